Source: an optimization exercise on an open RTL-to-GDS flow (aim: small area and a short achievable clock period). Production flows keep margins and buffers that such runs may drop.
Where RTL was checked, it was by simulation tests only, not by an equivalence proof against the original.
Runs are listed by start time; runs that overlapped did not see each other's results, and the first one shown may already differ from the original design.
Some runs may be left out. An edit can pass the tests and still lose a function that they never use.
The RTL of runs 6 to 9, 13, 17, 19 and 30 was laid out without a check of its function.
Power is estimated from default activity; no workload was simulated.

===== design.v =====
module RegistroCargaIn
#(parameter N = 4)
(
	clk, rst, Z_in, Y_in, mode_in, btn_change_in, Z_m, Y_m, mode_m, btn_change_m
);
	input logic clk;
	input logic rst;
	input logic [N-1:0] Z_in;
	input logic [N-1:0] Y_in;
	input logic [1:0] mode_in;
	input logic [1:0] btn_change_in;
	output logic [N-1:0] Z_m;
	output logic [N-1:0] Y_m;
	output logic [1:0] mode_m;
	output logic [1:0] btn_change_m;
	always @ (posedge clk or posedge rst)
		if (rst) begin
			Z_m <= 0;
			Y_m <= 0;
			mode_m <= 0;
			btn_change_m <= 0;
		end
		else begin
			Z_m <= Z_in;
			Y_m <= Y_in;
			mode_m <= mode_in;
			btn_change_m <= btn_change_in;
		end
endmodule
module RegistroCargaOut
#(parameter N = 4)
(
clk, rst, segA_out, segA_m, segB_out, segB_m, segD_out, segD_m, aritm_out_out, aritm_out_m
);
	input logic clk;
	input logic rst;
	output logic [6:0] segA_out;
	output logic [6:0] segB_out;
	output logic [6:0] segD_out;
	output logic [N-1:0] aritm_out_out;
	input [6:0] segA_m;
	input [6:0] segB_m;
	input [6:0] segD_m;
	input [N-1:0] aritm_out_m;
	always @ (posedge clk or posedge rst)
		if (rst) begin
			segA_out <= 0;
			segB_out <= 0;
			segD_out <= 0;
			aritm_out_out <= 0;
		end
		else begin
			segA_out <= segA_m;
			segB_out <= segB_m;
			segD_out <= segD_m;
			aritm_out_out <= aritm_out_m;
		end
endmodule
 module bin2bcd(
    bin,
     bcd
    );
    input [7:0] bin;
    output [11:0] bcd;
    reg [11 : 0] bcd; 
     reg [3:0] i;   
     always @(bin)
        begin
            bcd = 0;  
            for (i = 0; i < 8; i = i+1)  
            begin
                bcd = {bcd[10:0],bin[7-i]};  
                if(i < 7 && bcd[3:0] > 4) 
                    bcd[3:0] = bcd[3:0] + 3;
                if(i < 7 && bcd[7:4] > 4)
                    bcd[7:4] = bcd[7:4] + 3;
                if(i < 7 && bcd[11:8] > 4)
                    bcd[11:8] = bcd[11:8] + 3;  
            end
        end     
endmodule
module paramCalculator 
	# (parameter N = 4)	 
	(
	input		logic		[N-1 : 0]    Z, Y		,	 
	input		logic		[1 : 0]    mode		,	 
	input		logic		[1 : 0]    btn_change,	 
	output   logic    [6 : 0]    segA, segB,   
										  segD,
	output   logic    [N-1 : 0]  aritm_out  
	);
	logic    [N : 0]      temp_out;		 
	logic    [2*N-1 : 0]  prod_out;		 
	logic    [7 : 0]  	 bcd;				 
	logic 		  	  		 flag_N, flag_Z, 
								 flag_C, flag_V;
	logic    [N-1 : 0]    a1, b1;
	logic    [N   : 0]    p1;
	integer i;
	bin2bcd uut (
        .bin(aritm_out), 
        .bcd(bcd)
    );
	always_comb begin
		aritm_out = 0;
		temp_out	= 0;
		prod_out	= 0;
		flag_N = 0;
		flag_Z = 0;
		flag_C = 0;
		flag_V = 0;
		a1 = Z;
      b1 = Y;
      p1= 0;
		i = 0;
		case ({btn_change, mode})
			{2'b11, 2'b00}	:	begin		 
										temp_out = Z + Y;
										if (temp_out[N])
											begin
												aritm_out = 0;
												flag_C = 1;
											end
										else if (temp_out == 0)
											flag_Z = 1;
										else
											aritm_out = temp_out;
									 end
			{2'b11, 2'b01}	:	begin		 
										if (Z < Y)
											begin
												aritm_out = Y - Z;
												flag_N = 1; 			 
											end
										else if (Y == Z)
											flag_Z = 1;
										else if (Z > Y)
											aritm_out = Z - Y;
										end
			{2'b11, 2'b10}	:	begin		 
										prod_out = Z * Y;
										if (prod_out[2*N-1:N] != 0)
											begin
												aritm_out = 0;
												flag_C = 1;
											end
										else if (Z == 0  || Y == 0)
											begin
												flag_Z = 1;
												aritm_out = 0;
											end
										else
											aritm_out = prod_out[N-1:0];
										end
			{2'b11, 2'b11}	:	begin		 
										if (Y == 0)
											begin
												flag_V = 1;
												aritm_out = 0;
											end
										else if (Z == 0)
											begin
												flag_Z = 1;
												aritm_out = 0;
											end
										else  
											begin
											for(i=0;i < N;i=i+1)    
												begin  
													p1 = {p1[N-1:0],a1[N-1]};
													a1[N-1:1] = a1[N-2:0];
													p1 = p1-{1'b0,b1};
													if(p1[N] == 1)    
														begin
														 a1[0] = 0;
														 p1 = p1 + b1;   
														end
													else
														a1[0] = 1;
												end
											aritm_out = a1;
											end
										end	
			{2'b10, 2'b00}	:	begin		 
										if (Y == 0)
											begin
												flag_V = 1;
												aritm_out = 0;
											end
										else if (Z == 0)
											begin
												flag_Z = 1;
												aritm_out = 0;
											end
										else
											aritm_out = Z % Y;
										end	
			{2'b10, 2'b01}	:	begin		 
										aritm_out = Z & Y;
										if (aritm_out == 0)
											flag_Z = 1;
										end	
			{2'b10, 2'b10}	:	begin		 
										aritm_out = Z | Y;
										if (aritm_out == 0)
											flag_Z = 1;
										end
			{2'b10, 2'b11}	:	begin		 
										aritm_out = Z ^ Y;
										if (aritm_out == 0)
											flag_Z = 1;
										end
			{2'b00, 2'b10}	:	begin		 
										aritm_out = Z << Y;
										if (aritm_out == 0)
											flag_Z = 1;
										end
			{2'b00, 2'b01}	:	begin		 
										aritm_out = Z >> Y;
										if (aritm_out == 0)
											flag_Z = 1;
										end
			default:	
				aritm_out = 0;
		endcase
		case (bcd[3:0])
			4'b0000: segA = 7'b0000001;  
			4'b0001: segA = 7'b1001111;  
			4'b0010: segA = 7'b0010010;  
			4'b0011: segA = 7'b0000110;  
			4'b0100: segA = 7'b1001100;  
			4'b0101: segA = 7'b0100100;  
			4'b0110: segA = 7'b0100000;  
			4'b0111: segA = 7'b0001111;  
			4'b1000: segA = 7'b0000000;  
			4'b1001: segA = 7'b0000100;  
			default: segA = 7'b1111111;  
		 endcase
		case (bcd[7:4])
			4'b0000: segB = 7'b0000001;  
			4'b0001: segB = 7'b1001111;  
			4'b0010: segB = 7'b0010010;  
			4'b0011: segB = 7'b0000110;  
			4'b0100: segB = 7'b1001100;  
			4'b0101: segB = 7'b0100100;  
			4'b0110: segB = 7'b0100000;  
			4'b0111: segB = 7'b0001111;  
			4'b1000: segB = 7'b0000000;  
			4'b1001: segB = 7'b0000100;  
			default: segB = 7'b1111111;  
		endcase
		case ({flag_N, flag_Z, flag_C, flag_V})
			4'b1000:	begin
							segD = 7'b1111110;	 
						end
			4'b0100:	begin
							segD = 7'b0010010;    
						end
			4'b0010:	begin
							segD = 7'b1010101;    
						end
			4'b0001:	begin
							segD = 7'b1000001;    
						end
			default: 
						begin
							segD = 7'b1111111;  
						end
		endcase
	end
endmodule
module RegistroALU #(parameter N=16)
(
	clk, rst, Z_in, Y_in, mode_in, btn_change_in,
   segA_out, segB_out, segD_out, aritm_out_out
);
	input logic clk;
	input logic rst;
	input logic [N-1:0] Z_in;
	input logic [N-1:0] Y_in;
	input logic [1:0] mode_in;
	input logic [1:0] btn_change_in;
	logic [N-1:0] Z_m;
	logic [N-1:0] Y_m;
	logic [1:0] mode_m;	
	logic [1:0] btn_change_m;	
	output logic [6:0] segA_out;
	output logic [6:0] segB_out;
	output logic [6:0] segD_out;
	output logic [N-1:0] aritm_out_out;
	logic [6:0] segA_m;
	logic [6:0] segB_m;
	logic [6:0] segD_m;
	logic [N-1:0] aritm_out_m;
	RegistroCargaIn #(.N(N)) registroIn(clk, rst, Z_in, Y_in, mode_in, btn_change_in, Z_m, Y_m, mode_m, btn_change_m);
	paramCalculator #(.N(N)) alu_m(.Z(Z_m),
							.Y(Y_m),
							.mode(mode_m),
							.btn_change(btn_change_m),
							.segA(segA_m),
							.segB(segB_m),
							.segD(segD_m),
							.aritm_out(aritm_out_m)
							);
	RegistroCargaOut #(.N(N)) registroOut(clk, rst, segA_out, segA_m, segB_out, segB_m, segD_out, segD_m, aritm_out_out, aritm_out_m);
endmodule

===== run.sh =====
#!/bin/bash
# synth_recipe.tcl (not shown) runs the flow's synth.tcl, then flattens the netlist and writes it again
# the make line also repeats each setting of config.mk as NAME=value (left out here)
make -C /OpenROAD-flow-scripts/flow DESIGN_CONFIG=/design/flow/config.mk WORK_HOME=/design/flow/orfs CLKGATE_MAP_FILE= SYNTH_SCRIPT=/design/flow/synth_recipe.tcl finish

===== config.mk =====
export PLATFORM = sky130hd
export DESIGN_NAME = RegistroALU
export DESIGN_NICKNAME = RegistroALU
export VERILOG_FILES = /design/flow/design.v
export SDC_FILE = /design/flow/constraint.sdc
export NUM_CORES = 4
export LEC_CHECK = 0
export CAP_MARGIN = 20
export CORE_MARGIN = 2
export CORE_UTILIZATION = 40
export SLEW_MARGIN = 20

===== constraint.sdc =====
create_clock -name core_clock -period 55.0 [get_ports {clk}]
set_input_delay 11.0000 -clock core_clock [delete_from_list [all_inputs] [get_ports {clk}]]
set_output_delay 11.0000 -clock core_clock [all_outputs]
set_load 0.01 [all_outputs]

==> flow_summary.json, run 1 <==
{
  "rows": 121,
  "hold_class": "flop to flop",
  "yosysSeqAreaShare": 0.04074,
  "grt_pass1_vias": 41980,
  "drt_iter0_markers": 3443,
  "path_max_fanout": 16,
  "cts.sinks": 72,
  "die_h_um": 336.5,
  "netlist_top_cells_count": "ha_1, nor2_1, inv_1, nand2_1, a21oi_1",
  "ctsLongestPathBuffers": 2,
  "synth-seq-cells": 72,
  "fin_crit_ps": 51310,
  "yosys_most_used_dff": "dfrtp_1",
  "vias": 44000,
  "detail_route.first_pass.iterations": 8,
  "antenna_left": 0,
  "ys_types": 93,
  "maxCapViolCount": 0,
  "h-tree-depth": 3,
  "cts_root_buffer": "clkbuf_16",
  "syn_avg_cell_area_um2": 7.519,
  "grt_first_pass_wirelength_um": 244000,
  "reg2regPathDepth": 280,
  "worst_slew_pin_slew_ps": 1124,
  "synth_area_leaders": "ha_1, fa_1, xnor2_1",
  "numPortBuffers": 74,
  "slew_violations": 0,
  "synth_top_area_frac": 0.2337,
  "place_hpwl_um": 124800,
  "grt_usage": 0.2770,
  "clock_skew_ps": 19.29,
  "synth_top_area_cell": "ha_1",
  "crit_top_cell": "a21oi_1",
  "grt_max_degree": 54,
  "whs_path_depth": 2,
  "mappedNetlistArea_um2": 44220,
  "register_area_um2": 1823,
  "antenna_found_initial": 12,
  "status": "no timing/DRC/antenna violations",
  "initial_core_util": 0.4045,
  "cp.required_ps": 55280,
  "dieArea_um2": 113200,
  "critPathLaunchType": "flop",
  "synth_edf_count": 0,
  "yosysWarnings": 6,
  "drt_wl_total_um": 160500,
  "gr-total-overflow": 0,
  "die_x_um": 336.5,
  "cts_hold_buffers": 0,
  "pin_count": 75,
  "area_growth_pct": 10.62,
  "fmax_mhz": 19.49,
  "worstSetupPathType": "flop to flop",
  "gp_congestion": 1.034,
  "numCtsBuffers": 9,
  "yosys.cell_count.top_type": "ha_1",
  "end_kind": "flop",
  "final_nets": 7130,
  "fin_util": 0.4475,
  "cp_slowest_cell": "or4_1",
  "fin_crit_sh": 0.9329,
  "path_clk_slew_ps": 80,
  "regToRegSetupSlack_ps": 3690,
  "wl_per_cell_um": 21.34,
  "final-hold-violation-count": 0,
  "multi_input_area_um2": 40350,
  "tns_ps": 0,
  "clock_latency_ps": 390,
  "coreArea_um2": 109300,
  "critPathArrivalTime_ps": 51590,
  "critPathMaxStageDelay_ps": 570,
  "setup_viol": 0,
  "cts_tree": "built",
  "drc_errors": 0,
  "synthArstFlopShare": 1.000,
  "syn_inst": 5881,
  "vias_per_cell": 5.850,
  "drive_above_1_share": 0.09381,
  "relSlewSlack": 0.2429,
  "num-fill-cells": 11130
}
==> final timing paths <==
path,from,to
worst max-delay path,registroIn.Y_m[0],registroOut.segA_out[0]
worst min-delay path,registroIn.btn_change_m[1],registroOut.segD_out[4]
worst max register to register,registroIn.Y_m[0],registroOut.segA_out[0]
worst min register to register,registroIn.btn_change_m[1],registroOut.segD_out[4]
max in group asynchronous,rst,registroIn.Y_m[1]
min in group asynchronous,rst,registroOut.segA_out[6]
==> final cells by class <==
class | instances | area share
antenna | 2 | 0.0001023
clock buffer | 10 | 0.004681
clock inverter | 6 | 0.001381
inverter | 503 | 0.03870
multi-input combinational | 5123 | 0.8249
sequential | 72 | 0.03727
tap | 1476 | 0.03775
timing repair buffer | 330 | 0.05522
==> logic make-up after synthesis <==
| family | Yosys count | share of synthesized area |
|---|---|---|
| DFF | 72 | 0.04074 |
| buffers and inverters | 688 | 0.05916 |
| xor gates and xnor gates | 484 | 0.09586 |
| adders and majority gates | 1053 | 0.3365 |
| and+or+nand+nor | 1724 | 0.1783 |
| AOI/OAI and AO/OA | 1684 | 0.2457 |
| muxes | 176 | 0.04369 |
==> layout by cell type (no fill, tap or decap), types with 34 or more instances in the layout <==
cell             count
a21o_1             249
mux2_2             135
inv_1              481
buf_4              251
dfrtp_1             59
nand3_1             72
mux2i_1             40
o21ai_0            368
nor2b_1             66
a211oi_1            38
o21a_1             120
xor2_1             175
o21bai_1            73
nand2_1            483
a31oi_1             34
nor2_1             609
fa_1               224
nor3_1             171
nand2b_1            65
a21oi_1            404
ha_1               824
clkdlybuf4s50_1     74
o31ai_1             55
a21boi_0            37
xnor2_1            286
==> layer usage <==
| layer | GRT usage | routed length (um) | vias to the layer above |
|---|---|---|---|
| li1 | - | - | 21150 |
| met1 | 0.3647 | 69700 | 20990 |
| met2 | 0.4497 | 70860 | 1507 |
| met3 | 0.05504 | 13190 | 353 |
| met4 | 0.09669 | 6738 | 8 |
| met5 | 0 | 60 | - |
==> critical path, delay by kind of cell (launching register included) <==
kind / cells / cell delay (ps)
buf+inv: 13 / 2050
simple gates: 56 / 8170
compound gates: 149 / 26420
xor+xnor: 40 / 6930
fa+ha+maj: 21 / 6710
mux: 1 / 280
flops: 1 / 500
==> through the flow <==
| stage | instance area, um2 | instances | hold slack [ps] | setup slack (ps) |
|---|---|---|---|---|
| after CTS | 48190 | 7478 | 1011 | 17.52 |
| after global routing | 48910 | 7520 | 1036 | -298.7 |
| after global placement | 47870 | 7461 | 1019 | 144.3 |
| after detailed placement | 47870 | 7462 | 1009 | -778.5 |
| final | 48920 | 7522 | 1062 | 3691 |
| after floorplan | 44350 | 5881 | 732.6 | 80.52 |
==> timing repair <==
action,CTS,global route
pin swaps,1,52
cloned,0,3
resized for setup,4,92
setup endpoints to repair,8,16
buffers inserted,0,39
==> state kept, by name (all words and copies together), names as in the netlist <==
signal,count
registroIn.Y_m,16
registroIn.Z_m,16
registroOut.aritm_out_out,16
registroOut.segA_out,7
registroOut.segB_out,7
registroOut.segD_out,6
registroIn.btn_change_m,2
registroIn.mode_m,2
Power of run 1 is not shown: default switching activity piles up to over one toggle a cycle in this logic, so the estimate is an artifact.
==> run 2, diff against run 1 <==
==> design.v (replaced) <==
module RegistroCargaIn #(parameter KA = 10)
(
	input  logic          clk,
	input  logic          rst,
	input  logic [15:0]   R_d,
	input  logic [15:0]   Y_d,
	input  logic [KA-1:0] rem_d,
	input  logic [3:0]    op_d,
	input  logic          zz_d,
	output logic [15:0]   R_q,
	output logic [15:0]   Y_q,
	output logic [KA-1:0] rem_q,
	output logic [3:0]    op_q,
	output logic          zz_q
);
	always @ (posedge clk or posedge rst)
		if (rst) begin
			R_q <= 0;
			Y_q <= 0;
			rem_q <= 0;
			op_q <= 0;
			zz_q <= 0;
		end
		else begin
			R_q <= R_d;
			Y_q <= Y_d;
			rem_q <= rem_d;
			op_q <= op_d;
			zz_q <= zz_d;
		end
endmodule
module RegistroCargaOut
(
	input  logic        clk,
	input  logic        rst,
	input  logic [15:0] res_d,
	input  logic [6:0]  segD_d,
	output logic [15:0] res_q,
	output logic [6:0]  segD_q
);
	always @ (posedge clk or posedge rst)
		if (rst) begin
			res_q <= 0;
			segD_q <= 0;
		end
		else begin
			res_q <= res_d;
			segD_q <= segD_d;
		end
endmodule
module bin2bcd
(
	input  logic [7:0] bin,
	input  logic       on,
	output logic [6:0] segA,
	output logic [6:0] segB
);
	logic [11:0] bcd;
	integer i;
	function automatic logic [6:0] seg7(input logic [3:0] d);
		case (d)
			4'd0: seg7 = 7'b0000001;
			4'd1: seg7 = 7'b1001111;
			4'd2: seg7 = 7'b0010010;
			4'd3: seg7 = 7'b0000110;
			4'd4: seg7 = 7'b1001100;
			4'd5: seg7 = 7'b0100100;
			4'd6: seg7 = 7'b0100000;
			4'd7: seg7 = 7'b0001111;
			4'd8: seg7 = 7'b0000000;
			default: seg7 = 7'b0000100;
		endcase
	endfunction
	always_comb begin
		bcd = 0;
		for (i = 0; i < 8; i = i + 1) begin
			bcd = {bcd[10:0], bin[7-i]};
			if (i < 7 && bcd[3:0] > 4) bcd[3:0] = bcd[3:0] + 3;
			if (i < 7 && bcd[7:4] > 4) bcd[7:4] = bcd[7:4] + 3;
		end
		segA = on ? seg7(bcd[3:0]) : 7'b0000000;
		segB = on ? seg7(bcd[7:4]) : 7'b0000000;
	end
endmodule
module divRow #(parameter J = 1)
(
	input  logic [15:0] r,
	input  logic        b,
	input  logic [15:0] Y,
	output logic        q,
	output logic [15:0] ro
);
	logic [J-1:0] t, rn;
	logic [J:0]   d;
	logic         hz;
	generate
		if (J == 1) begin : g1
			assign t = b;
		end else begin : gn
			assign t = {r[J-2:0], b};
		end
		if (J == 16) begin : g16
			assign hz = 1'b1;
			assign ro = rn;
		end else begin : gl
			assign hz = ~|Y[15:J];
			assign ro = {{(16-J){1'b0}}, rn};
		end
	endgenerate
	assign d  = {1'b0, t} - {1'b0, Y[J-1:0]};
	assign q  = hz & ~d[J];
	assign rn = q ? d[J-1:0] : t;
endmodule
module divFront #(parameter KA = 10)
(
	input  logic [15:0]   Z, Y,
	input  logic [3:0]    op,
	output logic [15:0]   R,
	output logic [KA-1:0] rem,
	output logic          zz
);
	logic [15:0]   rr [0:KA];
	logic [KA-1:0] qhi;
	genvar g;
	assign rr[0] = 16'd0;
	generate
		for (g = 1; g <= KA; g++) begin : rows
			divRow #(.J(g)) row (.r(rr[g-1]), .b(Z[16-g]), .Y(Y), .q(qhi[KA-g]), .ro(rr[g]));
		end
	endgenerate
	assign rem = rr[KA][KA-1:0];
	assign zz  = (Z == 16'd0);
	assign R   = (op == 4'b1111 || op == 4'b1000) ? {qhi, Z[15-KA:0]} : Z;
endmodule
module paramCalculator #(parameter KA = 10)
(
	input  logic [15:0]   R,
	input  logic [15:0]   Y,
	input  logic [KA-1:0] rem,
	input  logic [3:0]    op,
	input  logic          zz,
	output logic [15:0]   res,
	output logic [6:0]    segD
);
	logic [15:0]    rr [KA:16];
	logic [15-KA:0] qlo;
	genvar g;
	assign rr[KA] = {{(16-KA){1'b0}}, rem};
	generate
		for (g = KA + 1; g <= 16; g++) begin : rows
			divRow #(.J(g)) row (.r(rr[g-1]), .b(R[16-g]), .Y(Y), .q(qlo[16-g]), .ro(rr[g]));
		end
	endgenerate
	logic [15:0] Z;
	logic [16:0] s, p;
	logic [16:0] d1;
	logic [15:0] d2, lg, zs;
	logic        ovf, zy, yz, big, fN, fZ, fC, fV;
	assign Z  = R;
	assign s  = {1'b0, Z} + {1'b0, Y};
	assign d1 = {1'b0, Z} - {1'b0, Y};
	assign d2 = Y - Z;
	assign p  = {1'b0, Z} * {1'b0, Y};
	assign zy = (Z == 16'd0);
	assign yz = (Y == 16'd0);
	assign big = |Y[15:4];
	always_comb begin
		for (int i = 0; i < 16; i++) zs[i] = |(Z >> i);
		ovf = p[16];
		for (int j = 1; j < 16; j++) ovf = ovf | (Y[j] & zs[16-j]);
	end
	always_comb begin
		res = 16'd0;
		fN = 1'b0; fZ = 1'b0; fC = 1'b0; fV = 1'b0;
		lg = 16'd0;
		case (op)
			4'b1100: begin  
				if (s[16]) fC = 1'b1;
				else begin
					res = s[15:0];
					fZ = zy & yz;
				end
			end
			4'b1101: begin  
				if (d1[16]) begin
					res = d2;
					fN = 1'b1;
				end else if (d1[15:0] == 16'd0) fZ = 1'b1;
				else res = d1[15:0];
			end
			4'b1110: begin  
				if (ovf) fC = 1'b1;
				else if (zy | yz) fZ = 1'b1;
				else res = p[15:0];
			end
			4'b1111: begin  
				if (yz) fV = 1'b1;
				else if (zz) fZ = 1'b1;
				else res = {R[15:16-KA], qlo};
			end
			4'b1000: begin  
				if (yz) fV = 1'b1;
				else if (zz) fZ = 1'b1;
				else res = rr[16];
			end
			4'b1001, 4'b1010, 4'b1011, 4'b0010, 4'b0001: begin
				case (op)
					4'b1001: lg = Z & Y;
					4'b1010: lg = Z | Y;
					4'b1011: lg = Z ^ Y;
					4'b0010: lg = big ? 16'd0 : Z << Y[3:0];
					default: lg = big ? 16'd0 : Z >> Y[3:0];
				endcase
				res = lg;
				fZ = (lg == 16'd0);
			end
			default: ;
		endcase
		case ({fN, fZ, fC, fV})
			4'b1000: segD = 7'b1111110;
			4'b0100: segD = 7'b0010010;
			4'b0010: segD = 7'b1010101;
			4'b0001: segD = 7'b1000001;
			default: segD = 7'b1111111;
		endcase
	end
endmodule
module RegistroALU #(parameter N=16)
(
	clk, rst, Z_in, Y_in, mode_in, btn_change_in,
	segA_out, segB_out, segD_out, aritm_out_out
);
	localparam KA = 10;               
	input  logic clk;
	input  logic rst;
	input  logic [N-1:0] Z_in;
	input  logic [N-1:0] Y_in;
	input  logic [1:0] mode_in;
	input  logic [1:0] btn_change_in;
	output logic [6:0] segA_out;
	output logic [6:0] segB_out;
	output logic [6:0] segD_out;
	output logic [N-1:0] aritm_out_out;
	logic [15:0]   R_a,  R_m;
	logic [KA-1:0] rem_a, rem_m;
	logic          zz_a, zz_m;
	logic [15:0]   Y_m;
	logic [3:0]    op_m;
	logic [15:0]   res_b;
	logic [6:0]    segD_b;
	divFront #(.KA(KA)) front (
		.Z(Z_in), .Y(Y_in), .op({btn_change_in, mode_in}),
		.R(R_a), .rem(rem_a), .zz(zz_a));
	RegistroCargaIn #(.KA(KA)) registroIn (
		.clk(clk), .rst(rst),
		.R_d(R_a), .Y_d(Y_in), .rem_d(rem_a), .op_d({btn_change_in, mode_in}), .zz_d(zz_a),
		.R_q(R_m), .Y_q(Y_m), .rem_q(rem_m), .op_q(op_m), .zz_q(zz_m));
	paramCalculator #(.KA(KA)) alu (
		.R(R_m), .Y(Y_m), .rem(rem_m), .op(op_m), .zz(zz_m),
		.res(res_b), .segD(segD_b));
	RegistroCargaOut registroOut (
		.clk(clk), .rst(rst), .res_d(res_b), .segD_d(segD_b),
		.res_q(aritm_out_out), .segD_q(segD_out));
	bin2bcd display (
		.bin(aritm_out_out[7:0]), .on(segD_out[6] | segD_out[4]),
		.segA(segA_out), .segB(segB_out));
endmodule
==> flow_summary.json, run 2 <==
{
  "status": "no timing/DRC/antenna violations",
  "grt_first_pass_wirelength_um": 112600,
  "synth_edf_count": 0,
  "slew_violations": 0,
  "synth_top_area_cell": "ha_1",
  "antenna_left": 0,
  "fin_crit_sh": 0.5187,
  "numPortBuffers": 74,
  "antenna_found_initial": 1,
  "yosys.cell_count.top_type": "ha_1",
  "grt_pass1_vias": 18710,
  "critPathArrivalTime_ps": 28780,
  "fin_util": 0.4421,
  "drc_errors": 0,
  "vias_per_cell": 6.018,
  "dieArea_um2": 50910,
  "synth_top_area_frac": 0.1777,
  "setup_viol": 0,
  "internal_power_mw": 0.3341,
  "tns_ps": 0,
  "ctsLongestPathBuffers": 2,
  "swShare": 0.5419,
  "worst_slew_pin_slew_ps": 991.5,
  "critPathLaunchType": "input port",
  "place_hpwl_um": 58000,
  "rows": 81,
  "yosysSeqAreaShare": 0.08787,
  "gp_congestion": 1.005,
  "numCtsBuffers": 9,
  "finalHoldWorstSlack_ps": 1004,
  "fin_crit_ps": 28530,
  "ir_worst_vdd_v": 0.00007929,
  "cts.sinks": 69,
  "path_clk_slew_ps": 70,
  "final_cell_mix": "ha_1, inv_1, nor2_1, nand2_1, a21oi_1",
  "syn_avg_cell_area_um2": 8.047,
  "grt_max_degree": 70,
  "coreArea_um2": 48750,
  "die_x_um": 225.6,
  "hold_class": "flop to flop",
  "yosysWarnings": 9,
  "area_growth_pct": 9.672,
  "cp.required_ps": 55250,
  "detail_route.first_pass.iterations": 8,
  "postCtsResizedCells": 0,
  "rsz0062_at_grt": "no",
  "gr-total-overflow": 0,
  "h-tree-depth": 3,
  "final-hold-violation-count": 0,
  "vias": 18980,
  "post-cts-setup-buffer-count": 0,
  "final_nets": 2913,
  "path_max_fanout": 13,
  "maxCapViolCount": 0,
  "yosys_most_used_dff": "dfrtp_1",
  "fmax_mhz": 35.05,
  "leakage_nw": 9.652,
  "die_h_um": 225.6,
  "pin_count": 75,
  "initial_core_util": 0.4031,
  "synth_area_leaders": "ha_1, fa_1, dfrtp_1",
  "mappedNetlistArea_um2": 19650,
  "largestRegisters": "registroIn.R_q (16), registroIn.Y_q (16), registroOut.res_q (16)",
  "final_common_cell": "ha_1",
  "critPathMaxStageDelay_ps": 780,
  "power_frac_clock": 0.081,
  "synth-seq-cells": 69,
  "wl_per_cell_um": 23.60,
  "cts_hold_buffers": 0,
  "cts_tree": "built",
  "powerDensity_nw_per_um2": 33.84,
  "drive_above_1_share": 0.08678,
  "end_kind": "flop",
  "cts_root_buffer": "clkbuf_16",
  "worstSetupPathType": "input port to flop",
  "netlist_top_cells_count": "ha_1, inv_1, nor2_1, nand2_1, a21oi_1",
  "synthArstFlopShare": 1.000,
  "drt_wl_total_um": 74420,
  "cp_slowest_cell": "a211oi_1",
  "relSlewSlack": 0.3320,
  "n_antenna_cell": 0,
  "crit_top_cell": "o21ai_0",
  "p_switching_mw": 0.3953,
  "clock_skew_ps": 15.29,
  "drt_iter0_markers": 1770,
  "ys_types": 89,
  "syn_inst": 2442,
  "p_seq_frac": 0.081,
  "power_frac_comb": 0.838,
  "grt_usage": 0.2930,
  "clock_latency_ps": 370
}
run 2: cell types whose count changed after synthesis, moves of 71 or more:
cell | before | now
xnor2_1 | 302 | 123
xor2_1 | 182 | 32
o21a_1 | 120 | 44
nor2_1 | 613 | 217
clkbuf_1 | 146 | 75
nor3_1 | 175 | 40
ha_1 | 826 | 279
fa_1 | 227 | 112
a21oi_1 | 425 | 147
a21o_1 | 249 | 28
nand2_1 | 483 | 207
inv_1 | 492 | 261
o21ai_0 | 390 | 128
run 2: logic make-up (layout without fill, tap and decap cells):
| logic type | after synthesis | after routing | synth area share |
|---|---|---|---|
| xor+xnor | 157 | 157 | 0.07106 |
| simple gates | 691 | 691 | 0.1645 |
| compound gates | 607 | 607 | 0.2099 |
| buf+inv | 358 | 405 | 0.06972 |
| mux | 169 | 169 | 0.1052 |
| flops | 69 | 69 | 0.08787 |
| fa+ha+maj | 391 | 391 | 0.2918 |
run 2: worst max-delay path, delay by kind of cell:
family | cells | cell delay, ps
adder cells (fa/ha/maj) | 9 | 3120
AND/OR/NAND/NOR | 19 | 3410
buffers and inverters | 7 | 1580
multiplexers | 4 | 1620
AO/OA/AOI/OAI | 36 | 8040
run 2: worst paths after layout:
| check | from | endpoint | slack (ps) | cells after the start |
|---|---|---|---|---|
| setup / recovery | Y_in[12] | registroIn.rem_q[7] | 26470 | 75 |
| hold / removal | registroIn.op_q[3] | registroOut.segD_q[4] | 1000 | 3 |
| setup reg to reg | registroIn.Y_q[8] | registroOut.res_q[8] | 38320 | 51 |
| hold reg to reg | registroIn.op_q[3] | registroOut.segD_q[4] | 1000 | 3 |
| max in group asynchronous | rst | registroIn.Y_q[1] | 43120 | 3 |
| min in group asynchronous | rst | registroOut.res_q[14] | 11230 | 3 |
run 2: final cells by class:
| class | instances | area, um2 |
|---|---|---|
| fill | 4935 | 27200 |
| multi-input combinational | 2015 | 16590 |
| sequential | 69 | 1729 |
| timing repair buffer | 124 | 1116 |
| inverter | 265 | 994.7 |
| tap | 664 | 830.8 |
| clock buffer | 9 | 225.2 |
| clock inverter | 7 | 63.81 |
run 2: power groups by stage:
| stage | Sequential [mW] | Clock, mW | Combinational [mW] |
|---|---|---|---|
| after floorplan | 0.0595 | 0 | 0.401 |
| after global placement | 0.0598 | 0 | 0.596 |
| after detailed placement | 0.0600 | 0 | 0.606 |
| after CTS | 0.0590 | 0.0601 | 0.611 |
| after global routing | 0.0595 | 0.0624 | 0.668 |
| final | 0.0591 | 0.0590 | 0.611 |
run 2: routing by layer:
metal	GRT usage	part of all wire	wire, um
met5	0	0	0
met4	0.1248	0.047	3513
met3	0.04007	0.066	4939
met2	0.4773	0.45	33660
met1	0.3887	0.43	32310
run 2: stage by stage:
step           area [um2]  power (mW)  std cells  setup slack (ps)
2_1_floorplan       19650      0.4601       2442             28250
3_3_place_gp        21250      0.6561       3136             26400
3_5_place_dp        21250      0.6656       3136             26010
4_1_cts             21540      0.7299       3152             26290
5_1_grt             21550      0.7900       3153             24680
6_report            21550      0.7293       3153             26470
==> run 3, diff against run 2 <==
--- a/design.v
+++ b/design.v
@@ -82,7 +82,7 @@
 		segB = on ? seg7(bcd[7:4]) : 7'b0000000;
 	end
 endmodule
-module divRow #(parameter J = 1)
+module divRow #(parameter J = 1, parameter RIP = 5)
 (
 	input  logic [15:0] r,
 	input  logic        b,
@@ -107,7 +107,19 @@
 			assign ro = {{(16-J){1'b0}}, rn};
 		end
 	endgenerate
-	assign d  = {1'b0, t} - {1'b0, Y[J-1:0]};
+	generate
+		if (J <= RIP) begin : rip
+			logic [J:0] bw;
+			assign bw[0] = 1'b0;
+			for (genvar i = 0; i < J; i++) begin : bit_
+				assign d[i]    = t[i] ^ Y[i] ^ bw[i];
+				assign bw[i+1] = (~t[i] & Y[i]) | (~t[i] & bw[i]) | (Y[i] & bw[i]);
+			end
+			assign d[J] = bw[J];
+		end else begin : cla
+			assign d = {1'b0, t} - {1'b0, Y[J-1:0]};
+		end
+	endgenerate
 	assign q  = hz & ~d[J];
 	assign rn = q ? d[J-1:0] : t;
 endmodule
@@ -157,10 +169,39 @@
 	logic [15:0] d2, lg, zs;
 	logic        ovf, zy, yz, big, fN, fZ, fC, fV;
 	assign Z  = R;
-	assign s  = {1'b0, Z} + {1'b0, Y};
-	assign d1 = {1'b0, Z} - {1'b0, Y};
-	assign d2 = Y - Z;
-	assign p  = {1'b0, Z} * {1'b0, Y};
+	function automatic logic [16:0] radd(input logic [15:0] a, input logic [15:0] b, input logic ci);
+		logic c;
+		c = ci;
+		for (int i = 0; i < 16; i++) begin
+			radd[i] = a[i] ^ b[i] ^ c;
+			c = (a[i] & b[i]) | (a[i] & c) | (b[i] & c);
+		end
+		radd[16] = c;
+	endfunction
+	logic [16:0] nd1, nd2;
+	assign s   = radd(Z, Y, 1'b0);
+	assign nd1 = radd(Z, ~Y, 1'b1);    
+	assign nd2 = radd(~Z, Y, 1'b1);    
+	assign d1  = {~nd1[16], nd1[15:0]};
+	assign d2  = nd2[15:0];
+	always_comb begin
+		logic [16:0] ps, pc, pp, ns, nc, cc;
+		ps = 0; pc = 0;
+		for (int i = 0; i < 16; i++) begin
+			pp = ({1'b0, Z} << i) & {17{Y[i]}};
+			for (int k = 0; k < 17; k++) begin
+				ns[k] = ps[k] ^ pc[k] ^ pp[k];
+				nc[k] = (ps[k] & pc[k]) | (ps[k] & pp[k]) | (pc[k] & pp[k]);
+			end
+			ps = ns;
+			pc = {nc[15:0], 1'b0};
+		end
+		cc = 0;
+		for (int k = 0; k < 17; k++) begin
+			p[k] = ps[k] ^ pc[k] ^ cc[k];
+			if (k < 16) cc[k+1] = (ps[k] & pc[k]) | (ps[k] & cc[k]) | (pc[k] & cc[k]);
+		end
+	end
 	assign zy = (Z == 16'd0);
 	assign yz = (Y == 16'd0);
 	assign big = |Y[15:4];
@@ -230,7 +271,7 @@
 	clk, rst, Z_in, Y_in, mode_in, btn_change_in,
 	segA_out, segB_out, segD_out, aritm_out_out
 );
-	localparam KA = 10;               
+	localparam KA = 6;               
 	input  logic clk;
 	input  logic rst;
 	input  logic [N-1:0] Z_in;
--- a/config.mk
+++ b/config.mk
@@ -5,6 +5,7 @@
 export SDC_FILE = /design/flow/constraint.sdc
 export NUM_CORES = 4
 export LEC_CHECK = 0
+export ABC_AREA = 1
 export CAP_MARGIN = 20
 export CORE_MARGIN = 2
 export CORE_UTILIZATION = 40
==> flow_summary.json, run 3 <==
{
  "path_clk_slew_ps": 60,
  "maxCapViolCount": 0,
  "grt_first_pass_wirelength_um": 102100,
  "critPathMaxStageDelay_ps": 940,
  "powerDensity_nw_per_um2": 45.20,
  "ir_worst_vdd_v": 0.00009479,
  "final-hold-violation-count": 0,
  "internal_power_mw": 0.4265,
  "hold_class": "flop to flop",
  "largestRegisters": "registroIn.R_q (16), registroIn.Y_q (16), registroOut.res_q (16)",
  "drt_iter0_markers": 1384,
  "n_antenna_cell": 0,
  "detail_route.first_pass.iterations": 5,
  "numCtsBuffers": 9,
  "synth_top_area_frac": 0.1843,
  "final_common_cell": "nand2_1",
  "area_growth_pct": 9.494,
  "clock_skew_ps": 13.01,
  "slew_violations": 0,
  "cts.sinks": 65,
  "relSlewSlack": 0.3626,
  "antenna_found_initial": 0,
  "ctsLongestPathBuffers": 2,
  "synthArstFlopShare": 1.000,
  "syn_avg_cell_area_um2": 6.859,
  "path_max_fanout": 21,
  "die_x_um": 218.9,
  "cp.required_ps": 55230,
  "drt_wl_total_um": 65710,
  "netlist_top_cells_count": "nand2_1, inv_1, ha_1, o21ai_0",
  "power_frac_comb": 0.862,
  "fin_crit_sh": 0.3972,
  "ys_types": 65,
  "tns_ps": 0,
  "gr-total-overflow": 0,
  "leakage_nw": 9.986,
  "yosysSeqAreaShare": 0.08809,
  "crit_top_cell": "nand2_1",
  "place_hpwl_um": 52360,
  "p_seq_frac": 0.063,
  "regToRegSetupSlack_ps": 33150,
  "dpl_cell_area_um2": 19870,
  "h-tree-depth": 3,
  "rows": 78,
  "vias_per_cell": 5.446,
  "worstSetupPathType": "flop to flop",
  "synth-seq-cells": 65,
  "final_nets": 3150,
  "wl_per_cell_um": 19.69,
  "pin_count": 75,
  "grt_usage": 0.2775,
  "gp_congestion": 0.9743,
  "fmax_mhz": 45.77,
  "die_h_um": 218.9,
  "postCtsResizedCells": 0,
  "finalInstanceArea_um2": 20220,
  "setup_viol": 0,
  "mappedNetlistArea_um2": 18460,
  "clock_latency_ps": 370,
  "cts_hold_buffers": 0,
  "cts_root_buffer": "clkbuf_16",
  "drc_errors": 0,
  "worst_slew_pin_slew_ps": 956.1,
  "dieArea_um2": 47900,
  "final_cell_mix": "nand2_1, inv_1, ha_1, o21ai_0",
  "vias": 18170,
  "drive_above_1_share": 0.05371,
  "swShare": 0.5333,
  "synth_area_leaders": "fa_1, ha_1, nand2_1",
  "post-cts-setup-buffer-count": 0,
  "synth_edf_count": 0,
  "end_kind": "flop",
  "synth_top_area_cell": "fa_1",
  "fin_crit_ps": 21850,
  "rsz0062_at_grt": "no",
  "cp_slowest_cell": "dfrtp_1",
  "syn_inst": 2692,
  "num-fill-cells": 4807,
  "antenna_left": 0,
  "yosysWarnings": 9,
  "coreArea_um2": 45480,
  "p_switching_mw": 0.4873,
  "critPathArrivalTime_ps": 22080,
  "yosys.cell_count.top_type": "nand2_1",
  "power_frac_clock": 0.076,
  "yosys_most_used_dff": "dfrtp_1",
  "initial_core_util": 0.4060,
  "grt_pass1_vias": 18320,
  "grt_max_degree": 66,
  "status": "no timing/DRC/antenna violations",
  "cts_tree": "built",
  "critPathLaunchType": "flop",
  "numPortBuffers": 74
}
[run 3: cell count changes in the layout (fill, tap and decap cells not counted), sizes merged, moves of 33 or more]
cell / change
nand2b: -33
mux2i: -50
xor2: +35
o21a: -40
nor2b: -40
nor2: -58
fa: +58
mux2: -88
nand3: +150
nand2: +495
inv: +139
xnor2: -94
ha: -69
o21ai: +65
[run 3: worst max-delay path, delay by kind of cell (launching register included)]
family	cells	cell delay (ps)
buffers and inverters	14	3330
AOI/OAI and AO/OA	26	4400
DFF	1	940
and+or+nand+nor	49	8970
adders and majority gates	10	4020
[run 3: final timing paths]
check / startpoint / to / cells past startpoint
min reg2reg: registroIn.R_q[0] / registroOut.res_q[0] / 3
max: registroIn.Y_q[6] / registroOut.res_q[3] / 99
min in group asynchronous: rst / registroIn.Y_q[0] / 3
min: registroIn.R_q[0] / registroOut.res_q[0] / 3
max reg2reg: registroIn.Y_q[6] / registroOut.res_q[3] / 99
max in group asynchronous: rst / registroIn.Y_q[1] / 3
[run 3: cell type report]
type	count	area, um2	area share
clock buffers	10	229.0	0.01133
clock inverters	6	115.1	0.005694
inverters	410	1541	0.07625
multi-input cells	2139	14960	0.7401
flip-flops and latches	65	1629	0.08058
well taps	600	750.7	0.03713
repair buffers	107	988.4	0.04889
[run 3: kinds of logic (layout without fill, tap and decap cells)]
family	Yosys count	count (layout)	share of synthesized area
AO/OA/AOI/OAI	484	484	0.1538
XOR/XNOR	97	97	0.04784
adder cells (fa/ha/maj)	380	380	0.3266
buffers and inverters	488	533	0.1015
flip-flops	65	65	0.08809
multiplexers	10	10	0.005557
AND/OR/NAND/NOR	1168	1168	0.2766
[run 3: power by group through the flow]
stage	Clock, mW	Sequential (mW)	Combinational, mW
2_1_floorplan	0	0.0560	0.564
3_3_place_gp	0	0.0580	0.788
3_5_place_dp	0	0.0580	0.805
4_1_cts	0.0706	0.0571	0.808
5_1_grt	0.0722	0.0576	0.891
6_report	0.0692	0.0571	0.787
[run 3: through the flow]
step	hold slack (ps)	power [mW]	std cells	worst slack (ps)	utilization
after floorplan	614.1	0.6201	2692	36580	-
after global placement	775.9	0.8457	3321	34140	0.4370
after detailed placement	795.5	0.8633	3321	33370	0.4370
after CTS	803.0	0.9353	3337	33290	0.4445
after global routing	857.5	1.020	3337	30740	0.4445
final	806.4	0.9138	3337	33150	0.4445
[run 3: per-layer routing]
layer	global-route usage	wire, um	up-vias
met1	0.3691	29340	8651
met3	0.03160	3396	127
li1	-	-	8826
met5	0	0	-
met4	0.1007	2489	0
met2	0.4643	30490	569
==> run 4, diff against run 3 <==
==> flow/run.sh (new file) <==
#!/bin/bash
# Standard layout, with repair_timing aiming for 37 ns of setup slack at the design's period.
set -euo pipefail
bash standard.sh SETUP_SLACK_MARGIN=37 finish > layout.log 2>&1
==> standard.sh (new file) <==
#!/bin/bash
# synth_recipe.tcl (not shown) runs the flow's synth.tcl, then flattens the netlist and writes it again
# the make line also repeats each setting of config.mk as NAME=value (left out here)
make -C /OpenROAD-flow-scripts/flow DESIGN_CONFIG=/design/flow/config.mk WORK_HOME=/design/flow/orfs CLKGATE_MAP_FILE= SYNTH_SCRIPT=/design/flow/synth_recipe.tcl "${@:-finish}"
removed: run.sh
==> flow_summary.json, run 4 <==
{
  "n_antenna_cell": 0,
  "detail_route.first_pass.iterations": 8,
  "startpoint": "Y_in[10]",
  "setup_viol": 0,
  "place_hpwl_um": 51550,
  "numPortBuffers": 74,
  "area_growth_pct": 15.81,
  "antenna_left": 0,
  "numCtsBuffers": 9,
  "crit_top_cell": "fa_2",
  "fmax_mhz": 56.09,
  "cp.required_ps": 55270,
  "reg2regPathDepth": 99,
  "die_h_um": 218.9,
  "syn_avg_cell_area_um2": 6.859,
  "antenna_found_initial": 2,
  "synth_edf_count": 0,
  "die_x_um": 218.9,
  "rsz0062_at_grt": "yes",
  "clock_latency_ps": 380,
  "netlist_top_cells_count": "nand2_1, inv_1, ha_1, o21ai_0",
  "r2r_end": "registroOut.res_q[2]",
  "vias": 18790,
  "synth_top_area_frac": 0.1843,
  "relSlewSlack": 0.3297,
  "multi_input_area_um2": 15480,
  "drive_above_1_share": 0.1170,
  "grt_first_pass_wirelength_um": 101500,
  "leakage_nw": 10.51,
  "grt_max_degree": 66,
  "wl_per_cell_um": 19.66,
  "yosys_most_used_dff": "dfrtp_1",
  "regToRegSetupSlack_ps": 38260,
  "cts_tree": "built",
  "dieArea_um2": 47900,
  "h-tree-depth": 3,
  "whs_path_depth": 3,
  "hold_path_end": "registroOut.res_q[0]",
  "clock_skew_ps": 14.84,
  "rr_startpoint": "registroIn.R_q[9]",
  "coreArea_um2": 45480,
  "end_kind": "flop",
  "critPathLaunchType": "input port",
  "mappedNetlistArea_um2": 18460,
  "final_common_cell": "nand2_1",
  "synth-seq-cells": 65,
  "dpl.cell_count": 3321,
  "slew_violations": 0,
  "yosys.cell_count.top_type": "nand2_1",
  "pin_count": 75,
  "drt_wl_total_um": 67100,
  "powerDensity_nw_per_um2": 44.25,
  "rows": 78,
  "critPathMaxStageDelay_ps": 390,
  "fin_crit_ps": 17830,
  "hold_class": "flop to flop",
  "fin_cells": 3413,
  "gp_congestion": 1.003,
  "cts_root_buffer": "clkbuf_16",
  "register_area_um2": 1642,
  "syn_inst": 2692,
  "final-hold-violation-count": 0,
  "yosysWarnings": 9,
  "num-fill-cells": 4676,
  "worstSetupPathType": "input port to flop",
  "grt_pass1_vias": 18260,
  "maxCapViolCount": 0,
  "synth_top_area_cell": "fa_1",
  "status": "no timing/DRC/antenna violations",
  "worstHoldStart": "registroIn.R_q[0]",
  "worst_slew_pin_slew_ps": 1006,
  "synthArstFlopShare": 1.000,
  "vias_per_cell": 5.507,
  "final_cell_mix": "nand2_1, inv_1, ha_1, nand3_1, fa_1",
  "drc_errors": 0,
  "fin_crit_sh": 0.3242,
  "path_clk_slew_ps": 70,
  "critPathArrivalTime_ps": 18100,
  "cts.sinks": 65,
  "ir_worst_vdd_v": 0.00009033,
  "final_nets": 3226,
  "drt_iter0_markers": 1451,
  "synth_area_leaders": "fa_1, ha_1, nand2_1",
  "ctsLongestPathBuffers": 2,
  "path_max_fanout": 5,
  "ys_types": 65,
  "yosysSeqAreaShare": 0.08809,
  "gr-total-overflow": 0,
  "grt_usage": 0.2754,
  "tns_ps": 0,
  "largestRegisters": "registroIn.R_q (16), registroIn.Y_q (16), registroOut.res_q (16)",
  "initial_core_util": 0.4060,
  "cp_slowest_cell": "fa_2",
  "p_total_mw": 0.9462
}
[run 4: cell counts after synthesis]
Identical to the previous run, type by type.
[run 4: worst max path at each step]
stage,to,slack [ps],cells past startpoint
finish,registroIn.rem_q[1],37170,42
global route,registroOut.res_q[2],36850,100
CTS,registroIn.rem_q[1],36960,43
detailed placement,registroOut.res_q[2],33520,95
global placement,registroOut.res_q[2],34520,99
floorplan,registroIn.rem_q[1],37010,42
[run 4: final cells by class]
cell class	count	area share
repair buffers	173	0.07478
flip-flops and latches	65	0.07677
clock buffers	9	0.01053
inverters	410	0.07384
clock inverters	7	0.003569
well taps	600	0.03511
repair inverters	4	0.001404
multi-input cells	2145	0.7240
[run 4: where the power goes]
group / internal [mW] / switching [mW] / total (mW)
clock: 0.0354 / 0.0261 / 0.0615
sequential: 0.0511 / 0.00532 / 0.0565
combinational: 0.343 / 0.485 / 0.828
total: 0.430 / 0.516 / 0.946
[run 4: cells by family after synthesis]
logic type / synth area share
AO/OA/AOI/OAI: 0.1538
XOR/XNOR: 0.04784
adder cells (fa/ha/maj): 0.3266
buffers and inverters: 0.1015
flip-flops: 0.08809
multiplexers: 0.005557
AND/OR/NAND/NOR: 0.2766
[run 4: timing repair]
action                     4_1_cts  5_1_grt
resized for setup               56      127
setup endpoints to repair       23       23
hold buffers                     0        0
cloned                           1       12
pin swaps                       18       43
setup buffers                   18       45
[run 4: per-stage QoR]
stage | area, um2 | hold WS, ps | util | worst slack [ps]
final | 21380 | 823.2 | 0.4702 | 37170
after global routing | 21380 | 878.8 | 0.4702 | 36850
after CTS | 20540 | 816.3 | 0.4516 | 36960
after detailed placement | 19910 | 810.7 | 0.4378 | 33520
after global placement | 19910 | 795.4 | 0.4378 | 34520
after floorplan | 18500 | 614.1 | - | 37010
[run 4: per-layer routing]
layer  vias up  routed length (um)  GRT usage
met2       651               30260     0.4474
met4         4                2556    0.09887
met3       126                4061    0.03604
met1      9021               30200     0.3751
li1       8992                   -          -
met5         -                  27          0
[run 4: worst max-delay path, delay by kind of cell]
kind	cells	cell delay [ps]
compound gates	5	740
fa+ha+maj	11	3230
buf+inv	8	660
mux	2	590
simple gates	16	1860
==> run 5, diff against run 4 <==
==> flow/run.sh (replaced) <==
#!/bin/bash
# Standard layout, with repair_timing aiming for 33 ns of setup slack at the design's period.
set -euo pipefail
bash standard.sh SETUP_SLACK_MARGIN=33 finish > layout.log 2>&1
==> flow_summary.json, run 5 <==
{
  "path_clk_slew_ps": 70,
  "synth-simple-area-share": 0.2766,
  "grt_pass1_vias": 18320,
  "whs_path_depth": 3,
  "slew_violations": 0,
  "power_frac_clock": 0.075,
  "vias_per_cell": 5.470,
  "critPathMaxStageDelay_ps": 550,
  "cts_hold_buffers": 0,
  "finalHoldWorstSlack_ps": 806.5,
  "p_seq_frac": 0.062,
  "worstSetupPathType": "input port to flop",
  "yosys_most_used_dff": "dfrtp_1",
  "netlist_top_cells_count": "nand2_1, inv_1, ha_1, o21ai_0",
  "synth-adder-area-share": 0.3266,
  "coreArea_um2": 45480,
  "internal_power_mw": 0.4275,
  "powerDensity_nw_per_um2": 45.15,
  "vias": 18280,
  "numCtsBuffers": 9,
  "reg2regPathDepth": 100,
  "gr-total-overflow": 0,
  "yosys.cell_count.top_type": "nand2_1",
  "setup_viol": 0,
  "cp.required_ps": 55260,
  "critPathArrivalTime_ps": 20110,
  "grt_first_pass_wirelength_um": 102100,
  "syn_avg_cell_area_um2": 6.859,
  "path_max_fanout": 12,
  "final_nets": 3154,
  "cts_tree": "built",
  "antenna_left": 0,
  "n_antenna_cell": 0,
  "yosysSeqAreaShare": 0.08809,
  "h-tree-depth": 3,
  "hold_class": "flop to flop",
  "synth-seq-cells": 65,
  "fin_crit_ps": 19850,
  "largestRegisters": "registroIn.R_q (16), registroIn.Y_q (16), registroOut.res_q (16)",
  "end_kind": "flop",
  "gp_congestion": 0.9743,
  "power_frac_comb": 0.862,
  "final_common_cell": "nand2_1",
  "ctsLongestPathBuffers": 2,
  "drt_wl_total_um": 65690,
  "relSlewSlack": 0.3343,
  "leakage_nw": 9.994,
  "final_cell_mix": "nand2_1, inv_1, ha_1, o21ai_0, fa_1",
  "syn_inst": 2692,
  "pin_count": 75,
  "dieArea_um2": 47900,
  "detail_route.first_pass.iterations": 5,
  "status": "no timing/DRC/antenna violations",
  "ys_types": 65,
  "maxCapViolCount": 0,
  "initial_core_util": 0.4060,
  "synth_edf_count": 0,
  "synthMuxAreaShare": 0.005557,
  "area_growth_pct": 9.853,
  "drc_errors": 0,
  "fin_crit_sh": 0.3609,
  "die_x_um": 218.9,
  "clock_latency_ps": 370,
  "worstHoldStart": "registroIn.R_q[0]",
  "rows": 78,
  "multi_input_area_um2": 14980,
  "synth_area_leaders": "fa_1, ha_1, nand2_1",
  "startpoint": "Y_in[9]",
  "ir_worst_vdd_v": 0.00009531,
  "mappedNetlistArea_um2": 18460,
  "tns_ps": 0,
  "synth_top_family_by_area": "adder cells",
  "antenna_found_initial": 0,
  "die_h_um": 218.9,
  "drive_above_1_share": 0.05910,
  "cts.sinks": 65,
  "synth_top_area_cell": "fa_1",
  "synth_compound_area_frac": 0.1538,
  "yosysWarnings": 9,
  "p_switching_mw": 0.4883,
  "final-hold-violation-count": 0,
  "swShare": 0.5332,
  "synthArstFlopShare": 1.000,
  "register_area_um2": 1630,
  "cts_root_buffer": "clkbuf_16",
  "worst_slew_pin_slew_ps": 998.6,
  "numPortBuffers": 74,
  "place_hpwl_um": 52360,
  "wl_per_cell_um": 19.66,
  "fmax_mhz": 50.37,
  "rr_startpoint": "registroIn.Y_q[6]",
  "clock_skew_ps": 12.69,
  "synth-xor-area-share": 0.04784,
  "grt_usage": 0.2775,
  "rsz0062_at_grt": "no",
  "synth_top_area_frac": 0.1843,
  "grt_max_degree": 66,
  "cp_slowest_cell": "o21ai_1",
  "drt_iter0_markers": 1474,
  "num-fill-cells": 4806,
  "critPathLaunchType": "input port"
}
==> run 5: changes by cell type in the layout (fill, tap and decap cells not counted), sizes merged <==
| cell | before | now |
|---|---|---|
| clkdlybuf4s50 | 59 | 74 |
| clkinv | 5 | 7 |
| nand3 | 175 | 174 |
| dlymetal6s2s | 11 | 0 |
| buf | 98 | 37 |
| clkbuf | 14 | 10 |
| nand2 | 707 | 702 |
| bufinv | 1 | 3 |
| clkinvlp | 13 | 4 |
==> run 5: layout make-up <==
type                       count  share of cell area
multi-input combinational   2139              0.7387
sequential                    65             0.08038
inverter                     410             0.07655
timing repair buffer         111             0.05040
tap                          600             0.03701
clock buffer                  10             0.01129
clock inverter                 6            0.005675
==> run 5: cells by family after synthesis <==
| kind of cell | count (synthesis) |
|---|---|
| flops | 65 |
| simple gates | 1168 |
| buf+inv | 488 |
| mux | 10 |
| fa+ha+maj | 380 |
| compound gates | 484 |
| xor+xnor | 97 |
==> run 5: power by group through the flow <==
| stage | registers (mW) | clock network, mW | logic, mW |
|---|---|---|---|
| after floorplan | 0.0560 | 0 | 0.564 |
| after global placement | 0.0580 | 0 | 0.788 |
| after detailed placement | 0.0580 | 0 | 0.805 |
| after CTS | 0.0571 | 0.0706 | 0.808 |
| after global routing | 0.0576 | 0.0722 | 0.891 |
| final | 0.0572 | 0.0691 | 0.789 |
==> run 5: critical path: cells and delay by family <==
kind                     cells  cell delay (ps)
AO/OA/AOI/OAI                5             1180
adder cells (fa/ha/maj)     11             3640
buffers and inverters        7              940
multiplexers                 2              670
AND/OR/NAND/NOR             18             2670
==> run 5: metrics by stage <==
step	util	std cells	power (mW)	area, um2	setup WS (ps)
floorplan	-	2692	0.6201	18460	36580
global placement	0.4370	3321	0.8457	19870	34140
detailed placement	0.4370	3321	0.8633	19870	33370
CTS	0.4445	3337	0.9353	20220	33290
global route	0.4460	3341	1.021	20280	33070
finish	0.4460	3341	0.9158	20280	35150
==> run 5: worst paths after layout <==
path                       slack (ps)                    to
max                             35150   registroIn.rem_q[1]
min                               810  registroOut.res_q[0]
max reg2reg                     35160  registroOut.res_q[3]
min reg2reg                       810  registroOut.res_q[0]
max in group asynchronous       43190     registroIn.Y_q[1]
min in group asynchronous       11200    registroIn.R_q[15]
==> run 5: per-layer routing <==
| layer | global-route usage | vias to the layer above | part of all wire |
|---|---|---|---|
| met5 | 0 | - | 0 |
| met1 | 0.3691 | 8737 | 0.45 |
| met4 | 0.1007 | 0 | 0.038 |
| li1 | - | 8838 | - |
| met2 | 0.4643 | 569 | 0.46 |
| met3 | 0.03160 | 131 | 0.048 |
==> run 5: repair_timing <==
action	in CTS	in global routing
endpoints found under the setup margin	0	16
setup buffers	0	4
gates resized for setup	0	14
==> run 6, diff against run 5 <==
==> design.v (replaced) <==
module RegistroCargaIn #(parameter KA = 6)
(
	input  logic          clk,
	input  logic          rst,
	input  logic [15:0]   R_d,
	input  logic [15:0]   Y_d,
	input  logic [KA-1:0] rem_d,
	input  logic [3:0]    op_d,
	input  logic          zz_d,
	input  logic          bb_d,
	output logic [15:0]   R_q,
	output logic [15:0]   Y_q,
	output logic [KA-1:0] rem_q,
	output logic [3:0]    op_q,
	output logic          zz_q,
	output logic          bb_q
);
	always @ (posedge clk or posedge rst)
		if (rst) begin
			R_q <= 0;
			Y_q <= 0;
			rem_q <= 0;
			op_q <= 0;
			zz_q <= 0;
			bb_q <= 0;
		end
		else begin
			R_q <= R_d;
			Y_q <= Y_d;
			rem_q <= rem_d;
			op_q <= op_d;
			zz_q <= zz_d;
			bb_q <= bb_d;
		end
endmodule
module RegistroCargaOut
(
	input  logic        clk,
	input  logic        rst,
	input  logic [15:0] res_d,
	input  logic [6:0]  segD_d,
	output logic [15:0] res_q,
	output logic [6:0]  segD_q
);
	always @ (posedge clk or posedge rst)
		if (rst) begin
			res_q <= 0;
			segD_q <= 0;
		end
		else begin
			res_q <= res_d;
			segD_q <= segD_d;
		end
endmodule
module bin2bcd
(
	input  logic [7:0] bin,
	input  logic       on,
	output logic [6:0] segA,
	output logic [6:0] segB
);
	function automatic logic [3:0] add3(input logic [3:0] d);
		add3[3] = d[3] | d[2] & (d[1] | d[0]);
		add3[2] = d[2] & ~d[1] & ~d[0] | d[3] & d[0];
		add3[1] = ~d[2] & d[1] | d[1] & d[0] | d[3] & ~d[0];
		add3[0] = ~d[3] & ~d[2] & d[0] | d[2] & d[1] & ~d[0] | d[3] & ~d[0];
	endfunction
	function automatic logic [6:0] seg7(input logic [3:0] d);
		seg7[6] = ~d[3] & ~d[2] & ~d[1] & d[0] | d[2] & ~d[1] & ~d[0];
		seg7[5] = d[2] & (d[1] ^ d[0]);
		seg7[4] = ~d[2] & d[1] & ~d[0];
		seg7[3] = ~d[3] & ~d[2] & ~d[1] & d[0] | d[2] & ~d[1] & ~d[0] | d[2] & d[1] & d[0];
		seg7[2] = d[0] | d[2] & ~d[1];
		seg7[1] = ~d[3] & ~d[2] & (d[1] | d[0]) | d[2] & d[1] & d[0];
		seg7[0] = ~d[3] & ~d[2] & ~d[1] | d[2] & d[1] & d[0];
	endfunction
	logic [3:0] u1, u2, u3, u4, u5, t6, t7;
	always_comb begin
		u1 = add3({1'b0, bin[7:5]});
		u2 = add3({u1[2:0], bin[4]});
		u3 = add3({u2[2:0], bin[3]});
		u4 = add3({u3[2:0], bin[2]});
		u5 = add3({u4[2:0], bin[1]});
		t6 = add3({1'b0, u1[3], u2[3], u3[3]});
		t7 = add3({t6[2:0], u4[3]});
		segA = on ? seg7({u5[2:0], bin[0]}) : 7'b0000000;
		segB = on ? seg7({t7[2:0], u5[3]}) : 7'b0000000;
	end
endmodule
module divRow #(parameter J = 1)
(
	input  logic [15:0] r,
	input  logic        b,
	input  logic [15:0] Y,
	output logic        q,
	output logic [15:0] ro
);
	logic [J-1:0] t, rn;
	logic [J:0]   d;
	logic         hz;
	generate
		if (J == 1) begin : g1
			assign t = b;
		end else begin : gn
			assign t = {r[J-2:0], b};
		end
		if (J == 16) begin : g16
			assign hz = 1'b1;
			assign ro = rn;
		end else begin : gl
			assign hz = ~|Y[15:J];
			assign ro = {{(16-J){1'b0}}, rn};
		end
		if (J <= 5) begin : rip
			logic [J:0] bw;
			assign bw[0] = 1'b0;
			for (genvar i = 0; i < J; i++) begin : bit_
				assign d[i]    = t[i] ^ Y[i] ^ bw[i];
				assign bw[i+1] = (~t[i] & Y[i]) | (~t[i] & bw[i]) | (Y[i] & bw[i]);
			end
			assign d[J] = bw[J];
		end else begin : cla
			assign d = {1'b0, t} - {1'b0, Y[J-1:0]};
		end
	endgenerate
	assign q  = hz & ~d[J];
	assign rn = q ? d[J-1:0] : t;
endmodule
module macRow #(parameter J = 9)
(
	input  logic [15:0] r,
	input  logic        b,
	input  logic [15:0] Y,
	input  logic        m,
	output logic        q,
	output logic [15:0] ro,
	output logic        ov
);
	logic [J-1:0] t, w, rn;
	logic [J:0]   s;
	logic [J+1:0] s1;
	logic         hz;
	assign t = {r[J-2:0], b & ~m};
	assign w = m ? (Y[J-1:0] & {J{b}}) : ~Y[J-1:0];
	assign s1 = {1'b0, t, 1'b1} + {1'b0, w, ~m};
	assign s  = s1[J+1:1];
	generate
		if (J == 16) begin : g16
			assign hz = 1'b1;
			assign ro = rn;
		end else begin : gl
			assign hz = ~|Y[15:J];
			assign ro = {{(16-J){1'b0}}, rn};
		end
	endgenerate
	assign q  = hz & s[J];
	assign rn = (m | q) ? s[J-1:0] : t;
	assign ov = m & (s[J] | b & ~hz);
endmodule
module aluFront #(parameter KA = 6)
(
	input  logic [15:0]   Z, Y,
	input  logic [3:0]    op,
	output logic [15:0]   R,
	output logic [15:0]   Yr,
	output logic [KA-1:0] rem,
	output logic          zz,
	output logic          bb
);
	logic [15:0]   rr [0:KA];
	logic [KA-1:0] qhi;
	logic          dm, mul, shl, shr, sw, big;
	logic [15:0]   zs, oh, msk, A;
	logic [7:0]    B;
	genvar g;
	assign rr[0] = 16'd0;
	generate
		for (g = 1; g <= KA; g++) begin : rows
			divRow #(.J(g)) row (.r(rr[g-1]), .b(Z[16-g]), .Y(Y), .q(qhi[KA-g]), .ro(rr[g]));
		end
	endgenerate
	always_comb begin
		dm  = (op == 4'b1111) | (op == 4'b1000);
		mul = (op == 4'b1110);
		shl = (op == 4'b0010);
		shr = (op == 4'b0001);
		rem = dm ? rr[KA][KA-1:0] : '0;
		for (int i = 0; i < 16; i++) zs[i] = shr ? Z[15-i] : Z[i];
		sw  = |Y[15:8];
		big = |Y[15:4];
		oh  = 16'd1 << Y[3:0];
		msk = 16'hFFFF >> Y[3:0];
		if (mul) begin
			A = sw ? Y : Z;
			B = sw ? Z[7:0] : Y[7:0];
		end else begin
			A = Y[3] ? oh : zs;
			B = big ? 8'd0 : (Y[3] ? zs[7:0] : oh[7:0]);
		end
		if (dm)                    R = {qhi, Z[15-KA:0]};
		else if (mul | shl | shr)  R = {8'd0, B};
		else                       R = Z;
		Yr = (mul | shl | shr) ? A : Y;
		if (shl | shr) zz = big | ((zs & msk) == 16'd0);
		else           zz = (Z == 16'd0) | (Y == 16'd0);
		bb = (|Z[15:8]) & sw;
	end
endmodule
module paramCalculator #(parameter KA = 6)
(
	input  logic [15:0]   R,
	input  logic [15:0]   Y,
	input  logic [KA-1:0] rem,
	input  logic [3:0]    op,
	input  logic          zz,
	input  logic          bb,
	output logic [15:0]   res,
	output logic [6:0]    segD
);
	logic [15:0]    rr [KA:16];
	logic [15-KA:0] qlo;
	logic [16:9]    ov;
	logic           mm;
	genvar g;
	assign mm = (op == 4'b1110) | (op == 4'b0010) | (op == 4'b0001);
	assign rr[KA] = {{(16-KA){1'b0}}, rem};
	generate
		for (g = KA + 1; g <= 8; g++) begin : rows
			divRow #(.J(g)) row (.r(rr[g-1]), .b(R[16-g]), .Y(Y), .q(qlo[16-g]), .ro(rr[g]));
		end
		for (g = 9; g <= 16; g++) begin : macs
			macRow #(.J(g)) row (.r(rr[g-1]), .b(R[16-g]), .Y(Y), .m(mm), .q(qlo[16-g]), .ro(rr[g]), .ov(ov[g]));
		end
	endgenerate
	function automatic logic [16:0] radd(input logic [15:0] a, input logic [15:0] b, input logic ci);
		logic c;
		c = ci;
		for (int i = 0; i < 16; i++) begin
			radd[i] = a[i] ^ b[i] ^ c;
			c = (a[i] & b[i]) | (a[i] & c) | (b[i] & c);
		end
		radd[16] = c;
	endfunction
	function automatic logic gtr(input logic [15:0] a, input logic [15:0] b);
		logic c;
		c = 1'b0;
		for (int i = 0; i < 16; i++) c = (a[i] & ~b[i]) | (a[i] & c) | (~b[i] & c);
		gtr = c;
	endfunction
	logic        sub, gt, yz, ovf, fN, fZ, fC, fV;
	logic [16:0] s;
	logic [15:0] lg, acc;
	always_comb begin
		sub = op[0];
		gt  = gtr(R, Y);
		s   = radd(R, sub ? ~Y : Y, sub & gt);
		yz  = (Y == 16'd0);
		acc = rr[16];
		ovf = bb | (|ov);
		res = 16'd0;
		fN = 1'b0; fZ = 1'b0; fC = 1'b0; fV = 1'b0;
		lg = 16'd0;
		case (op)
			4'b1100: begin  
				if (s[16]) fC = 1'b1;
				else begin
					res = s[15:0];
					fZ = (s[15:0] == 16'd0);
				end
			end
			4'b1101: begin  
				if (gt) res = s[15:0];
				else begin
					res = ~s[15:0];
					fZ = (s[15:0] == 16'hFFFF);
					fN = ~fZ;
				end
			end
			4'b1110: begin  
				if (ovf) fC = 1'b1;
				else begin
					res = acc;
					fZ = zz;
				end
			end
			4'b1111: begin  
				if (yz) fV = 1'b1;
				else begin
					res = {R[15:16-KA], qlo};
					fZ = zz;
				end
			end
			4'b1000: begin  
				if (yz) fV = 1'b1;
				else begin
					res = acc;
					fZ = zz;
				end
			end
			4'b0010: begin  
				res = acc;
				fZ = zz;
			end
			4'b0001: begin  
				for (int i = 0; i < 16; i++) res[i] = acc[15-i];
				fZ = zz;
			end
			4'b1001, 4'b1010, 4'b1011: begin
				case (op[1:0])
					2'b01:   lg = R & Y;
					2'b10:   lg = R | Y;
					default: lg = R ^ Y;
				endcase
				res = lg;
				fZ = (lg == 16'd0);
			end
			default: ;
		endcase
		case ({fN, fZ, fC, fV})
			4'b1000: segD = 7'b1111110;
			4'b0100: segD = 7'b0010010;
			4'b0010: segD = 7'b1010101;
			4'b0001: segD = 7'b1000001;
			default: segD = 7'b1111111;
		endcase
	end
endmodule
module RegistroALU #(parameter N=16)
(
	clk, rst, Z_in, Y_in, mode_in, btn_change_in,
	segA_out, segB_out, segD_out, aritm_out_out
);
	localparam KA = 7;                
	input  logic clk;
	input  logic rst;
	input  logic [N-1:0] Z_in;
	input  logic [N-1:0] Y_in;
	input  logic [1:0] mode_in;
	input  logic [1:0] btn_change_in;
	output logic [6:0] segA_out;
	output logic [6:0] segB_out;
	output logic [6:0] segD_out;
	output logic [N-1:0] aritm_out_out;
	logic [15:0]   R_a, R_m, Y_a, Y_m;
	logic [KA-1:0] rem_a, rem_m;
	logic          zz_a, zz_m, bb_a, bb_m;
	logic [3:0]    op_m;
	logic [15:0]   res_b;
	logic [6:0]    segD_b;
	aluFront #(.KA(KA)) front (
		.Z(Z_in), .Y(Y_in), .op({btn_change_in, mode_in}),
		.R(R_a), .Yr(Y_a), .rem(rem_a), .zz(zz_a), .bb(bb_a));
	RegistroCargaIn #(.KA(KA)) registroIn (
		.clk(clk), .rst(rst),
		.R_d(R_a), .Y_d(Y_a), .rem_d(rem_a), .op_d({btn_change_in, mode_in}), .zz_d(zz_a), .bb_d(bb_a),
		.R_q(R_m), .Y_q(Y_m), .rem_q(rem_m), .op_q(op_m), .zz_q(zz_m), .bb_q(bb_m));
	paramCalculator #(.KA(KA)) alu (
		.R(R_m), .Y(Y_m), .rem(rem_m), .op(op_m), .zz(zz_m), .bb(bb_m),
		.res(res_b), .segD(segD_b));
	RegistroCargaOut registroOut (
		.clk(clk), .rst(rst), .res_d(res_b), .segD_d(segD_b),
		.res_q(aritm_out_out), .segD_q(segD_out));
	bin2bcd display (
		.bin(aritm_out_out[7:0]), .on(segD_out[6] | segD_out[4]),
		.segA(segA_out), .segB(segB_out));
endmodule
==> flow/run.sh (replaced) <==
#!/bin/bash
# Standard layout, with repair_timing aiming for 37 ns of setup slack at the design's period.
set -euo pipefail
bash standard.sh SETUP_SLACK_MARGIN=37 finish > layout.log 2>&1
==> flow_summary.json, run 6 <==
{
  "status": "no timing/DRC/antenna violations",
  "ys_types": 68,
  "mappedNetlistArea_um2": 16140,
  "vias": 18680,
  "finalInstanceArea_um2": 20800,
  "h-tree-depth": 3,
  "n_antenna_cell": 0,
  "final_common_cell": "nand2_1",
  "die_x_um": 204.9,
  "final-hold-violation-count": 0,
  "num-fill-cells": 3915,
  "dieArea_um2": 41960,
  "final_cell_mix": "nand2_1, inv_1, o21ai_0, buf_4, nand3_1",
  "cp.required_ps": 55260,
  "path_max_fanout": 6,
  "initial_core_util": 0.4061,
  "maxCapViolCount": 0,
  "relSlewSlack": 0.2908,
  "clock_skew_ps": 8.007,
  "hold_class": "flop to flop",
  "antenna_found_initial": 1,
  "detail_route.first_pass.iterations": 5,
  "drt_wl_total_um": 62440,
  "grt_usage": 0.2794,
  "path_clk_slew_ps": 60,
  "dpl_cell_area_um2": 17270,
  "tns_ps": 0,
  "end_kind": "flop",
  "fmax_mhz": 51.09,
  "synth_edf_count": 0,
  "area_growth_pct": 28.91,
  "grt_max_degree": 95,
  "clock_latency_ps": 350,
  "cts_root_buffer": "clkbuf_16",
  "cts.sinks": 67,
  "critPathArrivalTime_ps": 19840,
  "largestRegisters": "registroIn.R_q (16), registroIn.Y_q (16), registroOut.res_q (16)",
  "rows": 73,
  "powerDensity_nw_per_um2": 41.20,
  "synth_area_leaders": "nand2_1, ha_1, inv_1",
  "yosys.cell_count.top_type": "nand2_1",
  "antenna_left": 0,
  "critPathLaunchType": "input port",
  "gp_congestion": 0.9795,
  "numCtsBuffers": 9,
  "synthArstFlopShare": 1.000,
  "synth_top_area_frac": 0.1321,
  "crit_top_cell": "fa_2",
  "place_hpwl_um": 46000,
  "slew_violations": 0,
  "numPortBuffers": 74,
  "grt_pass1_vias": 17180,
  "wl_per_cell_um": 18.52,
  "synth-seq-cells": 67,
  "netlist_top_cells_count": "nand2_1, inv_1, o21ai_0, nand3_1, ha_1",
  "setup_viol": 0,
  "coreArea_um2": 39730,
  "critPathMaxStageDelay_ps": 370,
  "yosysWarnings": 9,
  "cp_slowest_cell": "fa_2",
  "leakage_nw": 10.49,
  "cts_tree": "built",
  "drt_iter0_markers": 1666,
  "rsz0062_at_grt": "yes",
  "fin_crit_sh": 0.3559,
  "fin_crit_ps": 19570,
  "pin_count": 75,
  "drc_errors": 0,
  "die_h_um": 204.9,
  "syn_inst": 2633,
  "ir_worst_vdd_v": 0.00003037,
  "worst_slew_pin_slew_ps": 1060,
  "final_nets": 3086,
  "synth_top_area_cell": "nand2_1",
  "worstSetupPathType": "input port to flop",
  "yosysSeqAreaShare": 0.1039,
  "yosys_most_used_dff": "dfrtp_1",
  "drive_above_1_share": 0.2287,
  "vias_per_cell": 5.541,
  "gr-total-overflow": 0,
  "syn_avg_cell_area_um2": 6.129,
  "grt_first_pass_wirelength_um": 92110,
  "ctsLongestPathBuffers": 2
}
==> run 6: power breakdown <==
part | total (mW) | switching (mW) | internal, mW
Sequential | 0.0657 | 0.00887 | 0.0568
Clock | 0.0620 | 0.0212 | 0.0408
Combinational | 0.729 | 0.430 | 0.300
==> run 6: path summary, 6_finish.rpt <==
check,startpoint,end,slack (ps),cells after the start
max,Y_in[10],registroIn.rem_q[6],35430,58
min,registroIn.zz_q,registroOut.segD_q[0],830,6
max reg2reg,registroIn.Y_q[8],registroOut.segD_q[5],37820,128
min reg2reg,registroIn.zz_q,registroOut.segD_q[0],830,6
max in group asynchronous,rst,registroIn.Y_q[2],43160,3
min in group asynchronous,rst,registroIn.bb_q,11240,3
==> run 6: through the flow <==
| step | setup WS (ps) | instances | hold slack, ps | util | power [mW] |
|---|---|---|---|---|---|
| final | 35430 | 3372 | 832.2 | 0.5235 | 0.8569 |
| after global routing | 34980 | 3372 | 916.4 | 0.5235 | 0.9325 |
| after CTS | 35650 | 3247 | 834.0 | 0.4695 | 0.7604 |
| after detailed placement | 33190 | 3168 | 819.5 | 0.4345 | 0.6631 |
| after global placement | 33770 | 3168 | 807.5 | 0.4345 | 0.6598 |
| after floorplan | 35480 | 2633 | 645.2 | - | 0.4885 |
==> run 6: logic make-up after synthesis <==
group                    Yosys count  share of synthesized area
AND/OR/NAND/NOR                 1143                     0.3306
buffers and inverters            564                     0.1420
AO/OA/AOI/OAI                    554                     0.1923
adder cells (fa/ha/maj)          206                     0.1769
XOR/XNOR                          93                    0.05048
flip-flops                        67                     0.1039
multiplexers                       6                   0.003799
==> run 6: layout make-up <==
type                    instances  area (um2)  area share
multi-input cells            2006       13830      0.6649
flip-flops and latches         67        1688     0.08114
clock inverters                 6       88.84    0.004271
repair buffers                263        2305      0.1108
inverters                     491        1961     0.09426
repair inverters                4       32.53    0.001564
clock buffers                  10       239.0     0.01149
well taps                     525       656.9     0.03158
==> run 6: critical path, delay by kind of cell <==
family / cells / cell delay, ps
adders and majority gates: 12 / 3260
muxes: 1 / 260
buffers and inverters: 12 / 1010
and+or+nand+nor: 19 / 2610
AOI/OAI and AO/OA: 14 / 1650
==> run 6: per-layer routing <==
metal / track usage / vias up / share of wire / routed length (um)
met3: 0.04916 / 202 / 0.074 / 4648
met2: 0.4681 / 744 / 0.47 / 29200
li1: - / 9024 / - / -
met5: 0 / - / 0.00019 / 12
met4: 0.1326 / 2 / 0.052 / 3270
met1: 0.3467 / 8712 / 0.41 / 25310
==> run 6: what timing repair did <==
| item | 4_1_cts | 5_1_grt |
|---|---|---|
| endpoints found under the setup margin | 31 | 31 |
| pin swaps | 65 | 156 |
| resized for setup | 196 | 268 |
| endpoints found under the hold margin | 0 | 0 |
| hold buffers | 0 | 0 |
| gates cloned | 5 | 6 |
| buffers inserted | 58 | 119 |
==> run 7, diff against run 6 <==
==> flow/run.sh (replaced) <==
#!/bin/bash
# Standard layout, with repair_timing aiming for 40 ns of setup slack at the design's period.
set -euo pipefail
bash standard.sh SETUP_SLACK_MARGIN=40 finish > layout.log 2>&1
==> flow_summary.json, run 7 <==
{
  "drt_iter0_markers": 1555,
  "largestRegisters": "registroIn.R_q (16), registroIn.Y_q (16), registroOut.res_q (16)",
  "synth-seq-cells": 67,
  "final_common_cell": "nand2_1",
  "final.setup.worst_slack_ps": 35180,
  "critPathMaxStageDelay_ps": 410,
  "ctsLongestPathBuffers": 2,
  "final_cell_mix": "nand2_1, inv_1, buf_4, o21ai_0, nor2_1",
  "cts_tree": "built",
  "rr_startpoint": "registroIn.Y_q[15]",
  "register_area_um2": 1688,
  "maxCapViolCount": 0,
  "die_h_um": 204.9,
  "numCtsBuffers": 9,
  "cts_root_buffer": "clkbuf_16",
  "worst_slew_pin_slew_ps": 1157,
  "ir_worst_vdd_v": 0.00002982,
  "hold_class": "flop to flop",
  "relSlewSlack": 0.2285,
  "dp_slack_ps": 33160,
  "worstSetupPathType": "input port to flop",
  "cp.required_ps": 55270,
  "vias": 19650,
  "fin_crit_ps": 19820,
  "drc_errors": 0,
  "whs_path_depth": 6,
  "leakage_nw": 11.43,
  "ys_types": 68,
  "antenna_left": 0,
  "grt_max_degree": 68,
  "internal_power_mw": 0.4539,
  "synth_top_area_frac": 0.1321,
  "initial_core_util": 0.4061,
  "clock_skew_ps": 9.631,
  "p_switching_mw": 0.5083,
  "setup_viol": 0,
  "status": "no timing/DRC/antenna violations",
  "clock_latency_ps": 350,
  "place_hpwl_um": 45320,
  "pin_count": 75,
  "antenna_found_initial": 1,
  "dpl_cell_area_um2": 17630,
  "path_max_fanout": 6,
  "fmax_mhz": 50.45,
  "critPathLaunchType": "input port",
  "end_kind": "flop",
  "yosysSeqAreaShare": 0.1039,
  "cp.depth": 59,
  "area_growth_pct": 41.88,
  "yosys.cell_count.top_type": "nand2_1",
  "syn_avg_cell_area_um2": 6.129,
  "synth_area_leaders": "nand2_1, ha_1, inv_1",
  "rows": 73,
  "slew_violations": 0,
  "fin_util": 0.5762,
  "num-fill-cells": 3671,
  "tns_ps": 0,
  "wl_per_cell_um": 18.99,
  "worstHoldStart": "registroIn.bb_q",
  "synth_top_area_cell": "nand2_1",
  "path_clk_slew_ps": 60,
  "multi_input_area_um2": 14710,
  "detail_route.first_pass.iterations": 10,
  "p_seq_frac": 0.068,
  "synth_edf_count": 0,
  "synthArstFlopShare": 1.000,
  "final_nets": 3223,
  "critPathArrivalTime_ps": 20100,
  "h-tree-depth": 3,
  "rsz0062_at_grt": "yes",
  "dpl.cell_count": 3167,
  "yosys_most_used_dff": "dfrtp_1",
  "mappedNetlistArea_um2": 16140,
  "grt_pass1_vias": 18780,
  "numPortBuffers": 74,
  "power_frac_clock": 0.060,
  "dieArea_um2": 41960,
  "grt_usage": 0.3041,
  "crit_top_cell": "fa_2",
  "cts.sinks": 67,
  "syn_inst": 2633,
  "power_frac_comb": 0.871,
  "drt_wl_total_um": 66610,
  "crit_buf_inv": 13,
  "grt_first_pass_wirelength_um": 100600,
  "gp_congestion": 0.9586,
  "fin_crit_sh": 0.3604,
  "drive_above_1_share": 0.3057,
  "cp_slowest_cell": "fa_2",
  "cts_hold_buffers": 0,
  "reg2regPathDepth": 137,
  "n_antenna_cell": 0,
  "fin_cells": 3508,
  "swShare": 0.5283,
  "finalHoldWorstSlack_ps": 832.9,
  "yosysWarnings": 9,
  "startpoint": "Y_in[15]",
  "p_total_mw": 0.9622,
  "coreArea_um2": 39730,
  "final-hold-violation-count": 0,
  "finalInstanceArea_um2": 22890,
  "die_x_um": 204.9,
  "path_delay_family": "adder cells",
  "vias_per_cell": 5.601,
  "netlist_top_cells_count": "nand2_1, inv_1, o21ai_0, nand3_1, ha_1",
  "powerDensity_nw_per_um2": 42.03,
  "gr-total-overflow": 0
}
[run 7: cell counts after synthesis]
No cell type changed its count.
[run 7: timing repair]
item / in CTS / in global routing
setup endpoints to repair: 34 / 41
resized for setup: 428 / 171
cloned: 9 / 0
buffers inserted: 248 / 69
endpoints found under the hold margin: 0 / 0
pin swaps: 168 / 154
[run 7: cell families after synthesis]
family                   after synthesis  synth area share
AO/OA/AOI/OAI                        554            0.1923
buffers and inverters                564            0.1420
adder cells (fa/ha/maj)              206            0.1769
multiplexers                           6          0.003799
AND/OR/NAND/NOR                     1143            0.3306
XOR/XNOR                              93           0.05048
flip-flops                            67            0.1039
[run 7: path summary, 6_finish.rpt]
check,slack (ps),to
min in group asynchronous,11240,registroIn.Y_q[12]
max,35180,registroIn.rem_q[1]
min reg2reg,830,registroOut.segD_q[6]
min,830,registroOut.segD_q[6]
max in group asynchronous,43160,registroIn.Y_q[6]
max reg2reg,37840,registroOut.res_q[0]
[run 7: final cells by class]
cell class / count / area share
inverters: 491 / 0.08837
repair buffers: 400 / 0.1524
clock buffers: 11 / 0.01104
clock inverters: 4 / 0.002186
well taps: 525 / 0.02869
multi-input cells: 2007 / 0.6424
flip-flops and latches: 67 / 0.07372
repair inverters: 3 / 0.001148
[run 7: worst reg2reg max path: cells and delay by family, from the launching register on]
family | cells | cell delay (ps)
buf+inv | 18 | 1420
simple gates | 74 | 7810
flops | 1 | 530
xor+xnor | 2 | 380
fa+ha+maj | 7 | 1900
compound gates | 36 | 5010
[run 7: layer usage]
layer	global-route usage	part of all wire	vias to the layer above
met1	0.3745	0.40	9305
met4	0.1447	0.052	2
li1	-	-	9295
met5	0	0.00018	-
met3	0.04057	0.067	241
met2	0.5228	0.48	806
[run 7: power by group through the flow]
stage	clock [mW]	combinational (mW)	sequential, mW
2_1_floorplan	0	0.447	0.0662
3_3_place_gp	0	0.615	0.0663
3_5_place_dp	0	0.621	0.0665
4_1_cts	0.0591	0.759	0.0656
5_1_grt	0.0613	0.916	0.0669
6_report	0.0581	0.838	0.0658
==> run 8, diff against run 7 <==
--- a/design.v
+++ b/design.v
@@ -136,14 +136,12 @@
 	output logic [15:0] ro,
 	output logic        ov
 );
-	logic [J-1:0] t, w, rn;
-	logic [J:0]   s;
-	logic [J+1:0] s1;
+	logic [J-1:0] t, x, rn;
+	logic [J:0]   d;
 	logic         hz;
-	assign t = {r[J-2:0], b & ~m};
-	assign w = m ? (Y[J-1:0] & {J{b}}) : ~Y[J-1:0];
-	assign s1 = {1'b0, t, 1'b1} + {1'b0, w, ~m};
-	assign s  = s1[J+1:1];
+	assign t = {r[J-2:0], b | m};
+	assign x = Y[J-1:0] & {J{b | ~m}};
+	assign d = {1'b0, t} - {1'b0, x};
 	generate
 		if (J == 16) begin : g16
 			assign hz = 1'b1;
@@ -153,9 +151,9 @@
 			assign ro = {{(16-J){1'b0}}, rn};
 		end
 	endgenerate
-	assign q  = hz & s[J];
-	assign rn = (m | q) ? s[J-1:0] : t;
-	assign ov = m & (s[J] | b & ~hz);
+	assign q  = hz & ~d[J];
+	assign rn = (m | q) ? d[J-1:0] : t;
+	assign ov = m & (d[J] | b & ~hz);
 endmodule
 module aluFront #(parameter KA = 6)
 (
@@ -229,7 +227,8 @@
 			divRow #(.J(g)) row (.r(rr[g-1]), .b(R[16-g]), .Y(Y), .q(qlo[16-g]), .ro(rr[g]));
 		end
 		for (g = 9; g <= 16; g++) begin : macs
-			macRow #(.J(g)) row (.r(rr[g-1]), .b(R[16-g]), .Y(Y), .m(mm), .q(qlo[16-g]), .ro(rr[g]), .ov(ov[g]));
+			macRow #(.J(g)) row (.r(g == 9 ? rr[8] | {16{mm}} : rr[g-1]), .b(R[16-g]), .Y(Y), .m(mm),
+				.q(qlo[16-g]), .ro(rr[g]), .ov(ov[g]));
 		end
 	endgenerate
 	function automatic logic [16:0] radd(input logic [15:0] a, input logic [15:0] b, input logic ci);
@@ -255,7 +254,7 @@
 		gt  = gtr(R, Y);
 		s   = radd(R, sub ? ~Y : Y, sub & gt);
 		yz  = (Y == 16'd0);
-		acc = rr[16];
+		acc = ~rr[16];
 		ovf = bb | (|ov);
 		res = 16'd0;
 		fN = 1'b0; fZ = 1'b0; fC = 1'b0; fV = 1'b0;
@@ -293,7 +292,7 @@
 			4'b1000: begin  
 				if (yz) fV = 1'b1;
 				else begin
-					res = acc;
+					res = rr[16];
 					fZ = zz;
 				end
 			end
@@ -330,7 +329,7 @@
 	clk, rst, Z_in, Y_in, mode_in, btn_change_in,
 	segA_out, segB_out, segD_out, aritm_out_out
 );
-	localparam KA = 7;                
+	localparam KA = 6;                
 	input  logic clk;
 	input  logic rst;
 	input  logic [N-1:0] Z_in;
==> flow/run.sh (replaced) <==
#!/bin/bash
# Standard layout, with repair_timing asked for more setup slack than the period needs.
set -euo pipefail
bash standard.sh SETUP_SLACK_MARGIN=38 TNS_END_PERCENT=20 finish > layout.log 2>&1
==> flow_summary.json, run 8 <==
{
  "mappedNetlistArea_um2": 15240,
  "p_total_mw": 1.015,
  "critPathArrivalTime_ps": 18530,
  "whs_path_depth": 3,
  "vias_per_cell": 5.512,
  "synth-adder-area-share": 0.1847,
  "worst_slew_pin_slew_ps": 1150,
  "hold_class": "flop to flop",
  "grt_usage": 0.2910,
  "initial_core_util": 0.4056,
  "critPathMaxStageDelay_ps": 360,
  "status": "no timing/DRC/antenna violations",
  "yosys.cell_count.top_type": "nand2_1",
  "vias": 17760,
  "drc_errors": 0,
  "wl_per_cell_um": 18.43,
  "ys_types": 64,
  "antenna_found_initial": 0,
  "critPathLaunchType": "input port",
  "fin_crit_sh": 0.3324,
  "final_common_cell": "nand2_1",
  "r2r_end": "registroOut.segD_q[5]",
  "clock_skew_ps": 9.927,
  "final_nets": 2947,
  "die_h_um": 199.2,
  "drive_above_1_share": 0.2779,
  "synthMuxAreaShare": 0.005501,
  "detail_route.first_pass.iterations": 8,
  "cts.sinks": 66,
  "numPortBuffers": 74,
  "synth-seq-cells": 66,
  "synth_top_area_frac": 0.1388,
  "path_max_fanout": 5,
  "synth_edf_count": 0,
  "setup_viol": 0,
  "fin_crit_ps": 18280,
  "synth_top_area_cell": "ha_1",
  "synth_area_leaders": "ha_1, nand2_1, dfrtp_1",
  "drt_wl_total_um": 59370,
  "num-fill-cells": 3569,
  "ctsLongestPathBuffers": 2,
  "gr-total-overflow": 0,
  "register_area_um2": 1662,
  "synth_top_family_by_area": "simple AND/OR/NAND/NOR gates",
  "path_clk_slew_ps": 50,
  "yosysSeqAreaShare": 0.1084,
  "syn_inst": 2449,
  "crit_top_cell": "buf_4",
  "worstSetupPathType": "input port to flop",
  "drt_iter0_markers": 1510,
  "synth_compound_area_frac": 0.1666,
  "coreArea_um2": 37580,
  "regToRegSetupSlack_ps": 37700,
  "final_cell_mix": "nand2_1, inv_1, buf_4, nor2_1, nand3_1",
  "synth-xor-area-share": 0.05287,
  "end_kind": "flop",
  "clock_latency_ps": 350,
  "hold_path_end": "registroOut.res_q[0]",
  "rr_startpoint": "registroIn.Y_q[6]",
  "slew_violations": 0,
  "syn_avg_cell_area_um2": 6.223,
  "pin_count": 75,
  "die_x_um": 199.2,
  "numCtsBuffers": 9,
  "largestRegisters": "registroIn.R_q (16), registroIn.Y_q (16), registroOut.res_q (16)",
  "leakage_nw": 10.02,
  "multi_input_area_um2": 13840,
  "rows": 71,
  "cts_tree": "built",
  "yosysWarnings": 9,
  "dieArea_um2": 39680,
  "yosys_most_used_dff": "dfrtp_1",
  "gp_congestion": 0.9794,
  "area_growth_pct": 35.96,
  "fmax_mhz": 54.70,
  "cts_root_buffer": "clkbuf_16",
  "place_hpwl_um": 42590,
  "antenna_left": 0,
  "netlist_top_cells_count": "nand2_1, inv_1, nor2_1, nand3_1, ha_1",
  "rsz0062_at_grt": "yes",
  "cp.required_ps": 55240,
  "synth-simple-area-share": 0.3550,
  "powerDensity_nw_per_um2": 48.99,
  "h-tree-depth": 3,
  "worstHoldStart": "registroIn.bb_q",
  "maxCapViolCount": 0,
  "reg2regPathDepth": 130,
  "finalHoldWorstSlack_ps": 770.0,
  "grt_max_degree": 67,
  "relSlewSlack": 0.2337,
  "fin_util": 0.5514,
  "cp_slowest_cell": "fa_2",
  "final-hold-violation-count": 0,
  "synthArstFlopShare": 1.000,
  "ir_worst_vdd_v": 0.00003600,
  "grt_pass1_vias": 17180,
  "grt_first_pass_wirelength_um": 90890,
  "tns_ps": 0
}
==> run 8: cell count changes in the layout (fill, tap and decap cells not counted), sizes merged, moves of 11 or more <==
| cell | before | now |
|---|---|---|
| buf | 330 | 232 |
| inv | 474 | 390 |
| nand2 | 650 | 612 |
| nor2 | 169 | 212 |
| o21ai | 299 | 174 |
| nand3 | 208 | 197 |
==> run 8: worst max path at each step <==
stage / start / cells past startpoint / slack (ps) / endpoint
after floorplan: registroIn.Y_q[1] / 140 / 37130 / registroOut.res_q[15]
after global placement: registroIn.Y_q[1] / 134 / 32520 / registroOut.res_q[15]
after detailed placement: registroIn.Y_q[1] / 134 / 31800 / registroOut.res_q[0]
after CTS: Y_in[8] / 44 / 37040 / registroIn.rem_q[1]
after global routing: Y_in[9] / 44 / 36410 / registroIn.rem_q[1]
final: Y_in[9] / 53 / 36720 / registroIn.R_q[13]
==> run 8: repair_timing <==
| action | CTS | global route |
|---|---|---|
| setup endpoints to repair | 30 | 31 |
| hold buffers | 0 | 0 |
| cloned | 10 | 0 |
| buffers inserted | 140 | 72 |
| pin swaps | 86 | 176 |
| resized for setup | 318 | 215 |
==> run 8: layout make-up <==
class,count,area share
clock buffer,10,0.01105
multi-input combinational,1915,0.6681
clock inverter,6,0.003261
timing repair buffer,307,0.1278
inverter,404,0.07748
tap,511,0.03086
timing repair inverter,2,0.001147
antenna,1,0.0001208
sequential,66,0.08019
==> run 8: worst max-delay path: cells and delay by family <==
kind                       cells  cell delay, ps
buffers and inverters         41            5160
adders and majority gates      2             640
AOI/OAI and AO/OA              2             510
and+or+nand+nor                8            1190
==> run 8: kinds of logic (layout without fill, tap and decap cells) <==
logic type	after synthesis	in the layout
other cells	0	1
mux	8	8
xor+xnor	92	92
flops	66	66
buf+inv	475	729
fa+ha+maj	204	204
simple gates	1164	1171
compound gates	440	440
==> run 8: power breakdown <==
group / switching [mW] / internal [mW] / total [mW]
sequential: 0.00875 / 0.0565 / 0.0653
combinational: 0.511 / 0.382 / 0.893
clock: 0.0221 / 0.0351 / 0.0572
total: 0.542 / 0.474 / 1.02
==> run 8: stage by stage <==
stage | std cells | setup WS [ps] | area [um2]
2_1_floorplan | 2449 | 37130 | 15350
3_3_place_gp | 2983 | 32520 | 16470
3_5_place_dp | 2983 | 31800 | 16470
4_1_cts | 3149 | 37040 | 19160
5_1_grt | 3221 | 36410 | 20720
6_report | 3222 | 36720 | 20720
==> run 8: per-layer routing <==
metal  share of wire  vias up  global-route usage
met5               0        -                   0
li1                -     8555                   -
met4           0.048        0              0.1288
met2            0.48      713              0.5016
met1            0.40     8304              0.3556
met3           0.073      189             0.04810
==> run 9, diff against run 8 <==
==> flow/run.sh (replaced) <==
#!/bin/bash
# Standard layout, with repair_timing asked for more setup slack than the period needs.
set -euo pipefail
bash standard.sh SETUP_SLACK_MARGIN=37 finish > layout.log 2>&1
==> flow_summary.json, run 9 <==
{
  "status": "no timing/DRC/antenna violations",
  "vias_per_cell": 5.559,
  "numPortBuffers": 74,
  "cts_tree": "built",
  "synthArstFlopShare": 1.000,
  "synth-seq-cells": 66,
  "power_frac_clock": 0.063,
  "cp.required_ps": 55260,
  "syn_inst": 2449,
  "leakage_nw": 9.957,
  "cts_hold_buffers": 0,
  "fin_util": 0.5410,
  "yosys_most_used_dff": "dfrtp_1",
  "swShare": 0.5379,
  "internal_power_mw": 0.4506,
  "coreArea_um2": 37580,
  "gr-total-overflow": 0,
  "dieArea_um2": 39680,
  "initial_core_util": 0.4056,
  "ys_types": 64,
  "fin_crit_sh": 0.3287,
  "critPathMaxStageDelay_ps": 380,
  "pin_count": 75,
  "detail_route.first_pass.iterations": 6,
  "syn_avg_cell_area_um2": 6.223,
  "cts_root_buffer": "clkbuf_16",
  "hold_class": "flop to flop",
  "n_antenna_cell": 0,
  "fin_cells": 3199,
  "drt_wl_total_um": 58480,
  "drt_iter0_markers": 1534,
  "synth_top_area_cell": "ha_1",
  "die_x_um": 199.2,
  "drc_errors": 0,
  "regToRegSetupSlack_ps": 37580,
  "rows": 71,
  "grt_pass1_vias": 16520,
  "final-hold-violation-count": 0,
  "rr_startpoint": "registroIn.Y_q[3]",
  "grt_usage": 0.2797,
  "final_nets": 2925,
  "worst_slew_pin_slew_ps": 1121,
  "num-fill-cells": 3597,
  "cts.sinks": 66,
  "clock_skew_ps": 9.008,
  "setup_viol": 0,
  "powerDensity_nw_per_um2": 47.97,
  "antenna_left": 0,
  "dpl.cell_count": 2981,
  "critPathArrivalTime_ps": 18340,
  "yosysWarnings": 9,
  "reg2regPathDepth": 127,
  "grt_first_pass_wirelength_um": 87710,
  "r2r_end": "registroOut.res_q[1]",
  "critPathLaunchType": "input port",
  "vias": 17780,
  "h-tree-depth": 3,
  "antenna_found_initial": 0,
  "dpl_cell_area_um2": 16410,
  "startpoint": "Y_in[12]",
  "synth_edf_count": 0,
  "yosys.cell_count.top_type": "nand2_1",
  "relSlewSlack": 0.2463,
  "numCtsBuffers": 9,
  "mappedNetlistArea_um2": 15240,
  "netlist_top_cells_count": "nand2_1, inv_1, nor2_1, nand3_1, ha_1",
  "die_h_um": 199.2,
  "drive_above_1_share": 0.2626,
  "ctsLongestPathBuffers": 2,
  "maxCapViolCount": 0,
  "crit_path_end": "registroIn.rem_q[1]",
  "cp_slowest_cell": "fa_2",
  "fmax_mhz": 55.32,
  "p_switching_mw": 0.5246,
  "slew_violations": 0,
  "largestRegisters": "registroIn.R_q (16), registroIn.Y_q (16), registroOut.res_q (16)",
  "wl_per_cell_um": 18.28,
  "worstSetupPathType": "input port to flop",
  "finalInstanceArea_um2": 20330,
  "crit_top_cell": "fa_2",
  "yosysSeqAreaShare": 0.1084,
  "path_max_fanout": 5,
  "final_cell_mix": "nand2_1, inv_1, nor2_1, buf_4, nand3_1",
  "place_hpwl_um": 41900,
  "synth_area_leaders": "ha_1, nand2_1, dfrtp_1",
  "grt_max_degree": 67,
  "clock_latency_ps": 350,
  "ir_worst_vdd_v": 0.00003461,
  "tns_ps": 0,
  "whs_path_depth": 3,
  "area_growth_pct": 33.41,
  "rsz0062_at_grt": "yes",
  "synth_top_area_frac": 0.1388,
  "path_clk_slew_ps": 50,
  "power_frac_comb": 0.870,
  "p_seq_frac": 0.067,
  "end_kind": "flop",
  "fin_crit_ps": 18080,
  "gp_congestion": 0.9989,
  "final_common_cell": "nand2_1"
}
-- run 9: cell counts after synthesis --
No cell type changed its count.
-- run 9: what timing repair did --
item	4_1_cts	5_1_grt
setup endpoints to repair	29	30
pin swaps	55	174
gates resized for setup	206	356
buffers inserted	108	86
cloned	8	0
-- run 9: cells by family after synthesis --
kind of cell,share of synthesized area
DFF,0.1084
AOI/OAI and AO/OA,0.1666
buffers and inverters,0.1269
muxes,0.005501
xor gates and xnor gates,0.05287
and+or+nand+nor,0.3550
adders and majority gates,0.1847
-- run 9: stage by stage --
stage / setup WS (ps) / total power [mW] / hold slack, ps
finish: 36920 / 0.9752 / 784.5
global route: 36450 / 1.064 / 853.5
CTS: 36640 / 0.8778 / 719.7
detailed placement: 31860 / 0.7429 / 669.0
global placement: 32420 / 0.7383 / 672.2
floorplan: 37000 / 0.5534 / 549.3
-- run 9: power by group through the flow --
stage / combinational (mW) / sequential, mW / clock (mW)
2_1_floorplan: 0.487 / 0.0662 / 0
3_3_place_gp: 0.671 / 0.0669 / 0
3_5_place_dp: 0.676 / 0.0671 / 0
4_1_cts: 0.750 / 0.0654 / 0.0627
5_1_grt: 0.932 / 0.0667 / 0.0648
6_report: 0.848 / 0.0656 / 0.0614
-- run 9: worst min path at each step --
| stage | from | endpoint | slack, ps |
|---|---|---|---|
| after detailed placement | registroIn.bb_q | registroOut.res_q[0] | 670 |
| after global placement | registroIn.bb_q | registroOut.res_q[0] | 670 |
| final | registroIn.bb_q | registroOut.res_q[0] | 780 |
| after CTS | registroIn.bb_q | registroOut.res_q[0] | 720 |
| after floorplan | registroIn.bb_q | registroOut.res_q[0] | 550 |
| after global routing | registroIn.bb_q | registroOut.res_q[0] | 850 |
-- run 9: final cells by class --
cell class | count | area (um2) | share of cell area
clock buffer | 11 | 232.7 | 0.01145
clock inverter | 5 | 78.83 | 0.003877
inverter | 404 | 1607 | 0.07902
multi-input combinational | 1914 | 13570 | 0.6674
sequential | 66 | 1662 | 0.08173
tap | 511 | 639.4 | 0.03145
timing repair buffer | 287 | 2535 | 0.1247
timing repair inverter | 1 | 7.507 | 0.0003693
-- run 9: routing by layer --
| layer | up-vias | share of wire | wire length, um | GRT usage |
|---|---|---|---|---|
| met1 | 8358 | 0.41 | 23840 | 0.3553 |
| met3 | 188 | 0.064 | 3765 | 0.03409 |
| met4 | 0 | 0.044 | 2562 | 0.1028 |
| met5 | - | 0 | 0 | 0 |
| met2 | 717 | 0.48 | 28310 | 0.4842 |
| li1 | 8519 | - | - | - |
-- run 9: critical path: cells and delay by family --
family	cells	cell delay (ps)
fa+ha+maj	11	3420
simple gates	15	2090
buf+inv	11	980
compound gates	7	830
==> run 10, diff against run 9 <==
--- a/design.v
+++ b/design.v
@@ -111,7 +111,7 @@
 			assign hz = ~|Y[15:J];
 			assign ro = {{(16-J){1'b0}}, rn};
 		end
-		if (J <= 5) begin : rip
+		if (J <= 1) begin : rip
 			logic [J:0] bw;
 			assign bw[0] = 1'b0;
 			for (genvar i = 0; i < J; i++) begin : bit_
==> flow/run.sh (replaced) <==
#!/bin/bash
# Standard layout, with repair_timing asked for more setup slack than the period needs.
set -euo pipefail
bash standard.sh SETUP_SLACK_MARGIN=33 finish > layout.log 2>&1
==> flow_summary.json, run 10 <==
{
  "clock_skew_ps": 8.086,
  "rr_startpoint": "registroIn.Y_q[6]",
  "critPathLaunchType": "input port",
  "ir_worst_vdd_v": 0.00003085,
  "final.setup.worst_slack_ps": 34870,
  "final_common_cell": "nand2_1",
  "mappedNetlistArea_um2": 15130,
  "worstHoldStart": "registroIn.op_q[2]",
  "netlist_top_cells_count": "nand2_1, inv_1, nor2_1, o21ai_0, ha_1",
  "reg2regPathDepth": 140,
  "synth-seq-cells": 66,
  "critPathMaxStageDelay_ps": 610,
  "relSlewSlack": 0.3743,
  "coreArea_um2": 37490,
  "grt_usage": 0.2656,
  "ys_types": 61,
  "leakage_nw": 8.663,
  "cp_slowest_cell": "o21ai_1",
  "yosysWarnings": 9,
  "setup_viol": 0,
  "detail_route.first_pass.iterations": 5,
  "gp_congestion": 0.9813,
  "fmax_mhz": 49.69,
  "crit_top_cell": "nand2_1",
  "die_h_um": 198.5,
  "n_antenna_cell": 0,
  "antenna_left": 0,
  "cp.required_ps": 55250,
  "maxCapViolCount": 0,
  "pin_count": 75,
  "syn_inst": 2473,
  "final_cell_mix": "nand2_1, inv_1, nor2_1, o21ai_0, ha_1",
  "yosys_most_used_dff": "dfrtp_1",
  "area_growth_pct": 11.50,
  "cts.sinks": 66,
  "fin_crit_ps": 20130,
  "vias_per_cell": 5.404,
  "vias": 16410,
  "dieArea_um2": 39390,
  "wl_per_cell_um": 17.11,
  "fin_crit_sh": 0.3659,
  "syn_avg_cell_area_um2": 6.117,
  "grt_first_pass_wirelength_um": 82480,
  "end_kind": "flop",
  "tns_ps": 0,
  "place_hpwl_um": 42070,
  "yosys.cell_count.top_type": "nand2_1",
  "h-tree-depth": 3,
  "slew_violations": 0,
  "numCtsBuffers": 9,
  "die_x_um": 198.5,
  "clock_latency_ps": 350,
  "largestRegisters": "registroIn.R_q (16), registroIn.Y_q (16), registroOut.res_q (16)",
  "whs_path_depth": 3,
  "num-fill-cells": 4008,
  "synth_top_area_frac": 0.1472,
  "initial_core_util": 0.4035,
  "ctsLongestPathBuffers": 2,
  "r2r_end": "registroOut.res_q[7]",
  "drive_above_1_share": 0.08036,
  "drt_wl_total_um": 51970,
  "rsz0062_at_grt": "no",
  "cts_tree": "built",
  "rows": 71,
  "worstSetupPathType": "input port to flop",
  "hold_class": "flop to flop",
  "grt_max_degree": 67,
  "numPortBuffers": 74,
  "path_clk_slew_ps": 50,
  "drt_iter0_markers": 1292,
  "synth_edf_count": 0,
  "powerDensity_nw_per_um2": 49.18,
  "yosysSeqAreaShare": 0.1092,
  "regToRegSetupSlack_ps": 34980,
  "worst_slew_pin_slew_ps": 936.3,
  "status": "no timing/DRC/antenna violations",
  "synthArstFlopShare": 1.000,
  "final_nets": 2766,
  "drc_errors": 0,
  "synth_top_area_cell": "ha_1",
  "dp_slack_ps": 32660,
  "grt_pass1_vias": 15700,
  "path_max_fanout": 10,
  "hold_path_end": "registroOut.res_q[0]",
  "antenna_found_initial": 0,
  "gr-total-overflow": 0,
  "critPathArrivalTime_ps": 20380,
  "final-hold-violation-count": 0,
  "cts_root_buffer": "clkbuf_16",
  "synth_area_leaders": "ha_1, nand2_1, dfrtp_1"
}
-- run 10: changes by cell type after synthesis, sizes merged, moves of 7 or more --
cell	before	now
xnor2	28	35
o21ai	174	196
nor3	34	23
ha	169	178
nand3	197	189
nand2	605	646
-- run 10: kinds of logic after synthesis --
family	count (synthesis)	synth area share
compound gates	456	0.1732
xor+xnor	95	0.05500
fa+ha+maj	207	0.1856
buf+inv	467	0.1199
flops	66	0.1092
mux	6	0.004301
simple gates	1176	0.3529
-- run 10: layer usage --
layer / GRT usage / share of wire
met1: 0.3336 / 0.44
met2: 0.4511 / 0.46
met3: 0.04222 / 0.057
met4: 0.1128 / 0.044
met5: 0 / 0
-- run 10: repair_timing --
item | in CTS | in global routing
setup endpoints to repair | 16 | 22
hold buffers | 0 | 0
resized for setup | 5 | 40
setup buffers | 0 | 11
pin swaps | 0 | 2
cloned | 1 | 0
-- run 10: power by group --
part           switching (mW)  total (mW)  internal, mW  leakage (nW)
combinational           0.434       0.708         0.274          7.73
clock                  0.0227      0.0557        0.0331         0.138
sequential            0.00909      0.0659        0.0568         0.793
-- run 10: worst max path at each step --
stage	startpoint	end	slack [ps]
2_1_floorplan	registroIn.Y_q[2]	registroOut.res_q[0]	36990
3_3_place_gp	registroIn.Y_q[6]	registroOut.res_q[6]	33270
3_5_place_dp	registroIn.Y_q[6]	registroOut.res_q[6]	32660
4_1_cts	registroIn.Y_q[2]	registroOut.res_q[14]	33150
5_1_grt	registroIn.Y_q[6]	registroOut.res_q[0]	33100
6_report	Y_in[8]	registroIn.rem_q[2]	34870
-- run 10: per-stage QoR --
stage	std cells	instance area [um2]	power [mW]	util	hold slack, ps
5_1_grt	3037	16870	0.9237	0.4499	697.5
2_1_floorplan	2473	15130	0.5625	-	592.4
6_report	3037	16870	0.8295	0.4499	663.9
3_3_place_gp	3009	16330	0.7506	0.4356	649.0
3_5_place_dp	3009	16330	0.7559	0.4356	660.9
4_1_cts	3026	16640	0.8188	0.4438	669.7
-- run 10: final cells by class --
| type | count | area (um2) | area share |
|---|---|---|---|
| inverter | 400 | 1520 | 0.09013 |
| multi-input combinational | 1940 | 11760 | 0.6975 |
| clock buffer | 11 | 252.7 | 0.01499 |
| clock inverter | 5 | 37.54 | 0.002226 |
| sequential | 66 | 1662 | 0.09852 |
| timing repair inverter | 1 | 7.507 | 0.0004451 |
| timing repair buffer | 103 | 983.4 | 0.05831 |
| tap | 511 | 639.4 | 0.03791 |
-- run 10: worst max-delay path: cells and delay by family --
family                   cells  cell delay (ps)
buffers and inverters        8             1300
AND/OR/NAND/NOR             20             2910
adder cells (fa/ha/maj)      5             1850
AO/OA/AOI/OAI               12             3300
==> run 11, diff against run 10 <==
==> flow/run.sh (replaced) <==
#!/bin/bash
# Standard layout, with repair_timing asked for more setup slack than the period needs.
set -euo pipefail
bash standard.sh SETUP_SLACK_MARGIN=35 finish > layout.log 2>&1
==> flow_summary.json, run 11 <==
{
  "synth_top_family_by_area": "simple AND/OR/NAND/NOR gates",
  "coreArea_um2": 37490,
  "leakage_nw": 8.881,
  "setup_viol": 0,
  "ctsLongestPathBuffers": 2,
  "path_max_fanout": 10,
  "die_h_um": 198.5,
  "cts_tree": "built",
  "power_frac_comb": 0.860,
  "largestRegisters": "registroIn.R_q (16), registroIn.Y_q (16), registroOut.res_q (16)",
  "numPortBuffers": 74,
  "die_x_um": 198.5,
  "dpl.cell_count": 3009,
  "p_switching_mw": 0.4810,
  "wl_per_cell_um": 17.31,
  "final.setup.worst_slack_ps": 35850,
  "gr-total-overflow": 0,
  "synth_top_area_frac": 0.1472,
  "internal_power_mw": 0.3813,
  "fin_cells": 3070,
  "worst_slew_pin_slew_ps": 923.7,
  "slew_violations": 0,
  "netlist_top_cells_count": "nand2_1, inv_1, nor2_1, o21ai_0, ha_1",
  "synth_compound_area_frac": 0.1732,
  "h-tree-depth": 3,
  "final_cell_mix": "nand2_1, inv_1, nor2_1, nand3_1, ha_1",
  "critPathMaxStageDelay_ps": 460,
  "pin_count": 75,
  "clock_latency_ps": 350,
  "synth-simple-area-share": 0.3529,
  "final-hold-violation-count": 0,
  "critPathLaunchType": "input port",
  "drc_errors": 0,
  "p_total_mw": 0.8623,
  "multi_input_area_um2": 12060,
  "synth-xor-area-share": 0.05500,
  "synthArstFlopShare": 1.000,
  "drive_above_1_share": 0.1090,
  "hold_class": "flop to flop",
  "antenna_found_initial": 0,
  "p_seq_frac": 0.076,
  "power_frac_clock": 0.065,
  "detail_route.first_pass.iterations": 6,
  "syn_avg_cell_area_um2": 6.117,
  "synth_top_area_cell": "ha_1",
  "maxCapViolCount": 0,
  "grt_max_degree": 67,
  "final_nets": 2799,
  "register_area_um2": 1660,
  "mappedNetlistArea_um2": 15130,
  "relSlewSlack": 0.3827,
  "initial_core_util": 0.4035,
  "fmax_mhz": 52.21,
  "rows": 71,
  "syn_inst": 2473,
  "synth-adder-area-share": 0.1856,
  "ys_types": 61,
  "cts.sinks": 66,
  "fin_crit_sh": 0.3483,
  "finalInstanceArea_um2": 17420,
  "end_kind": "flop",
  "grt_pass1_vias": 15730,
  "synthMuxAreaShare": 0.004301,
  "gp_congestion": 0.9813,
  "dieArea_um2": 39390,
  "numCtsBuffers": 9,
  "cp.required_ps": 55250,
  "vias": 16620,
  "ir_worst_vdd_v": 0.00003151,
  "fin_crit_ps": 19150,
  "vias_per_cell": 5.414,
  "crit_top_cell": "nand2_1",
  "drt_wl_total_um": 53150,
  "synth-seq-cells": 66,
  "yosysWarnings": 9,
  "yosysSeqAreaShare": 0.1092,
  "drt_iter0_markers": 1391,
  "synth_area_leaders": "ha_1, nand2_1, dfrtp_1",
  "dpl_cell_area_um2": 16330,
  "place_hpwl_um": 42070,
  "final_common_cell": "nand2_1",
  "cp_slowest_cell": "clkdlybuf4s50_1",
  "worstSetupPathType": "input port to flop",
  "rsz0062_at_grt": "no",
  "swShare": 0.5578,
  "num-fill-cells": 3972,
  "grt_first_pass_wirelength_um": 82740,
  "critPathArrivalTime_ps": 19410,
  "n_antenna_cell": 0,
  "status": "no timing/DRC/antenna violations",
  "clock_skew_ps": 7.754,
  "tns_ps": 0,
  "grt_usage": 0.2669,
  "cts_root_buffer": "clkbuf_16",
  "dp_slack_ps": 32660,
  "yosys.cell_count.top_type": "nand2_1",
  "path_clk_slew_ps": 60,
  "area_growth_pct": 15.15,
  "synth_edf_count": 0,
  "yosys_most_used_dff": "dfrtp_1",
  "antenna_left": 0,
  "powerDensity_nw_per_um2": 49.50
}
run 11: cell counts after synthesis:
No cell type changed its count.
run 11: repair_timing:
action	CTS	global route
setup endpoints to repair	28	29
cloned	2	3
setup buffers	4	36
resized for setup	40	85
hold buffers	0	0
pin swaps	2	13
run 11: final timing paths:
| kind | from | endpoint | slack (ps) | depth (start not counted) |
|---|---|---|---|---|
| setup / recovery | Y_in[8] | registroIn.rem_q[2] | 35850 | 47 |
| hold / removal | registroIn.op_q[2] | registroOut.res_q[0] | 660 | 3 |
| setup reg to reg | registroIn.R_q[9] | registroOut.res_q[0] | 36220 | 132 |
| hold reg to reg | registroIn.op_q[2] | registroOut.res_q[0] | 660 | 3 |
| max in group asynchronous | rst | registroIn.Y_q[6] | 43140 | 3 |
| min in group asynchronous | rst | registroOut.segD_q[1] | 11230 | 3 |
run 11: final cells by class:
class	instances	area share
multi-input combinational	1943	0.6921
sequential	66	0.09532
inverter	400	0.08871
timing repair buffer	132	0.06967
tap	511	0.03670
clock buffer	11	0.01451
clock inverter	5	0.002155
timing repair inverter	2	0.0008619
run 11: metrics by stage:
step	hold WS, ps	utilization
floorplan	592.4	-
global placement	649.0	0.4356
detailed placement	660.9	0.4356
CTS	669.7	0.4471
global route	697.5	0.4647
finish	660.1	0.4647
run 11: critical path: cells and delay by family:
family	cells	cell delay, ps
and+or+nand+nor	22	3130
AOI/OAI and AO/OA	12	2030
adders and majority gates	5	1960
buffers and inverters	8	1270
run 11: cell families (layout without fill, tap and decap cells):
group | after synthesis | after routing
AND/OR/NAND/NOR | 1176 | 1179
buffers and inverters | 467 | 550
AO/OA/AOI/OAI | 456 | 456
adder cells (fa/ha/maj) | 207 | 207
XOR/XNOR | 95 | 95
flip-flops | 66 | 66
multiplexers | 6 | 6
run 11: power groups by stage:
stage	sequential (mW)	clock (mW)	combinational (mW)
floorplan	0.0666	0	0.496
global placement	0.0665	0	0.684
detailed placement	0.0668	0	0.689
CTS	0.0654	0.0568	0.703
global route	0.0665	0.0594	0.829
finish	0.0652	0.0557	0.741
run 11: per-layer routing:
metal	vias up	wire length, um	GRT usage	share of wire
met5	-	0	0	0
met4	0	2281	0.1175	0.043
met3	117	3248	0.04544	0.061
met2	534	24870	0.4502	0.47
met1	7682	22740	0.3342	0.43
li1	8288	-	-	-
==> run 12, diff against run 11 <==
==> flow/run.sh (replaced) <==
#!/bin/bash
# Standard layout, with repair_timing asked for more setup slack than the period needs.
set -euo pipefail
bash standard.sh SETUP_SLACK_MARGIN=36 finish > layout.log 2>&1
==> flow_summary.json, run 12 <==
{
  "tns_ps": 0,
  "initial_core_util": 0.4035,
  "largestRegisters": "registroIn.R_q (16), registroIn.Y_q (16), registroOut.res_q (16)",
  "powerDensity_nw_per_um2": 49.48,
  "drive_above_1_share": 0.1449,
  "grt_pass1_vias": 15880,
  "place_hpwl_um": 42070,
  "fin_crit_sh": 0.3350,
  "grt_use_met2": 0.4546,
  "worstHoldStart": "registroIn.op_q[2]",
  "yosysSeqAreaShare": 0.1092,
  "leakage_nw": 9.122,
  "path_max_fanout": 6,
  "final_cell_mix": "nand2_1, inv_1, nor2_1, nand3_1, ha_1",
  "n_antenna_cell": 0,
  "drc_errors": 0,
  "yosys_most_used_dff": "dfrtp_1",
  "wl_per_cell_um": 17.45,
  "gr-total-overflow": 0,
  "status": "no timing/DRC/antenna violations",
  "area_growth_pct": 19.59,
  "cts_tree": "built",
  "ctsLongestPathBuffers": 2,
  "end_kind": "flop",
  "rsz0062_at_grt": "no",
  "setup_viol": 0,
  "cts_hold_buffers": 0,
  "critPathArrivalTime_ps": 18690,
  "finalHoldWorstSlack_ps": 660.9,
  "met3_usage": 0.04256,
  "dieArea_um2": 39390,
  "register_area_um2": 1660,
  "relSlewSlack": 0.3684,
  "fin_util": 0.4826,
  "cp.required_ps": 55270,
  "yosysWarnings": 9,
  "synth_top_area_cell": "ha_1",
  "syn_avg_cell_area_um2": 6.117,
  "drt_wl_total_um": 54300,
  "yosys.cell_count.top_type": "nand2_1",
  "hold_path_end": "registroOut.res_q[0]",
  "clock_latency_ps": 350,
  "antenna_left": 0,
  "fin_crit_ps": 18430,
  "h-tree-depth": 3,
  "reg2regPathDepth": 132,
  "whs_path_depth": 3,
  "regToRegSetupSlack_ps": 37040,
  "gp_congestion": 0.9813,
  "hold_class": "flop to flop",
  "final-hold-violation-count": 0,
  "detail_route.first_pass.iterations": 6,
  "num-fill-cells": 3926,
  "use_met1": 0.3365,
  "maxCapViolCount": 0,
  "final_common_cell": "nand2_1",
  "cp_slowest_cell": "clkdlybuf4s50_1",
  "fmax_mhz": 54.27,
  "cts_root_buffer": "clkbuf_16",
  "slew_violations": 0,
  "grt_usage": 0.2684,
  "path_clk_slew_ps": 60,
  "synthArstFlopShare": 1.000,
  "die_x_um": 198.5,
  "die_h_um": 198.5,
  "r2r_end": "registroOut.res_q[0]",
  "grt.busiest_layer": "met2",
  "ir_worst_vdd_v": 0.00003084,
  "multi_input_area_um2": 12460,
  "coreArea_um2": 37490,
  "netlist_top_cells_count": "nand2_1, inv_1, nor2_1, o21ai_0, ha_1",
  "synth_top_area_frac": 0.1472,
  "syn_inst": 2473,
  "critPathLaunchType": "input port",
  "synth_area_leaders": "ha_1, nand2_1, dfrtp_1",
  "numCtsBuffers": 9,
  "vias": 16870,
  "numPortBuffers": 74,
  "finalInstanceArea_um2": 18090,
  "dpl_cell_area_um2": 16330,
  "pin_count": 75,
  "clock_skew_ps": 7.641,
  "rr_startpoint": "registroIn.R_q[9]",
  "ys_types": 61,
  "synth-seq-cells": 66,
  "grt_first_pass_wirelength_um": 83230,
  "grt_max_degree": 67,
  "worstSetupPathType": "input port to flop",
  "drt_iter0_markers": 1278,
  "antenna_found_initial": 0,
  "vias_per_cell": 5.420,
  "worst_slew_pin_slew_ps": 945.2,
  "cts.sinks": 66,
  "final_nets": 2841,
  "critPathMaxStageDelay_ps": 470,
  "synth_edf_count": 0,
  "rows": 71,
  "mappedNetlistArea_um2": 15130
}
## run 12: cell counts after synthesis
No cell type changed its count.
## run 12: per-stage QoR
step | std cells | worst slack [ps] | total power, mW
3_5_place_dp | 3009 | 32660 | 0.7559
2_1_floorplan | 2473 | 36990 | 0.5625
5_1_grt | 3112 | 35740 | 0.9866
4_1_cts | 3050 | 36010 | 0.8402
6_report | 3112 | 36570 | 0.8952
3_3_place_gp | 3009 | 33270 | 0.7506
## run 12: logic make-up after synthesis
family / synth area share
compound gates: 0.1732
xor+xnor: 0.05500
fa+ha+maj: 0.1856
buf+inv: 0.1199
flops: 0.1092
mux: 0.004301
simple gates: 0.3529
## run 12: area by class of cell
type | count | area share
clock buffer | 11 | 0.01397
multi-input combinational | 1948 | 0.6886
inverter | 400 | 0.08611
timing repair buffer | 168 | 0.08085
tap | 511 | 0.03534
clock inverter | 5 | 0.002075
timing repair inverter | 3 | 0.001245
sequential | 66 | 0.09178
## run 12: repair_timing
action	CTS	global route
buffers inserted	22	54
cloned	3	8
gates resized for setup	87	135
pin swaps	6	52
setup endpoints to repair	29	29
## run 12: worst max-delay path by stage
stage	cells after the start	slack, ps	start	endpoint
floorplan	139	36990	registroIn.Y_q[2]	registroOut.res_q[0]
global placement	131	33270	registroIn.Y_q[6]	registroOut.res_q[6]
detailed placement	129	32660	registroIn.Y_q[6]	registroOut.res_q[6]
CTS	139	36010	registroIn.R_q[9]	registroOut.res_q[14]
global route	130	35740	registroIn.R_q[9]	registroOut.res_q[0]
finish	49	36570	Y_in[8]	registroIn.rem_q[0]
## run 12: worst max-delay path, delay by kind of cell
kind / cells / cell delay (ps)
AND/OR/NAND/NOR: 22 / 2730
adder cells (fa/ha/maj): 5 / 1850
AO/OA/AOI/OAI: 13 / 1800
buffers and inverters: 9 / 1280
## run 12: power breakdown
part | switching (mW) | leakage, nW | internal (mW)
clock network | 0.0227 | 0.138 | 0.0331
logic | 0.464 | 8.19 | 0.310
registers | 0.00840 | 0.792 | 0.0568
total | 0.495 | 9.12 | 0.400
## run 12: metal layers
layer | routed length [um] | part of all wire
met5 | 0 | 0
met4 | 2432 | 0.045
met3 | 3437 | 0.063
met2 | 25430 | 0.47
met1 | 22990 | 0.42
==> run 13, diff against run 12 <==
--- a/design.v
+++ b/design.v
@@ -87,7 +87,39 @@
 		segB = on ? seg7({t7[2:0], u5[3]}) : 7'b0000000;
 	end
 endmodule
-module divRow #(parameter J = 1)
+module pSub #(parameter J = 16, parameter SK = 0)
+(
+	input  logic [J-1:0] t,
+	input  logic [J-1:0] x,
+	output logic [J-1:0] d,
+	output logic         bout
+);
+	logic [J-1:0] G, P, Gn, Pn, bin;
+	always_comb begin
+		G = ~t & x;      
+		P = ~t | x;      
+		for (int l = 0; (1 << l) < J; l++) begin
+			Gn = G;
+			Pn = P;
+			for (int i = 0; i < J; i++) begin
+				if (SK == 0 && i >= (1 << l)) begin
+					Gn[i] = G[i] | (P[i] & G[i - (1 << l)]);
+					Pn[i] = P[i] & P[i - (1 << l)];
+				end
+				if (SK != 0 && ((i >> l) & 1)) begin
+					Gn[i] = G[i] | (P[i] & G[((i >> l) << l) - 1]);
+					Pn[i] = P[i] & P[((i >> l) << l) - 1];
+				end
+			end
+			G = Gn;
+			P = Pn;
+		end
+		bin  = {G[J-2:0], 1'b0};
+		d    = (t ^ bin) ^ x;
+		bout = G[J-1];
+	end
+endmodule
+module divRow #(parameter J = 1, parameter SK = 0)
 (
 	input  logic [15:0] r,
 	input  logic        b,
@@ -111,22 +143,16 @@
 			assign hz = ~|Y[15:J];
 			assign ro = {{(16-J){1'b0}}, rn};
 		end
-		if (J <= 1) begin : rip
-			logic [J:0] bw;
-			assign bw[0] = 1'b0;
-			for (genvar i = 0; i < J; i++) begin : bit_
-				assign d[i]    = t[i] ^ Y[i] ^ bw[i];
-				assign bw[i+1] = (~t[i] & Y[i]) | (~t[i] & bw[i]) | (Y[i] & bw[i]);
-			end
-			assign d[J] = bw[J];
-		end else begin : cla
-			assign d = {1'b0, t} - {1'b0, Y[J-1:0]};
+		if (J == 1) begin : one
+			assign d = {~t & Y[0], t ^ Y[0]};
+		end else begin : sub
+			pSub #(.J(J), .SK(SK)) s (.t(t), .x(Y[J-1:0]), .d(d[J-1:0]), .bout(d[J]));
 		end
 	endgenerate
 	assign q  = hz & ~d[J];
 	assign rn = q ? d[J-1:0] : t;
 endmodule
-module macRow #(parameter J = 9)
+module macRow #(parameter J = 9, parameter SK = 0)
 (
 	input  logic [15:0] r,
 	input  logic        b,
@@ -141,7 +167,7 @@
 	logic         hz;
 	assign t = {r[J-2:0], b | m};
 	assign x = Y[J-1:0] & {J{b | ~m}};
-	assign d = {1'b0, t} - {1'b0, x};
+	pSub #(.J(J), .SK(SK)) s (.t(t), .x(x), .d(d[J-1:0]), .bout(d[J]));
 	generate
 		if (J == 16) begin : g16
 			assign hz = 1'b1;
@@ -329,7 +355,7 @@
 	clk, rst, Z_in, Y_in, mode_in, btn_change_in,
 	segA_out, segB_out, segD_out, aritm_out_out
 );
-	localparam KA = 6;                
+	localparam KA = 5;                
 	input  logic clk;
 	input  logic rst;
 	input  logic [N-1:0] Z_in;
==> flow/run.sh (replaced) <==
#!/bin/bash
# Standard layout, with repair_timing asked for more setup slack than the period needs.
set -euo pipefail
bash standard.sh SETUP_SLACK_MARGIN=38 finish > layout.log 2>&1
==> flow_summary.json, run 13 <==
{
  "status": "no timing/DRC/antenna violations",
  "synth_top_family_by_area": "simple AND/OR/NAND/NOR gates",
  "netlist_top_cells_count": "nand2_1, inv_1, nand3_1, nor2_1, o21ai_0",
  "fin_crit_ps": 16340,
  "final_common_cell": "nand2_1",
  "worstSetupPathType": "input port to flop",
  "grt_use_met2": 0.4418,
  "tns_ps": 0,
  "detail_route.first_pass.iterations": 6,
  "hold_class": "flop to flop",
  "reg2regPathDepth": 109,
  "fmax_mhz": 61.21,
  "h-tree-depth": 3,
  "vias": 20180,
  "clock_latency_ps": 340,
  "antenna_left": 0,
  "rows": 77,
  "whs_path_depth": 6,
  "numPortBuffers": 74,
  "ir_worst_vdd_v": 0.00007599,
  "worst_slew_pin_slew_ps": 1104,
  "final_cell_mix": "nand2_1, inv_1, nand3_1, nor2_1, nand2_2",
  "gr-total-overflow": 0,
  "critPathMaxStageDelay_ps": 450,
  "grt.busiest_layer": "met2",
  "grt_first_pass_wirelength_um": 98840,
  "cts.sinks": 65,
  "antenna_found_initial": 1,
  "grt_pass1_vias": 19150,
  "n_antenna_cell": 0,
  "drt_iter0_markers": 1680,
  "synth-simple-area-share": 0.5336,
  "path_clk_slew_ps": 70,
  "mappedNetlistArea_um2": 17740,
  "yosys.cell_count.top_type": "nand2_1",
  "synthArstFlopShare": 1.000,
  "syn_inst": 3189,
  "final_nets": 3371,
  "use_met1": 0.3435,
  "area_growth_pct": 8.687,
  "die_h_um": 214.6,
  "drive_above_1_share": 0.1044,
  "path_max_fanout": 7,
  "coreArea_um2": 44030,
  "die_x_um": 214.6,
  "numCtsBuffers": 9,
  "cts_tree": "built",
  "final.setup.worst_slack_ps": 38660,
  "synth_top_area_cell": "nand2_1",
  "place_hpwl_um": 50220,
  "grt_max_degree": 69,
  "critPathArrivalTime_ps": 16590,
  "cp_slowest_cell": "or3_1",
  "synth_edf_count": 0,
  "synth_compound_area_frac": 0.1124,
  "yosys_most_used_dff": "dfrtp_1",
  "vias_per_cell": 5.267,
  "cts_root_buffer": "clkbuf_16",
  "synth_area_leaders": "nand2_1, inv_1, nand3_1",
  "leakage_nw": 10.82,
  "end_kind": "flop",
  "dieArea_um2": 46060,
  "slew_violations": 0,
  "relSlewSlack": 0.2613,
  "largestRegisters": "registroIn.R_q (16), registroIn.Y_q (16), registroOut.res_q (16)",
  "dp_slack_ps": 37380,
  "maxCapViolCount": 0,
  "gp_congestion": 0.9823,
  "synthMuxAreaShare": 0.001199,
  "grt_usage": 0.2626,
  "cp.required_ps": 55260,
  "fin_crit_sh": 0.2971,
  "ctsLongestPathBuffers": 2,
  "synth-adder-area-share": 0.08208,
  "synth-xor-area-share": 0.03258,
  "yosysWarnings": 24,
  "syn_avg_cell_area_um2": 5.564,
  "drt_wl_total_um": 61940,
  "met3_usage": 0.03050,
  "clock_skew_ps": 16.41,
  "rsz0062_at_grt": "no",
  "drc_errors": 0,
  "initial_core_util": 0.4030,
  "pin_count": 75,
  "synth-seq-cells": 65,
  "final-hold-violation-count": 0,
  "wl_per_cell_um": 16.17,
  "powerDensity_nw_per_um2": 39.42,
  "setup_viol": 0,
  "synth_top_area_frac": 0.2185,
  "ys_types": 72,
  "critPathLaunchType": "input port",
  "yosysSeqAreaShare": 0.09167
}
==> run 13: changes by cell type in the layout (fill, tap and decap cells not counted), moves of 16 or more <==
cell and delta:
ha_1 -92, a21oi_1 -41, nand3_1 +151, nand2_1 +450, nand3b_1 +24, inv_1 +109, nand4_1 +16, nand3_2 +33
xnor2_1 -16, buf_4 -56, nand2_2 +65, o21ai_0 -26, nor2_1 +131
==> run 13: final timing paths <==
kind                                    from                     to  slack (ps)
max                                 Y_in[15]    registroIn.rem_q[1]       38660
min                          registroIn.bb_q  registroOut.segD_q[6]         760
max reg2reg                registroIn.Y_q[4]   registroOut.res_q[7]       39370
min reg2reg                  registroIn.bb_q  registroOut.segD_q[6]         760
max in group asynchronous                rst     registroIn.R_q[10]       43190
min in group asynchronous                rst  registroOut.segD_q[6]       11220
==> run 13: cells by family (layout without fill, tap and decap cells) <==
family                     Yosys count  count (layout)
and+or+nand+nor                   2045            2046
buffers and inverters              578             627
AOI/OAI and AO/OA                  334             334
adders and majority gates           99              99
xor gates and xnor gates            66              66
DFF                                 65              65
muxes                                2               2
==> run 13: cell type report <==
type	instances	area [um2]
well taps	592	740.7
inverters	498	1882
clock buffers	10	239.0
multi-input cells	2547	13690
fillers	4909	24740
clock inverters	6	50.05
repair buffers	113	1051
flip-flops and latches	65	1629
==> run 13: worst max-delay path, delay by kind of cell <==
family / cells / cell delay, ps
simple gates: 15 / 2170
compound gates: 11 / 1650
buf+inv: 6 / 980
fa+ha+maj: 2 / 790
==> run 13: metal layers <==
layer,part of all wire,routed length [um]
met1,0.45,27940
met2,0.45,28180
met3,0.053,3269
met4,0.041,2552
met5,0,0
==> run 13: power breakdown <==
part           internal, mW  switching, mW
Sequential           0.0549         0.0113
Combinational         0.226          0.412
Clock                0.0322         0.0238
==> run 13: through the flow <==
stage               power, mW  std cells  hold WS (ps)  utilization  instance area [um2]
floorplan              0.5204       3189         663.4            -                17740
global placement       0.6809       3790         752.2       0.4229                18620
detailed placement     0.6894       3790         781.0       0.4229                18620
CTS                    0.7481       3806         775.8       0.4296                18910
global route           0.8398       3831         838.5       0.4380                19290
finish                 0.7603       3831         764.6       0.4380                19290
==> run 13: what timing repair did <==
item	in CTS	in global routing
gates resized for setup	4	46
buffers inserted	0	24
pin swaps	0	8
setup endpoints to repair	6	28
hold buffers	0	0
cloned	0	1
==> run 14, diff against run 13 <==
--- a/design.v
+++ b/design.v
@@ -94,11 +94,35 @@
 	output logic [J-1:0] d,
 	output logic         bout
 );
-	logic [J-1:0] G, P, Gn, Pn, bin;
+	logic [J-1:0] G, P, Gn, Pn, bin, g2, p2;
 	always_comb begin
 		G = ~t & x;      
 		P = ~t | x;      
-		for (int l = 0; (1 << l) < J; l++) begin
+		for (int i = 0; i < J; i++) begin
+			g2[i] = (i == 0) ? G[0] : G[i] | (P[i] & G[i-1]);
+			p2[i] = (i == 0) ? P[0] : P[i] & P[i-1];
+		end
+		if (SK == 2) begin
+			for (int i = 1; i < J; i += 2) begin
+				G[i] = G[i] | (P[i] & G[i-1]);
+				P[i] = P[i] & P[i-1];
+			end
+			for (int l = 1; (1 << l) < J; l++) begin
+				Gn = G;
+				Pn = P;
+				for (int i = 1; i < J; i += 2)
+					if (i >= (1 << l) + 1) begin
+						Gn[i] = G[i] | (P[i] & G[i - (1 << l)]);
+						Pn[i] = P[i] & P[i - (1 << l)];
+					end
+				G = Gn;
+				P = Pn;
+			end
+			for (int i = 2; i < J; i += 2) begin
+				G[i] = g2[i] | (p2[i] & G[i-2]);
+			end
+		end
+		else for (int l = 0; (1 << l) < J; l++) begin
 			Gn = G;
 			Pn = P;
 			for (int i = 0; i < J; i++) begin
@@ -119,7 +143,7 @@
 		bout = G[J-1];
 	end
 endmodule
-module divRow #(parameter J = 1, parameter SK = 0)
+module divRow #(parameter J = 1, parameter SK = 2)
 (
 	input  logic [15:0] r,
 	input  logic        b,
@@ -152,7 +176,7 @@
 	assign q  = hz & ~d[J];
 	assign rn = q ? d[J-1:0] : t;
 endmodule
-module macRow #(parameter J = 9, parameter SK = 0)
+module macRow #(parameter J = 9, parameter SK = 2)
 (
 	input  logic [15:0] r,
 	input  logic        b,
==> flow/run.sh (replaced) <==
#!/bin/bash
# Standard layout, with repair_timing asked for more setup slack than the period needs.
set -euo pipefail
bash standard.sh SETUP_SLACK_MARGIN=40 finish > layout.log 2>&1
==> flow_summary.json, run 14 <==
{
  "area_growth_pct": 24.72,
  "gp_congestion": 0.9534,
  "num-fill-cells": 3957,
  "critPathArrivalTime_ps": 15680,
  "mappedNetlistArea_um2": 15550,
  "dieArea_um2": 40470,
  "multi_input_area_um2": 12790,
  "end_kind": "flop",
  "synth-xor-area-share": 0.05350,
  "n_antenna_cell": 0,
  "die_h_um": 201.2,
  "hold_class": "flop to flop",
  "fin_util": 0.5042,
  "drive_above_1_share": 0.2096,
  "register_area_um2": 1632,
  "yosys.cell_count.top_type": "nand2_1",
  "rsz0062_at_grt": "yes",
  "path_clk_slew_ps": 50,
  "grt_usage": 0.2686,
  "numCtsBuffers": 9,
  "finalHoldWorstSlack_ps": 750.0,
  "vias_per_cell": 5.346,
  "numPortBuffers": 74,
  "maxCapViolCount": 0,
  "yosysWarnings": 24,
  "cts_hold_buffers": 0,
  "synth-adder-area-share": 0.09236,
  "synth_area_leaders": "nand2_1, dfrtp_1, inv_1",
  "place_hpwl_um": 42680,
  "synthMuxAreaShare": 0.0006437,
  "grt_pass1_vias": 16890,
  "fmax_mhz": 64.75,
  "vias": 18640,
  "synth_edf_count": 0,
  "worstSetupPathType": "input port to flop",
  "dp_slack_ps": 38370,
  "synth-simple-area-share": 0.4397,
  "syn_inst": 2768,
  "status": "no timing/DRC/antenna violations",
  "critPathMaxStageDelay_ps": 210,
  "grt_max_degree": 66,
  "detail_route.first_pass.iterations": 8,
  "drc_errors": 0,
  "fin_crit_sh": 0.2808,
  "relSlewSlack": 0.2645,
  "fin_crit_ps": 15440,
  "coreArea_um2": 38470,
  "synth_top_area_cell": "nand2_1",
  "largestRegisters": "registroIn.R_q (16), registroIn.Y_q (16), registroOut.res_q (16)",
  "tns_ps": 0,
  "final_common_cell": "nand2_1",
  "whs_path_depth": 6,
  "cp_slowest_cell": "nor2_4",
  "yosysSeqAreaShare": 0.1046,
  "clock_latency_ps": 340,
  "yosys_most_used_dff": "dfrtp_1",
  "syn_avg_cell_area_um2": 5.618,
  "pin_count": 75,
  "synth_compound_area_frac": 0.1659,
  "rows": 72,
  "drt_iter0_markers": 1661,
  "h-tree-depth": 3,
  "die_x_um": 201.2,
  "path_max_fanout": 2,
  "synthArstFlopShare": 1.000,
  "final.setup.worst_slack_ps": 39560,
  "ys_types": 70,
  "final_nets": 3099,
  "netlist_top_cells_count": "nand2_1, inv_1, nor2_1, nand3_1, o21ai_0",
  "drt_wl_total_um": 57150,
  "synth_top_family_by_area": "simple AND/OR/NAND/NOR gates",
  "reg2regPathDepth": 110,
  "final-hold-violation-count": 0,
  "grt_first_pass_wirelength_um": 88260,
  "slew_violations": 0,
  "wl_per_cell_um": 16.39,
  "ir_worst_vdd_v": 0.00004761,
  "cts_tree": "built",
  "powerDensity_nw_per_um2": 41.83,
  "worst_slew_pin_slew_ps": 1099,
  "synth_top_area_frac": 0.1967,
  "cp.required_ps": 55240,
  "antenna_left": 0,
  "critPathLaunchType": "input port",
  "synth-seq-cells": 65,
  "ctsLongestPathBuffers": 2,
  "gr-total-overflow": 0,
  "clock_skew_ps": 12.26,
  "antenna_found_initial": 0,
  "cts.sinks": 65,
  "setup_viol": 0,
  "cts_root_buffer": "clkbuf_16",
  "initial_core_util": 0.4043,
  "crit_top_cell": "buf_4",
  "final_cell_mix": "nand2_1, inv_1, nor2_1, nand3_1, buf_4",
  "leakage_nw": 10.24
}
run 14: worst paths after layout:
kind,slack [ps],from,to
max,39560,Y_in[14],registroIn.R_q[15]
min,750,registroIn.bb_q,registroOut.segD_q[4]
max reg2reg,40950,registroIn.Y_q[9],registroOut.res_q[12]
min reg2reg,750,registroIn.bb_q,registroOut.segD_q[4]
max in group asynchronous,43180,rst,registroIn.Y_q[5]
min in group asynchronous,11210,rst,registroOut.res_q[5]
run 14: final cells by class:
| type | count | share of cell area |
|---|---|---|
| sequential | 65 | 0.08412 |
| timing repair buffer | 256 | 0.1160 |
| inverter | 448 | 0.09044 |
| clock inverter | 5 | 0.004064 |
| multi-input combinational | 2183 | 0.6595 |
| clock buffer | 11 | 0.01251 |
| tap | 518 | 0.03342 |
run 14: through the flow:
step                total power [mW]  instance area [um2]  cells
floorplan                     0.4983                15650   2768
global placement              0.6573                16570   3292
detailed placement            0.6613                16590   3294
CTS                           0.7397                17920   3419
global route                  0.8895                19400   3486
finish                        0.8113                19400   3486
run 14: critical path: cells and delay by family:
family                 cells  cell delay, ps
buffers and inverters     30            3560
AND/OR/NAND/NOR            6             910
AO/OA/AOI/OAI              1             170
run 14: timing repair:
item | CTS | global route
cloned | 2 | 5
gates resized for setup | 92 | 265
endpoints found under the setup margin | 29 | 37
setup buffers | 107 | 62
pin swaps | 30 | 70
run 14: cell families after synthesis:
logic type / count (synthesis)
compound gates: 434
xor+xnor: 95
fa+ha+maj: 98
buf+inv: 526
flops: 65
mux: 1
simple gates: 1549
run 14: where the power goes:
part / switching (mW) / internal (mW)
combinational: 0.419 / 0.264
clock: 0.0208 / 0.0408
sequential: 0.0110 / 0.0559
run 14: routing by layer:
layer	global-route usage	part of all wire	up-vias	wire length [um]
met5	0	0	-	0
li1	-	-	9256	-
met1	0.3574	0.44	8655	24860
met2	0.4561	0.48	597	27210
met3	0.02656	0.053	129	3037
met4	0.08850	0.036	0	2040
==> run 15, diff against run 14 <==
==> flow/run.sh (replaced) <==
#!/bin/bash
# Standard layout, with repair_timing asked for more setup slack than the period needs.
set -euo pipefail
bash standard.sh SETUP_SLACK_MARGIN=38 finish > layout.log 2>&1
==> flow_summary.json, run 15 <==
{
  "multi_input_area_um2": 11850,
  "h-tree-depth": 3,
  "syn_inst": 2768,
  "critPathArrivalTime_ps": 16680,
  "final-hold-violation-count": 0,
  "ir_worst_vdd_v": 0.00005420,
  "cp_slowest_cell": "clkdlybuf4s50_1",
  "crit_top_cell": "nand2_1",
  "yosys_most_used_dff": "dfrtp_1",
  "synth_top_area_frac": 0.1967,
  "hold_class": "flop to flop",
  "worst_slew_pin_slew_ps": 1071,
  "maxCapViolCount": 0,
  "end_kind": "flop",
  "critPathMaxStageDelay_ps": 450,
  "final_nets": 2945,
  "status": "no timing/DRC/antenna violations",
  "final_cell_mix": "nand2_1, inv_1, nor2_1, nand3_1, o21ai_0",
  "cp.required_ps": 55200,
  "coreArea_um2": 38470,
  "final.setup.worst_slack_ps": 38520,
  "rr_startpoint": "registroIn.Y_q[4]",
  "grt_max_degree": 66,
  "startpoint": "Y_in[8]",
  "antenna_left": 0,
  "rsz0062_at_grt": "no",
  "internal_power_mw": 0.3269,
  "p_seq_frac": 0.090,
  "ys_types": 70,
  "synthArstFlopShare": 1.000,
  "tns_ps": 0,
  "p_switching_mw": 0.4173,
  "dp_slack_ps": 37460,
  "fin_util": 0.4457,
  "synth_top_area_cell": "nand2_1",
  "worstHoldStart": "registroIn.bb_q",
  "reg2regPathDepth": 128,
  "place_hpwl_um": 42570,
  "numPortBuffers": 74,
  "leakage_nw": 9.269,
  "dieArea_um2": 40470,
  "synth_area_leaders": "nand2_1, dfrtp_1, inv_1",
  "register_area_um2": 1628,
  "powerDensity_nw_per_um2": 43.41,
  "path_delay_family": "simple AND/OR/NAND/NOR gates",
  "critPathLaunchType": "input port",
  "path_clk_slew_ps": 50,
  "relSlewSlack": 0.2832,
  "vias_per_cell": 5.309,
  "cts_hold_buffers": 0,
  "cts.sinks": 65,
  "die_h_um": 201.2,
  "gp_congestion": 0.9307,
  "numCtsBuffers": 9,
  "fin_crit_ps": 16480,
  "hold_path_end": "registroOut.segD_q[4]",
  "drt_wl_total_um": 53310,
  "drive_above_1_share": 0.09666,
  "fmax_mhz": 60.68,
  "cts_root_buffer": "clkbuf_16",
  "yosysSeqAreaShare": 0.1046,
  "largestRegisters": "registroIn.R_q (16), registroIn.Y_q (16), registroOut.res_q (16)",
  "num-fill-cells": 4225,
  "drc_errors": 0,
  "slew_violations": 0,
  "power_frac_clock": 0.083,
  "fin_cells": 3332,
  "pin_count": 75,
  "grt_first_pass_wirelength_um": 84990,
  "whs_path_depth": 6,
  "initial_core_util": 0.4043,
  "crit_buf_inv": 5,
  "fin_crit_sh": 0.2996,
  "final_common_cell": "nand2_1",
  "dpl.cell_count": 3292,
  "yosys.cell_count.top_type": "nand2_1",
  "grt_pass1_vias": 16330,
  "clock_latency_ps": 340,
  "synth-seq-cells": 65,
  "n_antenna_cell": 0,
  "gr-total-overflow": 0,
  "detail_route.first_pass.iterations": 6,
  "wl_per_cell_um": 16.00,
  "netlist_top_cells_count": "nand2_1, inv_1, nor2_1, nand3_1, o21ai_0",
  "regToRegSetupSlack_ps": 39630,
  "area_growth_pct": 10.24,
  "power_frac_comb": 0.827,
  "syn_avg_cell_area_um2": 5.618,
  "rows": 72,
  "swShare": 0.5607,
  "setup_viol": 0,
  "worstSetupPathType": "input port to flop",
  "antenna_found_initial": 0,
  "cts_tree": "built",
  "clock_skew_ps": 11.85,
  "path_max_fanout": 9,
  "mappedNetlistArea_um2": 15550,
  "drt_iter0_markers": 1433,
  "vias": 17690,
  "die_x_um": 201.2,
  "synth_edf_count": 0,
  "yosysWarnings": 24,
  "ctsLongestPathBuffers": 2,
  "grt_usage": 0.2575,
  "r2r_end": "registroOut.res_q[8]"
}
[run 15: cell count changes in the layout (fill, tap and decap cells not counted), moves of 13 or more]
| cell | previous run | this run |
|---|---|---|
| nand3_1 | 197 | 216 |
| nand2_2 | 111 | 58 |
| o21ai_0 | 112 | 128 |
| nand2_1 | 747 | 813 |
| buf_6 | 31 | 0 |
| a21oi_1 | 104 | 119 |
| inv_1 | 366 | 381 |
| nand3_2 | 28 | 15 |
| o21ai_2 | 37 | 19 |
| buf_4 | 150 | 33 |
| clkdlybuf4s50_1 | 60 | 74 |
[run 15: timing repair]
action | 4_1_cts | 5_1_grt
gates resized for setup | 2 | 32
pin swaps | 0 | 6
setup buffers | 0 | 23
setup endpoints to repair | 6 | 28
cloned | 0 | 1
[run 15: per-stage QoR]
step | instance area, um2 | hold WS (ps) | power, mW
after floorplan | 15550 | 653.5 | 0.4975
after global placement | 16490 | 707.4 | 0.6578
after detailed placement | 16490 | 719.7 | 0.6615
after CTS | 16820 | 747.5 | 0.7263
after global routing | 17140 | 798.0 | 0.8208
final | 17140 | 749.1 | 0.7441
[run 15: tightest hold or removal path, delay by kind of cell, from the launching register on]
family | cells | cell delay [ps]
flip-flops | 1 | 330
AND/OR/NAND/NOR | 4 | 270
buffers and inverters | 2 | 120
[run 15: how the worst max path moves through the flow]
| stage | to | slack (ps) | cells after the start |
|---|---|---|---|
| global placement | registroIn.rem_q[4] | 37550 | 32 |
| global route | registroOut.res_q[10] | 37980 | 130 |
| CTS | registroIn.rem_q[2] | 38020 | 35 |
| detailed placement | registroIn.rem_q[2] | 37460 | 33 |
| finish | registroIn.rem_q[3] | 38520 | 34 |
| floorplan | registroIn.rem_q[0] | 39240 | 36 |
[run 15: per-layer routing]
layer  global-route usage  wire length (um)
met1               0.3434             23810
met4              0.07274              1374
met5                    0                 0
met3              0.03126              3224
met2               0.4376             24900
[run 15: power by group through the flow]
stage	sequential (mW)	clock [mW]	combinational, mW
5_1_grt	0.0679	0.0656	0.687
6_report	0.0669	0.0618	0.615
3_3_place_gp	0.0676	0	0.590
2_1_floorplan	0.0658	0	0.432
4_1_cts	0.0666	0.0631	0.597
3_5_place_dp	0.0675	0	0.594
[run 15: logic make-up after synthesis]
kind of cell | after synthesis | share of synthesized area
adders and majority gates | 98 | 0.09236
and+or+nand+nor | 1549 | 0.4397
muxes | 1 | 0.0006437
xor gates and xnor gates | 95 | 0.05350
DFF | 65 | 0.1046
AOI/OAI and AO/OA | 434 | 0.1659
buffers and inverters | 526 | 0.1433
[run 15: layout make-up]
cell class	instances	area share
multi-input combinational	2178	0.6914
inverter	448	0.09896
sequential	65	0.09495
timing repair buffer	107	0.05766
tap	518	0.03780
clock buffer	10	0.01394
clock inverter	6	0.005328
==> run 16, diff against run 15 <==
==> flow/run.sh (replaced) <==
#!/bin/bash
# Standard layout, with repair_timing asked for more setup slack than the period needs.
set -euo pipefail
bash standard.sh SETUP_SLACK_MARGIN=39 finish > layout.log 2>&1
==> flow_summary.json, run 16 <==
{
  "status": "no timing/DRC/antenna violations",
  "final_common_cell": "nand2_1",
  "cts_hold_buffers": 0,
  "clock_latency_ps": 340,
  "final_nets": 2972,
  "area_growth_pct": 13.48,
  "cp_slowest_cell": "clkdlybuf4s50_1",
  "grt_first_pass_wirelength_um": 85420,
  "tns_ps": 0,
  "drive_above_1_share": 0.1257,
  "synthArstFlopShare": 1.000,
  "gp_congestion": 0.9307,
  "critPathMaxStageDelay_ps": 430,
  "wl_per_cell_um": 16.07,
  "rr_startpoint": "registroIn.Y_q[7]",
  "yosys_most_used_dff": "dfrtp_1",
  "cts_tree": "built",
  "synth-seq-cells": 65,
  "drc_errors": 0,
  "antenna_left": 0,
  "fmax_mhz": 63.57,
  "h-tree-depth": 3,
  "numCtsBuffers": 9,
  "cp.required_ps": 55210,
  "final-hold-violation-count": 0,
  "antenna_found_initial": 0,
  "synth_top_area_cell": "nand2_1",
  "relSlewSlack": 0.2964,
  "coreArea_um2": 38470,
  "largestRegisters": "registroIn.R_q (16), registroIn.Y_q (16), registroOut.res_q (16)",
  "numPortBuffers": 74,
  "path_clk_slew_ps": 50,
  "reg2regPathDepth": 124,
  "slew_violations": 0,
  "powerDensity_nw_per_um2": 42.83,
  "path_max_fanout": 5,
  "drt_iter0_markers": 1412,
  "worstHoldStart": "registroIn.bb_q",
  "cts_root_buffer": "clkbuf_16",
  "place_hpwl_um": 42570,
  "ctsLongestPathBuffers": 2,
  "crit_buf_inv": 3,
  "path_delay_family": "simple AND/OR/NAND/NOR gates",
  "dieArea_um2": 40470,
  "rows": 72,
  "syn_avg_cell_area_um2": 5.618,
  "ir_worst_vdd_v": 0.00005420,
  "yosysSeqAreaShare": 0.1046,
  "vias_per_cell": 5.329,
  "worstSetupPathType": "input port to flop",
  "setup_viol": 0,
  "synth_edf_count": 0,
  "fin_cells": 3359,
  "end_kind": "flop",
  "synth_area_leaders": "nand2_1, dfrtp_1, inv_1",
  "grt_max_degree": 66,
  "critPathArrivalTime_ps": 15940,
  "yosys.cell_count.top_type": "nand2_1",
  "fin_crit_sh": 0.2860,
  "final_cell_mix": "nand2_1, inv_1, nor2_1, nand3_1, o21ai_0",
  "regToRegSetupSlack_ps": 40250,
  "detail_route.first_pass.iterations": 7,
  "gr-total-overflow": 0,
  "n_antenna_cell": 0,
  "leakage_nw": 9.475,
  "dpl.cell_count": 3292,
  "maxCapViolCount": 0,
  "whs_path_depth": 6,
  "fin_crit_ps": 15730,
  "grt_pass1_vias": 16460,
  "mappedNetlistArea_um2": 15550,
  "vias": 17900,
  "clock_skew_ps": 13.79,
  "hold_path_end": "registroOut.segD_q[4]",
  "pin_count": 75,
  "rsz0062_at_grt": "yes",
  "r2r_end": "registroOut.res_q[0]",
  "grt_usage": 0.2588,
  "drt_wl_total_um": 54000,
  "startpoint": "Y_in[9]",
  "worst_slew_pin_slew_ps": 1051,
  "yosysWarnings": 24,
  "netlist_top_cells_count": "nand2_1, inv_1, nor2_1, nand3_1, o21ai_0",
  "hold_class": "flop to flop",
  "synth_top_area_frac": 0.1967,
  "critPathLaunchType": "input port",
  "ys_types": 70,
  "initial_core_util": 0.4043,
  "fin_util": 0.4588,
  "cts.sinks": 65,
  "die_x_um": 201.2,
  "die_h_um": 201.2,
  "syn_inst": 2768
}
-- run 16: cell counts after synthesis --
No cell type changed its count.
-- run 16: timing repair --
action | CTS | global route
pin swaps | 11 | 26
resized for setup | 33 | 97
buffers inserted | 11 | 37
cloned | 0 | 3
endpoints found under the setup margin | 28 | 28
-- run 16: logic make-up after synthesis --
logic type | count (synthesis) | share of synthesized area
AO/OA/AOI/OAI | 434 | 0.1659
XOR/XNOR | 95 | 0.05350
adder cells (fa/ha/maj) | 98 | 0.09236
buffers and inverters | 526 | 0.1433
flip-flops | 65 | 0.1046
multiplexers | 1 | 0.0006437
AND/OR/NAND/NOR | 1549 | 0.4397
-- run 16: worst max-delay path by stage --
stage / slack (ps) / endpoint / cells past startpoint
finish: 39270 / registroIn.rem_q[4] / 35
global route: 38860 / registroOut.segD_q[2] / 129
CTS: 39000 / registroIn.rem_q[4] / 35
detailed placement: 37460 / registroIn.rem_q[2] / 33
global placement: 37550 / registroIn.rem_q[4] / 32
floorplan: 39240 / registroIn.rem_q[0] / 36
-- run 16: stage by stage --
stage / cell area, um2 / setup WS, ps / total power [mW] / hold WS, ps
after floorplan: 15550 / 39240 / 0.4975 / 653.5
after global placement: 16490 / 37550 / 0.6578 / 707.4
after detailed placement: 16490 / 37460 / 0.6615 / 719.7
after CTS: 17010 / 39000 / 0.7279 / 747.5
after global routing: 17650 / 38860 / 0.8318 / 798.0
final: 17650 / 39270 / 0.7559 / 748.3
-- run 16: metal layers --
metal	track usage	part of all wire	vias up
li1	-	-	9011
met3	0.03142	0.059	95
met4	0.07852	0.029	0
met1	0.3433	0.44	8240
met2	0.4396	0.47	555
met5	0	0	-
-- run 16: cell type report --
| class | count | area, um2 |
|---|---|---|
| clock inverter | 6 | 91.34 |
| fill | 4193 | 20820 |
| multi-input combinational | 2179 | 12130 |
| timing repair buffer | 133 | 1195 |
| sequential | 65 | 1630 |
| inverter | 448 | 1710 |
| tap | 518 | 648.1 |
| clock buffer | 10 | 239.0 |
-- run 16: worst reg2reg max path: cells and delay by family, from the launching register on --
family | cells | cell delay, ps
DFF | 1 | 540
AOI/OAI and AO/OA | 10 | 1500
adders and majority gates | 4 | 1770
and+or+nand+nor | 93 | 8990
buffers and inverters | 17 | 1870
-- run 16: power breakdown --
part / total [mW] / switching [mW] / internal [mW]
combinational: 0.627 / 0.392 / 0.235
sequential: 0.0669 / 0.0110 / 0.0558
clock: 0.0621 / 0.0211 / 0.0410
total: 0.756 / 0.424 / 0.332
==> run 17, diff against run 16 <==
--- a/design.v
+++ b/design.v
@@ -104,7 +104,8 @@
 		end
 		if (SK == 2) begin
 			for (int i = 1; i < J; i += 2) begin
-				G[i] = G[i] | (P[i] & G[i-1]);
+				if (i == 1) G[i] = G[i] | ((P[i] & ~t[0]) & x[0]);
+				else        G[i] = G[i] | (P[i] & G[i-1]);
 				P[i] = P[i] & P[i-1];
 			end
 			for (int l = 1; (1 << l) < J; l++) begin
@@ -379,7 +380,7 @@
 	clk, rst, Z_in, Y_in, mode_in, btn_change_in,
 	segA_out, segB_out, segD_out, aritm_out_out
 );
-	localparam KA = 5;                
+	localparam KA = 4;                
 	input  logic clk;
 	input  logic rst;
 	input  logic [N-1:0] Z_in;
==> flow/run.sh (replaced) <==
#!/bin/bash
# Standard layout, with repair_timing asked for more setup slack than the period needs.
set -euo pipefail
bash standard.sh SETUP_SLACK_MARGIN=40 finish > layout.log 2>&1
==> flow_summary.json, run 17 <==
{
  "dpl_cell_area_um2": 18390,
  "path_max_fanout": 5,
  "relSlewSlack": 0.1937,
  "finalInstanceArea_um2": 20520,
  "drt_wl_total_um": 59460,
  "n_antenna_cell": 0,
  "final_nets": 3088,
  "cts_hold_buffers": 0,
  "area_growth_pct": 16.87,
  "ys_types": 84,
  "cts_root_buffer": "clkbuf_16",
  "end_kind": "output port",
  "largestRegisters": "registroIn.R_q (16), registroIn.Y_q (16), registroOut.res_q (16)",
  "rows": 76,
  "synth-seq-cells": 64,
  "drive_above_1_share": 0.2537,
  "cp_slowest_cell": "clkdlybuf4s50_1",
  "reg2regPathDepth": 130,
  "r2r_end": "registroOut.res_q[11]",
  "antenna_left": 0,
  "cts.sinks": 64,
  "vias": 18750,
  "cts_tree": "built",
  "clock_skew_ps": 12.40,
  "numPortBuffers": 74,
  "crit_buf_inv": 6,
  "initial_core_util": 0.4068,
  "synth_top_area_cell": "nand2_1",
  "fmax_mhz": 67.65,
  "yosys.cell_count.top_type": "nand2_1",
  "grt_usage": 0.2521,
  "hold_class": "flop to flop",
  "h-tree-depth": 3,
  "synth_area_leaders": "nand2_1, dfrtp_1, inv_1",
  "mappedNetlistArea_um2": 17560,
  "place_hpwl_um": 45990,
  "slew_violations": 0,
  "drt_iter0_markers": 1613,
  "die_x_um": 213.5,
  "clock_latency_ps": 340,
  "coreArea_um2": 43170,
  "status": "no timing/DRC/antenna violations",
  "final_cell_mix": "nand2_1, inv_1, nor2_1, nand3_1, nand2_2",
  "hold_path_end": "registroOut.segD_q[4]",
  "gr-total-overflow": 0,
  "maxCapViolCount": 0,
  "worst_slew_pin_slew_ps": 1210,
  "syn_inst": 2814,
  "die_h_um": 213.5,
  "vias_per_cell": 5.278,
  "grt_first_pass_wirelength_um": 91460,
  "ir_worst_vdd_v": 0.00009248,
  "setup_viol": 0,
  "cp.required_ps": 44000,
  "critPathArrivalTime_ps": 3780,
  "yosys_most_used_dff": "dfrtp_1",
  "synth_edf_count": 0,
  "numCtsBuffers": 9,
  "whs_path_depth": 6,
  "dieArea_um2": 45590,
  "antenna_found_initial": 0,
  "yosysSeqAreaShare": 0.09120,
  "final_common_cell": "nand2_1",
  "path_delay_family": "simple AND/OR/NAND/NOR gates",
  "path_cells": "inv_1 > nor3_4 > inv_1 > nor2_1 > a21oi_2 > nor2_1 > inv_1 > a21oi_2 > nor2_1 > inv_1 > nor2_1 > nor3_2 > inv_1 > a221oi_4 > nand2_1 > a21o_1 > nor2_1 > clkdlybuf4s50_1",
  "pin_count": 75,
  "final-hold-violation-count": 0,
  "yosysWarnings": 24,
  "rsz0062_at_grt": "yes",
  "grt_pass1_vias": 17040,
  "ctsLongestPathBuffers": 2,
  "worstHoldStart": "registroIn.bb_q",
  "path_clk_slew_ps": 60,
  "gp_congestion": 0.9418,
  "synthArstFlopShare": 1.000,
  "fin_crit_ps": 14780,
  "rr_startpoint": "registroIn.Y_q[0]",
  "detail_route.first_pass.iterations": 6,
  "worstSetupPathType": "flop to output port",
  "synth_top_area_frac": 0.1424,
  "num-fill-cells": 4489,
  "syn_avg_cell_area_um2": 6.240,
  "wl_per_cell_um": 16.73,
  "tns_ps": 0,
  "drc_errors": 0,
  "regToRegSetupSlack_ps": 40980,
  "powerDensity_nw_per_um2": 44.57,
  "critPathLaunchType": "flop",
  "critPathMaxStageDelay_ps": 550,
  "netlist_top_cells_count": "nand2_1, inv_1, nor2_1, nand3_1, nand2_2",
  "grt_max_degree": 65,
  "leakage_nw": 10.64,
  "fin_crit_sh": 0.2688
}
run 17: cell types whose count changed after synthesis, sizes merged, moves of 5 or more:
cell | previous run | this run
a21oi | 121 | 103
fa | 28 | 16
xnor2 | 38 | 60
inv | 435 | 420
or2 | 29 | 11
nand3b | 17 | 22
o221ai | 8 | 3
clkbuf | 34 | 51
nand2 | 884 | 910
buf | 44 | 26
nand3 | 238 | 285
run 17: stage by stage:
| step | worst slack (ps) | total power, mW | util | cells | hold slack, ps |
|---|---|---|---|---|---|
| final | 40220 | 0.9147 | 0.4754 | 3553 | 747.3 |
| after global routing | 39860 | 0.9932 | 0.4754 | 3553 | 817.2 |
| after CTS | 39960 | 0.8377 | 0.4358 | 3425 | 752.3 |
| after detailed placement | 39230 | 0.7664 | 0.4260 | 3408 | 727.1 |
| after global placement | 39540 | 0.7587 | 0.4260 | 3408 | 725.0 |
| after floorplan | 40650 | 0.5987 | - | 2814 | 647.6 |
run 17: power breakdown:
part | switching (mW) | total, mW | internal (mW) | leakage, nW
Combinational | 0.483 | 0.788 | 0.306 | 9.74
Clock | 0.0208 | 0.0593 | 0.0385 | 0.148
Sequential | 0.0119 | 0.0672 | 0.0553 | 0.753
run 17: layout make-up:
| cell class | instances | area, um2 | area share |
|---|---|---|---|
| Clock inverter | 2 | 37.54 | 0.001829 |
| Sequential cell | 64 | 1624 | 0.07913 |
| Tap cell | 585 | 732.0 | 0.03566 |
| Inverter | 436 | 1788 | 0.08712 |
| Clock buffer | 13 | 270.3 | 0.01317 |
| Multi-Input combinational cell | 2248 | 14210 | 0.6926 |
| Timing Repair Buffer | 205 | 1857 | 0.09047 |
run 17: worst max path at each step:
stage	from	endpoint	slack (ps)	cells past startpoint
floorplan	Y_in[5]	registroIn.rem_q[3]	40650	25
global placement	Y_in[1]	registroIn.rem_q[0]	39540	26
detailed placement	registroIn.Y_q[15]	registroOut.res_q[12]	39230	117
CTS	registroIn.Y_q[15]	registroOut.res_q[12]	39960	112
global route	registroIn.Y_q[5]	registroOut.res_q[11]	39860	135
finish	registroOut.res_q[7]	segA_out[6]	40220	18
run 17: per-layer routing:
metal,routed length (um),global-route usage,vias up
met4,1583,0.07447,0
met5,0,0,-
met2,27910,0.4195,572
met1,26680,0.3398,8724
li1,-,-,9364
met3,3277,0.03310,93
run 17: kinds of logic (layout without fill, tap and decap cells):
logic type,Yosys count,count (layout),synth area share
XOR/XNOR,118,118,0.06056
multiplexers,1,1,0.0005700
buffers and inverters,513,656,0.1395
adder cells (fa/ha/maj),86,86,0.06812
AND/OR/NAND/NOR,1614,1625,0.4825
flip-flops,64,64,0.09120
AO/OA/AOI/OAI,418,418,0.1575
run 17: timing repair:
item / 4_1_cts / 5_1_grt
resized for setup: 14 / 175
buffers inserted: 1 / 118
pin swaps: 1 / 40
cloned: 1 / 10
endpoints found under the setup margin: 33 / 41
run 17: worst register-to-register path, delay by kind of cell (launching register included):
family                   cells  cell delay [ps]
adder cells (fa/ha/maj)      1              180
flip-flops                   1              370
buffers and inverters       20             2260
AO/OA/AOI/OAI               10             1290
AND/OR/NAND/NOR             99             9790
==> run 18, diff against run 17 <==
--- a/design.v
+++ b/design.v
@@ -216,15 +216,281 @@
 	output logic          zz,
 	output logic          bb
 );
-	logic [15:0]   rr [0:KA];
+	logic [15:0]   rr [4:KA];
 	logic [KA-1:0] qhi;
 	logic          dm, mul, shl, shr, sw, big;
 	logic [15:0]   zs, oh, msk, A;
 	logic [7:0]    B;
+	function automatic logic [7:0] div4(input logic [3:0] z, input logic [3:0] y);
+		case ({z, y})
+			8'h00: div4 = 8'hf0;
+			8'h01: div4 = 8'h00;
+			8'h02: div4 = 8'h00;
+			8'h03: div4 = 8'h00;
+			8'h04: div4 = 8'h00;
+			8'h05: div4 = 8'h00;
+			8'h06: div4 = 8'h00;
+			8'h07: div4 = 8'h00;
+			8'h08: div4 = 8'h00;
+			8'h09: div4 = 8'h00;
+			8'h0a: div4 = 8'h00;
+			8'h0b: div4 = 8'h00;
+			8'h0c: div4 = 8'h00;
+			8'h0d: div4 = 8'h00;
+			8'h0e: div4 = 8'h00;
+			8'h0f: div4 = 8'h00;
+			8'h10: div4 = 8'hf0;
+			8'h11: div4 = 8'h10;
+			8'h12: div4 = 8'h01;
+			8'h13: div4 = 8'h01;
+			8'h14: div4 = 8'h01;
+			8'h15: div4 = 8'h01;
+			8'h16: div4 = 8'h01;
+			8'h17: div4 = 8'h01;
+			8'h18: div4 = 8'h01;
+			8'h19: div4 = 8'h01;
+			8'h1a: div4 = 8'h01;
+			8'h1b: div4 = 8'h01;
+			8'h1c: div4 = 8'h01;
+			8'h1d: div4 = 8'h01;
+			8'h1e: div4 = 8'h01;
+			8'h1f: div4 = 8'h01;
+			8'h20: div4 = 8'hf0;
+			8'h21: div4 = 8'h20;
+			8'h22: div4 = 8'h10;
+			8'h23: div4 = 8'h02;
+			8'h24: div4 = 8'h02;
+			8'h25: div4 = 8'h02;
+			8'h26: div4 = 8'h02;
+			8'h27: div4 = 8'h02;
+			8'h28: div4 = 8'h02;
+			8'h29: div4 = 8'h02;
+			8'h2a: div4 = 8'h02;
+			8'h2b: div4 = 8'h02;
+			8'h2c: div4 = 8'h02;
+			8'h2d: div4 = 8'h02;
+			8'h2e: div4 = 8'h02;
+			8'h2f: div4 = 8'h02;
+			8'h30: div4 = 8'hf0;
+			8'h31: div4 = 8'h30;
+			8'h32: div4 = 8'h11;
+			8'h33: div4 = 8'h10;
+			8'h34: div4 = 8'h03;
+			8'h35: div4 = 8'h03;
+			8'h36: div4 = 8'h03;
+			8'h37: div4 = 8'h03;
+			8'h38: div4 = 8'h03;
+			8'h39: div4 = 8'h03;
+			8'h3a: div4 = 8'h03;
+			8'h3b: div4 = 8'h03;
+			8'h3c: div4 = 8'h03;
+			8'h3d: div4 = 8'h03;
+			8'h3e: div4 = 8'h03;
+			8'h3f: div4 = 8'h03;
+			8'h40: div4 = 8'hf0;
+			8'h41: div4 = 8'h40;
+			8'h42: div4 = 8'h20;
+			8'h43: div4 = 8'h11;
+			8'h44: div4 = 8'h10;
+			8'h45: div4 = 8'h04;
+			8'h46: div4 = 8'h04;
+			8'h47: div4 = 8'h04;
+			8'h48: div4 = 8'h04;
+			8'h49: div4 = 8'h04;
+			8'h4a: div4 = 8'h04;
+			8'h4b: div4 = 8'h04;
+			8'h4c: div4 = 8'h04;
+			8'h4d: div4 = 8'h04;
+			8'h4e: div4 = 8'h04;
+			8'h4f: div4 = 8'h04;
+			8'h50: div4 = 8'hf0;
+			8'h51: div4 = 8'h50;
+			8'h52: div4 = 8'h21;
+			8'h53: div4 = 8'h12;
+			8'h54: div4 = 8'h11;
+			8'h55: div4 = 8'h10;
+			8'h56: div4 = 8'h05;
+			8'h57: div4 = 8'h05;
+			8'h58: div4 = 8'h05;
+			8'h59: div4 = 8'h05;
+			8'h5a: div4 = 8'h05;
+			8'h5b: div4 = 8'h05;
+			8'h5c: div4 = 8'h05;
+			8'h5d: div4 = 8'h05;
+			8'h5e: div4 = 8'h05;
+			8'h5f: div4 = 8'h05;
+			8'h60: div4 = 8'hf0;
+			8'h61: div4 = 8'h60;
+			8'h62: div4 = 8'h30;
+			8'h63: div4 = 8'h20;
+			8'h64: div4 = 8'h12;
+			8'h65: div4 = 8'h11;
+			8'h66: div4 = 8'h10;
+			8'h67: div4 = 8'h06;
+			8'h68: div4 = 8'h06;
+			8'h69: div4 = 8'h06;
+			8'h6a: div4 = 8'h06;
+			8'h6b: div4 = 8'h06;
+			8'h6c: div4 = 8'h06;
+			8'h6d: div4 = 8'h06;
+			8'h6e: div4 = 8'h06;
+			8'h6f: div4 = 8'h06;
+			8'h70: div4 = 8'hf0;
+			8'h71: div4 = 8'h70;
+			8'h72: div4 = 8'h31;
+			8'h73: div4 = 8'h21;
+			8'h74: div4 = 8'h13;
+			8'h75: div4 = 8'h12;
+			8'h76: div4 = 8'h11;
+			8'h77: div4 = 8'h10;
+			8'h78: div4 = 8'h07;
+			8'h79: div4 = 8'h07;
+			8'h7a: div4 = 8'h07;
+			8'h7b: div4 = 8'h07;
+			8'h7c: div4 = 8'h07;
+			8'h7d: div4 = 8'h07;
+			8'h7e: div4 = 8'h07;
+			8'h7f: div4 = 8'h07;
+			8'h80: div4 = 8'hf0;
+			8'h81: div4 = 8'h80;
+			8'h82: div4 = 8'h40;
+			8'h83: div4 = 8'h22;
+			8'h84: div4 = 8'h20;
+			8'h85: div4 = 8'h13;
+			8'h86: div4 = 8'h12;
+			8'h87: div4 = 8'h11;
+			8'h88: div4 = 8'h10;
+			8'h89: div4 = 8'h08;
+			8'h8a: div4 = 8'h08;
+			8'h8b: div4 = 8'h08;
+			8'h8c: div4 = 8'h08;
+			8'h8d: div4 = 8'h08;
+			8'h8e: div4 = 8'h08;
+			8'h8f: div4 = 8'h08;
+			8'h90: div4 = 8'hf0;
+			8'h91: div4 = 8'h90;
+			8'h92: div4 = 8'h41;
+			8'h93: div4 = 8'h30;
+			8'h94: div4 = 8'h21;
+			8'h95: div4 = 8'h14;
+			8'h96: div4 = 8'h13;
+			8'h97: div4 = 8'h12;
+			8'h98: div4 = 8'h11;
+			8'h99: div4 = 8'h10;
+			8'h9a: div4 = 8'h09;
+			8'h9b: div4 = 8'h09;
+			8'h9c: div4 = 8'h09;
+			8'h9d: div4 = 8'h09;
+			8'h9e: div4 = 8'h09;
+			8'h9f: div4 = 8'h09;
+			8'ha0: div4 = 8'hf0;
+			8'ha1: div4 = 8'ha0;
+			8'ha2: div4 = 8'h50;
+			8'ha3: div4 = 8'h31;
+			8'ha4: div4 = 8'h22;
+			8'ha5: div4 = 8'h20;
+			8'ha6: div4 = 8'h14;
+			8'ha7: div4 = 8'h13;
+			8'ha8: div4 = 8'h12;
+			8'ha9: div4 = 8'h11;
+			8'haa: div4 = 8'h10;
+			8'hab: div4 = 8'h0a;
+			8'hac: div4 = 8'h0a;
+			8'had: div4 = 8'h0a;
+			8'hae: div4 = 8'h0a;
+			8'haf: div4 = 8'h0a;
+			8'hb0: div4 = 8'hf0;
+			8'hb1: div4 = 8'hb0;
+			8'hb2: div4 = 8'h51;
+			8'hb3: div4 = 8'h32;
+			8'hb4: div4 = 8'h23;
+			8'hb5: div4 = 8'h21;
+			8'hb6: div4 = 8'h15;
+			8'hb7: div4 = 8'h14;
+			8'hb8: div4 = 8'h13;
+			8'hb9: div4 = 8'h12;
+			8'hba: div4 = 8'h11;
+			8'hbb: div4 = 8'h10;
+			8'hbc: div4 = 8'h0b;
+			8'hbd: div4 = 8'h0b;
+			8'hbe: div4 = 8'h0b;
+			8'hbf: div4 = 8'h0b;
+			8'hc0: div4 = 8'hf0;
+			8'hc1: div4 = 8'hc0;
+			8'hc2: div4 = 8'h60;
+			8'hc3: div4 = 8'h40;
+			8'hc4: div4 = 8'h30;
+			8'hc5: div4 = 8'h22;
+			8'hc6: div4 = 8'h20;
+			8'hc7: div4 = 8'h15;
+			8'hc8: div4 = 8'h14;
+			8'hc9: div4 = 8'h13;
+			8'hca: div4 = 8'h12;
+			8'hcb: div4 = 8'h11;
+			8'hcc: div4 = 8'h10;
+			8'hcd: div4 = 8'h0c;
+			8'hce: div4 = 8'h0c;
+			8'hcf: div4 = 8'h0c;
+			8'hd0: div4 = 8'hf0;
+			8'hd1: div4 = 8'hd0;
+			8'hd2: div4 = 8'h61;
+			8'hd3: div4 = 8'h41;
+			8'hd4: div4 = 8'h31;
+			8'hd5: div4 = 8'h23;
+			8'hd6: div4 = 8'h21;
+			8'hd7: div4 = 8'h16;
+			8'hd8: div4 = 8'h15;
+			8'hd9: div4 = 8'h14;
+			8'hda: div4 = 8'h13;
+			8'hdb: div4 = 8'h12;
+			8'hdc: div4 = 8'h11;
+			8'hdd: div4 = 8'h10;
+			8'hde: div4 = 8'h0d;
+			8'hdf: div4 = 8'h0d;
+			8'he0: div4 = 8'hf0;
+			8'he1: div4 = 8'he0;
+			8'he2: div4 = 8'h70;
+			8'he3: div4 = 8'h42;
+			8'he4: div4 = 8'h32;
+			8'he5: div4 = 8'h24;
+			8'he6: div4 = 8'h22;
+			8'he7: div4 = 8'h20;
+			8'he8: div4 = 8'h16;
+			8'he9: div4 = 8'h15;
+			8'hea: div4 = 8'h14;
+			8'heb: div4 = 8'h13;
+			8'hec: div4 = 8'h12;
+			8'hed: div4 = 8'h11;
+			8'hee: div4 = 8'h10;
+			8'hef: div4 = 8'h0e;
+			8'hf0: div4 = 8'hf0;
+			8'hf1: div4 = 8'hf0;
+			8'hf2: div4 = 8'h71;
+			8'hf3: div4 = 8'h50;
+			8'hf4: div4 = 8'h33;
+			8'hf5: div4 = 8'h30;
+			8'hf6: div4 = 8'h23;
+			8'hf7: div4 = 8'h21;
+			8'hf8: div4 = 8'h17;
+			8'hf9: div4 = 8'h16;
+			8'hfa: div4 = 8'h15;
+			8'hfb: div4 = 8'h14;
+			8'hfc: div4 = 8'h13;
+			8'hfd: div4 = 8'h12;
+			8'hfe: div4 = 8'h11;
+			8'hff: div4 = 8'h10;
+			default: div4 = 8'h00;
+		endcase
+	endfunction
+	logic [7:0] qr4;
+	logic       small4;
+	assign small4 = ~|Y[15:4];
+	assign qr4    = div4(Z[15:12], Y[3:0]);
+	assign qhi[KA-1:KA-4] = small4 ? qr4[7:4] : 4'd0;
+	assign rr[4] = {12'd0, small4 ? qr4[3:0] : Z[15:12]};
 	genvar g;
-	assign rr[0] = 16'd0;
 	generate
-		for (g = 1; g <= KA; g++) begin : rows
+		for (g = 5; g <= KA; g++) begin : rows
 			divRow #(.J(g)) row (.r(rr[g-1]), .b(Z[16-g]), .Y(Y), .q(qhi[KA-g]), .ro(rr[g]));
 		end
 	endgenerate
@@ -380,7 +646,7 @@
 	clk, rst, Z_in, Y_in, mode_in, btn_change_in,
 	segA_out, segB_out, segD_out, aritm_out_out
 );
-	localparam KA = 4;                
+	localparam KA = 5;                
 	input  logic clk;
 	input  logic rst;
 	input  logic [N-1:0] Z_in;
==> flow/run.sh (replaced) <==
#!/bin/bash
# Standard layout, with repair_timing asked for more setup slack than the period needs.
set -euo pipefail
bash standard.sh SETUP_SLACK_MARGIN=40 RECOVER_POWER=100 finish > layout.log 2>&1
==> flow_summary.json, run 18 <==
{
  "grt_first_pass_wirelength_um": 94020,
  "clock_latency_ps": 340,
  "clock_skew_ps": 6.158,
  "gp_congestion": 0.9432,
  "antenna_found_initial": 0,
  "crit_top_cell": "nand2_1",
  "ys_types": 74,
  "path_max_fanout": 22,
  "numCtsBuffers": 9,
  "coreArea_um2": 41110,
  "violations": "capacitance limit, slew limit",
  "final_cell_mix": "nand2_1, inv_1, nor2_1, nand3_1, o21ai_0",
  "critPathMaxStageDelay_ps": 880,
  "final-hold-violation-count": 0,
  "syn_inst": 2961,
  "rsz0062_at_grt": "yes",
  "synth_edf_count": 0,
  "yosys_most_used_dff": "dfrtp_1",
  "vias": 19210,
  "yosysSeqAreaShare": 0.09719,
  "yosysWarnings": 21,
  "die_h_um": 208.6,
  "crit_buf_inv": 10,
  "p_seq_frac": 0.093,
  "grt_pass1_vias": 18050,
  "syn_avg_cell_area_um2": 5.652,
  "ctsLongestPathBuffers": 2,
  "critPathLaunchType": "flop",
  "worst_slew_pin_slew_ps": 3333,
  "drc_errors": 0,
  "mappedNetlistArea_um2": 16740,
  "fmax_mhz": 55.75,
  "vias_per_cell": 5.404,
  "largestRegisters": "registroIn.R_q (16), registroIn.Y_q (16), registroOut.res_q (16)",
  "synth_top_area_frac": 0.1913,
  "detail_route.first_pass.iterations": 6,
  "cts_tree": "built",
  "finalHoldWorstSlack_ps": 772.1,
  "area_growth_pct": 9.921,
  "worstSetupPathType": "flop to flop",
  "maxCapViolCount": 1,
  "final_common_cell": "nand2_1",
  "hold_class": "flop to flop",
  "fin_crit_sh": 0.3261,
  "drt_iter0_markers": 1405,
  "n_antenna_cell": 0,
  "final_nets": 3153,
  "swShare": 0.5675,
  "power_frac_comb": 0.812,
  "place_hpwl_um": 46570,
  "status": "finished with violations",
  "power_frac_clock": 0.095,
  "pin_count": 75,
  "gr-total-overflow": 0,
  "die_x_um": 208.6,
  "drive_above_1_share": 0.1098,
  "yosys.cell_count.top_type": "nand2_1",
  "path_delay_family": "simple AND/OR/NAND/NOR gates",
  "synth_area_leaders": "nand2_1, dfrtp_1, inv_1",
  "ir_worst_vdd_v": 0.00005795,
  "numPortBuffers": 74,
  "cp.required_ps": 55220,
  "tns_ps": 0,
  "synth-seq-cells": 65,
  "h-tree-depth": 3,
  "grt_usage": 0.2648,
  "internal_power_mw": 0.3081,
  "rows": 74,
  "dieArea_um2": 43490,
  "critPathArrivalTime_ps": 18160,
  "initial_core_util": 0.4071,
  "setup_viol": 0,
  "grt_max_degree": 72,
  "p_total_mw": 0.7124,
  "synth_top_area_cell": "nand2_1",
  "synthArstFlopShare": 1.000,
  "cts_root_buffer": "clkbuf_16",
  "leakage_nw": 9.800,
  "end_kind": "flop",
  "netlist_top_cells_count": "nand2_1, inv_1, nor2_1, nand3_1, o21ai_0",
  "p_switching_mw": 0.4043,
  "antenna_left": 0,
  "slew_violations": 66,
  "relSlewSlack": -1.222,
  "path_clk_slew_ps": 60,
  "drt_wl_total_um": 59240,
  "wl_per_cell_um": 16.66,
  "powerDensity_nw_per_um2": 38.72,
  "fin_crit_ps": 17940,
  "cts.sinks": 65,
  "cp_slowest_cell": "clkinvlp_2",
  "regToRegSetupSlack_ps": 37060
}
-- run 18: metal layers --
metal | global-route usage | routed length, um
met4 | 0.08695 | 1953
met2 | 0.4553 | 27780
met3 | 0.02581 | 3313
met5 | 0 | 0
met1 | 0.3474 | 26190
-- run 18: final timing paths --
check	start	cells after the start	endpoint
hold reg to reg	registroIn.zz_q	4	registroOut.segD_q[0]
max in group asynchronous	rst	3	registroIn.Y_q[1]
hold / removal	registroIn.zz_q	4	registroOut.segD_q[0]
setup reg to reg	registroIn.Y_q[5]	114	registroOut.res_q[3]
setup / recovery	registroIn.Y_q[5]	114	registroOut.res_q[3]
min in group asynchronous	rst	3	registroOut.segD_q[1]
-- run 18: cell type report --
class                   instances  area (um2)
fillers                      4474       22710
multi-input cells            2350       12770
inverters                     460        1805
flip-flops and latches         65        1630
repair buffers                131        1164
well taps                     532       665.6
clock buffers                   9       225.2
clock inverters                 7       126.4
repair inverters                1       5.005
-- run 18: worst min-delay path, stage by stage (launching register included) --
cell	delay [ps]
dfrtp_1	380
nand4_1	130
nand2_1	100
nor3_1	50
nor2_1	80
-- run 18: power groups by stage --
stage | Sequential [mW] | Combinational (mW) | Clock, mW
6_report | 0.0662 | 0.578 | 0.0678
2_1_floorplan | 0.0653 | 0.423 | 0
3_3_place_gp | 0.0667 | 0.574 | 0
5_1_grt | 0.0672 | 0.649 | 0.0713
4_1_cts | 0.0660 | 0.579 | 0.0685
3_5_place_dp | 0.0669 | 0.577 | 0
-- run 18: kinds of logic (layout without fill, tap and decap cells) --
kind of cell | count (synthesis) | count (layout) | synth area share
adders and majority gates | 97 | 97 | 0.07970
buffers and inverters | 548 | 608 | 0.1423
DFF | 65 | 65 | 0.09719
muxes | 1 | 1 | 0.0005981
AOI/OAI and AO/OA | 466 | 466 | 0.1702
xor gates and xnor gates | 102 | 102 | 0.05383
and+or+nand+nor | 1682 | 1684 | 0.4562
-- run 18: through the flow --
step / setup WS (ps) / instance area [um2] / utilization / instances
global placement: 39740 / 17650 / 0.4293 / 3498
finish: 37060 / 18400 / 0.4475 / 3555
CTS: 40040 / 18010 / 0.4381 / 3515
floorplan: 41270 / 16740 / - / 2961
global route: 35290 / 18400 / 0.4475 / 3555
detailed placement: 39770 / 17660 / 0.4295 / 3499
-- run 18: timing repair --
action,4_1_cts,5_1_grt
setup buffers,0,37
gates resized for setup,0,85
endpoints found under the setup margin,0,40
hold buffers,0,0
==> run 19, diff against run 18 <==
--- a/design.v
+++ b/design.v
@@ -499,7 +499,7 @@
 		mul = (op == 4'b1110);
 		shl = (op == 4'b0010);
 		shr = (op == 4'b0001);
-		rem = dm ? rr[KA][KA-1:0] : '0;
+		rem = rr[KA][KA-1:0];
 		for (int i = 0; i < 16; i++) zs[i] = shr ? Z[15-i] : Z[i];
 		sw  = |Y[15:8];
 		big = |Y[15:4];
@@ -513,7 +513,7 @@
 			B = big ? 8'd0 : (Y[3] ? zs[7:0] : oh[7:0]);
 		end
 		if (dm)                    R = {qhi, Z[15-KA:0]};
-		else if (mul | shl | shr)  R = {8'd0, B};
+		else if (mul | shl | shr)  R = {Z[15:8], B};
 		else                       R = Z;
 		Yr = (mul | shl | shr) ? A : Y;
 		if (shl | shr) zz = big | ((zs & msk) == 16'd0);
==> flow/run.sh (replaced) <==
#!/bin/bash
# The standard layout with two changes: the synthesized netlist's combinational
# cells go back to x1 before the floorplan (downsize.tcl), and timing repair is
# asked for MARGIN ns of setup slack at the design's period, so that it sizes
# and buffers the real critical paths. Each tool's output goes to a log here.
set -euo pipefail
MARGIN=40
bash standard.sh synth > synth.log 2>&1
RESULTS=orfs/results/sky130hd/RegistroALU/base openroad -no_init -exit flow/downsize.tcl > downsize.log 2>&1
bash standard.sh SETUP_SLACK_MARGIN=$MARGIN finish > layout.log 2>&1
==> flow/downsize.tcl (new file) <==
# Sets every combinational cell of the synthesized netlist to the lowest drive
# strength of its kind (x1), undoing the sizing that synthesis did for a timing
# view that does not know the design's input and output delays. The layout's
# own timing repair then sizes up what the real critical paths need.
# Flip-flops are left as synthesis made them.
set results $::env(RESULTS)
read_db $results/1_synth.odb
set db [ord::get_db]
set block [ord::get_db_block]
set n 0
foreach inst [$block getInsts] {
  set name [[$inst getMaster] getName]
  if {![regexp {^(sky130_fd_sc_hd__[a-z0-9]+)_([0-9]+)$} $name -> base drive]} { continue }
  if {[regexp {df|dl|sdf|edf|conb|tap|fill|decap|clkbuf|clkinv|lpflow|probe} $base]} { continue }
  if {$drive <= 1} { continue }
  set m [$db findMaster ${base}_1]
  if {$m == "NULL"} { continue }
  $inst swapMaster $m
  incr n
}
puts "downsized $n cells"
write_db $results/1_synth.odb
==> flow_summary.json, run 19 <==
{
  "status": "no timing/DRC/antenna violations",
  "critPathMaxStageDelay_ps": 980,
  "finalInstanceArea_um2": 18850,
  "ir_worst_vdd_v": 0.00004520,
  "area_growth_pct": 18.08,
  "hold_path_end": "registroOut.segD_q[6]",
  "end_kind": "flop",
  "n_antenna_cell": 0,
  "yosysWarnings": 21,
  "relSlewSlack": 0.2173,
  "fin_crit_sh": 0.2676,
  "final-hold-violation-count": 0,
  "numCtsBuffers": 9,
  "num-fill-cells": 4212,
  "crit_top_cell": "nand3_1",
  "grt_usage": 0.2740,
  "pin_count": 75,
  "numPortBuffers": 74,
  "leakage_nw": 10.05,
  "path_delay_family": "buffers and inverters",
  "drt_wl_total_um": 59540,
  "regToRegSetupSlack_ps": 40980,
  "final_nets": 3221,
  "gr-total-overflow": 0,
  "powerDensity_nw_per_um2": 40.46,
  "path_clk_slew_ps": 60,
  "die_h_um": 203.8,
  "critPathLaunchType": "input port",
  "dpl_cell_area_um2": 16970,
  "dieArea_um2": 41530,
  "slew_violations": 0,
  "rr_startpoint": "registroIn.Y_q[7]",
  "syn_avg_cell_area_um2": 5.357,
  "setup_viol": 0,
  "vias": 19550,
  "coreArea_um2": 39550,
  "final_cell_mix": "nand2_1, inv_1, nor2_1, nand3_1, o21ai_0",
  "initial_core_util": 0.4037,
  "detail_route.first_pass.iterations": 5,
  "ctsLongestPathBuffers": 2,
  "drt_iter0_markers": 1653,
  "antenna_left": 0,
  "cts_tree": "built",
  "maxCapViolCount": 0,
  "antenna_found_initial": 0,
  "cts.sinks": 65,
  "h-tree-depth": 3,
  "hold_class": "flop to flop",
  "largestRegisters": "registroIn.R_q (16), registroIn.Y_q (16), registroOut.res_q (16)",
  "rsz0062_at_grt": "yes",
  "rows": 73,
  "reg2regPathDepth": 121,
  "finalHoldWorstSlack_ps": 752.3,
  "grt_first_pass_wirelength_um": 92340,
  "die_x_um": 203.8,
  "drc_errors": 0,
  "whs_path_depth": 6,
  "worst_slew_pin_slew_ps": 1166,
  "clock_skew_ps": 8.433,
  "critPathArrivalTime_ps": 14960,
  "final_common_cell": "nand2_1",
  "path_max_fanout": 18,
  "clock_latency_ps": 340,
  "wl_per_cell_um": 16.47,
  "syn_inst": 2980,
  "worstHoldStart": "registroIn.bb_q",
  "crit_buf_inv": 2,
  "path_cells": "clkdlybuf4s50_1 > clkinvlp_4 > nor2_1 > nand2_1 > o21ai_0 > a211oi_1 > a31oi_1 > nor2_1 > a21oi_1 > nand2_1 > nand3_1 > nand3_1 > nand3_1 > nand3_1 > o21ai_0",
  "drive_above_1_share": 0.09900,
  "mappedNetlistArea_um2": 15970,
  "fmax_mhz": 67.95,
  "place_hpwl_um": 45670,
  "cts_root_buffer": "clkbuf_16",
  "fin_util": 0.4767,
  "cp_slowest_cell": "clkdlybuf4s50_1",
  "tns_ps": 0,
  "r2r_end": "registroOut.res_q[12]",
  "gp_congestion": 0.9547,
  "vias_per_cell": 5.405,
  "fin_crit_ps": 14720,
  "worstSetupPathType": "input port to flop",
  "grt_max_degree": 76,
  "cp.required_ps": 55240,
  "grt_pass1_vias": 17620
}
==> run 19: worst min-delay path, delay by kind of cell, from the launching register on <==
kind                   cells  cell delay, ps
AND/OR/NAND/NOR            4             290
flip-flops                 1             330
buffers and inverters      2              90
==> run 19: how the worst max path moves through the flow <==
stage,start,end,slack (ps),depth (start not counted)
detailed placement,registroIn.Y_q[1],registroOut.res_q[4],35110,118
finish,Z_in[13],registroIn.rem_q[3],40280,15
global placement,registroIn.Y_q[1],registroOut.res_q[7],35730,109
global route,registroIn.Y_q[6],registroOut.res_q[7],39760,124
CTS,registroOut.res_q[7],segB_out[5],40010,23
floorplan,registroIn.Y_q[0],registroOut.res_q[8],40830,126
==> run 19: metal layers <==
layer  vias up  part of all wire  track usage
met3       135             0.057      0.03004
met1      8907              0.44       0.3600
li1       9819                 -            -
met4         0             0.036       0.1011
met2       685              0.46       0.4614
met5         -                 0            0
==> run 19: final cells by class <==
| type | instances | area (um2) | area share |
|---|---|---|---|
| sequential | 65 | 1635 | 0.08675 |
| inverter | 466 | 1812 | 0.09610 |
| clock buffer | 9 | 225.2 | 0.01195 |
| multi-input combinational | 2380 | 12920 | 0.6853 |
| tap | 525 | 656.9 | 0.03484 |
| timing repair buffer | 164 | 1509 | 0.08004 |
| clock inverter | 7 | 93.84 | 0.004978 |
==> run 19: repair_timing <==
action | in CTS | in global routing
setup endpoints to repair | 22 | 41
resized for setup | 42 | 196
buffers inserted | 15 | 53
hold buffers | 0 | 0
pin swaps | 6 | 42
gates cloned | 2 | 10
==> run 19: per-stage QoR <==
step                      std cells  power [mW]  setup WS, ps
after floorplan                2980      0.4645         40830
after global placement         3519      0.6272         35730
after detailed placement       3519      0.6302         35110
after CTS                      3552      0.7070         40010
after global routing           3616      0.8362         39760
final                          3616      0.7628         40280
==> run 19: power breakdown <==
part / switching [mW] / total (mW) / leakage (nW) / internal (mW)
combinational: 0.392 / 0.635 / 9.14 / 0.243
clock: 0.0222 / 0.0618 / 0.152 / 0.0396
sequential: 0.0103 / 0.0658 / 0.763 / 0.0555
total: 0.425 / 0.763 / 10.1 / 0.338
==> run 20, diff against run 19 <==
--- a/design.v
+++ b/design.v
@@ -499,7 +499,7 @@
 		mul = (op == 4'b1110);
 		shl = (op == 4'b0010);
 		shr = (op == 4'b0001);
-		rem = rr[KA][KA-1:0];
+		rem = dm ? rr[KA][KA-1:0] : '0;
 		for (int i = 0; i < 16; i++) zs[i] = shr ? Z[15-i] : Z[i];
 		sw  = |Y[15:8];
 		big = |Y[15:4];
@@ -513,7 +513,7 @@
 			B = big ? 8'd0 : (Y[3] ? zs[7:0] : oh[7:0]);
 		end
 		if (dm)                    R = {qhi, Z[15-KA:0]};
-		else if (mul | shl | shr)  R = {Z[15:8], B};
+		else if (mul | shl | shr)  R = {8'd0, B};
 		else                       R = Z;
 		Yr = (mul | shl | shr) ? A : Y;
 		if (shl | shr) zz = big | ((zs & msk) == 16'd0);
==> flow/run.sh (replaced) <==
#!/bin/bash
# Standard layout, with repair_timing asked for more setup slack than the period needs.
set -euo pipefail
bash standard.sh SETUP_SLACK_MARGIN=40 finish > layout.log 2>&1
removed: flow/downsize.tcl
==> flow_summary.json, run 20 <==
{
  "synthArstFlopShare": 1.000,
  "gr-total-overflow": 0,
  "grt_usage": 0.2648,
  "rows": 74,
  "rsz0062_at_grt": "yes",
  "largestRegisters": "registroIn.R_q (16), registroIn.Y_q (16), registroOut.res_q (16)",
  "cts_tree": "built",
  "synth_area_leaders": "nand2_1, dfrtp_1, inv_1",
  "path_clk_slew_ps": 60,
  "wl_met3_um": 3047,
  "detail_route.first_pass.iterations": 6,
  "yosysWarnings": 21,
  "yosys.cell_count.top_type": "nand2_1",
  "grt_first_pass_wirelength_um": 94020,
  "critPathLaunchType": "flop",
  "final-hold-violation-count": 0,
  "worst_slew_pin_slew_ps": 1113,
  "fin_crit_ps": 14750,
  "area_growth_pct": 11.19,
  "cts.sinks": 65,
  "cts_hold_buffers": 0,
  "netlist_top_cells_count": "nand2_1, inv_1, nor2_1, nand3_1, o21ai_0",
  "clock_skew_ps": 6.071,
  "initial_core_util": 0.4071,
  "slew_violations": 0,
  "antenna_left": 0,
  "n_antenna_cell": 0,
  "final_nets": 3153,
  "fmax_mhz": 67.81,
  "syn_inst": 2961,
  "relSlewSlack": 0.2550,
  "drt_wl_total_um": 59100,
  "synth_top_area_cell": "nand2_1",
  "ctsLongestPathBuffers": 2,
  "syn_avg_cell_area_um2": 5.652,
  "cp.required_ps": 44000,
  "num-fill-cells": 4438,
  "dr_wl_met2_um": 27740,
  "critPathArrivalTime_ps": 3750,
  "pin_count": 75,
  "grt_pass1_vias": 18050,
  "crit_top_cell": "inv_1",
  "regToRegSetupSlack_ps": 41420,
  "p_total_mw": 0.7312,
  "numCtsBuffers": 9,
  "place_hpwl_um": 46570,
  "leakage_nw": 9.894,
  "ys_types": 74,
  "final_common_cell": "nand2_1",
  "grt_max_degree": 72,
  "h-tree-depth": 3,
  "die_h_um": 208.6,
  "maxCapViolCount": 0,
  "synth_top_area_frac": 0.1913,
  "setup_viol": 0,
  "drive_above_1_share": 0.1171,
  "drt_iter0_markers": 1408,
  "yosysSeqAreaShare": 0.09719,
  "wl_per_cell_um": 16.62,
  "path_cells": "inv_1 > nor2_1 > inv_1 > nor2_1 > inv_1 > nor2_1 > inv_1 > o21ai_0 > nor2_1 > a221o_1 > nor2_1 > inv_1 > o22ai_1 > inv_1 > or2_2 > nand2_1 > inv_1 > o21ai_2 > nand2_1 > o21ai_0 > clkdlybuf4s50_1",
  "cp_slowest_cell": "clkdlybuf4s50_1",
  "wl_met1_um": 26340,
  "ir_worst_vdd_v": 0.00006464,
  "tns_ps": 0,
  "vias": 19210,
  "cts_root_buffer": "clkbuf_16",
  "die_x_um": 208.6,
  "hold_class": "flop to flop",
  "powerDensity_nw_per_um2": 39.29,
  "mappedNetlistArea_um2": 16740,
  "end_kind": "output port",
  "final_cell_mix": "nand2_1, inv_1, nor2_1, nand3_1, o21ai_0",
  "highest_layer": "met4",
  "antenna_found_initial": 0,
  "status": "no timing/DRC/antenna violations",
  "fin_crit_sh": 0.2681,
  "coreArea_um2": 41110,
  "path_max_fanout": 4,
  "vias_per_cell": 5.404,
  "gp_congestion": 0.9432,
  "dieArea_um2": 43490,
  "synth_edf_count": 0,
  "numPortBuffers": 74,
  "yosys_most_used_dff": "dfrtp_1",
  "critPathMaxStageDelay_ps": 560,
  "synth-seq-cells": 65,
  "worstSetupPathType": "flop to output port",
  "drc_errors": 0,
  "clock_latency_ps": 340
}
-- run 20: cell count changes in the layout (fill, tap and decap cells not counted), sizes merged, moves of 7 or more --
cell	change
nand2	+23
o22ai	-11
buf	-32
nand3	-9
nor2	-15
a21oi	-32
or2	-7
-- run 20: repair_timing --
action / CTS / global route
setup buffers: 0 / 37
setup endpoints to repair: 0 / 40
gates resized for setup: 0 / 85
-- run 20: per-stage QoR --
step | util | instances | hold slack (ps) | setup WS (ps) | cell area, um2
floorplan | - | 2961 | 653.3 | 41270 | 16740
global placement | 0.4293 | 3498 | 718.5 | 39740 | 17650
detailed placement | 0.4295 | 3499 | 755.0 | 39770 | 17660
CTS | 0.4381 | 3515 | 764.4 | 40040 | 18010
global route | 0.4527 | 3555 | 845.8 | 39900 | 18610
finish | 0.4527 | 3555 | 770.0 | 40250 | 18610
-- run 20: final timing paths --
kind,from,end,cells after the start
min in group asynchronous,rst,registroOut.segD_q[1],3
worst max register to register,registroIn.Y_q[5],registroOut.res_q[4],112
worst min-delay path,registroIn.zz_q,registroOut.segD_q[4],4
max in group asynchronous,rst,registroIn.Y_q[1],3
worst min register to register,registroIn.zz_q,registroOut.segD_q[4],4
worst max-delay path,registroOut.res_q[7],segA_out[3],21
-- run 20: area by class of cell --
| class | instances | area (um2) | area share |
|---|---|---|---|
| Clock buffer | 9 | 225.2 | 0.01210 |
| Clock inverter | 7 | 126.4 | 0.006791 |
| Inverter | 460 | 1815 | 0.09756 |
| Multi-Input combinational cell | 2350 | 12920 | 0.6945 |
| Sequential cell | 65 | 1632 | 0.08768 |
| Tap cell | 532 | 665.6 | 0.03577 |
| Timing Repair Buffer | 131 | 1216 | 0.06535 |
| Timing Repair inverter | 1 | 5.005 | 0.0002689 |
-- run 20: cells by family after synthesis --
family / count (synthesis) / synth area share
AOI/OAI and AO/OA: 466 / 0.1702
xor gates and xnor gates: 102 / 0.05383
adders and majority gates: 97 / 0.07970
buffers and inverters: 548 / 0.1423
DFF: 65 / 0.09719
muxes: 1 / 0.0005981
and+or+nand+nor: 1682 / 0.4562
-- run 20: critical path: cells and delay by family (launching register included) --
family          cells  cell delay (ps)
simple gates        8             1020
flops               1              390
buf+inv             8             1090
compound gates      5              900
-- run 20: per-layer routing --
metal | up-vias | track usage
met5 | - | 0
met4 | 0 | 0.08695
met1 | 8848 | 0.3474
met2 | 599 | 0.4553
li1 | 9651 | -
met3 | 114 | 0.02581
-- run 20: where the power goes --
part	switching [mW]	internal [mW]
Combinational	0.376	0.222
Clock	0.0229	0.0448
Sequential	0.0109	0.0556
==> run 21, diff against run 20 <==
--- a/config.mk
+++ b/config.mk
@@ -8,5 +8,5 @@
 export ABC_AREA = 1
 export CAP_MARGIN = 20
 export CORE_MARGIN = 2
-export CORE_UTILIZATION = 40
+export CORE_UTILIZATION = 60
 export SLEW_MARGIN = 20
==> flow_summary.json, run 21 <==
{
  "status": "no timing/DRC/antenna violations",
  "path_clk_slew_ps": 60,
  "yosys.cell_count.top_type": "nand2_1",
  "cp.required_ps": 44000,
  "drt_iter0_markers": 1886,
  "worst_slew_pin_slew_ps": 1131,
  "yosys_most_used_dff": "dfrtp_1",
  "synthArstFlopShare": 1.000,
  "fin_crit_ps": 14720,
  "synth_area_leaders": "nand2_1, dfrtp_1, inv_1",
  "synth-seq-cells": 65,
  "vias": 19730,
  "largestRegisters": "registroIn.R_q (16), registroIn.Y_q (16), registroOut.res_q (16)",
  "grt_max_degree": 73,
  "gr-total-overflow": 0,
  "ir_worst_vdd_v": 0.00004809,
  "hold_class": "flop to flop",
  "clock_latency_ps": 340,
  "dpl.cell_count": 3343,
  "use_met1": 0.4721,
  "final_cell_mix": "nand2_1, inv_1, nor2_1, nand3_1, o21ai_0",
  "leakage_nw": 9.769,
  "met3_usage": 0.06500,
  "synth_edf_count": 0,
  "critPathArrivalTime_ps": 3720,
  "cts.sinks": 65,
  "pin_count": 75,
  "clock_skew_ps": 9.129,
  "yosysSeqAreaShare": 0.09719,
  "grt_use_met2": 0.6038,
  "h-tree-depth": 3,
  "cts_tree": "built",
  "die_x_um": 171.0,
  "final_nets": 3136,
  "coreArea_um2": 27630,
  "ctsLongestPathBuffers": 2,
  "grt_usage": 0.3703,
  "synth_top_area_cell": "nand2_1",
  "yosysWarnings": 21,
  "ys_types": 74,
  "mappedNetlistArea_um2": 16740,
  "place_hpwl_um": 43570,
  "vias_per_cell": 5.829,
  "tns_ps": 0,
  "drt_wl_total_um": 56340,
  "die_h_um": 171.0,
  "final-hold-violation-count": 0,
  "gp_congestion": 0.9978,
  "drc_errors": 0,
  "netlist_top_cells_count": "nand2_1, inv_1, nor2_1, nand3_1, o21ai_0",
  "syn_avg_cell_area_um2": 5.652,
  "fin_cells": 3385,
  "numPortBuffers": 74,
  "critPathLaunchType": "flop",
  "wl_per_cell_um": 16.64,
  "detail_route.first_pass.iterations": 8,
  "finalInstanceArea_um2": 18270,
  "area_growth_pct": 9.151,
  "final_common_cell": "nand2_1",
  "cts_root_buffer": "clkbuf_16",
  "rsz0062_at_grt": "no",
  "grt_pass1_vias": 17370,
  "dieArea_um2": 29250,
  "fin_crit_sh": 0.2676,
  "antenna_left": 0,
  "syn_inst": 2961,
  "antenna_found_initial": 1,
  "path_max_fanout": 4,
  "dpl_cell_area_um2": 17440,
  "grt.busiest_layer": "met2",
  "rows": 61,
  "relSlewSlack": 0.2400,
  "setup_viol": 0,
  "grt_first_pass_wirelength_um": 87190,
  "initial_core_util": 0.6057,
  "numCtsBuffers": 9,
  "end_kind": "output port",
  "slew_violations": 0,
  "maxCapViolCount": 0,
  "synth_top_area_frac": 0.1913,
  "worstSetupPathType": "flop to output port",
  "fmax_mhz": 67.93,
  "powerDensity_nw_per_um2": 40.15,
  "drive_above_1_share": 0.1124
}
run 21: worst max-delay path: stages (launching register included):
cell             delay, ps
dfrtp_1                410
inv_1                   90
nor2_2                  40
inv_1                   80
nor2_1                  40
inv_1                  120
nor2_1                  50
inv_1                   70
o211ai_1               190
a221o_1                430
nor2_2                 130
inv_1                   50
o22ai_1                110
inv_1                  100
or2_2                  290
nand3_1                130
inv_1                   90
ha_1                   180
nor2_1                  90
nand2_1                 60
nand2_1                 60
clkdlybuf4s50_1        540
run 21: layout make-up:
type                       count  area, um2
tap                          378      473.0
timing repair inverter         1      5.005
inverter                     460       1790
clock inverter                 6      90.09
antenna                        1      2.502
sequential                    65       1632
fill                        2673       9361
timing repair buffer         114       1081
multi-input combinational   2350      12950
clock buffer                  10      239.0
run 21: what timing repair did:
| action | 4_1_cts | 5_1_grt |
|---|---|---|
| gates cloned | 0 | 3 |
| endpoints found under the setup margin | 3 | 40 |
| pin swaps | 0 | 6 |
| buffers inserted | 0 | 22 |
| hold buffers | 0 | 0 |
| resized for setup | 1 | 84 |
run 21: final timing paths:
| path | cells past startpoint | start | endpoint | slack, ps |
|---|---|---|---|---|
| setup / recovery | 21 | registroOut.res_q[7] | segA_out[1] | 40280 |
| hold / removal | 6 | registroIn.bb_q | registroOut.segD_q[6] | 740 |
| setup reg to reg | 109 | registroIn.Y_q[3] | registroOut.res_q[11] | 41330 |
| hold reg to reg | 6 | registroIn.bb_q | registroOut.segD_q[6] | 740 |
| max in group asynchronous | 3 | rst | registroIn.Y_q[3] | 43180 |
| min in group asynchronous | 3 | rst | registroOut.segD_q[0] | 11210 |
run 21: report_power, final:
group	switching, mW	total [mW]	internal (mW)
Combinational	0.380	0.605	0.225
Clock	0.0218	0.0629	0.0410
Sequential	0.0104	0.0659	0.0555
run 21: metrics by stage:
stage | setup slack (ps) | util | total power, mW | hold slack (ps)
after global routing | 39930 | 0.6611 | 0.7981 | 830.5
final | 40280 | 0.6612 | 0.7335 | 735.4
after CTS | 40090 | 0.6433 | 0.7005 | 735.2
after detailed placement | 39630 | 0.6313 | 0.6356 | 722.0
after floorplan | 41270 | - | 0.4883 | 653.3
after global placement | 39700 | 0.6313 | 0.6250 | 718.9
run 21: metal layers:
metal | up-vias | wire length [um]
li1 | 9628 | -
met1 | 8920 | 23490
met2 | 981 | 25340
met3 | 201 | 4874
met4 | 0 | 2627
met5 | - | 0
run 21: cell families after synthesis:
group,Yosys count,synth area share
simple gates,1682,0.4562
buf+inv,548,0.1423
mux,1,0.0005981
compound gates,466,0.1702
xor+xnor,102,0.05383
fa+ha+maj,97,0.07970
flops,65,0.09719
==> run 22, diff against run 21 <==
==> flow/run.sh (replaced) <==
#!/bin/bash
# Standard layout, with repair_timing asked for more setup slack than the period needs.
set -euo pipefail
bash standard.sh SETUP_SLACK_MARGIN=41 finish > layout.log 2>&1
--- a/config.mk
+++ b/config.mk
@@ -8,5 +8,5 @@
 export ABC_AREA = 1
 export CAP_MARGIN = 20
 export CORE_MARGIN = 2
-export CORE_UTILIZATION = 60
+export CORE_UTILIZATION = 40
 export SLEW_MARGIN = 20
==> flow_summary.json, run 22 <==
{
  "final_nets": 3281,
  "end_kind": "output port",
  "reg2regPathDepth": 112,
  "cts_hold_buffers": 0,
  "grt_usage": 0.2706,
  "ys_types": 74,
  "power_frac_comb": 0.846,
  "coreArea_um2": 41110,
  "place_hpwl_um": 46570,
  "numCtsBuffers": 9,
  "crit_buf_inv": 5,
  "fin_crit_sh": 0.2582,
  "cp.depth": 17,
  "synth_top_area_frac": 0.1913,
  "dpl.cell_count": 3499,
  "fin_cells": 3683,
  "final.setup.worst_slack_ps": 40800,
  "antenna_left": 0,
  "leakage_nw": 10.82,
  "setup_viol": 0,
  "dp_slack_ps": 39770,
  "critPathLaunchType": "flop",
  "path_delay_family": "simple AND/OR/NAND/NOR gates",
  "whs_path_depth": 4,
  "synth_area_leaders": "nand2_1, dfrtp_1, inv_1",
  "swShare": 0.5570,
  "path_clk_slew_ps": 60,
  "worst_slew_pin_slew_ps": 1079,
  "critPathArrivalTime_ps": 3200,
  "yosysWarnings": 21,
  "cp_slowest_cell": "dfrtp_2",
  "slew_violations": 0,
  "num-fill-cells": 4202,
  "grt_first_pass_wirelength_um": 95910,
  "numPortBuffers": 74,
  "powerDensity_nw_per_um2": 42.26,
  "path_max_fanout": 3,
  "yosys.cell_count.top_type": "nand2_1",
  "fin_crit_ps": 14200,
  "netlist_top_cells_count": "nand2_1, inv_1, nor2_1, nand3_1, o21ai_0",
  "detail_route.first_pass.iterations": 6,
  "syn_avg_cell_area_um2": 5.652,
  "cts_tree": "built",
  "gr-total-overflow": 0,
  "antenna_found_initial": 0,
  "regToRegSetupSlack_ps": 41680,
  "area_growth_pct": 24.78,
  "hold_class": "flop to flop",
  "p_switching_mw": 0.4915,
  "maxCapViolCount": 0,
  "final-hold-violation-count": 0,
  "internal_power_mw": 0.3910,
  "r2r_end": "registroOut.res_q[8]",
  "drt_iter0_markers": 1502,
  "status": "no timing/DRC/antenna violations",
  "initial_core_util": 0.4071,
  "die_h_um": 208.6,
  "cp.required_ps": 44000,
  "grt_pass1_vias": 18440,
  "clock_skew_ps": 7.002,
  "p_seq_frac": 0.078,
  "n_antenna_cell": 0,
  "pin_count": 75,
  "largestRegisters": "registroIn.R_q (16), registroIn.Y_q (16), registroOut.res_q (16)",
  "worstHoldStart": "registroIn.zz_q",
  "vias": 20220,
  "tns_ps": 0,
  "critPathMaxStageDelay_ps": 450,
  "final_common_cell": "nand2_1",
  "cts.sinks": 65,
  "fmax_mhz": 70.42,
  "path_cells": "inv_2 > nor2_4 > nor3_2 > nand2_1 > o21ai_4 > nor2_2 > a221o_1 > nor2_2 > inv_1 > o22ai_2 > inv_2 > or2_4 > nand3_4 > buf_4 > nand4_1 > o21ai_1 > buf_2",
  "cts_root_buffer": "clkbuf_16",
  "synth_top_area_cell": "nand2_1",
  "ir_worst_vdd_v": 0.00006608,
  "die_x_um": 208.6,
  "yosysSeqAreaShare": 0.09719,
  "grt_max_degree": 72,
  "rsz0062_at_grt": "yes",
  "worstSetupPathType": "flop to output port",
  "yosys_most_used_dff": "dfrtp_1",
  "synth_edf_count": 0,
  "rows": 74,
  "drc_errors": 0,
  "dieArea_um2": 43490,
  "vias_per_cell": 5.489,
  "clock_latency_ps": 340,
  "finalHoldWorstSlack_ps": 770.5,
  "wl_per_cell_um": 17.34,
  "mappedNetlistArea_um2": 16740,
  "synthArstFlopShare": 1.000,
  "syn_inst": 2961,
  "synth-seq-cells": 65,
  "relSlewSlack": 0.2778,
  "drt_wl_total_um": 63860,
  "gp_congestion": 0.9432,
  "hold_path_end": "registroOut.segD_q[4]",
  "ctsLongestPathBuffers": 2,
  "rr_startpoint": "registroIn.Y_q[0]",
  "final_cell_mix": "nand2_1, inv_1, nor2_1, nand3_1, nand2_2",
  "power_frac_clock": 0.077,
  "h-tree-depth": 3,
  "drive_above_1_share": 0.2336
}
run 22: what timing repair did:
item                       in CTS  in global routing
resized for setup             164                345
cloned                          2                 15
setup endpoints to repair      44                 42
pin swaps                      24                 87
setup buffers                  38                113
run 22: power by group through the flow:
stage | Clock (mW) | Sequential, mW | Combinational (mW)
after global placement | 0 | 0.0667 | 0.574
final | 0.0676 | 0.0686 | 0.746
after global routing | 0.0712 | 0.0693 | 0.814
after CTS | 0.0685 | 0.0667 | 0.613
after floorplan | 0 | 0.0653 | 0.423
after detailed placement | 0 | 0.0669 | 0.577
run 22: tightest hold or removal path, delay by kind of cell, from the launching register on:
family / cells / cell delay [ps]
buffers and inverters: 1 / 70
flip-flops: 1 / 380
AND/OR/NAND/NOR: 3 / 290
run 22: worst max-delay path by stage:
stage	start	end	slack [ps]
after floorplan	registroOut.res_q[7]	segA_out[3]	41270
after global placement	Z_in[12]	registroIn.rem_q[0]	39740
after detailed placement	Z_in[12]	registroIn.rem_q[0]	39770
after CTS	registroOut.res_q[7]	segA_out[5]	40890
after global routing	registroOut.res_q[5]	segB_out[1]	40650
final	registroOut.res_q[5]	segA_out[0]	40800
run 22: cells by family (layout without fill, tap and decap cells):
logic type      Yosys count  after routing  synth area share
fa+ha+maj                97             97           0.07970
mux                       1              1         0.0005981
compound gates          466            466            0.1702
xor+xnor                102            102           0.05383
simple gates           1682           1696            0.4562
flops                    65             65           0.09719
buf+inv                 548            724            0.1423
run 22: cell type report:
class                   instances  area [um2]  share of cell area
flip-flops and latches         65        1640             0.07855
clock buffers                   9       225.2             0.01078
well taps                     532       665.6             0.03187
repair inverters                1       5.005           0.0002396
inverters                     460        1836             0.08789
multi-input cells            2362       14230              0.6813
repair buffers                247        2158              0.1033
clock inverters                 7       126.4            0.006051
run 22: metal layers:
layer	track usage	routed length (um)
met2	0.4662	30590
met5	0	0
met3	0.02747	3833
met4	0.09704	2527
met1	0.3505	26910
run 22: metrics by stage:
stage,util,total power [mW],cell area [um2]
floorplan,-,0.4883,16740
global placement,0.4293,0.6404,17650
detailed placement,0.4295,0.6434,17660
CTS,0.4521,0.7479,18590
global route,0.5080,0.9550,20880
finish,0.5080,0.8825,20880
==> run 23, diff against run 22 <==
--- a/design.v
+++ b/design.v
@@ -191,7 +191,7 @@
 	logic [J:0]   d;
 	logic         hz;
 	assign t = {r[J-2:0], b | m};
-	assign x = Y[J-1:0] & {J{b | ~m}};
+	assign x = Y[J-1:0];
 	pSub #(.J(J), .SK(SK)) s (.t(t), .x(x), .d(d[J-1:0]), .bout(d[J]));
 	generate
 		if (J == 16) begin : g16
@@ -203,8 +203,8 @@
 		end
 	endgenerate
 	assign q  = hz & ~d[J];
-	assign rn = (m | q) ? d[J-1:0] : t;
-	assign ov = m & (d[J] | b & ~hz);
+	assign rn = (m ? b : q) ? d[J-1:0] : t;
+	assign ov = m & b & (d[J] | ~hz);
 endmodule
 module aluFront #(parameter KA = 6)
 (
==> flow/run.sh (replaced) <==
#!/bin/bash
# Standard layout, with repair_timing asked for more setup slack than the period needs.
set -euo pipefail
bash standard.sh SETUP_SLACK_MARGIN=40 finish > layout.log 2>&1
--- a/config.mk
+++ b/config.mk
@@ -8,5 +8,5 @@
 export ABC_AREA = 1
 export CAP_MARGIN = 20
 export CORE_MARGIN = 2
-export CORE_UTILIZATION = 40
+export CORE_UTILIZATION = 60
 export SLEW_MARGIN = 20
==> flow_summary.json, run 23 <==
{
  "met3_usage": 0.05461,
  "yosysSeqAreaShare": 0.09309,
  "vias_per_cell": 5.921,
  "path_max_fanout": 4,
  "synth_edf_count": 0,
  "area_growth_pct": 8.965,
  "synthMuxAreaShare": 0,
  "path_clk_slew_ps": 60,
  "netlist_top_cells_count": "nand2_1, inv_1, nand3_1, nor2_1, nand2_2",
  "final-hold-violation-count": 0,
  "use_met1": 0.4713,
  "regToRegSetupSlack_ps": 41030,
  "relSlewSlack": 0.2633,
  "clock_latency_ps": 350,
  "fmax_mhz": 67.99,
  "hold_path_end": "registroOut.segD_q[0]",
  "r2r_end": "registroOut.res_q[5]",
  "synthArstFlopShare": 1.000,
  "synth_area_leaders": "nand2_1, dfrtp_1, inv_1",
  "drt_wl_total_um": 59130,
  "hold_class": "flop to flop",
  "antenna_found_initial": 0,
  "synth_top_area_frac": 0.1463,
  "clock_skew_ps": 5.947,
  "drc_errors": 0,
  "syn_avg_cell_area_um2": 6.168,
  "synth-simple-area-share": 0.4680,
  "cp.required_ps": 44000,
  "rows": 62,
  "drive_above_1_share": 0.2004,
  "final_nets": 3029,
  "end_kind": "output port",
  "initial_core_util": 0.6088,
  "rr_startpoint": "registroIn.Y_q[14]",
  "pin_count": 75,
  "grt.busiest_layer": "met2",
  "synth_compound_area_frac": 0.1695,
  "rsz0062_at_grt": "no",
  "status": "no timing/DRC/antenna violations",
  "ys_types": 81,
  "place_hpwl_um": 45270,
  "dieArea_um2": 30500,
  "leakage_nw": 9.813,
  "tns_ps": 0,
  "mappedNetlistArea_um2": 17470,
  "vias": 19440,
  "numCtsBuffers": 9,
  "fin_util": 0.6633,
  "synth-seq-cells": 65,
  "critPathArrivalTime_ps": 3710,
  "antenna_left": 0,
  "critPathLaunchType": "flop",
  "synth-adder-area-share": 0.07633,
  "maxCapViolCount": 0,
  "whs_path_depth": 5,
  "reg2regPathDepth": 114,
  "final_common_cell": "nand2_1",
  "die_x_um": 174.7,
  "drt_iter0_markers": 2171,
  "fin_crit_sh": 0.2674,
  "syn_inst": 2833,
  "gp_congestion": 1.006,
  "powerDensity_nw_per_um2": 33.78,
  "wl_per_cell_um": 18.01,
  "cts_tree": "built",
  "ir_worst_vdd_v": 0.00002807,
  "synth_top_area_cell": "nand2_1",
  "worst_slew_pin_slew_ps": 1101,
  "numPortBuffers": 74,
  "yosys_most_used_dff": "dfrtp_1",
  "detail_route.first_pass.iterations": 7,
  "fin_crit_ps": 14710,
  "die_h_um": 174.7,
  "synth_top_family_by_area": "simple AND/OR/NAND/NOR gates",
  "grt_max_degree": 66,
  "n_antenna_cell": 0,
  "worstHoldStart": "registroIn.zz_q",
  "grt_use_met2": 0.6281,
  "largestRegisters": "registroIn.R_q (16), registroIn.Y_q (16), registroOut.res_q (16)",
  "num-fill-cells": 2681,
  "cts_root_buffer": "clkbuf_16",
  "setup_viol": 0,
  "yosysWarnings": 21,
  "worstSetupPathType": "flop to output port",
  "synth-xor-area-share": 0.05106,
  "final_cell_mix": "nand2_1, inv_1, nand3_1, nor2_1, nand2_2",
  "cts.sinks": 65,
  "grt_first_pass_wirelength_um": 92250,
  "ctsLongestPathBuffers": 2,
  "grt_pass1_vias": 17950,
  "gr-total-overflow": 0,
  "slew_violations": 0,
  "h-tree-depth": 3,
  "grt_usage": 0.3745,
  "yosys.cell_count.top_type": "nand2_1",
  "coreArea_um2": 28700
}
-- run 23: cells by family (layout without fill, tap and decap cells) --
kind of cell             Yosys count  in the layout
adder cells (fa/ha/maj)           97             97
XOR/XNOR                         101            101
flip-flops                        65             65
buffers and inverters            507            563
AND/OR/NAND/NOR                 1587           1597
AO/OA/AOI/OAI                    476            476
-- run 23: power by group --
group,switching [mW],internal (mW),total (mW)
Clock,0.0224,0.0408,0.0633
Combinational,0.327,0.191,0.518
Sequential,0.00813,0.0540,0.0621
-- run 23: worst max-delay path, cell delays in order, from the launching register on --
cell and delay (ps):
dfrtp_1 410, inv_1 100, nor2_2 50, inv_1 90
nor2_1 50, inv_1 100, nand2_1 60, o211ai_1 460
a221o_1 290, nor2_2 50, o21ai_1 240, nor2_1 70
inv_1 90, nor2_1 40, inv_1 60, nand3_1 100
inv_1 130, a21oi_1 90, a21o_1 180, o21ai_0 130
clkdlybuf4s50_1 550
-- run 23: cell type report --
| class | instances | area (um2) | area share |
|---|---|---|---|
| Clock buffer | 11 | 242.7 | 0.01275 |
| Clock inverter | 5 | 78.83 | 0.004140 |
| Inverter | 416 | 1708 | 0.08970 |
| Multi-Input combinational cell | 2271 | 13700 | 0.7195 |
| Sequential cell | 65 | 1637 | 0.08596 |
| Tap cell | 384 | 480.5 | 0.02523 |
| Timing Repair Buffer | 131 | 1195 | 0.06276 |
-- run 23: layer usage --
metal,share of wire,routed length (um)
met1,0.40,23520
met2,0.46,27290
met3,0.091,5373
met4,0.050,2937
met5,0,0
-- run 23: stage by stage --
step / power [mW] / setup slack, ps / instance area [um2] / hold WS, ps / cells
2_1_floorplan: 0.4376 / 41150 / 17470 / 708.8 / 2833
3_3_place_gp: 0.5420 / 39410 / 18040 / 842.3 / 3223
3_5_place_dp: 0.5510 / 39480 / 18040 / 860.0 / 3223
4_1_cts: 0.6164 / 40000 / 18380 / 865.1 / 3239
5_1_grt: 0.6969 / 39920 / 19040 / 927.0 / 3283
6_report: 0.6431 / 40290 / 19040 / 872.9 / 3283
-- run 23: how the worst max path moves through the flow --
stage,startpoint,endpoint,slack [ps],depth (start not counted)
floorplan,Y_in[9],registroIn.rem_q[1],41150,16
global placement,Z_in[12],registroIn.rem_q[0],39410,17
detailed placement,Z_in[12],registroIn.rem_q[1],39480,20
CTS,registroIn.Y_q[14],registroOut.res_q[1],40000,115
global route,registroIn.Y_q[14],registroOut.segD_q[5],39920,127
finish,registroOut.res_q[7],segB_out[3],40290,20
-- run 23: timing repair --
action	in CTS	in global routing
setup buffers	0	34
hold buffers	0	0
pin swaps	0	10
setup endpoints to repair	28	39
resized for setup	4	71
cloned	0	10
==> run 24, diff against run 23 <==
--- a/design.v
+++ b/design.v
@@ -38,18 +38,18 @@
 	input  logic        clk,
 	input  logic        rst,
 	input  logic [15:0] res_d,
-	input  logic [6:0]  segD_d,
+	input  logic [2:0]  flag_d,
 	output logic [15:0] res_q,
-	output logic [6:0]  segD_q
+	output logic [2:0]  flag_q
 );
 	always @ (posedge clk or posedge rst)
 		if (rst) begin
 			res_q <= 0;
-			segD_q <= 0;
+			flag_q <= 0;
 		end
 		else begin
 			res_q <= res_d;
-			segD_q <= segD_d;
+			flag_q <= flag_d;
 		end
 endmodule
 module bin2bcd
@@ -530,7 +530,7 @@
 	input  logic          zz,
 	input  logic          bb,
 	output logic [15:0]   res,
-	output logic [6:0]    segD
+	output logic [2:0]    flag
 );
 	logic [15:0]    rr [KA:16];
 	logic [15-KA:0] qlo;
@@ -633,11 +633,11 @@
 			default: ;
 		endcase
 		case ({fN, fZ, fC, fV})
-			4'b1000: segD = 7'b1111110;
-			4'b0100: segD = 7'b0010010;
-			4'b0010: segD = 7'b1010101;
-			4'b0001: segD = 7'b1000001;
-			default: segD = 7'b1111111;
+			4'b1000: flag = 3'b110;
+			4'b0100: flag = 3'b010;
+			4'b0010: flag = 3'b101;
+			4'b0001: flag = 3'b100;
+			default: flag = 3'b111;
 		endcase
 	end
 endmodule
@@ -662,7 +662,7 @@
 	logic          zz_a, zz_m, bb_a, bb_m;
 	logic [3:0]    op_m;
 	logic [15:0]   res_b;
-	logic [6:0]    segD_b;
+	logic [2:0]    flag_b, flag_q;
 	aluFront #(.KA(KA)) front (
 		.Z(Z_in), .Y(Y_in), .op({btn_change_in, mode_in}),
 		.R(R_a), .Yr(Y_a), .rem(rem_a), .zz(zz_a), .bb(bb_a));
@@ -672,11 +672,13 @@
 		.R_q(R_m), .Y_q(Y_m), .rem_q(rem_m), .op_q(op_m), .zz_q(zz_m), .bb_q(bb_m));
 	paramCalculator #(.KA(KA)) alu (
 		.R(R_m), .Y(Y_m), .rem(rem_m), .op(op_m), .zz(zz_m), .bb(bb_m),
-		.res(res_b), .segD(segD_b));
+		.res(res_b), .flag(flag_b));
 	RegistroCargaOut registroOut (
-		.clk(clk), .rst(rst), .res_d(res_b), .segD_d(segD_b),
-		.res_q(aritm_out_out), .segD_q(segD_out));
+		.clk(clk), .rst(rst), .res_d(res_b), .flag_d(flag_b),
+		.res_q(aritm_out_out), .flag_q(flag_q));
 	bin2bcd display (
-		.bin(aritm_out_out[7:0]), .on(segD_out[6] | segD_out[4]),
+		.bin(aritm_out_out[7:0]), .on(flag_q[2] | flag_q[1]),
 		.segA(segA_out), .segB(segB_out));
+	assign segD_out = {flag_q[2], flag_q[2] & flag_q[1], flag_q[1] | flag_q[0], flag_q[2] & flag_q[1],
+	                   flag_q[2] & (flag_q[1] | flag_q[0]), flag_q[1], flag_q[2] & ~(flag_q[1] & ~flag_q[0])};
 endmodule
==> flow/run.sh (replaced) <==
#!/bin/bash
# The standard layout with two changes: the synthesized netlist's combinational
# cells go back to x1 before the floorplan (downsize.tcl), and timing repair is
# asked for MARGIN ns of setup slack at the design's period, so that it sizes
# and buffers the real critical paths. Each tool's output goes to a log here.
set -euo pipefail
MARGIN=40
bash standard.sh synth > synth.log 2>&1
RESULTS=orfs/results/sky130hd/RegistroALU/base openroad -no_init -exit flow/downsize.tcl > downsize.log 2>&1
bash standard.sh SETUP_SLACK_MARGIN=$MARGIN finish > layout.log 2>&1
==> flow/downsize.tcl (new file) <==
# Sets every combinational cell of the synthesized netlist to the lowest drive
# strength of its kind (x1), undoing the sizing that synthesis did for a timing
# view that does not know the design's input and output delays. The layout's
# own timing repair then sizes up what the real critical paths need.
# Flip-flops are left as synthesis made them.
set results $::env(RESULTS)
read_db $results/1_synth.odb
set db [ord::get_db]
set block [ord::get_db_block]
set n 0
foreach inst [$block getInsts] {
  set name [[$inst getMaster] getName]
  if {![regexp {^(sky130_fd_sc_hd__[a-z0-9]+)_([0-9]+)$} $name -> base drive]} { continue }
  if {[regexp {df|dl|sdf|edf|conb|tap|fill|decap|clkbuf|clkinv|lpflow|probe} $base]} { continue }
  if {$drive <= 1} { continue }
  set m [$db findMaster ${base}_1]
  if {$m == "NULL"} { continue }
  $inst swapMaster $m
  incr n
}
puts "downsized $n cells"
write_db $results/1_synth.odb
--- a/config.mk
+++ b/config.mk
@@ -8,5 +8,5 @@
 export ABC_AREA = 1
 export CAP_MARGIN = 20
 export CORE_MARGIN = 2
-export CORE_UTILIZATION = 60
+export CORE_UTILIZATION = 70
 export SLEW_MARGIN = 20
==> flow_summary.json, run 24 <==
{
  "status": "no timing/DRC/antenna violations",
  "detail_route.first_pass.iterations": 13,
  "dpl.cell_count": 3065,
  "cts.sinks": 62,
  "pin_count": 75,
  "leakage_nw": 9.289,
  "fin_crit_ps": 14850,
  "hold_class": "flop to flop",
  "syn_avg_cell_area_um2": 5.426,
  "whs_path_depth": 3,
  "syn_inst": 2789,
  "initial_core_util": 0.7176,
  "drc_errors": 0,
  "rows": 53,
  "dieArea_um2": 22810,
  "fmax_mhz": 67.36,
  "maxCapViolCount": 0,
  "grt_pass1_vias": 18110,
  "place_hpwl_um": 40690,
  "finalHoldWorstSlack_ps": 835.7,
  "mappedNetlistArea_um2": 15130,
  "power_frac_comb": 0.795,
  "swShare": 0.5541,
  "cts_tree": "built",
  "final_nets": 3003,
  "vias_per_cell": 6.522,
  "grt_usage": 0.4754,
  "wl_per_cell_um": 18.50,
  "worstSetupPathType": "flop to output port",
  "grt_first_pass_wirelength_um": 87090,
  "drive_above_1_share": 0.08388,
  "drt_wl_total_um": 58310,
  "powerDensity_nw_per_um2": 34.48,
  "final_common_cell": "nand2_1",
  "ir_worst_vdd_v": 0.00002892,
  "gr-total-overflow": 0,
  "fin_util": 0.8235,
  "largestRegisters": "registroIn.R_q (16), registroIn.Y_q (16), registroOut.res_q (16)",
  "final_cell_mix": "nand2_1, inv_1, nand3_1, nor2_1, a21oi_1",
  "antenna_left": 0,
  "end_kind": "output port",
  "setup_viol": 0,
  "clock_skew_ps": 11.22,
  "cp.required_ps": 44000,
  "coreArea_um2": 21090,
  "tns_ps": 0,
  "p_seq_frac": 0.102,
  "num-fill-cells": 1528,
  "p_total_mw": 0.5988,
  "numCtsBuffers": 9,
  "slew_violations": 0,
  "power_frac_clock": 0.103,
  "cts_root_buffer": "clkbuf_16",
  "numPortBuffers": 74,
  "internal_power_mw": 0.2670,
  "critPathLaunchType": "flop",
  "ctsLongestPathBuffers": 2,
  "gp_congestion": 1.055,
  "grt_max_degree": 63,
  "relSlewSlack": 0.2009,
  "yosysWarnings": 21,
  "drt_iter0_markers": 2953,
  "h-tree-depth": 3,
  "rsz0062_at_grt": "no",
  "fin_cells": 3151,
  "die_x_um": 151.0,
  "cts_hold_buffers": 0,
  "clock_latency_ps": 340,
  "area_growth_pct": 14.76,
  "die_h_um": 151.0,
  "antenna_found_initial": 2,
  "reg2regPathDepth": 119,
  "register_area_um2": 1568,
  "worst_slew_pin_slew_ps": 1188,
  "p_switching_mw": 0.3318,
  "final-hold-violation-count": 0,
  "path_max_fanout": 6,
  "path_clk_slew_ps": 50,
  "multi_input_area_um2": 12190,
  "fin_crit_sh": 0.2699,
  "vias": 20550,
  "critPathArrivalTime_ps": 3850
}
==> run 24: path summary, 6_finish.rpt <==
check,from,endpoint,slack [ps]
max in group asynchronous,rst,registroIn.Y_q[7],43180
min,registroIn.zz_q,registroOut.flag_q[2],840
min in group asynchronous,rst,registroOut.res_q[8],11200
max,registroOut.res_q[6],segA_out[1],40150
max reg2reg,registroIn.Y_q[14],registroOut.res_q[8],40610
min reg2reg,registroIn.zz_q,registroOut.flag_q[2],840
==> run 24: cell type report <==
| cell class | instances | share of cell area |
|---|---|---|
| diodes | 3 | 0.0004323 |
| clock buffers | 12 | 0.01419 |
| clock inverters | 4 | 0.004035 |
| inverters | 402 | 0.09042 |
| multi-input cells | 2244 | 0.7018 |
| flip-flops and latches | 62 | 0.09027 |
| well taps | 275 | 0.01981 |
| repair buffers | 148 | 0.07875 |
| repair inverters | 1 | 0.0002882 |
==> run 24: repair_timing <==
item | 4_1_cts | 5_1_grt
setup buffers | 9 | 46
endpoints found under the hold margin | 0 | 0
setup endpoints to repair | 20 | 37
cloned | 4 | 8
pin swaps | 6 | 21
gates resized for setup | 45 | 143
==> run 24: power by group through the flow <==
stage          sequential [mW]  clock (mW)  combinational (mW)
2_1_floorplan           0.0592           0               0.301
3_3_place_gp            0.0608           0               0.406
3_5_place_dp            0.0611           0               0.421
4_1_cts                 0.0606      0.0608               0.431
5_1_grt                 0.0617      0.0630               0.520
6_report                0.0613      0.0616               0.476
==> run 24: critical path, cell delays in order, from the launching register on <==
cell	delay, ps
dfrtp_1	450
inv_1	110
nor3_1	240
inv_1	110
o22ai_1	120
inv_1	90
nor2_1	90
inv_1	50
o21ai_1	100
inv_1	100
o22ai_1	270
inv_1	90
or2_1	230
nand2_1	80
a21oi_2	70
ha_1	210
o41ai_1	470
clkdlybuf4s50_1	620
==> run 24: routing by layer <==
layer	share of wire	track usage
met5	0	0
met4	0.078	0.2991
met3	0.15	0.1488
met2	0.43	0.7284
met1	0.35	0.5794
==> run 24: stage by stage <==
stage	setup slack (ps)	area (um2)
2_1_floorplan	40540	15130
3_3_place_gp	36790	15810
3_5_place_dp	36080	15810
4_1_cts	40020	16380
5_1_grt	39640	17360
6_report	40150	17370
==> run 25, diff against run 24 <==
--- a/design.v
+++ b/design.v
@@ -38,18 +38,18 @@
 	input  logic        clk,
 	input  logic        rst,
 	input  logic [15:0] res_d,
-	input  logic [2:0]  flag_d,
+	input  logic [6:0]  segD_d,
 	output logic [15:0] res_q,
-	output logic [2:0]  flag_q
+	output logic [6:0]  segD_q
 );
 	always @ (posedge clk or posedge rst)
 		if (rst) begin
 			res_q <= 0;
-			flag_q <= 0;
+			segD_q <= 0;
 		end
 		else begin
 			res_q <= res_d;
-			flag_q <= flag_d;
+			segD_q <= segD_d;
 		end
 endmodule
 module bin2bcd
@@ -530,7 +530,7 @@
 	input  logic          zz,
 	input  logic          bb,
 	output logic [15:0]   res,
-	output logic [2:0]    flag
+	output logic [6:0]    segD
 );
 	logic [15:0]    rr [KA:16];
 	logic [15-KA:0] qlo;
@@ -633,11 +633,11 @@
 			default: ;
 		endcase
 		case ({fN, fZ, fC, fV})
-			4'b1000: flag = 3'b110;
-			4'b0100: flag = 3'b010;
-			4'b0010: flag = 3'b101;
-			4'b0001: flag = 3'b100;
-			default: flag = 3'b111;
+			4'b1000: segD = 7'b1111110;
+			4'b0100: segD = 7'b0010010;
+			4'b0010: segD = 7'b1010101;
+			4'b0001: segD = 7'b1000001;
+			default: segD = 7'b1111111;
 		endcase
 	end
 endmodule
@@ -662,7 +662,7 @@
 	logic          zz_a, zz_m, bb_a, bb_m;
 	logic [3:0]    op_m;
 	logic [15:0]   res_b;
-	logic [2:0]    flag_b, flag_q;
+	logic [6:0]    segD_b;
 	aluFront #(.KA(KA)) front (
 		.Z(Z_in), .Y(Y_in), .op({btn_change_in, mode_in}),
 		.R(R_a), .Yr(Y_a), .rem(rem_a), .zz(zz_a), .bb(bb_a));
@@ -672,13 +672,11 @@
 		.R_q(R_m), .Y_q(Y_m), .rem_q(rem_m), .op_q(op_m), .zz_q(zz_m), .bb_q(bb_m));
 	paramCalculator #(.KA(KA)) alu (
 		.R(R_m), .Y(Y_m), .rem(rem_m), .op(op_m), .zz(zz_m), .bb(bb_m),
-		.res(res_b), .flag(flag_b));
+		.res(res_b), .segD(segD_b));
 	RegistroCargaOut registroOut (
-		.clk(clk), .rst(rst), .res_d(res_b), .flag_d(flag_b),
-		.res_q(aritm_out_out), .flag_q(flag_q));
+		.clk(clk), .rst(rst), .res_d(res_b), .segD_d(segD_b),
+		.res_q(aritm_out_out), .segD_q(segD_out));
 	bin2bcd display (
-		.bin(aritm_out_out[7:0]), .on(flag_q[2] | flag_q[1]),
+		.bin(aritm_out_out[7:0]), .on(segD_out[6] | segD_out[4]),
 		.segA(segA_out), .segB(segB_out));
-	assign segD_out = {flag_q[2], flag_q[2] & flag_q[1], flag_q[1] | flag_q[0], flag_q[2] & flag_q[1],
-	                   flag_q[2] & (flag_q[1] | flag_q[0]), flag_q[1], flag_q[2] & ~(flag_q[1] & ~flag_q[0])};
 endmodule
--- a/config.mk
+++ b/config.mk
@@ -8,5 +8,5 @@
 export ABC_AREA = 1
 export CAP_MARGIN = 20
 export CORE_MARGIN = 2
-export CORE_UTILIZATION = 70
+export CORE_UTILIZATION = 60
 export SLEW_MARGIN = 20
==> flow_summary.json, run 25 <==
{
  "yosysWarnings": 21,
  "power_frac_clock": 0.098,
  "num-fill-cells": 2335,
  "area_growth_pct": 14.90,
  "h-tree-depth": 3,
  "fin_crit_ps": 14630,
  "critPathArrivalTime_ps": 3630,
  "gp_congestion": 1.002,
  "highest_layer": "met5",
  "drt_iter0_markers": 2795,
  "powerDensity_nw_per_um2": 32.98,
  "clock_latency_ps": 330,
  "critPathLaunchType": "flop",
  "rsz0062_at_grt": "no",
  "pin_count": 75,
  "gr-total-overflow": 0,
  "relSlewSlack": 0.3151,
  "drive_above_1_share": 0.08282,
  "leakage_nw": 9.328,
  "drc_errors": 0,
  "dieArea_um2": 26870,
  "cts_tree": "built",
  "fin_crit_sh": 0.2661,
  "die_x_um": 163.9,
  "worstSetupPathType": "flop to output port",
  "path_max_fanout": 4,
  "cp.required_ps": 44000,
  "power_frac_comb": 0.797,
  "syn_avg_cell_area_um2": 5.417,
  "syn_inst": 2833,
  "wl_met3_um": 7505,
  "p_switching_mw": 0.3183,
  "grt_pass1_vias": 17460,
  "largestRegisters": "registroIn.R_q (16), registroIn.Y_q (16), registroOut.res_q (16)",
  "vias_per_cell": 6.116,
  "antenna_left": 0,
  "place_hpwl_um": 42300,
  "maxCapViolCount": 0,
  "numCtsBuffers": 9,
  "n_antenna_cell": 0,
  "drt_wl_total_um": 57790,
  "ir_worst_vdd_v": 0.00005689,
  "p_seq_frac": 0.105,
  "wl_met1_um": 21900,
  "die_h_um": 163.9,
  "detail_route.first_pass.iterations": 9,
  "coreArea_um2": 25180,
  "register_area_um2": 1642,
  "final_cell_mix": "nand2_1, inv_1, nand3_1, nor2_1, a21oi_1",
  "ctsLongestPathBuffers": 2,
  "setup_viol": 0,
  "numPortBuffers": 74,
  "grt_max_degree": 66,
  "worst_slew_pin_slew_ps": 1021,
  "grt_usage": 0.4061,
  "vias": 19960,
  "tns_ps": 0,
  "wl_per_cell_um": 17.70,
  "status": "no timing/DRC/antenna violations",
  "rows": 58,
  "end_kind": "output port",
  "mappedNetlistArea_um2": 15350,
  "cts_root_buffer": "clkbuf_16",
  "initial_core_util": 0.6094,
  "fmax_mhz": 68.33,
  "antenna_found_initial": 1,
  "hold_class": "flop to flop",
  "cts_hold_buffers": 0,
  "final_nets": 3065,
  "p_total_mw": 0.5816,
  "internal_power_mw": 0.2632,
  "final-hold-violation-count": 0,
  "swShare": 0.5474,
  "path_clk_slew_ps": 50,
  "slew_violations": 0,
  "dr_wl_met2_um": 25110,
  "final_common_cell": "nand2_1",
  "multi_input_area_um2": 12210,
  "cts.sinks": 65,
  "clock_skew_ps": 8.732,
  "grt_first_pass_wirelength_um": 87330
}
==> run 25: critical path: stages (launching register included) <==
cell and delay (ps):
dfrtp_1 370, inv_1 60, nor2_1 130, inv_1 90
nor2_1 110, inv_1 90, o21ai_1 240, nor2_1 110
a221o_1 360, nor2_2 120, inv_1 50, o22ai_1 100
inv_1 100, or2_1 230, nand3_1 90, inv_1 80
ha_1 280, nand2_1 50, nor2_1 80, clkdlybuf4s50_1 550
==> run 25: worst paths after layout <==
check                                        end  cells past startpoint                  from  slack, ps
hold / removal              registroOut.res_q[5]                      5    registroIn.op_q[2]        870
max in group asynchronous      registroIn.Y_q[6]                      3                   rst      43160
min in group asynchronous  registroOut.segD_q[6]                      3                   rst      11220
setup reg to reg            registroOut.res_q[6]                    117     registroIn.Y_q[7]      40820
hold reg to reg             registroOut.res_q[5]                      5    registroIn.op_q[2]        870
setup / recovery                     segA_out[5]                     19  registroOut.res_q[7]      40370
==> run 25: area by class of cell <==
cell class | instances | share of cell area
inverter | 416 | 0.09189
clock buffer | 12 | 0.01455
clock inverter | 3 | 0.002271
sequential | 65 | 0.09310
tap | 330 | 0.02342
multi-input combinational | 2274 | 0.6924
timing repair buffer | 164 | 0.08238
==> run 25: power groups by stage <==
stage,Combinational (mW),Clock (mW),Sequential (mW)
floorplan,0.300,0,0.0614
global placement,0.411,0,0.0619
detailed placement,0.417,0,0.0621
CTS,0.424,0.0574,0.0613
global route,0.511,0.0599,0.0616
finish,0.463,0.0571,0.0609
==> run 25: routing by layer <==
layer / track usage / vias to the layer above
li1: - / 9411
met4: 0.1958 / 2
met1: 0.5222 / 8886
met3: 0.08636 / 283
met5: 0 / -
met2: 0.6474 / 1380
==> run 25: timing repair <==
action / CTS / global route
pin swaps: 6 / 28
buffers inserted: 7 / 56
setup endpoints to repair: 22 / 36
gates cloned: 5 / 8
gates resized for setup: 50 / 121
==> run 25: through the flow <==
stage                     utilization  hold slack [ps]  instances  setup WS, ps  area [um2]
after global placement         0.6406            839.0       3173         36490       16130
after CTS                      0.6629            882.6       3200         40000       16690
after floorplan                     -            719.0       2833         40270       15350
final                          0.7002            868.8       3264         40370       17630
after global routing           0.7002            906.6       3264         39680       17630
after detailed placement       0.6406            872.9       3173         35440       16130
==> run 26, diff against run 25 <==
--- a/design.v
+++ b/design.v
@@ -38,18 +38,18 @@
 	input  logic        clk,
 	input  logic        rst,
 	input  logic [15:0] res_d,
-	input  logic [6:0]  segD_d,
+	input  logic [2:0]  flag_d,
 	output logic [15:0] res_q,
-	output logic [6:0]  segD_q
+	output logic [2:0]  flag_q
 );
 	always @ (posedge clk or posedge rst)
 		if (rst) begin
 			res_q <= 0;
-			segD_q <= 0;
+			flag_q <= 0;
 		end
 		else begin
 			res_q <= res_d;
-			segD_q <= segD_d;
+			flag_q <= flag_d;
 		end
 endmodule
 module bin2bcd
@@ -530,7 +530,7 @@
 	input  logic          zz,
 	input  logic          bb,
 	output logic [15:0]   res,
-	output logic [6:0]    segD
+	output logic [2:0]    flag
 );
 	logic [15:0]    rr [KA:16];
 	logic [15-KA:0] qlo;
@@ -633,11 +633,11 @@
 			default: ;
 		endcase
 		case ({fN, fZ, fC, fV})
-			4'b1000: segD = 7'b1111110;
-			4'b0100: segD = 7'b0010010;
-			4'b0010: segD = 7'b1010101;
-			4'b0001: segD = 7'b1000001;
-			default: segD = 7'b1111111;
+			4'b1000: flag = 3'b110;
+			4'b0100: flag = 3'b010;
+			4'b0010: flag = 3'b101;
+			4'b0001: flag = 3'b100;
+			default: flag = 3'b111;
 		endcase
 	end
 endmodule
@@ -662,7 +662,7 @@
 	logic          zz_a, zz_m, bb_a, bb_m;
 	logic [3:0]    op_m;
 	logic [15:0]   res_b;
-	logic [6:0]    segD_b;
+	logic [2:0]    flag_b, flag_q;
 	aluFront #(.KA(KA)) front (
 		.Z(Z_in), .Y(Y_in), .op({btn_change_in, mode_in}),
 		.R(R_a), .Yr(Y_a), .rem(rem_a), .zz(zz_a), .bb(bb_a));
@@ -672,11 +672,13 @@
 		.R_q(R_m), .Y_q(Y_m), .rem_q(rem_m), .op_q(op_m), .zz_q(zz_m), .bb_q(bb_m));
 	paramCalculator #(.KA(KA)) alu (
 		.R(R_m), .Y(Y_m), .rem(rem_m), .op(op_m), .zz(zz_m), .bb(bb_m),
-		.res(res_b), .segD(segD_b));
+		.res(res_b), .flag(flag_b));
 	RegistroCargaOut registroOut (
-		.clk(clk), .rst(rst), .res_d(res_b), .segD_d(segD_b),
-		.res_q(aritm_out_out), .segD_q(segD_out));
+		.clk(clk), .rst(rst), .res_d(res_b), .flag_d(flag_b),
+		.res_q(aritm_out_out), .flag_q(flag_q));
 	bin2bcd display (
-		.bin(aritm_out_out[7:0]), .on(segD_out[6] | segD_out[4]),
+		.bin(aritm_out_out[7:0]), .on(flag_q[2] | flag_q[1]),
 		.segA(segA_out), .segB(segB_out));
+	assign segD_out = {flag_q[2], flag_q[2] & flag_q[1], flag_q[1] | flag_q[0], flag_q[2] & flag_q[1],
+	                   flag_q[2] & (flag_q[1] | flag_q[0]), flag_q[1], flag_q[2] & ~(flag_q[1] & ~flag_q[0])};
 endmodule
==> flow/run.sh (replaced) <==
#!/bin/bash
# The standard layout with two changes: the synthesized netlist's combinational
# cells go back to x1 before the floorplan (downsize.tcl), and timing repair is
# asked for MARGIN ns of setup slack at the design's period, so that it sizes
# and buffers the real critical paths; the buffers synthesis added are taken
# out at the floorplan. Each tool's output goes to a log here.
set -euo pipefail
MARGIN=40
bash standard.sh synth > synth.log 2>&1
RESULTS=orfs/results/sky130hd/RegistroALU/base openroad -no_init -exit flow/downsize.tcl > downsize.log 2>&1
bash standard.sh SETUP_SLACK_MARGIN=$MARGIN REMOVE_ABC_BUFFERS=1 finish > layout.log 2>&1
==> flow_summary.json, run 26 <==
{
  "area_growth_pct": 14.54,
  "maxCapViolCount": 0,
  "ir_worst_vdd_v": 0.00006267,
  "cts_tree": "built",
  "fin_crit_sh": 0.2675,
  "dieArea_um2": 26510,
  "mappedNetlistArea_um2": 15130,
  "cp_slowest_cell": "clkdlybuf4s50_1",
  "detail_route.first_pass.iterations": 6,
  "grt_pass1_vias": 17160,
  "largestRegisters": "registroIn.R_q (16), registroIn.Y_q (16), registroOut.res_q (16)",
  "status": "no timing/DRC/antenna violations",
  "rsz0062_at_grt": "yes",
  "drc_errors": 0,
  "clock_latency_ps": 340,
  "hold_class": "flop to flop",
  "worstSetupPathType": "input port to flop",
  "path_cells": "clkdlybuf4s50_1 > ha_1 > ha_1 > inv_1 > nand2_1 > nor2_1 > o21ai_0 > o211ai_1 > o2111ai_1 > o21ai_0 > nand2_1 > o211ai_1 > o21ai_0 > nand2_1 > o21ai_0 > a21boi_0 > o211ai_1 > nand3_2 > a211oi_1",
  "wl_per_cell_um": 17.41,
  "grt_max_degree": 63,
  "critPathLaunchType": "input port",
  "clock_skew_ps": 10.51,
  "final_nets": 3000,
  "tns_ps": 0,
  "leakage_nw": 9.215,
  "numCtsBuffers": 9,
  "antenna_left": 0,
  "met3_usage": 0.07028,
  "drive_above_1_share": 0.07840,
  "antenna_found_initial": 0,
  "grt.busiest_layer": "met2",
  "n_antenna_cell": 0,
  "die_h_um": 162.8,
  "worst_slew_pin_slew_ps": 1007,
  "use_met1": 0.5316,
  "critPathMaxStageDelay_ps": 710,
  "drt_iter0_markers": 2552,
  "vias": 19260,
  "setup_viol": 0,
  "grt_usage": 0.4029,
  "slew_violations": 0,
  "vias_per_cell": 6.018,
  "die_x_um": 162.8,
  "final-hold-violation-count": 0,
  "ctsLongestPathBuffers": 2,
  "path_max_fanout": 10,
  "path_clk_slew_ps": 50,
  "syn_avg_cell_area_um2": 5.426,
  "gr-total-overflow": 0,
  "cp.required_ps": 55230,
  "drt_wl_total_um": 55700,
  "yosysWarnings": 21,
  "critPathArrivalTime_ps": 14950,
  "final_common_cell": "nand2_1",
  "register_area_um2": 1562,
  "relSlewSlack": 0.3222,
  "fmax_mhz": 67.96,
  "cts_root_buffer": "clkbuf_16",
  "powerDensity_nw_per_um2": 33.43,
  "pin_count": 75,
  "h-tree-depth": 3,
  "finalHoldWorstSlack_ps": 773.8,
  "end_kind": "flop",
  "grt_use_met2": 0.6391,
  "place_hpwl_um": 40980,
  "gp_congestion": 1.044,
  "final_cell_mix": "nand2_1, inv_1, nand3_1, nor2_1, a21oi_1",
  "cts.sinks": 62,
  "multi_input_area_um2": 12150,
  "fin_crit_ps": 14710,
  "numPortBuffers": 74,
  "coreArea_um2": 24960,
  "rows": 58,
  "num-fill-cells": 2338,
  "crit_top_cell": "o21ai_0",
  "initial_core_util": 0.6062,
  "grt_first_pass_wirelength_um": 86500,
  "cts_hold_buffers": 0,
  "syn_inst": 2789
}
[run 26: per-stage QoR]
stage	util	std cells	power [mW]	instance area [um2]	setup WS [ps]
3_5_place_dp	0.6367	3122	0.4806	15900	35990
4_1_cts	0.6620	3159	0.5508	16530	40040
5_1_grt	0.6944	3200	0.6311	17330	39870
3_3_place_gp	0.6367	3122	0.4723	15900	36690
2_1_floorplan	-	2698	0.3537	14590	39930
6_report	0.6944	3200	0.5795	17330	40290
[run 26: critical path: cells and delay by family]
| family | cells | cell delay (ps) |
|---|---|---|
| AO/OA/AOI/OAI | 10 | 1880 |
| buffers and inverters | 2 | 810 |
| AND/OR/NAND/NOR | 5 | 680 |
| adder cells (fa/ha/maj) | 2 | 570 |
[run 26: worst paths after layout]
kind	startpoint	end	slack [ps]	cells past startpoint
worst max-delay path	Y_in[0]	registroIn.rem_q[1]	40290	19
worst min-delay path	registroIn.zz_q	registroOut.flag_q[2]	770	3
worst max register to register	registroIn.Y_q[7]	registroOut.res_q[9]	41060	120
worst min register to register	registroIn.zz_q	registroOut.flag_q[2]	770	3
max in group asynchronous	rst	registroIn.Y_q[1]	43200	3
min in group asynchronous	rst	registroIn.op_q[2]	11210	3
[run 26: repair_timing]
item,CTS,global route
endpoints found under the setup margin,19,28
buffers inserted,17,32
cloned,4,9
pin swaps,6,21
resized for setup,49,129
endpoints found under the hold margin,0,0
[run 26: routing by layer]
metal	part of all wire	wire length (um)
met5	0	0
met4	0.055	3070
met3	0.11	6260
met2	0.44	24320
met1	0.40	22040
[run 26: report_power, final]
group	internal, mW	switching (mW)	total (mW)
Combinational	0.171	0.290	0.461
Clock	0.0366	0.0218	0.0584
Sequential	0.0518	0.00800	0.0598
Total	0.260	0.320	0.580
[run 26: final cells by class]
cell class,count,share of cell area
clock buffer,12,0.01422
clock inverter,4,0.003176
inverter,402,0.09008
multi-input combinational,2245,0.7008
sequential,62,0.09008
tap,330,0.02382
timing repair buffer,144,0.07752
timing repair inverter,1,0.0002887
==> run 27, diff against run 26 <==
==> flow/run.sh (replaced) <==
#!/bin/bash
# The standard layout with two changes: the synthesized netlist's combinational
# cells go back to x1 before the floorplan (downsize.tcl), and timing repair is
# asked for MARGIN ns of setup slack at the design's period, so that it sizes
# and buffers the real critical paths. Each tool's output goes to a log here.
set -euo pipefail
MARGIN=41
bash standard.sh synth > synth.log 2>&1
RESULTS=orfs/results/sky130hd/RegistroALU/base openroad -no_init -exit flow/downsize.tcl > downsize.log 2>&1
bash standard.sh SETUP_SLACK_MARGIN=$MARGIN finish > layout.log 2>&1
==> flow_summary.json, run 27 <==
{
  "status": "no timing/DRC/antenna violations",
  "clock_skew_ps": 8.755,
  "leakage_nw": 10.29,
  "final_common_cell": "nand2_1",
  "cts_root_buffer": "clkbuf_16",
  "grt_usage": 0.4058,
  "rsz0062_at_grt": "yes",
  "rows": 58,
  "maxCapViolCount": 0,
  "grt_pass1_vias": 17370,
  "p_total_mw": 0.7058,
  "grt_first_pass_wirelength_um": 87000,
  "worst_slew_pin_slew_ps": 1388,
  "cts_tree": "built",
  "numPortBuffers": 74,
  "path_cells": "inv_2 > nor2_4 > nor3_2 > inv_1 > o22ai_1 > inv_1 > nor2_1 > inv_1 > nand2_2 > nand2_4 > o21ai_2 > nand2_2 > nor2_1 > inv_1 > buf_4 > a21oi_2 > inv_1 > a21oi_2 > a21o_1 > inv_2 > nand2_2 > nand2_1 > buf_2",
  "powerDensity_nw_per_um2": 35.27,
  "reg2regPathDepth": 120,
  "critPathArrivalTime_ps": 3190,
  "syn_inst": 2789,
  "worstSetupPathType": "flop to output port",
  "drc_errors": 0,
  "vias_per_cell": 6.443,
  "area_growth_pct": 32.23,
  "die_h_um": 162.8,
  "drt_wl_total_um": 64730,
  "die_x_um": 162.8,
  "grt_max_degree": 47,
  "crit_top_cell": "inv_1",
  "initial_core_util": 0.6062,
  "ir_worst_vdd_v": 0.00008326,
  "wl_per_cell_um": 19.54,
  "cp_slowest_cell": "dfrtp_2",
  "critPathMaxStageDelay_ps": 440,
  "mappedNetlistArea_um2": 15130,
  "path_max_fanout": 4,
  "h-tree-depth": 3,
  "dieArea_um2": 26510,
  "final_nets": 3112,
  "path_delay_family": "buffers and inverters",
  "hold_class": "flop to flop",
  "cp.required_ps": 44000,
  "relSlewSlack": 0.06620,
  "end_kind": "output port",
  "final_cell_mix": "nand2_1, inv_1, nand3_1, nor2_1, nand2_2",
  "largestRegisters": "registroIn.R_q (16), registroIn.Y_q (16), registroOut.res_q (16)",
  "syn_avg_cell_area_um2": 5.426,
  "vias": 21350,
  "gr-total-overflow": 0,
  "grt_use_met2": 0.6448,
  "whs_path_depth": 3,
  "setup_viol": 0,
  "path_clk_slew_ps": 60,
  "final-hold-violation-count": 0,
  "yosysWarnings": 21,
  "cts.sinks": 62,
  "place_hpwl_um": 40490,
  "ctsLongestPathBuffers": 2,
  "antenna_found_initial": 1,
  "cts_hold_buffers": 0,
  "use_met1": 0.5239,
  "finalHoldWorstSlack_ps": 782.4,
  "tns_ps": 0,
  "clock_latency_ps": 330,
  "met3_usage": 0.08683,
  "critPathLaunchType": "flop",
  "crit_buf_inv": 9,
  "drt_iter0_markers": 3249,
  "fin_crit_sh": 0.2581,
  "slew_violations": 0,
  "numCtsBuffers": 9,
  "coreArea_um2": 24960,
  "antenna_left": 0,
  "num-fill-cells": 1790,
  "pin_count": 75,
  "detail_route.first_pass.iterations": 11,
  "drive_above_1_share": 0.2445,
  "cp.depth": 23,
  "gp_congestion": 1.022,
  "grt.busiest_layer": "met2",
  "fmax_mhz": 70.46,
  "fin_crit_ps": 14190
}
## run 27: worst paths after layout
path / startpoint / endpoint / slack [ps]
max reg2reg: registroIn.Y_q[12] / registroOut.res_q[6] / 40860
min reg2reg: registroIn.zz_q / registroOut.flag_q[2] / 780
max in group asynchronous: rst / registroIn.Y_q[8] / 43090
min: registroIn.zz_q / registroOut.flag_q[2] / 780
max: registroOut.res_q[5] / segB_out[3] / 40810
min in group asynchronous: rst / registroOut.res_q[1] / 10960
## run 27: where the power goes
part	internal (mW)	leakage, nW	switching [mW]	total (mW)
combinational	0.219	9.40	0.366	0.584
clock	0.0396	0.152	0.0210	0.0605
sequential	0.0522	0.741	0.00867	0.0609
total	0.311	10.3	0.395	0.706
## run 27: through the flow
step | instances | cell area [um2] | setup WS, ps | util
2_1_floorplan | 2789 | 15140 | 41040 | -
3_3_place_gp | 3120 | 15880 | 37080 | 0.6362
3_5_place_dp | 3120 | 15880 | 36380 | 0.6362
4_1_cts | 3185 | 17030 | 40920 | 0.6823
5_1_grt | 3312 | 20010 | 40140 | 0.8015
6_report | 3313 | 20010 | 40810 | 0.8016
## run 27: cell type report
type                            count  area (um2)  share of cell area
Timing Repair Buffer              250        2227              0.1113
Tap cell                          330       412.9             0.02063
Sequential cell                    62        1584             0.07916
Timing Repair inverter              3       15.01           0.0007503
Multi-Input combinational cell   2249       13860              0.6928
Clock buffer                       10       229.0             0.01144
Clock inverter                      6       86.33            0.004314
Antenna cell                        1       2.502           0.0001251
Inverter                          402        1590             0.07947
## run 27: timing repair
action	in CTS	in global routing
setup buffers	37	117
cloned	12	10
endpoints found under the setup margin	50	40
gates resized for setup	175	580
pin swaps	22	136
## run 27: per-layer routing
layer | wire length, um | vias to the layer above
met2 | 28210 | 1788
li1 | - | 9541
met4 | 4927 | 0
met1 | 22810 | 9484
met5 | 0 | -
met3 | 8774 | 533
## run 27: worst reg2reg max path: cells and delay by family, from the launching register on
kind / cells / cell delay, ps
simple gates: 99 / 10900
flops: 1 / 380
buf+inv: 13 / 1690
compound gates: 8 / 1070
==> run 28, diff against run 27 <==
--- a/flow/run.sh
+++ b/flow/run.sh
@@ -4,7 +4,7 @@
 # asked for MARGIN ns of setup slack at the design's period, so that it sizes
 # and buffers the real critical paths. Each tool's output goes to a log here.
 set -euo pipefail
-MARGIN=41
+MARGIN=40
 bash standard.sh synth > synth.log 2>&1
 RESULTS=orfs/results/sky130hd/RegistroALU/base openroad -no_init -exit flow/downsize.tcl > downsize.log 2>&1
 bash standard.sh SETUP_SLACK_MARGIN=$MARGIN finish > layout.log 2>&1
==> flow_summary.json, run 28 <==
{
  "slew_violations": 0,
  "syn_avg_cell_area_um2": 5.426,
  "met3_usage": 0.07130,
  "coreArea_um2": 24960,
  "clock_latency_ps": 340,
  "die_x_um": 162.8,
  "mappedNetlistArea_um2": 15130,
  "gr-total-overflow": 0,
  "dpl.cell_count": 3121,
  "maxCapViolCount": 0,
  "pin_count": 75,
  "final_common_cell": "nand2_1",
  "critPathLaunchType": "input port",
  "ir_worst_vdd_v": 0.00005431,
  "final_nets": 3000,
  "drt_wl_total_um": 55910,
  "grt_use_met2": 0.6290,
  "worstSetupPathType": "input port to flop",
  "vias_per_cell": 6.049,
  "rr_startpoint": "registroIn.Y_q[0]",
  "grt_max_degree": 63,
  "setup_viol": 0,
  "critPathArrivalTime_ps": 15020,
  "cts_tree": "built",
  "antenna_found_initial": 1,
  "hold_class": "flop to flop",
  "end_kind": "flop",
  "rsz0062_at_grt": "no",
  "r2r_end": "registroOut.res_q[3]",
  "n_antenna_cell": 0,
  "path_max_fanout": 11,
  "cts.sinks": 62,
  "tns_ps": 0,
  "final-hold-violation-count": 0,
  "grt_pass1_vias": 16820,
  "fin_crit_sh": 0.2689,
  "powerDensity_nw_per_um2": 33.06,
  "status": "no timing/DRC/antenna violations",
  "ctsLongestPathBuffers": 2,
  "use_met1": 0.5328,
  "h-tree-depth": 3,
  "cp.required_ps": 55230,
  "clock_skew_ps": 10.73,
  "numPortBuffers": 74,
  "place_hpwl_um": 40990,
  "syn_inst": 2789,
  "path_cells": "clkdlybuf4s50_1 > inv_1 > ha_1 > ha_1 > o22ai_1 > o31ai_1 > o31ai_1 > a221o_1 > nand3_1 > o21ai_0 > inv_1 > nand2_1 > a21boi_0 > o211ai_1 > nand3_2 > a211oi_1",
  "reg2regPathDepth": 115,
  "drc_errors": 0,
  "critPathMaxStageDelay_ps": 550,
  "die_h_um": 162.8,
  "crit_buf_inv": 3,
  "numCtsBuffers": 9,
  "path_delay_family": "compound AO/OA/AOI/OAI gates",
  "regToRegSetupSlack_ps": 40990,
  "hold_path_end": "registroOut.flag_q[2]",
  "cts_root_buffer": "clkbuf_16",
  "drive_above_1_share": 0.07566,
  "cp_slowest_cell": "clkdlybuf4s50_1",
  "relSlewSlack": 0.2626,
  "fin_cells": 3198,
  "area_growth_pct": 13.96,
  "antenna_left": 0,
  "final_cell_mix": "nand2_1, inv_1, nand3_1, nor2_1, a21oi_1",
  "leakage_nw": 9.207,
  "grt_usage": 0.4001,
  "num-fill-cells": 2358,
  "gp_congestion": 1.013,
  "detail_route.first_pass.iterations": 6,
  "grt_first_pass_wirelength_um": 85280,
  "largestRegisters": "registroIn.R_q (16), registroIn.Y_q (16), registroOut.res_q (16)",
  "wl_per_cell_um": 17.48,
  "whs_path_depth": 3,
  "drt_iter0_markers": 2269,
  "worst_slew_pin_slew_ps": 1096,
  "worstHoldStart": "registroIn.zz_q",
  "fmax_mhz": 67.61,
  "grt.busiest_layer": "met2",
  "path_clk_slew_ps": 50,
  "fin_crit_ps": 14790,
  "yosysWarnings": 21,
  "dieArea_um2": 26510,
  "rows": 58,
  "vias": 19340,
  "initial_core_util": 0.6062
}
## run 28: timing repair
item                                    4_1_cts  5_1_grt
gates resized for setup                      43      122
hold buffers                                  0        0
gates cloned                                  3        9
pin swaps                                     6       19
endpoints found under the setup margin       19       31
buffers inserted                              9       42
## run 28: how the worst max path moves through the flow
stage / to / slack [ps] / from / cells past startpoint
3_3_place_gp: registroOut.res_q[3] / 36950 / registroIn.Y_q[1] / 122
5_1_grt: registroOut.res_q[3] / 39760 / registroIn.Y_q[0] / 126
2_1_floorplan: registroOut.res_q[7] / 40540 / registroIn.Y_q[3] / 129
4_1_cts: registroIn.rem_q[2] / 40010 / Y_in[9] / 16
6_report: registroIn.rem_q[1] / 40210 / Y_in[1] / 16
3_5_place_dp: registroOut.res_q[3] / 36150 / registroIn.Y_q[1] / 120
## run 28: final cells by class
cell class                      count  area, um2  share of cell area
Multi-Input combinational cell   2245      12130              0.7031
Tap cell                          330      412.9             0.02394
Timing Repair Buffer              145       1318             0.07639
Clock inverter                      4      25.02            0.001451
Sequential cell                    62       1568             0.09090
Inverter                          402       1559             0.09040
Clock buffer                       10      239.0             0.01386
## run 28: where the power goes
| group | leakage, nW | internal, mW | switching, mW | total [mW] |
|---|---|---|---|---|
| combinational | 8.33 | 0.170 | 0.290 | 0.460 |
| clock | 0.126 | 0.0309 | 0.0195 | 0.0505 |
| sequential | 0.749 | 0.0519 | 0.00788 | 0.0598 |
| total | 9.21 | 0.253 | 0.317 | 0.570 |
## run 28: metrics by stage
stage	util	cell area, um2	hold WS, ps	power, mW	setup WS (ps)
finish	0.6909	17250	804.7	0.5702	40210
global route	0.6909	17250	876.4	0.6205	39760
CTS	0.6570	16400	785.9	0.5385	40010
detailed placement	0.6364	15890	763.5	0.4794	36150
global placement	0.6364	15890	736.4	0.4719	36950
floorplan	-	15130	656.2	0.3598	40540
## run 28: per-layer routing
layer | part of all wire | up-vias
li1 | - | 9269
met4 | 0.052 | 2
met3 | 0.12 | 234
met1 | 0.39 | 8630
met5 | 0.00023 | -
met2 | 0.44 | 1209
## run 28: tightest hold or removal path, stage by stage (launching register included)
cell	delay (ps)
dfrtp_1	410
nand4_1	170
nand2_1	90
nand4_1	90
==> run 29, diff against run 28 <==
--- a/flow/run.sh
+++ b/flow/run.sh
@@ -4,7 +4,7 @@
 # asked for MARGIN ns of setup slack at the design's period, so that it sizes
 # and buffers the real critical paths. Each tool's output goes to a log here.
 set -euo pipefail
-MARGIN=40
+MARGIN=39.5
 bash standard.sh synth > synth.log 2>&1
 RESULTS=orfs/results/sky130hd/RegistroALU/base openroad -no_init -exit flow/downsize.tcl > downsize.log 2>&1
 bash standard.sh SETUP_SLACK_MARGIN=$MARGIN finish > layout.log 2>&1
==> flow_summary.json, run 29 <==
{
  "status": "no timing/DRC/antenna violations",
  "cts_tree": "built",
  "grt_max_degree": 63,
  "die_h_um": 162.8,
  "num-fill-cells": 2404,
  "worst_slew_pin_slew_ps": 1109,
  "drt_iter0_markers": 2344,
  "grt_first_pass_wirelength_um": 84920,
  "drive_above_1_share": 0.05442,
  "syn_avg_cell_area_um2": 5.426,
  "antenna_found_initial": 0,
  "register_area_um2": 1565,
  "critPathArrivalTime_ps": 15390,
  "final_common_cell": "nand2_1",
  "finalInstanceArea_um2": 16910,
  "dpl_cell_area_um2": 15890,
  "tns_ps": 0,
  "drt_wl_total_um": 55360,
  "area_growth_pct": 11.72,
  "powerDensity_nw_per_um2": 33.32,
  "final-hold-violation-count": 0,
  "worstSetupPathType": "input port to flop",
  "final_nets": 2980,
  "h-tree-depth": 3,
  "grt_usage": 0.3985,
  "dieArea_um2": 26510,
  "cts_root_buffer": "clkbuf_16",
  "clock_skew_ps": 12.76,
  "fin_crit_ps": 15180,
  "slew_violations": 0,
  "path_clk_slew_ps": 50,
  "numPortBuffers": 74,
  "syn_inst": 2789,
  "antenna_left": 0,
  "r2r_end": "registroOut.res_q[3]",
  "cts.sinks": 62,
  "p_total_mw": 0.5633,
  "whs_path_depth": 3,
  "cp.required_ps": 55220,
  "vias": 19140,
  "n_antenna_cell": 0,
  "hold_class": "flop to flop",
  "ctsLongestPathBuffers": 2,
  "fmax_mhz": 65.88,
  "place_hpwl_um": 40990,
  "mappedNetlistArea_um2": 15130,
  "rr_startpoint": "registroIn.Y_q[6]",
  "grt_pass1_vias": 16730,
  "numCtsBuffers": 9,
  "detail_route.first_pass.iterations": 9,
  "final_cell_mix": "nand2_1, inv_1, nand3_1, nor2_1, a21oi_1",
  "coreArea_um2": 24960,
  "largestRegisters": "registroIn.R_q (16), registroIn.Y_q (16), registroOut.res_q (16)",
  "worstHoldStart": "registroIn.zz_q",
  "gp_congestion": 1.013,
  "ir_worst_vdd_v": 0.00005422,
  "leakage_nw": 9.063,
  "critPathLaunchType": "input port",
  "clock_latency_ps": 340,
  "regToRegSetupSlack_ps": 40730,
  "end_kind": "flop",
  "relSlewSlack": 0.2537,
  "finalHoldWorstSlack_ps": 801.8,
  "setup_viol": 0,
  "gr-total-overflow": 0,
  "yosysWarnings": 21,
  "hold_path_end": "registroOut.flag_q[2]",
  "path_max_fanout": 27,
  "pin_count": 75,
  "reg2regPathDepth": 112,
  "die_x_um": 162.8,
  "fin_crit_sh": 0.2760,
  "multi_input_area_um2": 11980,
  "wl_per_cell_um": 17.42,
  "drc_errors": 0,
  "initial_core_util": 0.6062,
  "fin_util": 0.6773,
  "maxCapViolCount": 0,
  "vias_per_cell": 6.021,
  "rows": 58,
  "rsz0062_at_grt": "no"
}
## run 29: area by class of cell
| type | count | area share |
|---|---|---|
| clock buffer | 10 | 0.01413 |
| tap | 330 | 0.02442 |
| multi-input combinational | 2247 | 0.7087 |
| sequential | 62 | 0.09258 |
| inverter | 402 | 0.09199 |
| clock inverter | 4 | 0.001480 |
| timing repair buffer | 123 | 0.06675 |
## run 29: per-stage QoR
stage               instances  worst slack [ps]
finish                   3178             39820
global route             3178             39370
CTS                      3145             39520
detailed placement       3121             36150
global placement         3121             36950
floorplan                2789             40540
## run 29: worst max path at each step
stage / depth (start not counted) / to / startpoint
after floorplan: 129 / registroOut.res_q[7] / registroIn.Y_q[3]
after global placement: 122 / registroOut.res_q[3] / registroIn.Y_q[1]
after detailed placement: 120 / registroOut.res_q[3] / registroIn.Y_q[1]
after CTS: 121 / registroOut.res_q[3] / registroIn.Y_q[5]
after global routing: 124 / registroOut.res_q[3] / registroIn.Y_q[5]
final: 20 / registroIn.rem_q[4] / Y_in[2]
## run 29: metal layers
metal,wire length [um],track usage,vias up
met4,2625,0.1830,0
li1,-,-,9237
met3,6482,0.06825,212
met5,0,0,-
met1,22080,0.5323,8533
met2,24170,0.6275,1153
## run 29: repair_timing
item / 4_1_cts / 5_1_grt
resized for setup: 34 / 79
endpoints found under the setup margin: 19 / 19
hold buffers: 0 / 0
gates cloned: 2 / 11
pin swaps: 4 / 15
setup buffers: 8 / 22
## run 29: report_power, final
part	total [mW]	internal [mW]	leakage, nW	switching [mW]
clock	0.0506	0.0309	0.126	0.0197
combinational	0.453	0.167	8.18	0.286
sequential	0.0597	0.0519	0.751	0.00774
total	0.563	0.250	9.06	0.314
## run 29: worst max-delay path: stages
cell and delay [ps]:
clkdlybuf4s50_1 450, buf_4 290, clkinv_1 510, ha_1 500, nor2_1 120, nand2_1 110, o22ai_1 260, o31ai_1 140
o31ai_1 130, a221o_1 220, nand3_1 90, o21ai_0 190, inv_1 100, nor2_1 130, inv_1 70, a21boi_0 300
o211ai_1 160, nand3_1 330, nor2_1 80, a32o_1 220
==> run 30, diff against run 29 <==
--- a/design.v
+++ b/design.v
@@ -646,7 +646,7 @@
 	clk, rst, Z_in, Y_in, mode_in, btn_change_in,
 	segA_out, segB_out, segD_out, aritm_out_out
 );
-	localparam KA = 5;                
+	localparam KA = 4;                
 	input  logic clk;
 	input  logic rst;
 	input  logic [N-1:0] Z_in;
--- a/flow/run.sh
+++ b/flow/run.sh
@@ -4,7 +4,7 @@
 # asked for MARGIN ns of setup slack at the design's period, so that it sizes
 # and buffers the real critical paths. Each tool's output goes to a log here.
 set -euo pipefail
-MARGIN=39.5
+MARGIN=40
 bash standard.sh synth > synth.log 2>&1
 RESULTS=orfs/results/sky130hd/RegistroALU/base openroad -no_init -exit flow/downsize.tcl > downsize.log 2>&1
 bash standard.sh SETUP_SLACK_MARGIN=$MARGIN finish > layout.log 2>&1
==> flow_summary.json, run 30 <==
{
  "status": "no timing/DRC/antenna violations",
  "grt_first_pass_wirelength_um": 87810,
  "fin_crit_ps": 15720,
  "dr_wl_met2_um": 27240,
  "h-tree-depth": 3,
  "crit_top_cell": "nand2_1",
  "relSlewSlack": 0.1466,
  "drt_iter0_markers": 3483,
  "syn_avg_cell_area_um2": 5.351,
  "numPortBuffers": 74,
  "highest_layer": "met4",
  "critPathArrivalTime_ps": 15930,
  "fin_util": 0.8002,
  "maxCapViolCount": 0,
  "dpl.cell_count": 3137,
  "clock_latency_ps": 340,
  "grt_max_degree": 62,
  "vias": 21330,
  "numCtsBuffers": 9,
  "internal_power_mw": 0.2905,
  "drc_errors": 0,
  "regToRegSetupSlack_ps": 39280,
  "power_frac_clock": 0.093,
  "cts_root_buffer": "clkbuf_16",
  "final_cell_mix": "nand2_1, inv_1, nand3_1, nor2_1, nand2_2",
  "mappedNetlistArea_um2": 15060,
  "yosysWarnings": 20,
  "hold_class": "flop to flop",
  "syn_inst": 2815,
  "fin_cells": 3303,
  "antenna_left": 0,
  "die_x_um": 162.4,
  "largestRegisters": "registroIn.R_q (16), registroIn.Y_q (16), registroOut.res_q (16)",
  "critPathMaxStageDelay_ps": 650,
  "drive_above_1_share": 0.2063,
  "clock_skew_ps": 17.21,
  "num-fill-cells": 1779,
  "antenna_found_initial": 2,
  "p_switching_mw": 0.3664,
  "tns_ps": 0,
  "initial_core_util": 0.6158,
  "r2r_end": "registroOut.res_q[15]",
  "rows": 57,
  "path_max_fanout": 9,
  "final-hold-violation-count": 0,
  "leakage_nw": 10.11,
  "wl_per_cell_um": 19.46,
  "detail_route.first_pass.iterations": 12,
  "drt_wl_total_um": 64280,
  "area_growth_pct": 29.95,
  "cp_slowest_cell": "a21oi_1",
  "end_kind": "flop",
  "cts_hold_buffers": 0,
  "finalHoldWorstSlack_ps": 725.5,
  "dieArea_um2": 26390,
  "hold_path_end": "registroOut.flag_q[2]",
  "ir_worst_vdd_v": 0.00004912,
  "worstHoldStart": "registroIn.zz_q",
  "swShare": 0.5578,
  "cp.required_ps": 55210,
  "power_frac_comb": 0.818,
  "path_clk_slew_ps": 60,
  "die_h_um": 162.4,
  "fmax_mhz": 63.60,
  "worst_slew_pin_slew_ps": 1268,
  "setup_viol": 0,
  "worstSetupPathType": "flop to flop",
  "multi_input_area_um2": 13690,
  "wl_met3_um": 9039,
  "vias_per_cell": 6.459,
  "slew_violations": 0,
  "final_common_cell": "nand2_1",
  "cts.sinks": 61,
  "p_seq_frac": 0.089,
  "gr-total-overflow": 0,
  "critPathLaunchType": "flop",
  "register_area_um2": 1553,
  "final_nets": 3108,
  "rsz0062_at_grt": "yes",
  "grt_pass1_vias": 17610,
  "fin_crit_sh": 0.2859,
  "grt_usage": 0.4101,
  "coreArea_um2": 24460,
  "wl_met1_um": 22460,
  "rr_startpoint": "registroIn.Y_q[15]",
  "cts_tree": "built",
  "p_total_mw": 0.6569,
  "powerDensity_nw_per_um2": 33.56,
  "place_hpwl_um": 40640,
  "reg2regPathDepth": 118,
  "pin_count": 75,
  "ctsLongestPathBuffers": 2,
  "gp_congestion": 1.027,
  "whs_path_depth": 3
}
[run 30: layer usage]
metal,vias up,global-route usage
li1,9485,-
met1,9362,0.5350
met2,1896,0.6497
met3,590,0.07359
met4,0,0.2108
met5,-,0
[run 30: worst max-delay path: cells and delay by family (launching register included)]
kind / cells / cell delay [ps]
flip-flops: 1 / 440
AO/OA/AOI/OAI: 10 / 2450
AND/OR/NAND/NOR: 98 / 11580
buffers and inverters: 10 / 1070
[run 30: repair_timing]
item / in CTS / in global routing
gates cloned: 7 / 11
endpoints found under the setup margin: 19 / 22
setup buffers: 19 / 110
gates resized for setup: 91 / 487
pin swaps: 6 / 94
[run 30: through the flow]
stage | area (um2) | setup WS (ps)
detailed placement | 15910 | 34730
global route | 19570 | 38480
floorplan | 15070 | 40030
global placement | 15910 | 35700
CTS | 16770 | 40010
finish | 19580 | 39280
[run 30: worst max-delay path by stage]
stage / slack [ps] / startpoint / end
2_1_floorplan: 40030 / registroIn.Y_q[12] / registroOut.res_q[3]
3_3_place_gp: 35700 / registroIn.Y_q[4] / registroOut.res_q[3]
3_5_place_dp: 34730 / registroIn.Y_q[4] / registroOut.res_q[1]
4_1_cts: 40010 / registroIn.Y_q[15] / registroOut.res_q[1]
5_1_grt: 38480 / registroIn.Y_q[15] / registroOut.res_q[15]
6_report: 39280 / registroIn.Y_q[15] / registroOut.res_q[15]
[run 30: power groups by stage]
stage               sequential, mW  combinational [mW]  clock (mW)
global route                0.0589               0.577      0.0642
floorplan                   0.0581               0.285           0
CTS                         0.0594               0.413      0.0616
global placement            0.0599               0.391           0
finish                      0.0584               0.537      0.0611
detailed placement          0.0600               0.398           0
[run 30: layout make-up]
type / count / area share
multi-input combinational: 2271 / 0.6996
timing repair buffer: 222 / 0.1027
inverter: 405 / 0.08060
sequential: 61 / 0.07932
tap: 324 / 0.02071
clock buffer: 9 / 0.01151
clock inverter: 7 / 0.004986
antenna: 3 / 0.0003835
timing repair inverter: 1 / 0.0002557
==> run 31, diff against run 30 <==
--- a/design.v
+++ b/design.v
@@ -646,7 +646,7 @@
 	clk, rst, Z_in, Y_in, mode_in, btn_change_in,
 	segA_out, segB_out, segD_out, aritm_out_out
 );
-	localparam KA = 4;                
+	localparam KA = 5;                
 	input  logic clk;
 	input  logic rst;
 	input  logic [N-1:0] Z_in;
--- a/config.mk
+++ b/config.mk
@@ -10,3 +10,4 @@
 export CORE_MARGIN = 2
 export CORE_UTILIZATION = 60
 export SLEW_MARGIN = 20
+export TNS_END_PERCENT = 30
==> flow_summary.json, run 31 <==
{
  "cp_slowest_cell": "clkdlybuf4s50_1",
  "path_cells": "clkdlybuf4s50_1 > inv_1 > ha_1 > ha_1 > o22ai_1 > o31ai_1 > o31ai_1 > a221o_1 > nand3_1 > o21ai_0 > inv_1 > nand2_1 > a21boi_0 > o211ai_1 > nand3_2 > a211oi_1",
  "fin_util": 0.6908,
  "wl_met1_um": 21940,
  "clock_skew_ps": 10.55,
  "rr_startpoint": "registroIn.Y_q[0]",
  "ir_worst_vdd_v": 0.00005431,
  "tns_ps": 0,
  "drt_wl_total_um": 55960,
  "die_x_um": 162.8,
  "final_cell_mix": "nand2_1, inv_1, nand3_1, nor2_1, a21oi_1",
  "relSlewSlack": 0.2476,
  "cts_root_buffer": "clkbuf_16",
  "gp_congestion": 1.013,
  "crit_path_end": "registroIn.rem_q[1]",
  "area_growth_pct": 13.95,
  "critPathLaunchType": "input port",
  "yosysWarnings": 21,
  "final_common_cell": "nand2_1",
  "maxCapViolCount": 0,
  "final_nets": 3000,
  "setup_viol": 0,
  "path_delay_family": "compound AO/OA/AOI/OAI gates",
  "cts.sinks": 62,
  "grt_first_pass_wirelength_um": 85280,
  "cp.depth": 16,
  "place_hpwl_um": 40990,
  "grt_pass1_vias": 16820,
  "wl_per_cell_um": 17.50,
  "dieArea_um2": 26510,
  "slew_violations": 0,
  "antenna_found_initial": 1,
  "status": "no timing/DRC/antenna violations",
  "numPortBuffers": 74,
  "largestRegisters": "registroIn.R_q (16), registroIn.Y_q (16), registroOut.res_q (16)",
  "hold_class": "flop to flop",
  "end_kind": "flop",
  "fin_crit_sh": 0.2685,
  "drive_above_1_share": 0.07531,
  "syn_avg_cell_area_um2": 5.426,
  "fmax_mhz": 67.71,
  "num-fill-cells": 2358,
  "pin_count": 75,
  "fin_crit_ps": 14770,
  "antenna_left": 0,
  "n_antenna_cell": 0,
  "numCtsBuffers": 9,
  "worstSetupPathType": "input port to flop",
  "vias": 19310,
  "regToRegSetupSlack_ps": 41020,
  "mappedNetlistArea_um2": 15130,
  "clock_latency_ps": 340,
  "cp.required_ps": 55230,
  "leakage_nw": 9.207,
  "drc_errors": 0,
  "worst_slew_pin_slew_ps": 1118,
  "path_clk_slew_ps": 50,
  "gr-total-overflow": 0,
  "grt_usage": 0.4001,
  "critPathMaxStageDelay_ps": 550,
  "critPathArrivalTime_ps": 15000,
  "dr_wl_met2_um": 24720,
  "path_max_fanout": 11,
  "vias_per_cell": 6.037,
  "register_area_um2": 1568,
  "powerDensity_nw_per_um2": 33.06,
  "ctsLongestPathBuffers": 2,
  "syn_inst": 2789,
  "cts_tree": "built",
  "p_total_mw": 0.5700,
  "final-hold-violation-count": 0,
  "coreArea_um2": 24960,
  "multi_input_area_um2": 12120,
  "grt_max_degree": 63,
  "crit_buf_inv": 3,
  "rows": 58,
  "wl_met3_um": 6590,
  "startpoint": "Y_in[1]",
  "dp_slack_ps": 36150,
  "reg2regPathDepth": 120,
  "h-tree-depth": 3,
  "final.setup.worst_slack_ps": 40230,
  "cts_hold_buffers": 0,
  "rsz0062_at_grt": "yes",
  "highest_layer": "met5",
  "initial_core_util": 0.6062,
  "drt_iter0_markers": 2253,
  "r2r_end": "registroOut.res_q[1]",
  "die_h_um": 162.8,
  "detail_route.first_pass.iterations": 6
}
run 31: worst min-delay path by stage:
stage / startpoint / to / cells after the start
CTS: registroIn.zz_q / registroOut.flag_q[2] / 3
global route: registroIn.zz_q / registroOut.flag_q[2] / 3
detailed placement: registroIn.zz_q / registroOut.flag_q[2] / 3
global placement: registroIn.zz_q / registroOut.flag_q[2] / 3
floorplan: registroIn.zz_q / registroOut.flag_q[2] / 3
finish: registroIn.zz_q / registroOut.flag_q[2] / 3
run 31: through the flow:
stage	area, um2	instances	hold slack, ps
2_1_floorplan	15130	2789	656.2
3_3_place_gp	15890	3121	736.4
3_5_place_dp	15890	3121	763.5
4_1_cts	16400	3147	785.9
5_1_grt	17240	3198	876.4
6_report	17240	3198	797.6
run 31: area by class of cell:
class	count	share of cell area
Multi-Input combinational cell	2245	0.7030
Clock buffer	10	0.01386
Inverter	402	0.09041
Tap cell	330	0.02394
Timing Repair Buffer	145	0.07640
Clock inverter	4	0.001451
Sequential cell	62	0.09092
run 31: power by group:
group | internal [mW] | switching, mW
logic | 0.170 | 0.289
clock network | 0.0309 | 0.0196
registers | 0.0519 | 0.00778
run 31: repair_timing:
action | in CTS | in global routing
endpoints found under the setup margin | 19 | 31
resized for setup | 43 | 121
setup buffers | 9 | 42
cloned | 3 | 9
pin swaps | 6 | 19
hold endpoints to repair | 0 | 0
run 31: routing by layer:
| metal | global-route usage | vias to the layer above |
|---|---|---|
| met5 | 0 | - |
| met4 | 0.1858 | 2 |
| met3 | 0.07130 | 211 |
| met2 | 0.6290 | 1164 |
| met1 | 0.5328 | 8657 |
| li1 | - | 9272 |
run 31: worst register-to-register path: cells and delay by family, from the launching register on:
kind	cells	cell delay [ps]
buffers and inverters	14	1560
AOI/OAI and AO/OA	11	1580
and+or+nand+nor	95	10260
DFF	1	380

[afterwards: timing with drivers on the ports]
In the flow no input, the clock included, has a driving cell. The finished layouts below were timed again as built, in two steps. Step 1 assumes that a clkbuf_16 drives the clock port and a buf_2 every other input. Step 2 adds t to the input delays and takes it off the output delays; t is the mean of the earliest and latest rising clock arrival at the registers after step 1. Input paths then give back, and output paths get back, about the clock's delay inside the block. Three values: ideal, step 1, step 2; two values: the first two.
run	t, ns	slack for setup (ns)	worst setup path at the end	worst slew at a driven data input, ns	pins driven straight from the clock port
run 1	0.442	3.691 / 3.691 / 3.691	register to register	0.05	1
run 2	0.427	26.470 / 26.508 / 26.080	input to register	0.04	1
run 3	0.416	33.152 / 33.152 / 33.152	register to register	0.05	1
run 4	0.417	37.170 / 37.185 / 36.767	input to register	0.05	1
run 5	0.415	35.148 / 35.156 / 34.759	input to register	0.05	1
run 6	0.388	35.426 / 35.432 / 35.044	input to register	0.05	1
run 7	0.394	35.177 / 35.193 / 34.799	input to register	0.06	1
run 8	0.393	36.718 / 36.735 / 36.342	input to register	0.04	1
run 9	0.389	36.922 / 36.940 / 36.551	input to register	0.06	1
run 10	0.395	34.874 / 34.895 / 34.500	input to register	0.05	1
run 11	0.394	35.846 / 35.868 / 35.474	input to register	0.05	1
run 12	0.397	36.575 / 36.597 / 36.200	input to register	0.05	1
run 13	0.368	38.662 / 38.679 / 38.311	input to register	0.05	1
run 14	0.380	39.557 / 39.557 / 39.177	input to register	0.05	1
run 15	0.378	38.520 / 38.543 / 38.165	input to register	0.03	1
run 16	0.381	39.270 / 39.289 / 38.908	input to register	0.04	1
run 17	0.367	40.219 / 40.180 / 40.109	input to register	0.04	1
run 18	0.383	37.064 / 37.064 / 37.064	register to register	0.04	1
run 19	0.385	40.283 / 40.285 / 39.923	input to register	0.04	1
run 20	0.383	40.253 / 40.207 / 40.054	input to register	0.04	1
run 21	0.377	40.280 / 40.238 / 39.950	input to register	0.04	1
run 22	0.385	40.800 / 40.751 / 40.811	input to register	0.04	1
run 23	0.392	40.292 / 40.244 / 40.040	input to register	0.04	1
run 24	0.384	40.153 / 40.105 / 39.940	input to register	0.04	1
run 25	0.374	40.365 / 40.321 / 40.100	input to register	0.04	1
run 26	0.377	40.286 / 40.306 / 39.929	input to register	0.04	1
run 27	0.370	40.807 / 40.760 / 40.736	input to register	0.05	1
run 28	0.373	40.209 / 40.231 / 39.858	input to register	0.04	1
run 29	0.378	39.821 / 39.844 / 39.466	input to register	0.04	1
run 30	0.372	39.276 / 39.276 / 39.276	register to register	0.04	1
run 31	0.376	40.231 / 40.253 / 39.877	input to register	0.04	1
The setup slack of run 4, which loses most, moves by +0.015 ns with the drivers and by -0.403 ns with both steps.
